Source: an optimization exercise on an open RTL-to-GDS flow (aim: small area, a short achievable clock period and few clock cycles). Production flows keep margins and buffers that such runs may drop. RTL that was checked went through simulation tests only; none was proved equivalent to the original. The runs stand in the order in which they began. Some may have run side by side, so a run need not build on the results above it, and the first need not be the original design. The series may have gaps, and a smaller design here may also do less where the tests do not look. For runs 10, 12, 14, 16, 20, 21 and 23 to 25, only the layout was checked, not whether the RTL still works. Power is estimated from default activity; no workload was simulated.

## flow/run.sh

```bash
#!/bin/bash
# synth_recipe.tcl (not shown) runs the flow's synth.tcl, then flattens the netlist and writes it again
# the make line also repeats each setting of config.mk as NAME=value (left out here)
make -C /OpenROAD-flow-scripts/flow DESIGN_CONFIG=/design/flow/config.mk WORK_HOME=/design/flow/orfs CLKGATE_MAP_FILE= SYNTH_SCRIPT=/design/flow/synth_recipe.tcl finish
```

## flow/config.mk

```make
export PLATFORM = sky130hd
export DESIGN_NAME = CPU_6507
export DESIGN_NICKNAME = CPU_6507
export VERILOG_FILES = /design/flow/design.v
export SDC_FILE = /design/flow/constraint.sdc
export NUM_CORES = 4
export LEC_CHECK = 0
export CAP_MARGIN = 20
export CORE_MARGIN = 2
export CORE_UTILIZATION = 40
export SLEW_MARGIN = 20
```

## flow/constraint.sdc

```tcl
create_clock -name core_clock -period 9.0 [get_ports {clk}]
set_input_delay 1.8000 -clock core_clock [delete_from_list [all_inputs] [get_ports {clk}]]
set_output_delay 1.8000 -clock core_clock [all_outputs]
set_load 0.01 [all_outputs]
```

## flow/design.v

```verilog
module CPU_6507(
	output [12:0] addr_bus,
	output reg [7:0] d_out,
	input [7:0] d_in,
	output reg wenb,
	input clk,
	input rstb,
	input rdy
);
reg [7:0] A;
reg [7:0] X;
reg [7:0] Y;
reg carry;
reg intr_disable;
reg overflow;
reg decimal;
reg [7:0] stack_ptr;
reg negative;
reg zero;
reg [15:0] PC;
reg [15:0] full_addr;
assign addr_bus = full_addr[12:0];
reg [7:0] addr_in_buff;
reg [7:0] I;
reg is_reset;
reg [3:0] phase;
wire [7:0] instr = phase == 1 ? d_in : I;
wire isNOP = instr == 8'hEA;
wire isLoadOrStore = instr[7:6] == 2'b10 && !isNOP && !(
		instr == 8'h90 ||
		instr == 8'hB0 ||
		instr[3:0] == 4'h8 ||
		instr[3:0] == 4'hA
	);
wire isLoad = isLoadOrStore && instr[5];
wire isStore = isLoadOrStore && !instr[5];
wire isJSR = instr == 8'h20;
wire isRTS = instr == 8'h60;
wire isRTI = instr == 8'h40;
wire isTransfer = instr == 8'h98 || instr == 8'hA8 || (instr[3:0] == 4'hA && instr[7:6] == 2'b10);
wire isBranch = instr[4:0] == 5'h10;
wire isJump = instr == 8'h4C || instr == 8'h6C;
wire isStack = ~instr[7] && instr[4:0] == 5'h08;
wire pull = instr[5];
wire isSpecial = (~instr[7] && instr[4:0] == 5'h18) || instr == 8'hB8 || instr == 8'hD8 || instr == 8'hF8;
wire isArith = !isLoadOrStore && !isNOP && !isTransfer && !isBranch && !isJump && !isTransfer && !isStack && !isSpecial;
wire isBreak = instr == 8'h00;
wire isImplied = instr[3:0] == 4'hA || instr[3:0] == 4'h8;
wire isImmediate = instr[4:0] == 5'h09 || instr[3:0] == 4'h02 || (instr[7] && ~instr[4] && instr[3:0] == 0); 
wire isIndexed = instr[4];
wire indexedByY = instr[3:0] == 4'h1 || instr[3:0] == 4'h9 || instr == 8'h96 || instr == 8'hB6 || instr == 8'hBE;
wire indexedIndirect = instr[4:0] == 5'h01;
wire indirectIndexed = instr[4:0] == 5'h11;
wire zeropage = (indexedIndirect || indirectIndexed || instr[3:2] == 2'b01) && !isImplied;
wire addr16 = !isImmediate && (instr[3:0] == 4'h9 || instr[3:2] == 2'b11 || instr == 8'h20) && !isImplied;
wire isCompare = (instr[7:5] == 3'b110 && instr[1:0] == 2'b01) || instr[3:0] == 4'h4 || instr[3:0] == 4'h0 || instr[3:0] == 4'hC;
wire isBit = instr == 8'h2C || instr == 8'h24;
wire [7:0] ALU_in1 = ~instr[0] && instr[3:0] != 4'hA && ~instr[7] ? d_in : (  
		instr[7] && instr[1:0] == 2'b00 ? (instr[5] ? X : Y) : (
		instr[7] && instr[1:0] == 2'b01 ? A : (
		(instr[7] && instr[1:0] == 2'b10 && instr != 8'hCA) || isBit ? d_in : (
		instr == 8'hCA ? X : (instr == 8'h88 ? Y : A)
	))));
wire [7:0] ALU_in2 = d_in;
wire [7:0] ALU_nin2 = ~d_in;
reg [8:0] ALU_res;
wire [7:0] ALU_sub = ALU_in1 - ALU_in2;
wire [7:0] ALU_sbc = ALU_sub - !carry;
wire [3:0] ALU_opsel = {instr[0], instr[7:5]};
wire [8:0] CMP_res = {1'b0, ALU_in1} + {1'b0, ALU_nin2} + 9'd1;
always @(*) begin
	case(ALU_opsel)
		0: ALU_res <= {ALU_in1, 1'b0};
		1: ALU_res <= {ALU_in1, carry};
		2: ALU_res <= {ALU_in1[0], 1'b0, ALU_in1[7:1]};
		3: ALU_res <= {ALU_in1[0], carry, ALU_in1[7:1]};
		4: ALU_res <= {carry, ALU_in1 - 1'b1};
		5: ALU_res <= {carry, ALU_in1};
		6: ALU_res <= instr == 8'hC8 ? {carry, ALU_in1 + 1'b1} : {carry, ALU_in1 - 1'b1};
		7: ALU_res <= {carry, ALU_in1 + 1'b1};
		8: ALU_res <= {carry, ALU_in1 | ALU_in2};
		9: ALU_res <= {carry, ALU_in1 & ALU_in2};
		10: ALU_res <= {carry, ALU_in1 ^ ALU_in2};
		11: ALU_res <= ALU_in1 + ALU_in2 + carry;
		12: ALU_res <= {carry, ALU_in1};
		13: ALU_res <= {carry, ALU_in1};
		14: ALU_res <= ALU_in1 + ALU_nin2 + 1'b1;
		15: ALU_res <= ALU_in1 + ALU_nin2 + carry;
	endcase
end
wire toA = !isLoadOrStore && !isCompare && (
		instr[3:0] == 4'h1 ||
		instr[3:0] == 4'h5 ||
		instr[3:0] == 4'h9 ||
		(instr[3:0] == 4'hA && ~instr[7]) ||
		instr[3:0] == 4'hD
	);
wire toY = instr == 8'hC8 || instr == 8'h88;
wire toX = instr == 8'hE8 || instr == 8'hCA;
wire toMem = (instr[3:0] == 4'hE || instr[3:0] == 4'h6) && !isLoadOrStore;
wire loadstoreTargetA = instr[1:0] == 2'b01;
wire loadstoreTargetX = instr[1:0] == 2'b10;
wire loadstoreTargetY = instr[1:0] == 2'b00;
wire [7:0] status_word = {negative, overflow, 1'b0, 1'b0, decimal, intr_disable, zero, carry};
reg should_branch;
always @(*) begin
	case(instr[7:5])
		0: should_branch <= negative == 1'b0;
		1: should_branch <= negative == 1'b1;
		2: should_branch <= overflow == 1'b0;
		3: should_branch <= overflow == 1'b1;
		4: should_branch <= carry == 1'b0;
		5: should_branch <= carry == 1'b1;
		6: should_branch <= zero == 1'b0;
		7: should_branch <= zero == 1'b1;
	endcase
end
wire [2:0] transfer_idx = {instr[1], instr[5:4]};
reg [7:0] transfer_source;
always @(*) begin
	case(transfer_idx)
		1: transfer_source <= Y;
		2: transfer_source <= A;
		4: transfer_source <= X;
		5: transfer_source <= X;
		6: transfer_source <= A;
		7: transfer_source <= stack_ptr;
		default: transfer_source <= A;
	endcase
end
always @(posedge clk) begin
	if(!rstb) begin
		d_out <= 8'h00;
		full_addr <= 16'h0000;
		phase <= 2;
		is_reset <= 1'b1;
		I <= 8'h00;  
		wenb <= 1'b1;
		carry <= 1'b0;
		addr_in_buff <= 8'h00;
		intr_disable <= 1'b1;
		overflow <= 1'b0;
		decimal <= 1'b0;
		stack_ptr <= 8'h00;
		negative <= 1'b0;
		A <= 8'h00;
		X <= 8'h00;
		Y <= 8'h00;
		zero <= 1'b1;
	end else if(rdy) begin
		phase <= phase + 1;
		if(phase == 0) begin
			wenb <= 1'b1;
			full_addr <= PC;
			PC <= PC + 1;
		end else if(phase == 1) begin
			I <= d_in;
			if(isNOP) begin
				phase <= 0;
			end else if(isStack) begin
				if(pull) begin
					full_addr <= {8'h01, stack_ptr + 1'b1};
					stack_ptr <= stack_ptr + 1'b1;
					wenb <= 1'b1;
					phase <= 4;
				end else begin
					full_addr <= {8'h01, stack_ptr};
					stack_ptr <= stack_ptr - 1'b1;
					wenb <= 1'b0;
					d_out <= instr[6] ? A : status_word;
					phase <= 0;
				end
			end else if(isSpecial) begin
				case(instr[7:5])
					0: carry <= 1'b0;
					1: carry <= 1'b1;
					2: intr_disable <= 1'b0;
					3: intr_disable <= 1'b1;
					5: overflow <= 1'b0;
					6: decimal <= 1'b0;
					7: decimal <= 1'b1;
				endcase
				phase <= 0;
			end else if(isRTS || isRTI) begin
				phase <= isRTS ? 14 : 13;
				full_addr <= {8'h01, stack_ptr + 1'b1};
				stack_ptr <= stack_ptr + 1;
				wenb <= 1'b1;
			end else if(isTransfer) begin
				case(transfer_idx)
					1: A <= transfer_source;
					2: Y <= transfer_source;
					4: A <= transfer_source;
					5: stack_ptr <= transfer_source;
					6: X <= transfer_source;
					7: X <= transfer_source;
				endcase
				if(transfer_idx != 5) begin
					negative <= transfer_source[7];
					zero <= transfer_source == 8'h00;
				end
				phase <= 0;
			end else begin
				if(isImmediate || isBranch) begin
					full_addr <= PC;
					PC <= PC + 1;
					phase <= 4;
				end
				if(zeropage || addr16 || isJump || isJSR) begin
					full_addr <= PC;
					PC <= PC + 1;
				end
			end
		end else if(phase == 2) begin
			if(isBreak) begin
				full_addr <= 16'hFFFC | (~is_reset << 1);
			end else begin
				if(zeropage) begin
					if(indexedIndirect) begin
						full_addr <= {8'h00, d_in + X};
						phase <= 8;
					end else if(indirectIndexed) begin
						full_addr <= {8'h00, d_in};
						phase <= 8;
					end else if(isIndexed) begin
						full_addr <= {8'h00, d_in + (indexedByY ? Y : X)};
						phase <= 4;
					end else begin
						full_addr <= {8'h00, d_in};
						phase <= 4;
					end
				end
				if(addr16 || isJump || isJSR) begin
					addr_in_buff <= d_in;
					full_addr <= PC;
					PC <= PC + 1;
					if(isJSR) begin
						phase <= 10;
					end
				end
			end
		end else if(phase == 3) begin
			if(isBreak) begin
				addr_in_buff <= d_in;
				full_addr <= full_addr | 1;
			end else if(addr16 || isJump) begin
				if(instr == 8'h6C) begin
					full_addr <= {d_in, addr_in_buff};
					phase <= 8;
				end else if(isIndexed) begin
					full_addr <= {d_in, addr_in_buff} + (indexedByY ? Y : X);
				end else begin
					full_addr <= {d_in, addr_in_buff};
				end
			end
		end else if(phase == 4) begin
			phase <= 0;
			if(isBreak) begin
				if(is_reset) begin
					PC <= {d_in, addr_in_buff};
				end else begin
					phase <= 10;
				end
				is_reset <= 1'b0;
			end else if(isStack) begin
				if(instr[6]) begin
					A <= d_in;
					negative <= d_in[7];
					zero <= d_in == 8'h00;
				end else begin
					negative <= d_in[7];
					overflow <= d_in[6];
					decimal <= d_in[3];
					intr_disable <= d_in[2];
					zero <= d_in[1];
					carry <= d_in[0];
				end
			end else if(isJump) begin
				PC <= full_addr;
			end else if(isBranch) begin
				if(should_branch) begin
					PC <= PC + {d_in[7], d_in[7], d_in[7], d_in[7], d_in[7], d_in[7], d_in[7], d_in[7], d_in};
				end
			end else if(isBit) begin
				negative <= ALU_in1[7];
				overflow <= ALU_in1[6];
				zero <= (A & d_in) == 8'h00;
			end else if(isLoadOrStore) begin
				if(isLoad) begin
					if(loadstoreTargetA) begin
						A <= d_in;
					end else if(loadstoreTargetX) begin
						X <= d_in;
					end else if(loadstoreTargetY) begin
						Y <= d_in;
					end
					negative <= d_in[7];
					zero <= d_in == 8'h00;
				end else if(isStore) begin
					if(loadstoreTargetA) begin
						d_out <= A;
					end else if(loadstoreTargetX) begin
						d_out <= X;
					end else if(loadstoreTargetY) begin
						d_out <= Y;
					end
					wenb <= 1'b0;
				end
			end else if(toMem) begin
				d_out <= ALU_res[7:0];
				wenb <= 1'b0;
				negative <= ALU_res[7];
				zero <= ALU_res[7:0] == 0;
				if(~instr[7]) begin
					carry <= ALU_res[8];
				end
			end else if(toA) begin
				A <= ALU_res[7:0];
				carry <= ALU_res[8];
				zero <= ALU_res[7:0] == 0;
				negative <= ALU_res[7];
				if(ALU_opsel == 4'd11 || ALU_opsel == 4'd15) begin
					overflow <= (ALU_in1[7] == (ALU_opsel == 4'd11 ? ALU_in2[7] : ALU_nin2[7])) && (ALU_res[7] != ALU_in1[7]);
				end
			end else if(toX) begin
				X <= ALU_res[7:0];
				zero <= ALU_res[7:0] == 0;
				negative <= ALU_res[7];
			end else if(toY) begin
				Y <= ALU_res[7:0];
				zero <= ALU_res[7:0] == 0;
				negative <= ALU_res[7];
			end else if(isCompare) begin
				carry <= CMP_res[8];
				zero <= CMP_res[7:0] == 0;
				negative <= CMP_res[7];
			end
		end else if(phase == 8) begin
			addr_in_buff <= d_in;
			full_addr <= {full_addr[15:8], full_addr[7:0] + 1'b1};
			wenb <= 1'b1;
		end else if(phase == 9) begin
			if(indirectIndexed) begin
				full_addr <= {d_in, addr_in_buff} + Y;
			end else begin
				full_addr <= {d_in, addr_in_buff};
			end
			phase <= 4;
		end else if(phase == 10) begin
			full_addr <= {8'h01, stack_ptr};
			d_out <= PC[15:8];
			PC[15:8] <= d_in;
			wenb <= 1'b0;
			stack_ptr <= stack_ptr - 1;
		end else if(phase == 11) begin
			full_addr <= {8'h01, stack_ptr};
			d_out <= PC[7:0];
			PC[7:0] <= addr_in_buff;
			wenb <= 1'b0;
			stack_ptr <= stack_ptr - 1;
			if(!isBreak) begin
				phase <= 0;
			end
		end else if(phase == 12) begin
			full_addr <= {8'h01, stack_ptr};
			d_out <= status_word;
			wenb <= 1'b0;
			stack_ptr <= stack_ptr - 1;
			phase <= 0;
			intr_disable <= 1'b1;
		end else if(phase == 13) begin
			negative <= d_in[7];
			overflow <= d_in[6];
			decimal <= d_in[3];
			intr_disable <= d_in[2];
			zero <= d_in[1];
			carry <= d_in[0];
			full_addr <= {8'h01, stack_ptr + 1'b1};
			stack_ptr <= stack_ptr + 1;
			wenb <= 1'b1;
		end else if(phase == 14) begin
			PC[7:0] <= d_in;
			full_addr <= {8'h01, stack_ptr + 1'b1};
			stack_ptr <= stack_ptr + 1;
			wenb <= 1'b1;
		end else if(phase == 15) begin
			PC[15:8] <= d_in;
			full_addr <= {8'h01, stack_ptr + 1'b1};
			wenb <= 1'b1;
			phase <= 0;
		end else begin
			phase <= 0;
		end
	end
end
endmodule
```

==> impl_metrics.ini, run 1 <==
[floorplanning]
ios = 33
initial_core_util = 0.404
core_sq_um = 36300
dieWidth_um = 196
die_h_um = 196
rows = 70
die_area_sq_um = 38300

[grt]
grt.busiest_layer = met2
antenna_found_initial = 2
grtUsageTotal = 0.379
grt_use_met3 = 0.0902
use_met1 = 0.508
use_met2 = 0.562
grt_max_degree = 57
grt_pass1_vias = 16400
overflow = 0
grt_pass1_wl_um = 109000

[timing]
tightest_slew_ns = 1.15
rsz0062_at_grt = false
hold_viol = 0
period_share = 0.889
hold_slack_ns = 0.477
min_period_ns = 8.00
fin_tns_setup_ns = 0
fmax_mhz = 125
skew_ns = 0.0144
slew_headroom = 0.236
setup_viol = 0
drv_slew = 0

[power]
power.total_mw = 2.87
p_leak_nw = 5.72
power_frac_seq = 0.218
netSwitchingFraction = 0.540
pwr-share-clk = 0.146
powerDensity_nw_per_um2 = 184
p_comb_frac = 0.636
ir_worst_vdd_mv = 0.120
netSwitchingPower_mw = 1.55
p_int_mw = 1.32

[route]
wl_um = 74000
ant_nets = 0
vias = 17800
drtIter0Drc = 2784
post_drt_wl_per_cell_um = 29.6
dr.pass1.iters = 8
drc = 0
vias_per_cell = 7.14

[synthesis]
synth-edff-count = 16
synth-compound-area-share = 0.359
synthDominantCellAreaShare = 0.115
yosys.area_share.adder = 0.0830
yosysMostFrequentCell = nand2_1
synthMuxAreaShare = 0.0461
synthArstFlopShare = 0
synthFlopType = dfxtp_1
synth_cells = 2084
ys_seq_elements = 100
yosysTopAreaCell = dfxtp_1
ys_types = 109
synth_xor_area_frac = 0.0608
synth_top_family_by_area = compound AO/OA/AOI/OAI gates
syn_area_per_cell_sq_um = 7.05
synth_common_cells = nand2_1 (217), nor2_1 (202), a21oi_1 (172)
ys_top_cells_by_area = dfxtp_1 (11%), ha_1 (7.1%), a21oi_1 (5.9%), nand2_1 (5.5%), nor2_1 (5.2%)
syn_area_sq_um = 14700
synth-warning-count = 1
seq_area_frac_synth = 0.147
synth-simple-area-share = 0.236
syn_nets = 2187

[cts]
cts_tree = done
holdBufCountCts = 0
cts_buffer_depth = 2
post_cts_resized = 0
h-tree-depth = 3
cts_root_buf = clkbuf_16
cts_buffers = 9
path_clk_slew_ns = 0.08
post-cts-setup-buffer-count = 0
clkSinkCount = 100
clock_latency_ns = 0.40

[critical_path]
ff2ff_setup_slack_ns = 1.80
critPathLaunchType = input pin
crit_fanout = 22
crit-reg2reg-launch = phase[0]$_SDFFE_PN0P_
crit_required_ns = 9.29
path_class = in -> reg
critPathLaunch = d_in[2]
cp.arrival_ns = 8.29
r2r_cells = 21
cp-end-kind = register
rr_endpoint = Y[7]$_SDFFE_PN0P_

[layout]
fillers = 3795
multi_input_area_sq_um = 11500
layout-drive-gt1-share = 0.0819
seq_area_sq_um = 2160
syn_to_final_growth_pct = 6.47
final_net_count = 2126

[place]
gp_congestion = 1.05
io_buffer_count = 32
place_hpwl_um = 55300

[min_path]
min_to = d_out[0]$_SDFFE_PN0P_
hold_depth = 2
hold_class = reg -> reg
min_from = d_out[0]$_SDFFE_PN0P_

[run_status]
outcome = no timing/DRC/antenna violations

[job]
max_cap_viol_count = 0
[kinds of logic after synthesis]
group / after synthesis
simple gates: 726
fa+ha+maj: 92
mux: 65
compound gates: 760
buf+inv: 239
flops: 100
xor+xnor: 102
[worst max-delay path, cell delays in order]
cell and delay, ns:
clkdlybuf4s50_1 0.53, buf_4 0.34, nor2b_1 0.51, nand4_1 0.20, a32oi_1 0.65, a21oi_1 0.19, o31ai_2 0.84, ha_1 0.44
o21bai_1 0.22, a21oi_1 0.14, o31ai_1 0.33, a221o_1 0.22, xor2_1 0.14, nor2_1 0.06, o32a_1 0.35, a211oi_1 0.33
and2_1 0.43, a211oi_1 0.17, o311a_1 0.37
[area by class of cell]
| class | count | area share |
|---|---|---|
| clock buffer | 11 | 0.0155 |
| sequential | 100 | 0.138 |
| clock inverter | 5 | 0.00272 |
| tap | 468 | 0.0375 |
| antenna | 3 | 0.000480 |
| inverter | 72 | 0.0174 |
| multi-input combinational | 1745 | 0.739 |
| timing repair buffer | 95 | 0.0495 |
[per-layer routing]
layer	vias to the layer above	part of all wire
met4	0	0.063
li1	7747	-
met2	1380	0.41
met3	309	0.13
met5	-	0
met1	8404	0.40
[registers in the layout (all words and copies together), names as in the netlist, 4 cells and up]
register      flops
PC               16
full_addr        16
A                 8
I                 8
X                 8
Y                 8
addr_in_buff      8
d_out             8
stack_ptr         8
phase             4
[through the flow]
step                setup WS [ns]  cell area (sq um)  instances   util
global placement            0.980              15300       2480  0.422
finish                       1.00              15600       2499  0.430
floorplan                    2.24              14700       2084      -
global route                0.797              15600       2496  0.430
CTS                          1.25              15600       2496  0.430
detailed placement          0.844              15300       2480  0.422
[layout by cell type (no fill, tap or decap), drive strengths merged, types with 10 or more instances in the layout]
| master | Yosys | layout |
|---|---|---|
| nand2 | 219 | 219 |
| nor2 | 203 | 203 |
| a21oi | 175 | 175 |
| o21ai | 138 | 138 |
| dfxtp | 84 | 84 |
| ha | 83 | 83 |
| nand3 | 73 | 73 |
| inv | 69 | 73 |
| nor3 | 67 | 67 |
| buf | 46 | 67 |
| xnor2 | 65 | 65 |
| a211oi | 52 | 52 |
| mux2i | 44 | 44 |
| o22ai | 38 | 38 |
| xor2 | 37 | 37 |
| o211ai | 37 | 37 |
| a31oi | 37 | 37 |
| o221ai | 33 | 33 |
| o31ai | 32 | 32 |
| a221oi | 30 | 30 |
| clkdlybuf4s50 | 0 | 28 |
| and3 | 25 | 25 |
| mux2 | 21 | 21 |
| a21o | 21 | 21 |
| and2 | 19 | 19 |
| nand2b | 18 | 18 |
| nand4 | 17 | 17 |
| edfxtp | 16 | 16 |
| a22oi | 16 | 16 |
| nor4 | 15 | 15 |
| o21bai | 14 | 14 |
| or3 | 13 | 13 |
| o21a | 12 | 12 |
| nor2b | 11 | 11 |
| clkbuf | 121 | 11 |
| a311oi | 10 | 10 |
| o311a | 10 | 10 |
[worst max path at each step]
| stage | endpoint | slack (ns) | depth (start not counted) |
|---|---|---|---|
| 5_1_grt | Y[7]$_SDFFE_PN0P_ | 0.80 | 19 |
| 4_1_cts | Y[7]$_SDFFE_PN0P_ | 1.25 | 19 |
| 3_5_place_dp | Y[7]$_SDFFE_PN0P_ | 0.84 | 19 |
| 3_3_place_gp | Y[7]$_SDFFE_PN0P_ | 0.98 | 19 |
| 2_1_floorplan | Y[7]$_SDFFE_PN0P_ | 2.24 | 23 |
| 6_report | Y[7]$_SDFFE_PN0P_ | 1.00 | 19 |
[power by group through the flow]
stage	Combinational (mW)	Sequential (mW)	Clock [mW]
floorplan	1.22	0.567	0
global placement	1.74	0.632	0
detailed placement	1.74	0.631	0
CTS	1.75	0.621	0.419
global route	1.93	0.629	0.433
finish	1.82	0.626	0.420
Testbench counts, summed over its fixed seeds: cycles 295,555.
==> inputs of run 2 (changes only) <==
==> flow/design.v (replaced) <==
module CPU_6507(
	output [12:0] addr_bus,
	output reg [7:0] d_out,
	input [7:0] d_in,
	output reg wenb,
	input clk,
	input rstb,
	input rdy
);
localparam T0 = 5'd0, T1 = 5'd1, ABS2 = 5'd2, IDX = 5'd3, BR = 5'd4, BRFIX = 5'd5;
localparam DATA = 5'd8, MOD = 5'd9, WR = 5'd10, PLO = 5'd11, PHI = 5'd12, PHIJ = 5'd13;
localparam PUSHH = 5'd16, PUSHL = 5'd17, PUSHR = 5'd18, SINC = 5'd19, PULLP = 5'd20, PULLL = 5'd21, PULLH = 5'd22, PULLA = 5'd23;
reg [7:0] A, X, Y, S;
reg N, V, D, I, Z, C;
reg [15:0] PC;
reg [7:0] IR, DL, ABL;
reg [4:0] ABH;
reg [4:0] st;
wire [7:0] P = {N, V, 2'b00, D, I, Z, C};
assign addr_bus = st[4] ? {5'b00001, S} : st[3] ? {ABH, ABL} : PC[12:0];
wire [2:0] aaa = IR[7:5];
wire [2:0] bbb = IR[4:2];
wire [1:0] cc = IR[1:0];
wire g1 = cc == 2'b01;
wire g2 = cc == 2'b10;
wire g0 = cc == 2'b00;
wire m_imm = (g1 & bbb == 3'b010) | (~g1 & bbb == 3'b000 & aaa[2]);
wire m_zp = bbb == 3'b001;
wire m_zpi = bbb == 3'b101;
wire m_izx = g1 & bbb == 3'b000;
wire m_izy = g1 & bbb == 3'b100;
wire m_absi = bbb == 3'b111 | (g1 & bbb == 3'b110);
wire use_y = (g1 & (bbb == 3'b110 | bbb == 3'b100)) | (g2 & aaa[2:1] == 2'b10);
wire is_store = aaa == 3'b100 & ~(g0 & ~bbb[0]) & ~(g2 & bbb[1:0] == 2'b10);
wire is_rmw = g2 & ~(aaa[2:1] == 2'b10) & bbb[0];
wire is_branch = g0 & bbb == 3'b100;
wire is_jmp = IR == 8'h4C;
wire is_jmpi = IR == 8'h6C;
wire is_jsr = IR == 8'h20;
wire is_brk = IR == 8'h00;
reg take;
always @(*) begin
	case (aaa[2:1])
		2'b00: take = N;
		2'b01: take = V;
		2'b10: take = C;
		default: take = Z;
	endcase
	take = take == aaa[0];
end
localparam R0 = 4'd0, RA = 4'd1, RX = 4'd2, RY = 4'd3, RS = 4'd4, RPL = 4'd5, RPH = 4'd6, RAL = 4'd7, RDL = 4'd8;
localparam OP_ADD = 3'd0, OP_AND = 3'd1, OP_OR = 3'd2, OP_EOR = 3'd3, OP_SHL = 3'd4, OP_SHR = 3'd5;
reg [3:0] rsel;
reg [1:0] msel;  
reg [2:0] op;
reg cin;
reg wA, wX, wY, wS, wNZ, wC, wV, bitop;
always @(*) begin
	rsel = R0; msel = 2'd2; op = OP_OR; cin = 1'b0;
	wA = 0; wX = 0; wY = 0; wS = 0; wNZ = 0; wC = 0; wV = 0; bitop = 0;
	case (st)
		T0: begin
			casez (IR)
				8'b000???01: begin rsel = RA; msel = 0; op = OP_OR; wA = 1; wNZ = 1; end
				8'b001???01: begin rsel = RA; msel = 0; op = OP_AND; wA = 1; wNZ = 1; end
				8'b010???01: begin rsel = RA; msel = 0; op = OP_EOR; wA = 1; wNZ = 1; end
				8'b011???01: begin rsel = RA; msel = 0; op = OP_ADD; cin = C; wA = 1; wNZ = 1; wC = 1; wV = 1; end
				8'b111???01: begin rsel = RA; msel = 1; op = OP_ADD; cin = C; wA = 1; wNZ = 1; wC = 1; wV = 1; end
				8'b101???01, 8'h68: begin msel = 0; wA = 1; wNZ = 1; end
				8'b110???01: begin rsel = RA; msel = 1; op = OP_ADD; cin = 1; wNZ = 1; wC = 1; end
				8'hA2, 8'hA6, 8'hAE, 8'hB6, 8'hBE: begin msel = 0; wX = 1; wNZ = 1; end
				8'hA0, 8'hA4, 8'hAC, 8'hB4, 8'hBC: begin msel = 0; wY = 1; wNZ = 1; end
				8'hE0, 8'hE4, 8'hEC: begin rsel = RX; msel = 1; op = OP_ADD; cin = 1; wNZ = 1; wC = 1; end
				8'hC0, 8'hC4, 8'hCC: begin rsel = RY; msel = 1; op = OP_ADD; cin = 1; wNZ = 1; wC = 1; end
				8'h24, 8'h2C: begin rsel = RA; msel = 0; op = OP_AND; wNZ = 1; bitop = 1; wV = 1; end
				8'hAA: begin rsel = RA; wX = 1; wNZ = 1; end
				8'hA8: begin rsel = RA; wY = 1; wNZ = 1; end
				8'h8A: begin rsel = RX; wA = 1; wNZ = 1; end
				8'h98: begin rsel = RY; wA = 1; wNZ = 1; end
				8'hBA: begin rsel = RS; wX = 1; wNZ = 1; end
				8'h9A: begin rsel = RX; wS = 1; end
				8'hE8: begin rsel = RX; op = OP_ADD; cin = 1; wX = 1; wNZ = 1; end
				8'hCA: begin rsel = RX; msel = 3; op = OP_ADD; wX = 1; wNZ = 1; end
				8'hC8: begin rsel = RY; op = OP_ADD; cin = 1; wY = 1; wNZ = 1; end
				8'h88: begin rsel = RY; msel = 3; op = OP_ADD; wY = 1; wNZ = 1; end
				8'h0A: begin rsel = RA; op = OP_SHL; cin = 0; wA = 1; wNZ = 1; wC = 1; end
				8'h2A: begin rsel = RA; op = OP_SHL; cin = C; wA = 1; wNZ = 1; wC = 1; end
				8'h4A: begin rsel = RA; op = OP_SHR; cin = 0; wA = 1; wNZ = 1; wC = 1; end
				8'h6A: begin rsel = RA; op = OP_SHR; cin = C; wA = 1; wNZ = 1; wC = 1; end
				default: ;
			endcase
		end
		MOD: begin
			rsel = RDL; wNZ = 1;
			case (aaa)
				3'b000: begin op = OP_SHL; cin = 0; wC = 1; end
				3'b001: begin op = OP_SHL; cin = C; wC = 1; end
				3'b010: begin op = OP_SHR; cin = 0; wC = 1; end
				3'b011: begin op = OP_SHR; cin = C; wC = 1; end
				3'b110: begin op = OP_ADD; msel = 3; end
				default: begin op = OP_ADD; cin = 1; end
			endcase
		end
		IDX: begin rsel = use_y ? RY : RX; msel = 0; op = OP_ADD; end
		ABS2: begin rsel = m_absi ? (use_y ? RY : RX) : R0; msel = 0; op = OP_ADD; end
		PHI: begin rsel = m_izy ? RY : R0; msel = 0; op = OP_ADD; end
		PLO: begin rsel = RAL; op = OP_ADD; cin = 1; end
		BR: begin rsel = RPL; msel = 0; op = OP_ADD; end
		BRFIX: begin rsel = RPH; msel = DL[7] ? 2'd3 : 2'd2; op = OP_ADD; cin = ~DL[7]; end
		PUSHH, PUSHL, PUSHR: begin rsel = RS; msel = 3; op = OP_ADD; wS = 1; end
		SINC, PULLL: begin rsel = RS; op = OP_ADD; cin = 1; wS = 1; end
		PULLP: begin rsel = RS; op = OP_ADD; cin = 1; wS = ~IR[3]; end
		default: ;
	endcase
end
reg [7:0] R;
always @(*) begin
	case (rsel)
		RA: R = A;
		RX: R = X;
		RY: R = Y;
		RS: R = S;
		RPL: R = PC[7:0];
		RPH: R = PC[15:8];
		RAL: R = ABL;
		RDL: R = DL;
		default: R = 8'h00;
	endcase
end
wire [7:0] M = msel == 2'd0 ? DL : msel == 2'd1 ? ~DL : msel == 2'd2 ? 8'h00 : 8'hFF;
wire [8:0] sum = {1'b0, R} + {1'b0, M} + {8'b0, cin};
reg [7:0] res;
reg cout;
always @(*) begin
	cout = sum[8];
	case (op)
		OP_ADD: res = sum[7:0];
		OP_AND: res = R & M;
		OP_OR: res = R | M;
		OP_EOR: res = R ^ M;
		OP_SHL: begin res = {R[6:0], cin}; cout = R[7]; end
		default: begin res = {cin, R[7:1]}; cout = R[0]; end
	endcase
end
wire ovf = (R[7] == M[7]) & (res[7] != R[7]);
reg [4:0] ns;
always @(*) begin
	ns = T0;
	case (st)
		T0: begin
			if ((d_in[3:0] == 4'h8 & (d_in[7] | d_in[4])) | (d_in[3:0] == 4'hA & (d_in[7] | ~d_in[4])))
				ns = T0;
			else if (d_in == 8'h08 || d_in == 8'h48) ns = PUSHR;
			else if (d_in == 8'h00) ns = PUSHH;
			else if (d_in == 8'h28 || d_in == 8'h68 || d_in == 8'h40 || d_in == 8'h60) ns = SINC;
			else ns = T1;
		end
		T1: begin
			if (m_imm) ns = T0;
			else if (is_branch) ns = take ? BR : T0;
			else if (m_zp) ns = DATA;
			else if (m_zpi | m_izx) ns = IDX;
			else if (m_izy) ns = PLO;
			else ns = ABS2;
		end
		IDX: ns = m_izx ? PLO : DATA;
		ABS2: ns = is_jmp ? T0 : is_jsr ? PUSHH : is_jmpi ? PLO : DATA;
		PLO: ns = (is_jmpi | is_brk) ? PHIJ : PHI;
		PHI: ns = DATA;
		PHIJ: ns = T0;
		DATA: ns = is_rmw ? MOD : T0;
		MOD: ns = WR;
		WR: ns = T0;
		BR: ns = (cout != DL[7]) ? BRFIX : T0;
		BRFIX: ns = T0;
		PUSHH: ns = PUSHL;
		PUSHL: ns = is_brk ? PUSHR : T0;
		PUSHR: ns = is_brk ? PLO : T0;
		SINC: ns = IR[3] ? (IR[6] ? PULLA : PULLP) : (IR[5] ? PULLL : PULLP);
		PULLP: ns = IR[3] ? T0 : PULLL;
		PULLL: ns = PULLH;
		PULLH: ns = T0;
		PULLA: ns = T0;
		default: ns = T0;
	endcase
end
always @(*) begin
	if (st[4]) begin
		case (st[1:0])
			2'b00: d_out = PC[15:8];
			2'b01: d_out = PC[7:0];
			default: d_out = IR[6] ? A : P;
		endcase
	end else if (st[1]) d_out = DL;
	else d_out = cc[0] ? A : cc[1] ? X : Y;
end
wire [15:0] PCinc = PC + 16'd1;
wire [4:0] ABHc = d_in[4:0] + {4'b0, cout};
always @(posedge clk) begin
	if (!rstb) begin
		st <= PLO;
		IR <= 8'h00;
		ABL <= 8'hFC;
		ABH <= 5'h1F;
		wenb <= 1'b1;
		A <= 0; X <= 0; Y <= 0; S <= 0;
		N <= 0; V <= 0; D <= 0; I <= 1; Z <= 1; C <= 0;
	end else if (rdy) begin
		st <= ns;
		wenb <= ~(ns == WR || ns == PUSHH || ns == PUSHL || ns == PUSHR || (ns == DATA && is_store));
		if (wA) A <= res;
		if (wX) X <= res;
		if (wY) Y <= res;
		if (wS) S <= res;
		if (wNZ) begin N <= bitop ? M[7] : res[7]; Z <= res == 8'h00; end
		if (wC) C <= cout;
		if (wV) V <= bitop ? M[6] : ovf;
		case (st)
			T0: begin
				IR <= d_in;
				PC <= PCinc;
				casez (IR)
					8'b00?11000: C <= IR[5];
					8'b01?11000: I <= IR[5];
					8'hB8: V <= 1'b0;
					8'b11?11000: D <= IR[5];
					default: ;
				endcase
			end
			T1: begin
				DL <= d_in;
				PC <= PCinc;
				ABL <= d_in;
				ABH <= 5'd0;
			end
			IDX: begin ABL <= res; ABH <= 5'd0; end
			ABS2: begin
				if (is_jmp) PC <= {d_in, DL};
				else PC <= PCinc;
				if (is_jsr) ABL <= d_in;
				else begin ABL <= res; ABH <= ABHc; end
			end
			PLO: begin DL <= d_in; ABL <= res; end
			PHI: begin ABL <= res; ABH <= ABHc; end
			PHIJ: PC <= {d_in, DL};
			DATA: DL <= d_in;
			MOD: DL <= res;
			BR: PC[7:0] <= res;
			BRFIX: PC[15:8] <= res;
			PUSHH: if (is_jsr) PC[15:8] <= ABL;
			PUSHL: if (is_jsr) PC[7:0] <= DL;
			PUSHR: if (is_brk) begin I <= 1'b1; ABL <= 8'hFE; ABH <= 5'h1F; end
			PULLP: begin N <= d_in[7]; V <= d_in[6]; D <= d_in[3]; I <= d_in[2]; Z <= d_in[1]; C <= d_in[0]; end
			PULLL: PC[7:0] <= d_in;
			PULLH: PC[15:8] <= d_in;
			PULLA: DL <= d_in;
			default: ;
		endcase
	end
end
endmodule
==> run 2 against run 1 <==
Compared with the run above: core utilization rose by 1.5 points; critical path type is now reg -> reg; wire length fell by 52%; synthesized cell count fell by 46%; first-iteration DRC count fell by 52%; still clean.
==> impl_metrics.ini, run 2 <==
[critical_path]
r2r_cells = 24
worstSetupPathDepth = 24
cp-end-kind = register
critPathSlowestCell = dfxtp_1
crit-reg2reg-launch = IR[0]$_SDFFE_PN0P_
path_class = reg -> reg
crit_fanout = 34
path_delay_family = compound AO/OA/AOI/OAI gates
path_cells = nand4bb_1 > nor3_1 > o31ai_1 > a21oi_1 > a22o_1 > a221o_1 > fa_1 > inv_1 > fa_1 > nor2b_1 > o31a_1 > o21a_1 > o21a_1 > o21ai_0 > nand2_1 > o221ai_2 > inv_1 > ha_1 > ha_1 > nand3_1 > xnor2_1 > o211ai_1 > o21ai_0 > nand2_1
crit_required_ns = 9.25
rr_endpoint = ABH[4]$_SDFFE_PN1P_
cp.arrival_ns = 6.76
max_stage_delay_ns = 1.09
critPathLaunchType = register
crit_buf_inv = 2
ff2ff_setup_slack_ns = 2.49

[run_status]
outcome = no timing/DRC/antenna violations

[synthesis]
synth-simple-area-share = 0.226
syn_area_per_cell_sq_um = 7.72
synth-compound-area-share = 0.299
synthFlopType = dfxtp_1
yosysMostFrequentCell = nand2_1
seq_area_frac_synth = 0.235
synthArstFlopShare = 0
synth-warning-count = 1
syn_nets = 1149
synth_top_family_by_area = compound AO/OA/AOI/OAI gates
synth-edff-count = 24
synth_xor_area_frac = 0.0335
yosys.area_share.adder = 0.0334
synthMuxAreaShare = 0.110
ys_types = 102
synthDominantCellAreaShare = 0.151
syn_area_sq_um = 8620
synth_cells = 1117
ys_top_cells_by_area = dfxtp_1 (15%), edfxtp_1 (8.4%), mux2i_1 (6.5%), nand2_1 (5.4%), nor2_1 (5.0%)
ys_seq_elements = 89
synth_common_cells = nand2_1 (123), nor2_1 (115), o21ai_0 (85)
yosysTopAreaCell = dfxtp_1

[layout]
layout-drive-gt1-share = 0.0933
largest_register = PC
syn_to_final_growth_pct = 8.91
most-common-layout-cells = nand2_1 (123), nor2_1 (115), o21ai_0 (85), a21oi_1 (70), dfxtp_1 (64)
final_net_count = 1131
largest_register_ffs = 16
final_common_cell = nand2_1
diodes = 0

[cts]
cts_buffer_depth = 2
post-cts-setup-buffer-count = 0
holdBufCountCts = 0
h-tree-depth = 3
cts_root_buf = clkbuf_16
cts_buffers = 9
clock_latency_ns = 0.38
cts_tree = done
post_cts_resized = 0
clkSinkCount = 89
path_clk_slew_ns = 0.08

[grt]
antenna_found_initial = 0
grt_pass1_wl_um = 53100
grtUsageTotal = 0.312
overflow = 0
grt_max_degree = 46
grt_pass1_vias = 8562

[floorplanning]
die_area_sq_um = 22700
rows = 53
core_sq_um = 21100
initial_core_util = 0.409
dieWidth_um = 151
die_h_um = 151
ios = 33

[route]
vias_per_cell = 6.68
dr.pass1.iters = 5
vias = 9208
drtIter0Drc = 1341
ant_nets = 0
wl_um = 35400
post_drt_wl_per_cell_um = 25.7
drc = 0

[power]
pwr-share-clk = 0.308
netSwitchingFraction = 0.411
p_comb_frac = 0.376
power_frac_seq = 0.316
ir_worst_vdd_mv = 0.0977
p_int_mw = 0.843
powerDensity_nw_per_um2 = 153
p_leak_nw = 3.14
netSwitchingPower_mw = 0.589

[place]
gp_congestion = 1.00
place_hpwl_um = 25700
place_ws_ns = 2.76
io_buffer_count = 32

[timing]
fmax_mhz = 154
rsz0062_at_grt = false
final.setup.worst_slack_ns = 2.49
setup_viol = 0
period_share = 0.723
skew_ns = 0.0154
slew_headroom = 0.230
tightest_slew_ns = 1.15
min_period_ns = 6.51
drv_slew = 0
fin_tns_setup_ns = 0
hold_viol = 0

[min_path]
hold_class = reg -> reg
min_from = I$_SDFFE_PN1P_
hold_depth = 1
min_to = I$_SDFFE_PN1P_

[job]
max_cap_viol_count = 0
## run 2: changes by cell type in the layout (fill, tap and decap cells not counted), sizes merged, moves of 46 or more
cell   previous run  this run
ha               83        19
a21oi           175        72
nand2           219       123
xnor2            65        13
nor2            203       120
buf              67        21
## run 2: worst register-to-register path, delay by kind of cell (launching register included)
| kind | cells | cell delay, ns |
|---|---|---|
| and+or+nand+nor | 6 | 0.94 |
| xor gates and xnor gates | 1 | 0.13 |
| buffers and inverters | 2 | 0.18 |
| DFF | 1 | 1.09 |
| AOI/OAI and AO/OA | 11 | 3.00 |
| adders and majority gates | 4 | 1.05 |
## run 2: final cells by class
class,instances,area [sq um]
Clock inverter,7,90.1
Multi-Input combinational cell,905,6070
Inverter,41,154
Sequential cell,89,2020
Tap cell,275,344
Fill cell,2188,11700
Clock buffer,9,225
Timing Repair Buffer,53,478
## run 2: cell families after synthesis
| group | after synthesis |
|---|---|
| and+or+nand+nor | 406 |
| AOI/OAI and AO/OA | 361 |
| buffers and inverters | 123 |
| DFF | 89 |
| muxes | 83 |
| xor gates and xnor gates | 33 |
| adders and majority gates | 22 |
## run 2: metrics by stage
step / power (mW) / cell area [sq um] / hold WS (ns) / std cells / utilization
finish: 1.43 / 9390 / 0.510 / 1379 / 0.445
floorplan: 0.801 / 8620 / 0.431 / 1117 / -
global route: 1.48 / 9390 / 0.531 / 1379 / 0.445
global placement: 0.981 / 9070 / 0.477 / 1363 / 0.430
detailed placement: 0.979 / 9070 / 0.480 / 1363 / 0.430
CTS: 1.41 / 9380 / 0.505 / 1379 / 0.445
## run 2: worst max path at each step
stage / start / end
2_1_floorplan: st[2]$_SDFFE_PN0P_ / ABH[4]$_SDFFE_PN1P_
4_1_cts: IR[0]$_SDFFE_PN0P_ / ABH[4]$_SDFFE_PN1P_
6_report: IR[0]$_SDFFE_PN0P_ / ABH[4]$_SDFFE_PN1P_
3_3_place_gp: IR[0]$_SDFFE_PN0P_ / ABH[4]$_SDFFE_PN1P_
3_5_place_dp: IR[0]$_SDFFE_PN0P_ / ABH[4]$_SDFFE_PN1P_
5_1_grt: IR[0]$_SDFFE_PN0P_ / ABH[4]$_SDFFE_PN1P_
## run 2: power groups by stage
stage          Combinational [mW]  Clock (mW)  Sequential (mW)
6_report                    0.538       0.442            0.452
5_1_grt                     0.570       0.453            0.453
4_1_cts                     0.522       0.439            0.451
3_5_place_dp                0.519           0            0.460
3_3_place_gp                0.520           0            0.461
2_1_floorplan               0.353           0            0.448
## run 2: per-layer routing
metal  GRT usage  part of all wire  wire [um]
met3      0.0584              0.10       3670
met4       0.132             0.040       1430
met5           0                 0          0
met2       0.478              0.44      15500
met1       0.429              0.42      14800
Testbench counts for the RTL of run 2, summed over its fixed seeds: cycles 244,174.
==> inputs of run 3 (changes only) <==
--- a/flow/design.v
+++ b/flow/design.v
@@ -50,82 +50,89 @@
 end
-localparam R0 = 4'd0, RA = 4'd1, RX = 4'd2, RY = 4'd3, RS = 4'd4, RPL = 4'd5, RPH = 4'd6, RAL = 4'd7, RDL = 4'd8;
 localparam OP_ADD = 3'd0, OP_AND = 3'd1, OP_OR = 3'd2, OP_EOR = 3'd3, OP_SHL = 3'd4, OP_SHR = 3'd5;
-reg [3:0] rsel;
-reg [1:0] msel;  
-reg [2:0] op;
-reg cin;
-reg wA, wX, wY, wS, wNZ, wC, wV, bitop;
-always @(*) begin
-	rsel = R0; msel = 2'd2; op = OP_OR; cin = 1'b0;
-	wA = 0; wX = 0; wY = 0; wS = 0; wNZ = 0; wC = 0; wV = 0; bitop = 0;
+localparam [7:0] SA = 8'h80, SX = 8'h40, SY = 8'h20, SS = 8'h10, SPL = 8'h08, SPH = 8'h04, SAL = 8'h02, SDL = 8'h01, S0 = 8'h00;
+localparam [1:0] MDL = 2'b10, MNDL = 2'b11, M00 = 2'b00, MFF = 2'b01;
+localparam [1:0] C0 = 2'b00, C1 = 2'b10, CC = 2'b01;
+function [14:0] cw;
+	input [7:0] r; input [1:0] m; input [1:0] c; input [2:0] o;
+	cw = {r, m, c, o};
+endfunction
+localparam [14:0] CW_NONE = 15'd0;
+localparam [14:0] CW_SDEC = {SS, MFF, C0, OP_ADD};
+localparam [14:0] CW_SINC = {SS, M00, C1, OP_ADD};
+localparam [14:0] CW_ALINC = {SAL, M00, C1, OP_ADD};
+reg [14:0] cw_exec;
+always @(*) begin
+	casez (IR)
+		8'b000???01: cw_exec = {SA, MDL, C0, OP_OR};
+		8'b001???01: cw_exec = {SA, MDL, C0, OP_AND};
+		8'b010???01: cw_exec = {SA, MDL, C0, OP_EOR};
+		8'b011???01: cw_exec = {SA, MDL, CC, OP_ADD};
+		8'b111???01: cw_exec = {SA, MNDL, CC, OP_ADD};
+		8'b110???01: cw_exec = {SA, MNDL, C1, OP_ADD};
+		8'b111???00: cw_exec = {SX, MNDL, C1, OP_ADD};
+		8'b110???00: cw_exec = {SY, MNDL, C1, OP_ADD};
+		8'b001???00: cw_exec = {SA, MDL, C0, OP_AND};
+		default: cw_exec = {S0, MDL, C0, OP_OR};    
+	endcase
+end
+reg [14:0] cw_mod;
+always @(*) begin
+	case (aaa)
+		3'b000: cw_mod = {SDL, M00, C0, OP_SHL};
+		3'b001: cw_mod = {SDL, M00, CC, OP_SHL};
+		3'b010: cw_mod = {SDL, M00, C0, OP_SHR};
+		3'b011: cw_mod = {SDL, M00, CC, OP_SHR};
+		3'b110: cw_mod = {SDL, MFF, C0, OP_ADD};
+		default: cw_mod = {SDL, M00, C1, OP_ADD};
+	endcase
+end
+wire [7:0] idxsel = use_y ? SY : SX;
+reg [14:0] cw_op;
+always @(*) begin
+	casez (d_in)
+		8'b00?0_1010: cw_op = {SA, M00, C0, OP_SHL} | {8'h0, 2'b0, 1'b0, d_in[5], 3'b0};
+		8'b01?0_1010: cw_op = {SA, M00, C0, OP_SHR} | {8'h0, 2'b0, 1'b0, d_in[5], 3'b0};
+		8'h8A, 8'h9A: cw_op = {SX, M00, C0, OP_OR};
+		8'hAA, 8'hA8: cw_op = {SA, M00, C0, OP_OR};
+		8'hBA: cw_op = {SS, M00, C0, OP_OR};
+		8'h98: cw_op = {SY, M00, C0, OP_OR};
+		8'hE8: cw_op = {SX, M00, C1, OP_ADD};
+		8'hCA: cw_op = {SX, MFF, C0, OP_ADD};
+		8'hC8: cw_op = {SY, M00, C1, OP_ADD};
+		8'h88: cw_op = {SY, MFF, C0, OP_ADD};
+		8'h08, 8'h48, 8'h00: cw_op = CW_SDEC;
+		default: cw_op = CW_SINC;
+	endcase
+end
+reg [14:0] cw_nx;
+always @(*) begin
 	case (st)
-		T0: begin
-			casez (IR)
-				8'b000???01: begin rsel = RA; msel = 0; op = OP_OR; wA = 1; wNZ = 1; end
-				8'b001???01: begin rsel = RA; msel = 0; op = OP_AND; wA = 1; wNZ = 1; end
-				8'b010???01: begin rsel = RA; msel = 0; op = OP_EOR; wA = 1; wNZ = 1; end
-				8'b011???01: begin rsel = RA; msel = 0; op = OP_ADD; cin = C; wA = 1; wNZ = 1; wC = 1; wV = 1; end
-				8'b111???01: begin rsel = RA; msel = 1; op = OP_ADD; cin = C; wA = 1; wNZ = 1; wC = 1; wV = 1; end
-				8'b101???01, 8'h68: begin msel = 0; wA = 1; wNZ = 1; end
-				8'b110???01: begin rsel = RA; msel = 1; op = OP_ADD; cin = 1; wNZ = 1; wC = 1; end
-				8'hA2, 8'hA6, 8'hAE, 8'hB6, 8'hBE: begin msel = 0; wX = 1; wNZ = 1; end
-				8'hA0, 8'hA4, 8'hAC, 8'hB4, 8'hBC: begin msel = 0; wY = 1; wNZ = 1; end
-				8'hE0, 8'hE4, 8'hEC: begin rsel = RX; msel = 1; op = OP_ADD; cin = 1; wNZ = 1; wC = 1; end
-				8'hC0, 8'hC4, 8'hCC: begin rsel = RY; msel = 1; op = OP_ADD; cin = 1; wNZ = 1; wC = 1; end
-				8'h24, 8'h2C: begin rsel = RA; msel = 0; op = OP_AND; wNZ = 1; bitop = 1; wV = 1; end
-				8'hAA: begin rsel = RA; wX = 1; wNZ = 1; end
-				8'hA8: begin rsel = RA; wY = 1; wNZ = 1; end
-				8'h8A: begin rsel = RX; wA = 1; wNZ = 1; end
-				8'h98: begin rsel = RY; wA = 1; wNZ = 1; end
-				8'hBA: begin rsel = RS; wX = 1; wNZ = 1; end
-				8'h9A: begin rsel = RX; wS = 1; end
-				8'hE8: begin rsel = RX; op = OP_ADD; cin = 1; wX = 1; wNZ = 1; end
-				8'hCA: begin rsel = RX; msel = 3; op = OP_ADD; wX = 1; wNZ = 1; end
-				8'hC8: begin rsel = RY; op = OP_ADD; cin = 1; wY = 1; wNZ = 1; end
-				8'h88: begin rsel = RY; msel = 3; op = OP_ADD; wY = 1; wNZ = 1; end
-				8'h0A: begin rsel = RA; op = OP_SHL; cin = 0; wA = 1; wNZ = 1; wC = 1; end
-				8'h2A: begin rsel = RA; op = OP_SHL; cin = C; wA = 1; wNZ = 1; wC = 1; end
-				8'h4A: begin rsel = RA; op = OP_SHR; cin = 0; wA = 1; wNZ = 1; wC = 1; end
-				8'h6A: begin rsel = RA; op = OP_SHR; cin = C; wA = 1; wNZ = 1; wC = 1; end
-				default: ;
-			endcase
-		end
-		MOD: begin
-			rsel = RDL; wNZ = 1;
-			case (aaa)
-				3'b000: begin op = OP_SHL; cin = 0; wC = 1; end
-				3'b001: begin op = OP_SHL; cin = C; wC = 1; end
-				3'b010: begin op = OP_SHR; cin = 0; wC = 1; end
-				3'b011: begin op = OP_SHR; cin = C; wC = 1; end
-				3'b110: begin op = OP_ADD; msel = 3; end
-				default: begin op = OP_ADD; cin = 1; end
-			endcase
-		end
-		IDX: begin rsel = use_y ? RY : RX; msel = 0; op = OP_ADD; end
-		ABS2: begin rsel = m_absi ? (use_y ? RY : RX) : R0; msel = 0; op = OP_ADD; end
-		PHI: begin rsel = m_izy ? RY : R0; msel = 0; op = OP_ADD; end
-		PLO: begin rsel = RAL; op = OP_ADD; cin = 1; end
-		BR: begin rsel = RPL; msel = 0; op = OP_ADD; end
-		BRFIX: begin rsel = RPH; msel = DL[7] ? 2'd3 : 2'd2; op = OP_ADD; cin = ~DL[7]; end
-		PUSHH, PUSHL, PUSHR: begin rsel = RS; msel = 3; op = OP_ADD; wS = 1; end
-		SINC, PULLL: begin rsel = RS; op = OP_ADD; cin = 1; wS = 1; end
-		PULLP: begin rsel = RS; op = OP_ADD; cin = 1; wS = ~IR[3]; end
-		default: ;
-	endcase
-end
-reg [7:0] R;
-always @(*) begin
-	case (rsel)
-		RA: R = A;
-		RX: R = X;
-		RY: R = Y;
-		RS: R = S;
-		RPL: R = PC[7:0];
-		RPH: R = PC[15:8];
-		RAL: R = ABL;
-		RDL: R = DL;
-		default: R = 8'h00;
-	endcase
-end
-wire [7:0] M = msel == 2'd0 ? DL : msel == 2'd1 ? ~DL : msel == 2'd2 ? 8'h00 : 8'hFF;
+		T0: cw_nx = cw_op;
+		T1: begin
+			if (m_imm) cw_nx = cw_exec;
+			else if (is_branch) cw_nx = {SPL, MDL, C0, OP_ADD};
+			else if (m_izy) cw_nx = CW_ALINC;
+			else if (m_zpi | m_izx) cw_nx = {idxsel, MDL, C0, OP_ADD};
+			else cw_nx = {m_absi ? idxsel : S0, MDL, C0, OP_ADD};
+		end
+		IDX: cw_nx = CW_ALINC;
+		ABS2: cw_nx = is_jsr ? CW_SDEC : CW_ALINC;
+		PLO: cw_nx = {m_izy ? SY : S0, MDL, C0, OP_ADD};
+		DATA: cw_nx = is_rmw ? cw_mod : cw_exec;
+		BR: cw_nx = {SPH, 1'b0, DL[7], ~DL[7], 1'b0, OP_ADD};
+		PUSHH, PUSHL: cw_nx = CW_SDEC;
+		PUSHR: cw_nx = CW_ALINC;
+		SINC, PULLP: cw_nx = CW_SINC;
+		PULLA: cw_nx = cw_exec;
+		default: cw_nx = CW_NONE;
+	endcase
+end
+reg [14:0] cwr;
+wire rA = cwr[14], rX = cwr[13], rY = cwr[12], rS = cwr[11], rPL = cwr[10], rPH = cwr[9], rAL = cwr[8], rDL = cwr[7];
+wire mEn = cwr[6], mInv = cwr[5], cOne = cwr[4], cC = cwr[3];
+wire [2:0] op = cwr[2:0];
+wire [7:0] R = ({8{rA}} & A) | ({8{rX}} & X) | ({8{rY}} & Y) | ({8{rS}} & S) |
+	({8{rPL}} & PC[7:0]) | ({8{rPH}} & PC[15:8]) | ({8{rAL}} & ABL) | ({8{rDL}} & DL);
+wire [7:0] M = ({8{mEn}} & DL) ^ {8{mInv}};
+wire cin = cOne | (cC & C);
 wire [8:0] sum = {1'b0, R} + {1'b0, M} + {8'b0, cin};
@@ -145,2 +152,29 @@
 wire ovf = (R[7] == M[7]) & (res[7] != R[7]);
+reg wA, wX, wY, wS, wNZ, wC, wV, bitop;
+always @(*) begin
+	wA = 0; wX = 0; wY = 0; wS = 0; wNZ = 0; wC = 0; wV = 0; bitop = 0;
+	case (st)
+		T0: begin
+			casez (IR)
+				8'b0?0???01, 8'b001???01: begin wA = 1; wNZ = 1; end
+				8'b101???01, 8'h68: begin wA = 1; wNZ = 1; end
+				8'b011???01, 8'b111???01: begin wA = 1; wNZ = 1; wC = 1; wV = 1; end
+				8'b110???01, 8'hE0, 8'hE4, 8'hEC, 8'hC0, 8'hC4, 8'hCC: begin wNZ = 1; wC = 1; end
+				8'hA2, 8'hA6, 8'hAE, 8'hB6, 8'hBE: begin wX = 1; wNZ = 1; end
+				8'hA0, 8'hA4, 8'hAC, 8'hB4, 8'hBC: begin wY = 1; wNZ = 1; end
+				8'h24, 8'h2C: begin wNZ = 1; bitop = 1; wV = 1; end
+				8'hAA, 8'hBA, 8'hE8, 8'hCA: begin wX = 1; wNZ = 1; end
+				8'hA8, 8'hC8, 8'h88: begin wY = 1; wNZ = 1; end
+				8'h8A, 8'h98: begin wA = 1; wNZ = 1; end
+				8'h9A: wS = 1;
+				8'h0A, 8'h2A, 8'h4A, 8'h6A: begin wA = 1; wNZ = 1; wC = 1; end
+				default: ;
+			endcase
+		end
+		MOD: begin wNZ = 1; wC = ~aaa[2]; end
+		PUSHH, PUSHL, PUSHR, SINC, PULLL: wS = 1;
+		PULLP: wS = ~IR[3];
+		default: ;
+	endcase
+end
 reg [4:0] ns;
@@ -197,3 +231,4 @@
 wire [15:0] PCinc = PC + 16'd1;
-wire [4:0] ABHc = d_in[4:0] + {4'b0, cout};
+wire [4:0] dinc = d_in[4:0] + 5'd1;
+wire [4:0] ABHc = cout ? dinc : d_in[4:0];
 always @(posedge clk) begin
@@ -205,2 +240,3 @@
 		wenb <= 1'b1;
+		cwr <= CW_ALINC;
 		A <= 0; X <= 0; Y <= 0; S <= 0;
@@ -209,2 +245,3 @@
 		st <= ns;
+		cwr <= cw_nx;
 		wenb <= ~(ns == WR || ns == PUSHH || ns == PUSHL || ns == PUSHR || (ns == DATA && is_store));
==> run 3 against run 2 <==
Compared with the run above: via count up 0.71%; fmax up 38%; non-clock buffer count up 6; sequential cell count up 15; clock power down 7.5%; synthesized cell count up 3.2%; hold slack about the same; critical path type is now in -> reg.
==> impl_metrics.ini, run 3 <==
[cts]
clock_latency_ns = 0.38
clkSinkCount = 104
holdBufCountCts = 0
post-cts-setup-buffer-count = 0
post_cts_resized = 0
h-tree-depth = 3
path_clk_slew_ns = 0.08
cts_buffer_depth = 2
cts_buffers = 9
cts_tree = done
cts_root_buf = clkbuf_16

[layout]
largest_register_ffs = 16
diodes = 0
biggestRegsByFlops = PC (16), cwr (15)
layout-drive-gt1-share = 0.0805
most-common-layout-cells = nand2_1 (130), nor2_1 (80), dfxtp_1 (78), o21ai_0 (67), a21oi_1 (61)
final_net_count = 1159
syn_to_final_growth_pct = 8.66
design_area_sq_um = 9720
final_common_cell = nand2_1
largest_register = PC
fillers = 2242

[synthesis]
synthFlopType = dfxtp_1
ys_types = 86
ys_seq_elements = 104
synth-edff-count = 24
synthDominantCellAreaShare = 0.179
synth_common_cells = nand2_1 (130), dfxtp_1 (80), nor2_1 (80)
synth-warning-count = 1
ys_top_cells_by_area = dfxtp_1 (18%), edfxtp_1 (8.1%), mux2i_1 (6.4%), nand2_1 (5.5%), o21ai_0 (3.7%)
synth_cells = 1153
yosysTopAreaCell = dfxtp_1
yosysMostFrequentCell = nand2_1
syn_area_per_cell_sq_um = 7.76
seq_area_frac_synth = 0.260
synthArstFlopShare = 0
syn_nets = 1186
syn_area_sq_um = 8940

[floorplanning]
die_h_um = 154
rows = 54
core_sq_um = 21900
die_area_sq_um = 23600
dieWidth_um = 154
initial_core_util = 0.409
ios = 33

[min_path]
min_from = ABH[0]$_SDFFE_PN1P_
hold_class = reg -> reg

[place]
place_area_sq_um = 9430
gp_congestion = 0.939
io_buffer_count = 32
place_hpwl_um = 24100

[grt]
grtUsageTotal = 0.280
grt_pass1_wl_um = 52100
antenna_found_initial = 0
overflow = 0
grt_pass1_vias = 8379
grt_max_degree = 83

[timing]
hold_slack_ns = 0.510
slew_headroom = 0.236
rsz0062_at_grt = false
period_share = 0.524
hold_viol = 0
min_period_ns = 4.71
skew_ns = 0.0139
fmax_mhz = 212
setup_viol = 0
tightest_slew_ns = 1.14
drv_slew = 0
fin_tns_setup_ns = 0

[critical_path]
crit_fanout = 9
crit-reg2reg-launch = cwr[11]$_SDFFE_PN0P_
critPathLaunchType = input pin
path_class = in -> reg
crit_required_ns = 9.23
cp.arrival_ns = 4.95
critPathLaunch = d_in[0]
cp-end-kind = register

[power]
powerDensity_nw_per_um2 = 133
ir_worst_vdd_mv = 0.0834
p_leak_nw = 3.35
power.total_mw = 1.30

[route]
ant_nets = 0
post_drt_wl_per_cell_um = 24.1
vias_per_cell = 6.57
drtIter0Drc = 1319
drc = 0
wl_um = 33900
vias = 9273
dr.pass1.iters = 6

[job]
max_cap_viol_count = 0

[run_status]
outcome = no timing/DRC/antenna violations
## run 3: cell count changes after synthesis, sizes merged, moves of 15 or more
| cell | before | now |
|---|---|---|
| clkbuf | 48 | 71 |
| dfxtp | 65 | 80 |
| nor2 | 120 | 80 |
| nor2b | 13 | 48 |
| o21ai | 94 | 74 |
## run 3: layer usage
layer  up-vias  global-route usage  share of wire
met5         -                   0              0
met4         0              0.0760          0.023
met3        69              0.0431          0.097
met2       532               0.424           0.43
met1      4442               0.415           0.45
li1       4230                   -              -
## run 3: path summary, 6_finish.rpt
check,cells after the start,endpoint,slack (ns)
worst min-delay path,2,ABH[0]$_SDFFE_PN1P_,0.51
worst max-delay path,10,st[0]$_SDFFE_PN1P_,4.29
worst min register to register,2,ABH[0]$_SDFFE_PN1P_,0.51
worst max register to register,12,C$_SDFFE_PN0P_,4.75
## run 3: metrics by stage
stage / instances / setup WS, ns / utilization
finish: 1411 / 4.29 / 0.444
global placement: 1395 / 4.02 / 0.431
floorplan: 1153 / 4.82 / -
detailed placement: 1395 / 3.97 / 0.431
global route: 1411 / 4.17 / 0.444
CTS: 1411 / 4.34 / 0.444
## run 3: area by class of cell
| class | count | area (sq um) | share of cell area |
|---|---|---|---|
| clock buffers | 9 | 225 | 0.0232 |
| clock inverters | 7 | 65.1 | 0.00669 |
| inverters | 38 | 143 | 0.0147 |
| multi-input cells | 914 | 6090 | 0.627 |
| flip-flops and latches | 104 | 2320 | 0.239 |
| well taps | 280 | 350 | 0.0360 |
| repair buffers | 59 | 518 | 0.0533 |
## run 3: cells by family (layout without fill, tap and decap cells)
logic type / count (synthesis) / after routing / share of synthesized area
XOR/XNOR: 34 / 34 / 0.0333
flip-flops: 104 / 104 / 0.260
buffers and inverters: 135 / 113 / 0.0592
AO/OA/AOI/OAI: 340 / 340 / 0.261
multiplexers: 83 / 83 / 0.108
AND/OR/NAND/NOR: 435 / 435 / 0.246
adder cells (fa/ha/maj): 22 / 22 / 0.0325
## run 3: worst max-delay path, cell delays in order
cell	delay [ns]
clkdlybuf4s50_1	0.62
inv_1	0.26
ha_1	0.35
or4b_4	0.53
or3_1	0.33
a21oi_2	0.15
o21ai_1	0.09
or4_1	0.49
a211oi_2	0.20
a22oi_1	0.12
## run 3: power by group
part | switching, mW | total (mW) | leakage (nW) | internal [mW]
combinational | 0.233 | 0.370 | 2.35 | 0.137
clock | 0.215 | 0.409 | 0.139 | 0.194
sequential | 0.0221 | 0.517 | 0.866 | 0.495
Testbench counts for the RTL of run 3, summed over its fixed seeds: cycles 244,174.
==> inputs of run 4 (changes only) <==
--- a/flow/config.mk
+++ b/flow/config.mk
@@ -7,5 +7,7 @@
 export LEC_CHECK = 0
+export ABC_AREA = 1
 export CAP_MARGIN = 20
 export CORE_MARGIN = 2
-export CORE_UTILIZATION = 40
+export CORE_UTILIZATION = 60
+export SETUP_SLACK_MARGIN = 5
 export SLEW_MARGIN = 20
==> run 4 against run 3 <==
Compared with the run above: wire length grew 5.1%; synthesized cell count grew 25%; combinational power grew 22%; core utilization grew 22 points; still clean on timing, DRC and antenna; largest cell class unchanged; clock skew shrank 0.0010 ns; via count grew 15%; cell count grew 16%; die area shrank 33%; highest routed layer unchanged; critical path type unchanged; critical path depth grew 2; register-to-register slack gained 0.35 ns; design area shrank 0.80%.
==> impl_metrics.ini, run 4 <==
[run_status]
outcome = no timing/DRC/antenna violations

[synthesis]
synth_cells = 1442
synthArstFlopShare = 0
syn_nets = 1475
yosysMostFrequentCell = nand2_1
ys_top_cells_by_area = dfxtp_1 (18%), nand2_1 (16%), edfxtp_1 (8.1%), o21ai_0 (7.2%), a21oi_1 (7.1%)
syn_area_per_cell_sq_um = 6.14
ys_seq_elements = 104
yosysTopAreaCell = dfxtp_1
ys_types = 54
synthDominantCellAreaShare = 0.181
synth_common_cells = nand2_1 (386), nor2_1 (144), inv_1 (135)
synthFlopType = dfxtp_1
syn_area_sq_um = 8860
synth-edff-count = 24
seq_area_frac_synth = 0.262
synth-warning-count = 1

[critical_path]
critPathSlowestCell = clkdlybuf4s50_1
crit_fanout = 7
critPathMostFrequentCell = nand2_1
ff2ff_setup_slack_ns = 5.10
crit-reg2reg-launch = cwr[11]$_SDFFE_PN0P_
rr_endpoint = PC[10]$_DFFE_PP_
cp-end-kind = register
max_stage_delay_ns = 0.77
cp-endpoint = cwr[1]$_SDFFE_PN0P_
path_class = in -> reg
path_cells = clkdlybuf4s50_1 > inv_2 > nand2_1 > nor2_1 > nand3_1 > nand3_1 > nor2_1 > nand2_1 > nand2_1 > o22ai_1 > nand2_1 > o21ai_0
critPathLaunch = d_in[6]
r2r_cells = 14
crit_required_ns = 9.29
critPathLaunchType = input pin
cp.arrival_ns = 4.27

[place]
place_hpwl_um = 26600
io_buffer_count = 32
gp_congestion = 1.07
dp.cells = 1615
place_area_sq_um = 9190

[route]
vias = 10700
drc = 0
ant_nets = 0
wl_um = 35700
wl_met1_um = 13000
top_layer_used = met4
dr.pass1.iters = 9
drtIter0Drc = 1654
vias_per_cell = 6.53
met2WireLength_um = 15100
post_drt_wl_per_cell_um = 21.7
met3WireLength_um = 4990

[layout]
final_common_cell = nand2_1
layout-drive-gt1-share = 0.0940
diodes = 0
multi_input_area_sq_um = 5630
biggestRegsByFlops = PC (16), cwr (15)
design_area_sq_um = 9640
most-common-layout-cells = nand2_1 (385), nor2_1 (143), inv_1 (132), a21oi_1 (126), o21ai_0 (124)
largest_register = PC
final_net_count = 1485
seq_area_sq_um = 2330
fillers = 1346
largest_register_ffs = 16
stdcell_count = 1641
syn_to_final_growth_pct = 8.83

[cts]
holdBufCountCts = 0
path_clk_slew_ns = 0.08
cts_buffers = 9
h-tree-depth = 3
cts_buffer_depth = 2
cts_root_buf = clkbuf_16
clkSinkCount = 104
cts_tree = done
clock_latency_ns = 0.36

[min_path]
hold_class = reg -> reg

[floorplanning]
die_area_sq_um = 15800
core_sq_um = 14500
initial_core_util = 0.612
dieWidth_um = 126
rows = 44
ios = 33
die_h_um = 126

[timing]
min_period_ns = 3.98
tightest_slew_ns = 0.852
hold_viol = 0
drv_slew = 0
fin_tns_setup_ns = 0
slew_headroom = 0.432
skew_ns = 0.0129
period_share = 0.442
hold_slack_ns = 0.472
setup_viol = 0
fmax_mhz = 251
rsz0062_at_grt = true

[power]
p_leak_nw = 4.43
ir_worst_vdd_mv = 0.0859
powerDensity_nw_per_um2 = 144

[job]
max_cap_viol_count = 0

[grt]
antenna_found_initial = 0
grt_pass1_wl_um = 54500
grt_max_degree = 62
overflow = 0
grtUsageTotal = 0.446
grt_pass1_vias = 9838
[run 4: what timing repair did]
action                                  in CTS  in global routing
endpoints found under the setup margin       8                 41
buffers inserted                             5                  5
resized for setup                           18                 20
pin swaps                                    1                  1
[run 4: logic make-up after synthesis]
group | share of synthesized area
AOI/OAI and AO/OA | 0.231
adders and majority gates | 0.0328
and+or+nand+nor | 0.351
xor gates and xnor gates | 0.0178
buffers and inverters | 0.105
DFF | 0.262
[run 4: stage by stage]
stage	util	power [mW]	setup slack, ns
2_1_floorplan	-	0.803	5.52
6_report	0.666	1.39	5.02
5_1_grt	0.666	1.42	4.96
3_3_place_gp	0.634	0.961	4.52
4_1_cts	0.660	1.35	5.00
3_5_place_dp	0.635	0.967	4.44
[run 4: layout make-up]
| class | count | share of cell area |
|---|---|---|
| clock buffers | 12 | 0.0266 |
| clock inverters | 4 | 0.00311 |
| flip-flops and latches | 104 | 0.242 |
| well taps | 184 | 0.0239 |
| multi-input cells | 1113 | 0.584 |
| repair buffers | 49 | 0.0501 |
| inverters | 175 | 0.0709 |
[run 4: layer usage]
metal  vias to the layer above  global-route usage
li1                       4827                   -
met1                      4795               0.578
met2                       878               0.671
met3                       210               0.114
met4                         0               0.263
met5                         -                   0
[run 4: worst min path at each step]
| stage | from | to | cells after the start |
|---|---|---|---|
| 6_report | ABH[1]$_SDFFE_PN1P_ | ABH[1]$_SDFFE_PN1P_ | 2 |
| 5_1_grt | ABH[1]$_SDFFE_PN1P_ | ABH[1]$_SDFFE_PN1P_ | 2 |
| 4_1_cts | ABH[1]$_SDFFE_PN1P_ | ABH[1]$_SDFFE_PN1P_ | 2 |
| 3_5_place_dp | ABH[1]$_SDFFE_PN1P_ | ABH[1]$_SDFFE_PN1P_ | 2 |
| 3_3_place_gp | ABH[1]$_SDFFE_PN1P_ | ABH[1]$_SDFFE_PN1P_ | 2 |
| 2_1_floorplan | ABH[2]$_SDFFE_PN1P_ | ABH[2]$_SDFFE_PN1P_ | 2 |
[run 4: critical path: cells and delay by family]
family / cells / cell delay (ns)
simple gates: 8 / 0.99
buf+inv: 2 / 1.15
compound gates: 2 / 0.31
[run 4: report_power, final]
part	leakage (nW)	internal [mW]	switching (mW)
combinational	3.42	0.137	0.316
clock	0.139	0.204	0.195
sequential	0.869	0.501	0.0329
total	4.43	0.843	0.544
==> inputs of run 5 (changes only) <==
--- a/flow/config.mk
+++ b/flow/config.mk
@@ -11,3 +11,2 @@
 export CORE_UTILIZATION = 60
-export SETUP_SLACK_MARGIN = 5
 export SLEW_MARGIN = 20
==> run 5 against run 4 <==
Compared with the run above: still clean; synthesized cell count did not move; core utilization fell by 1.1 points; combinational power fell by 2%; global-route usage fell by 0.32 points.
==> impl_metrics.ini, run 5 <==
[power]
powerDensity_nw_per_um2 = 145
p_int_mw = 0.841
power.total_mw = 1.38
p_leak_nw = 4.25
netSwitchingPower_mw = 0.538
p_comb_frac = 0.323
power_frac_seq = 0.388
ir_worst_vdd_mv = 0.0869
netSwitchingFraction = 0.390
pwr-share-clk = 0.288

[timing]
fmax_mhz = 194
rsz0062_at_grt = false
hold_viol = 0
final.setup.worst_slack_ns = 3.84
fin_tns_setup_ns = 0
hold_slack_ns = 0.473
setup_viol = 0
tightest_slew_ns = 1.04
min_period_ns = 5.16
drv_slew = 0
skew_ns = 0.00984
slew_headroom = 0.302
period_share = 0.573

[cts]
post_cts_resized = 0
holdBufCountCts = 0
cts_buffer_depth = 2
post-cts-setup-buffer-count = 0
cts_buffers = 9
clock_latency_ns = 0.36
h-tree-depth = 3
cts_tree = done
clkSinkCount = 104
path_clk_slew_ns = 0.08
cts_root_buf = clkbuf_16

[critical_path]
cp-end-kind = output port
path_class = reg -> out
cp.arrival_ns = 3.36
crit_fanout = 17
critPathLaunchType = register
crit_required_ns = 7.20

[place]
gp_congestion = 1.07
place_area_sq_um = 9190
io_buffer_count = 32
place_hpwl_um = 26600
place_ws_ns = 4.44
dp.cells = 1615

[synthesis]
ys_seq_elements = 104
synth_cells = 1442
synth_common_cells = nand2_1 (386), nor2_1 (144), inv_1 (135)
yosysMostFrequentCell = nand2_1
syn_area_sq_um = 8860
syn_nets = 1475
yosysTopAreaCell = dfxtp_1
ys_types = 54
synthDominantCellAreaShare = 0.181
synthFlopType = dfxtp_1
syn_area_per_cell_sq_um = 6.14
ys_top_cells_by_area = dfxtp_1 (18%), nand2_1 (16%), edfxtp_1 (8.1%), o21ai_0 (7.2%), a21oi_1 (7.1%)
synth-warning-count = 1
synthArstFlopShare = 0
synth-edff-count = 24
seq_area_frac_synth = 0.262

[floorplanning]
die_area_sq_um = 15800
initial_core_util = 0.612
rows = 44
die_h_um = 126
dieWidth_um = 126
ios = 33
core_sq_um = 14500

[grt]
overflow = 0
grt_pass1_vias = 9794
grt_max_degree = 62
grtUsageTotal = 0.443
antenna_found_initial = 0
grt_pass1_wl_um = 54200

[layout]
biggestRegsByFlops = PC (16), cwr (15)
largest_register = PC
design_area_sq_um = 9480
stdcell_count = 1632
layout-drive-gt1-share = 0.0802
final_util = 0.655
final_common_cell = nand2_1
final_net_count = 1475
fillers = 1366
syn_to_final_growth_pct = 6.96
most-common-layout-cells = nand2_1 (386), nor2_1 (144), inv_1 (135), o21ai_0 (127), a21oi_1 (126)
largest_register_ffs = 16

[route]
post_drt_wl_per_cell_um = 21.7
wl_um = 35400
vias_per_cell = 6.49
drtIter0Drc = 1622
vias = 10600
drc = 0
dr.pass1.iters = 6
ant_nets = 0

[job]
max_cap_viol_count = 0

[run_status]
outcome = no timing/DRC/antenna violations

[min_path]
hold_class = reg -> reg
[run 5: path summary, 6_finish.rpt]
path	start	endpoint	slack, ns	cells past startpoint
setup reg to reg	cwr[11]$_SDFFE_PN0P_	Z$_SDFFE_PN1P_	5.09	20
hold / removal	ABH[1]$_SDFFE_PN1P_	ABH[1]$_SDFFE_PN1P_	0.47	2
setup / recovery	st[1]$_SDFFE_PN1P_	d_out[0]	3.84	7
hold reg to reg	ABH[1]$_SDFFE_PN1P_	ABH[1]$_SDFFE_PN1P_	0.47	2
[run 5: logic make-up after synthesis]
family,count (synthesis),synth area share
DFF,104,0.262
and+or+nand+nor,711,0.351
AOI/OAI and AO/OA,362,0.231
adders and majority gates,22,0.0328
xor gates and xnor gates,18,0.0178
buffers and inverters,225,0.105
[run 5: cell type report]
class / instances / area, sq um / area share
Inverter: 175 / 664 / 0.0701
Timing Repair Buffer: 39 / 363 / 0.0383
Sequential cell: 104 / 2320 / 0.245
Antenna cell: 1 / 2.50 / 0.000264
Multi-Input combinational cell: 1113 / 5610 / 0.592
Tap cell: 184 / 230 / 0.0243
Clock buffer: 12 / 256 / 0.0271
Clock inverter: 4 / 30.0 / 0.00317
[run 5: power by group through the flow]
| stage | Clock, mW | Combinational, mW | Sequential (mW) |
|---|---|---|---|
| after global placement | 0 | 0.419 | 0.543 |
| after floorplan | 0 | 0.278 | 0.525 |
| after CTS | 0.391 | 0.427 | 0.532 |
| after global routing | 0.408 | 0.476 | 0.535 |
| after detailed placement | 0 | 0.424 | 0.543 |
| final | 0.397 | 0.446 | 0.535 |
[run 5: routing by layer]
layer,vias up,track usage,wire [um]
met5,-,0,0
met4,0,0.263,2290
met3,170,0.116,4820
met2,838,0.667,15200
met1,4763,0.569,13100
li1,4813,-,-
[run 5: critical path, stage by stage, from the launching register on]
cell,delay [ns]
dfxtp_1,0.84
clkinv_1,0.70
a21oi_1,0.30
o21ai_0,0.12
o21ai_0,0.08
a21oi_1,0.05
o21ai_0,0.29
clkdlybuf4s50_1,0.60
==> inputs of run 6 (changes only) <==
--- a/flow/design.v
+++ b/flow/design.v
@@ -2,3 +2,3 @@
 	output [12:0] addr_bus,
-	output reg [7:0] d_out,
+	output [7:0] d_out,
 	input [7:0] d_in,
@@ -11,3 +11,3 @@
 localparam DATA = 5'd8, MOD = 5'd9, WR = 5'd10, PLO = 5'd11, PHI = 5'd12, PHIJ = 5'd13;
-localparam PUSHH = 5'd16, PUSHL = 5'd17, PUSHR = 5'd18, SINC = 5'd19, PULLP = 5'd20, PULLL = 5'd21, PULLH = 5'd22, PULLA = 5'd23;
+localparam PUSH = 5'd16, SINC = 5'd17, PUSHL = 5'd18, PUSHP = 5'd19, PULLP = 5'd20, PULLL = 5'd21, PULLH = 5'd22, PULLA = 5'd23;
 reg [7:0] A, X, Y, S;
@@ -51,14 +51,8 @@
 localparam OP_ADD = 3'd0, OP_AND = 3'd1, OP_OR = 3'd2, OP_EOR = 3'd3, OP_SHL = 3'd4, OP_SHR = 3'd5;
-localparam [7:0] SA = 8'h80, SX = 8'h40, SY = 8'h20, SS = 8'h10, SPL = 8'h08, SPH = 8'h04, SAL = 8'h02, SDL = 8'h01, S0 = 8'h00;
+localparam [8:0] SA = 9'h100, SX = 9'h080, SY = 9'h040, SS = 9'h020, SPL = 9'h010, SPH = 9'h008, SAL = 9'h004, SDL = 9'h002, SP = 9'h001, S0 = 9'h000;
 localparam [1:0] MDL = 2'b10, MNDL = 2'b11, M00 = 2'b00, MFF = 2'b01;
 localparam [1:0] C0 = 2'b00, C1 = 2'b10, CC = 2'b01;
-function [14:0] cw;
-	input [7:0] r; input [1:0] m; input [1:0] c; input [2:0] o;
-	cw = {r, m, c, o};
-endfunction
-localparam [14:0] CW_NONE = 15'd0;
-localparam [14:0] CW_SDEC = {SS, MFF, C0, OP_ADD};
-localparam [14:0] CW_SINC = {SS, M00, C1, OP_ADD};
-localparam [14:0] CW_ALINC = {SAL, M00, C1, OP_ADD};
-reg [14:0] cw_exec;
+localparam [15:0] CW_NONE = 16'd0;
+localparam [15:0] CW_ALINC = {SAL, M00, C1, OP_ADD};
+reg [15:0] cw_exec;
 always @(*) begin
@@ -77,3 +71,3 @@
 end
-reg [14:0] cw_mod;
+reg [15:0] cw_mod;
 always @(*) begin
@@ -88,10 +82,12 @@
 end
-wire [7:0] idxsel = use_y ? SY : SX;
-reg [14:0] cw_op;
+wire [8:0] idxsel = use_y ? SY : SX;
+wire [8:0] stsel = cc[0] ? SA : cc[1] ? SX : SY;
+wire [15:0] CW_STORE = {stsel, M00, C0, OP_OR};
+reg [15:0] cw_op;
 always @(*) begin
 	casez (d_in)
-		8'b00?0_1010: cw_op = {SA, M00, C0, OP_SHL} | {8'h0, 2'b0, 1'b0, d_in[5], 3'b0};
-		8'b01?0_1010: cw_op = {SA, M00, C0, OP_SHR} | {8'h0, 2'b0, 1'b0, d_in[5], 3'b0};
+		8'b00?0_1010: cw_op = {SA, M00, C0, OP_SHL} | {9'h0, 2'b0, 1'b0, d_in[5], 3'b0};
+		8'b01?0_1010: cw_op = {SA, M00, C0, OP_SHR} | {9'h0, 2'b0, 1'b0, d_in[5], 3'b0};
 		8'h8A, 8'h9A: cw_op = {SX, M00, C0, OP_OR};
-		8'hAA, 8'hA8: cw_op = {SA, M00, C0, OP_OR};
+		8'hAA, 8'hA8, 8'h48: cw_op = {SA, M00, C0, OP_OR};
 		8'hBA: cw_op = {SS, M00, C0, OP_OR};
@@ -102,7 +98,7 @@
 		8'h88: cw_op = {SY, MFF, C0, OP_ADD};
-		8'h08, 8'h48, 8'h00: cw_op = CW_SDEC;
-		default: cw_op = CW_SINC;
-	endcase
-end
-reg [14:0] cw_nx;
+		8'h00: cw_op = {SPH, M00, C0, OP_OR};
+		default: cw_op = {SP, M00, C0, OP_OR};
+	endcase
+end
+reg [15:0] cw_nx;
 always @(*) begin
@@ -113,2 +109,3 @@
 			else if (is_branch) cw_nx = {SPL, MDL, C0, OP_ADD};
+			else if (m_zp) cw_nx = CW_STORE;
 			else if (m_izy) cw_nx = CW_ALINC;
@@ -117,10 +114,12 @@
 		end
-		IDX: cw_nx = CW_ALINC;
-		ABS2: cw_nx = is_jsr ? CW_SDEC : CW_ALINC;
+		IDX: cw_nx = m_izx ? CW_ALINC : CW_STORE;
+		ABS2: cw_nx = is_jsr ? {SPH, M00, C0, OP_OR} : is_jmpi ? CW_ALINC : CW_STORE;
 		PLO: cw_nx = {m_izy ? SY : S0, MDL, C0, OP_ADD};
+		PHI: cw_nx = CW_STORE;
 		DATA: cw_nx = is_rmw ? cw_mod : cw_exec;
+		MOD: cw_nx = {SDL, M00, C0, OP_OR};
 		BR: cw_nx = {SPH, 1'b0, DL[7], ~DL[7], 1'b0, OP_ADD};
-		PUSHH, PUSHL: cw_nx = CW_SDEC;
-		PUSHR: cw_nx = CW_ALINC;
-		SINC, PULLP: cw_nx = CW_SINC;
+		PUSH: cw_nx = {SPL, M00, C0, OP_OR};
+		PUSHL: cw_nx = {SP, M00, C0, OP_OR};
+		PUSHP: cw_nx = CW_ALINC;
 		PULLA: cw_nx = cw_exec;
@@ -129,4 +128,4 @@
 end
-reg [14:0] cwr;
-wire rA = cwr[14], rX = cwr[13], rY = cwr[12], rS = cwr[11], rPL = cwr[10], rPH = cwr[9], rAL = cwr[8], rDL = cwr[7];
+reg [15:0] cwr;
+wire rA = cwr[15], rX = cwr[14], rY = cwr[13], rS = cwr[12], rPL = cwr[11], rPH = cwr[10], rAL = cwr[9], rDL = cwr[8], rP = cwr[7];
 wire mEn = cwr[6], mInv = cwr[5], cOne = cwr[4], cC = cwr[3];
@@ -134,3 +133,4 @@
 wire [7:0] R = ({8{rA}} & A) | ({8{rX}} & X) | ({8{rY}} & Y) | ({8{rS}} & S) |
-	({8{rPL}} & PC[7:0]) | ({8{rPH}} & PC[15:8]) | ({8{rAL}} & ABL) | ({8{rDL}} & DL);
+	({8{rPL}} & PC[7:0]) | ({8{rPH}} & PC[15:8]) | ({8{rAL}} & ABL) | ({8{rDL}} & DL) | ({8{rP}} & P);
+assign d_out = R;
 wire [7:0] M = ({8{mEn}} & DL) ^ {8{mInv}};
@@ -174,4 +174,2 @@
 		MOD: begin wNZ = 1; wC = ~aaa[2]; end
-		PUSHH, PUSHL, PUSHR, SINC, PULLL: wS = 1;
-		PULLP: wS = ~IR[3];
 		default: ;
@@ -179,13 +177,16 @@
 end
+wire sdec = st == PUSH || st == PUSHL || st == PUSHP;
+wire sinc = st == SINC || st == PULLL || (st == PULLP && ~IR[3]);
+wire d_stk = ~d_in[7] & ~d_in[4] & ~d_in[2] & ~d_in[1] & ~d_in[0] & (d_in[3] | ~(d_in[5] & ~d_in[6]));
+wire d_push = d_stk & ~d_in[5] & (d_in[3] | ~d_in[6]);
+wire d_impl = (d_in[3:0] == 4'h8 & (d_in[7] | d_in[4])) | (d_in[3:0] == 4'hA & (d_in[7] | ~d_in[4]));
 reg [4:0] ns;
+reg wr_n;
 always @(*) begin
 	ns = T0;
+	wr_n = 1'b0;
 	case (st)
 		T0: begin
-			if ((d_in[3:0] == 4'h8 & (d_in[7] | d_in[4])) | (d_in[3:0] == 4'hA & (d_in[7] | ~d_in[4])))
-				ns = T0;
-			else if (d_in == 8'h08 || d_in == 8'h48) ns = PUSHR;
-			else if (d_in == 8'h00) ns = PUSHH;
-			else if (d_in == 8'h28 || d_in == 8'h68 || d_in == 8'h40 || d_in == 8'h60) ns = SINC;
-			else ns = T1;
+			ns = {d_stk, 3'b000, ~d_impl & ~d_push};
+			wr_n = d_push;
 		end
@@ -198,10 +199,14 @@
 			else ns = ABS2;
-		end
-		IDX: ns = m_izx ? PLO : DATA;
-		ABS2: ns = is_jmp ? T0 : is_jsr ? PUSHH : is_jmpi ? PLO : DATA;
+			wr_n = m_zp & is_store;
+		end
+		IDX: begin ns = m_izx ? PLO : DATA; wr_n = ~m_izx & is_store; end
+		ABS2: begin
+			ns = is_jmp ? T0 : is_jsr ? PUSH : is_jmpi ? PLO : DATA;
+			wr_n = is_jsr | (is_store & ~is_jmp & ~is_jmpi);
+		end
 		PLO: ns = (is_jmpi | is_brk) ? PHIJ : PHI;
-		PHI: ns = DATA;
+		PHI: begin ns = DATA; wr_n = is_store; end
 		PHIJ: ns = T0;
 		DATA: ns = is_rmw ? MOD : T0;
-		MOD: ns = WR;
+		MOD: begin ns = WR; wr_n = 1'b1; end
 		WR: ns = T0;
@@ -209,5 +214,5 @@
 		BRFIX: ns = T0;
-		PUSHH: ns = PUSHL;
-		PUSHL: ns = is_brk ? PUSHR : T0;
-		PUSHR: ns = is_brk ? PLO : T0;
+		PUSH: begin ns = (is_brk | is_jsr) ? PUSHL : T0; wr_n = is_brk | is_jsr; end
+		PUSHL: begin ns = is_brk ? PUSHP : T0; wr_n = is_brk; end
+		PUSHP: ns = PLO;
 		SINC: ns = IR[3] ? (IR[6] ? PULLA : PULLP) : (IR[5] ? PULLL : PULLP);
@@ -220,13 +225,5 @@
 end
-always @(*) begin
-	if (st[4]) begin
-		case (st[1:0])
-			2'b00: d_out = PC[15:8];
-			2'b01: d_out = PC[7:0];
-			default: d_out = IR[6] ? A : P;
-		endcase
-	end else if (st[1]) d_out = DL;
-	else d_out = cc[0] ? A : cc[1] ? X : Y;
-end
 wire [15:0] PCinc = PC + 16'd1;
+wire [7:0] sx = S ^ {8{sdec}};
+wire [6:0] st_t = {&sx[6:0], &sx[5:0], &sx[4:0], &sx[3:0], &sx[2:0], &sx[1:0], sx[0]};
 wire [4:0] dinc = d_in[4:0] + 5'd1;
@@ -246,3 +243,3 @@
 		cwr <= cw_nx;
-		wenb <= ~(ns == WR || ns == PUSHH || ns == PUSHL || ns == PUSHR || (ns == DATA && is_store));
+		wenb <= ~wr_n;
 		if (wA) A <= res;
@@ -251,2 +248,3 @@
 		if (wS) S <= res;
+		else if (sdec | sinc) S <= S ^ {st_t, 1'b1};
 		if (wNZ) begin N <= bitop ? M[7] : res[7]; Z <= res == 8'h00; end
@@ -281,3 +279,3 @@
 			PHI: begin ABL <= res; ABH <= ABHc; end
-			PHIJ: PC <= {d_in, DL};
+			PHIJ, PULLH: PC <= {d_in, DL};
 			DATA: DL <= d_in;
@@ -286,9 +284,7 @@
 			BRFIX: PC[15:8] <= res;
-			PUSHH: if (is_jsr) PC[15:8] <= ABL;
+			PUSH: if (is_jsr) PC[15:8] <= ABL;
 			PUSHL: if (is_jsr) PC[7:0] <= DL;
-			PUSHR: if (is_brk) begin I <= 1'b1; ABL <= 8'hFE; ABH <= 5'h1F; end
+			PUSHP: begin I <= 1'b1; ABL <= 8'hFE; ABH <= 5'h1F; end
 			PULLP: begin N <= d_in[7]; V <= d_in[6]; D <= d_in[3]; I <= d_in[2]; Z <= d_in[1]; C <= d_in[0]; end
-			PULLL: PC[7:0] <= d_in;
-			PULLH: PC[15:8] <= d_in;
-			PULLA: DL <= d_in;
+			PULLL, PULLA: DL <= d_in;
 			default: ;
--- a/flow/config.mk
+++ b/flow/config.mk
@@ -11,2 +11,3 @@
 export CORE_UTILIZATION = 60
+export SETUP_SLACK_MARGIN = 5
 export SLEW_MARGIN = 20
==> run 6 against run 5 <==
Compared with the run above: fmax is 32% higher; sequential cell count rose by 1; critical path depth decreased by 2; wire length decreased by 11%; cell count down 3.1%.
==> impl_metrics.ini, run 6 <==
[power]
powerDensity_nw_per_um2 = 145
p_leak_nw = 4.22
ir_worst_vdd_mv = 0.114

[critical_path]
cp-end-kind = output port
path_class = reg -> out
crit_fanout = 9
ff2ff_setup_slack_ns = 5.30
cp.arrival_ns = 2.12
crit_required_ns = 7.20
critPathLaunchType = register

[grt]
overflow = 0
grt_pass1_vias = 8717
grt_pass1_wl_um = 47500
grtUsageTotal = 0.414
antenna_found_initial = 0
grt_max_degree = 45

[floorplanning]
die_h_um = 123
die_area_sq_um = 15200
ios = 33
initial_core_util = 0.616
rows = 43
core_sq_um = 13900
dieWidth_um = 123

[synthesis]
ys_top_cells_by_area = dfxtp_1 (19%), nand2_1 (18%), edfxtp_1 (8.4%), a21oi_1 (7.0%), o21ai_0 (6.7%)
synth-warning-count = 1
synth-edff-count = 24
yosysMostFrequentCell = nand2_1
syn_area_per_cell_sq_um = 6.11
synthArstFlopShare = 0
seq_area_frac_synth = 0.274
synth_cells = 1399
yosysTopAreaCell = dfxtp_1
syn_nets = 1432
ys_seq_elements = 105
ys_types = 50
syn_area_sq_um = 8550
synthDominantCellAreaShare = 0.190
synth_common_cells = nand2_1 (418), inv_1 (147), nor2_1 (128)
synthFlopType = dfxtp_1

[layout]
biggestRegsByFlops = PC (16), cwr (16)
syn_to_final_growth_pct = 7.89
fillers = 1337
final_net_count = 1430
final_common_cell = nand2_1
most-common-layout-cells = nand2_1 (418), inv_1 (146), nor2_1 (128), a21oi_1 (120), o21ai_0 (115)
diodes = 0
layout-drive-gt1-share = 0.0449

[route]
met3WireLength_um = 3830
ant_nets = 0
wl_um = 31600
wl_met1_um = 12300
dr.pass1.iters = 10
vias = 9986
vias_per_cell = 6.31
top_layer_used = met4
post_drt_wl_per_cell_um = 20.0
met2WireLength_um = 13900
drtIter0Drc = 1664
drc = 0

[timing]
tightest_slew_ns = 0.903
fin_tns_setup_ns = 0
hold_slack_ns = 0.473
hold_viol = 0
setup_viol = 0
period_share = 0.435
final.setup.worst_slack_ns = 5.08
min_period_ns = 3.92
slew_headroom = 0.395
fmax_mhz = 255
rsz0062_at_grt = true
drv_slew = 0
skew_ns = 0.0107

[cts]
cts_buffers = 9
cts_tree = done
path_clk_slew_ns = 0.07
cts_buffer_depth = 2
cts_root_buf = clkbuf_16
clock_latency_ns = 0.37
clkSinkCount = 105
holdBufCountCts = 0
h-tree-depth = 3

[run_status]
outcome = no timing/DRC/antenna violations

[place]
io_buffer_count = 32
place_hpwl_um = 23700
gp_congestion = 1.06
place_ws_ns = 4.64

[min_path]
hold_class = reg -> reg

[job]
max_cap_viol_count = 0
-- run 6: cell types whose count changed after synthesis, sizes merged, moves of 14 or more --
| cell | before | now |
|---|---|---|
| o21ai | 163 | 124 |
| inv | 172 | 157 |
| nor2 | 170 | 137 |
| buf | 34 | 20 |
| clkbuf | 16 | 31 |
| nand2 | 402 | 423 |
-- run 6: logic make-up (layout without fill, tap and decap cells) --
logic type               Yosys count  count (layout)  share of synthesized area
AND/OR/NAND/NOR                  723             723                      0.362
AO/OA/AOI/OAI                    316             316                      0.211
buffers and inverters            211             214                     0.0963
flip-flops                       105             105                      0.274
adder cells (fa/ha/maj)           22              22                     0.0340
XOR/XNOR                          22              22                     0.0225
-- run 6: power breakdown --
part,leakage [nW],total (mW),switching (mW),internal (mW)
clock network,0.141,0.405,0.188,0.217
registers,0.877,0.539,0.0349,0.504
logic,3.20,0.390,0.270,0.119
total,4.22,1.33,0.493,0.841
-- run 6: layout make-up --
cell class / count / area [sq um] / share of cell area
Multi-Input combinational cell: 1083 / 5390 / 0.585
Sequential cell: 105 / 2340 / 0.254
Inverter: 160 / 604 / 0.0655
Timing Repair Buffer: 38 / 365 / 0.0396
Clock buffer: 12 / 236 / 0.0256
Tap cell: 180 / 225 / 0.0244
Clock inverter: 4 / 52.6 / 0.00570
-- run 6: worst paths after layout --
check | start | end | cells past startpoint
worst max-delay path | cwr[12]$_SDFFE_PN0P_ | d_out[7] | 5
worst min-delay path | cwr[3]$_SDFFE_PN0P_ | cwr[3]$_SDFFE_PN0P_ | 2
worst max register to register | PC[8]$_DFFE_PP_ | Z$_SDFFE_PN1P_ | 20
worst min register to register | cwr[3]$_SDFFE_PN0P_ | cwr[3]$_SDFFE_PN0P_ | 2
-- run 6: through the flow --
step / util / area (sq um) / instances / power [mW]
after floorplan: - / 8550 / 1399 / 0.769
after global placement: 0.641 / 8900 / 1564 / 0.916
after detailed placement: 0.641 / 8900 / 1565 / 0.919
after CTS: 0.663 / 9200 / 1581 / 1.31
after global routing: 0.664 / 9220 / 1582 / 1.37
final: 0.664 / 9220 / 1582 / 1.33
-- run 6: per-layer routing --
| layer | vias to the layer above | global-route usage |
|---|---|---|
| met4 | 0 | 0.205 |
| met3 | 133 | 0.0923 |
| li1 | 4658 | - |
| met2 | 676 | 0.644 |
| met1 | 4519 | 0.541 |
| met5 | - | 0 |
-- run 6: what timing repair did --
| item | in CTS | in global routing |
|---|---|---|
| endpoints found under the setup margin | 13 | 25 |
| buffers inserted | 0 | 1 |
| endpoints found under the hold margin | 0 | 0 |
| gates resized for setup | 3 | 2 |
-- run 6: critical path, cell delays in order, from the launching register on --
cell,delay [ns]
dfxtp_1,0.62
nand2_1,0.16
nand2_1,0.12
inv_1,0.05
nand3_1,0.21
clkdlybuf4s50_1,0.59
Testbench counts for the RTL of run 6, summed over its fixed seeds: cycles 244,174.
==> inputs of run 7 (changes only) <==
==> flow/flow/run.sh (new file) <==
#!/bin/bash
set -euo pipefail
bash standard.sh SETUP_SLACK_MARGIN=6.0 finish > flow_make.log 2>&1
==> flow/standard.sh (new file) <==
#!/bin/bash
# synth_recipe.tcl (not shown) runs the flow's synth.tcl, then flattens the netlist and writes it again
# the make line also repeats each setting of config.mk as NAME=value (left out here)
make -C /OpenROAD-flow-scripts/flow DESIGN_CONFIG=/design/flow/config.mk WORK_HOME=/design/flow/orfs CLKGATE_MAP_FILE= SYNTH_SCRIPT=/design/flow/synth_recipe.tcl "${@:-finish}"
--- a/flow/config.mk
+++ b/flow/config.mk
@@ -11,3 +11,2 @@
 export CORE_UTILIZATION = 60
-export SETUP_SLACK_MARGIN = 5
 export SLEW_MARGIN = 20
removed: flow/run.sh
==> run 7 against run 6 <==
Compared with the run above: cell count increased by 5.6%; still clean; global-route usage up 3.3 points; die area did not move; synthesized area is the same; critical path type unchanged.
==> impl_metrics.ini, run 7 <==
[synthesis]
syn_nets = 1432
yosysTopAreaCell = dfxtp_1
synth-edff-count = 24
synthFlopType = dfxtp_1
synthDominantCellAreaShare = 0.190
synth-warning-count = 1
seq_area_frac_synth = 0.274
synthArstFlopShare = 0
yosysMostFrequentCell = nand2_1
ys_top_cells_by_area = dfxtp_1 (19%), nand2_1 (18%), edfxtp_1 (8.4%), a21oi_1 (7.0%), o21ai_0 (6.7%)
synth_common_cells = nand2_1 (418), inv_1 (147), nor2_1 (128)
synth_cells = 1399
syn_area_sq_um = 8550
syn_area_per_cell_sq_um = 6.11
ys_types = 50
ys_seq_elements = 105

[floorplanning]
rows = 43
die_h_um = 123
core_sq_um = 13900
dieWidth_um = 123
die_area_sq_um = 15200
initial_core_util = 0.616
ios = 33

[route]
ant_nets = 0
drtIter0Drc = 1810
vias_per_cell = 6.51
drc = 0
wl_um = 34900
post_drt_wl_per_cell_um = 20.9
vias = 10900
dr.pass1.iters = 8

[grt]
grt_use_met3 = 0.112
use_met1 = 0.578
grt.busiest_layer = met2
grt_max_degree = 40
overflow = 0
grt_pass1_wl_um = 51700
grt_pass1_vias = 9425
use_met2 = 0.688
antenna_found_initial = 0
grtUsageTotal = 0.447

[power]
p_int_mw = 0.885
netSwitchingFraction = 0.387
netSwitchingPower_mw = 0.558
ir_worst_vdd_mv = 0.111
p_comb_frac = 0.338
powerDensity_nw_per_um2 = 137
pwr-share-clk = 0.291
power_frac_seq = 0.371
p_leak_nw = 4.82

[critical_path]
cp-end-kind = output port
critPathSlowestCell = edfxtp_1
max_stage_delay_ns = 0.44
path_class = reg -> out
crit_fanout = 3
path_cells = nand2_1 > nand2_2 > nor2_2 > nand3_2 > buf_6
cp.arrival_ns = 1.47
critPathLaunchType = register
crit_required_ns = 7.20

[layout]
stdcell_count = 1671
layout-drive-gt1-share = 0.197
most-common-layout-cells = nand2_1 (397), inv_1 (131), nor2_1 (117), o21ai_0 (108), a21oi_1 (107)
fillers = 1086
seq_area_sq_um = 2390
final_common_cell = nand2_1
syn_to_final_growth_pct = 23.3
multi_input_area_sq_um = 5810
biggestRegsByFlops = PC (16), cwr (16)
final_net_count = 1518

[timing]
slew_headroom = 0.463
min_period_ns = 3.27
hold_slack_ns = 0.480
drv_slew = 0
hold_viol = 0
setup_viol = 0
rsz0062_at_grt = true
fin_tns_setup_ns = 0
period_share = 0.363
skew_ns = 0.0114
fmax_mhz = 306
tightest_slew_ns = 0.785

[min_path]
hold_class = reg -> reg

[run_status]
outcome = no timing/DRC/antenna violations

[place]
io_buffer_count = 32
place_hpwl_um = 23300
gp_congestion = 0.988
dp.cells = 1565

[cts]
cts_root_buf = clkbuf_16
cts_tree = done
cts_buffer_depth = 2
path_clk_slew_ns = 0.08
h-tree-depth = 3
clkSinkCount = 105
clock_latency_ns = 0.37
cts_buffers = 9

[job]
max_cap_viol_count = 0
==> run 7: cell counts after synthesis <==
Identical to the previous run, type by type.
==> run 7: worst paths after layout <==
path / startpoint / endpoint / slack [ns] / cells after the start
max: PC[8]$_DFFE_PP_ / d_out[0] / 5.73 / 5
min: cwr[3]$_SDFFE_PN0P_ / cwr[3]$_SDFFE_PN0P_ / 0.48 / 2
max reg2reg: PC[8]$_DFFE_PP_ / PC[10]$_DFFE_PP_ / 5.94 / 19
min reg2reg: cwr[3]$_SDFFE_PN0P_ / cwr[3]$_SDFFE_PN0P_ / 0.48 / 2
==> run 7: worst max-delay path: cells and delay by family, from the launching register on <==
family	cells	cell delay (ns)
DFF	1	0.44
and+or+nand+nor	4	0.48
buffers and inverters	1	0.17
==> run 7: timing repair <==
item                       in CTS  in global routing
setup buffers                  65                 21
setup endpoints to repair     140                 73
hold endpoints to repair        0                  0
hold buffers                    0                  0
pin swaps                      34                 41
resized for setup             214                103
gates cloned                    3                  0
==> run 7: cells by family after synthesis <==
group,after synthesis,synth area share
AOI/OAI and AO/OA,316,0.211
buffers and inverters,211,0.0963
and+or+nand+nor,723,0.362
adders and majority gates,22,0.0340
DFF,105,0.274
xor gates and xnor gates,22,0.0225
==> run 7: power by group through the flow <==
stage                     Clock, mW  Combinational, mW  Sequential (mW)
after floorplan                   0              0.242            0.528
after global placement            0              0.368            0.546
after detailed placement          0              0.369            0.547
after CTS                     0.407              0.421            0.531
after global routing          0.428              0.513            0.536
final                         0.419              0.488            0.536
==> run 7: stage by stage <==
stage / area, sq um / total power, mW / setup slack (ns) / utilization
finish: 10500 / 1.44 / 5.73 / 0.759
global route: 10500 / 1.48 / 5.72 / 0.759
CTS: 10100 / 1.36 / 5.79 / 0.726
detailed placement: 8930 / 0.916 / 4.75 / 0.643
global placement: 8930 / 0.914 / 4.87 / 0.643
floorplan: 8570 / 0.769 / 5.76 / -
==> run 7: layer usage <==
metal | share of wire | up-vias
met5 | 0 | -
met3 | 0.14 | 272
met4 | 0.074 | 0
li1 | - | 4839
met2 | 0.43 | 990
met1 | 0.36 | 4782
==> run 7: final cells by class <==
cell class | count | share of cell area
clock inverter | 6 | 0.00487
tap | 180 | 0.0214
inverter | 160 | 0.0611
clock buffer | 10 | 0.0237
multi-input combinational | 1083 | 0.551
timing repair inverter | 1 | 0.00107
sequential | 105 | 0.227
timing repair buffer | 125 | 0.110
antenna | 1 | 0.000237
==> inputs of run 8 (changes only) <==
--- a/flow/design.v
+++ b/flow/design.v
@@ -54,28 +54,28 @@
 localparam [1:0] C0 = 2'b00, C1 = 2'b10, CC = 2'b01;
-localparam [15:0] CW_NONE = 16'd0;
-localparam [15:0] CW_ALINC = {SAL, M00, C1, OP_ADD};
-reg [15:0] cw_exec;
+localparam [16:0] CW_NONE = 17'd0;
+localparam [16:0] CW_ALINC = {1'b0, SAL, M00, C1, OP_ADD};
+reg [16:0] cw_exec;
 always @(*) begin
 	casez (IR)
-		8'b000???01: cw_exec = {SA, MDL, C0, OP_OR};
-		8'b001???01: cw_exec = {SA, MDL, C0, OP_AND};
-		8'b010???01: cw_exec = {SA, MDL, C0, OP_EOR};
-		8'b011???01: cw_exec = {SA, MDL, CC, OP_ADD};
-		8'b111???01: cw_exec = {SA, MNDL, CC, OP_ADD};
-		8'b110???01: cw_exec = {SA, MNDL, C1, OP_ADD};
-		8'b111???00: cw_exec = {SX, MNDL, C1, OP_ADD};
-		8'b110???00: cw_exec = {SY, MNDL, C1, OP_ADD};
-		8'b001???00: cw_exec = {SA, MDL, C0, OP_AND};
-		default: cw_exec = {S0, MDL, C0, OP_OR};    
-	endcase
-end
-reg [15:0] cw_mod;
+		8'b000???01: cw_exec = {1'b0, SA, MDL, C0, OP_OR};
+		8'b001???01: cw_exec = {1'b0, SA, MDL, C0, OP_AND};
+		8'b010???01: cw_exec = {1'b0, SA, MDL, C0, OP_EOR};
+		8'b011???01: cw_exec = {1'b0, SA, MDL, CC, OP_ADD};
+		8'b111???01: cw_exec = {1'b0, SA, MNDL, CC, OP_ADD};
+		8'b110???01: cw_exec = {1'b0, SA, MNDL, C1, OP_ADD};
+		8'b111???00: cw_exec = {1'b0, SX, MNDL, C1, OP_ADD};
+		8'b110???00: cw_exec = {1'b0, SY, MNDL, C1, OP_ADD};
+		8'b001???00: cw_exec = {1'b0, SA, MDL, C0, OP_AND};
+		default: cw_exec = {1'b0, S0, MDL, C0, OP_OR};    
+	endcase
+end
+reg [16:0] cw_mod;
 always @(*) begin
 	case (aaa)
-		3'b000: cw_mod = {SDL, M00, C0, OP_SHL};
-		3'b001: cw_mod = {SDL, M00, CC, OP_SHL};
-		3'b010: cw_mod = {SDL, M00, C0, OP_SHR};
-		3'b011: cw_mod = {SDL, M00, CC, OP_SHR};
-		3'b110: cw_mod = {SDL, MFF, C0, OP_ADD};
-		default: cw_mod = {SDL, M00, C1, OP_ADD};
+		3'b000: cw_mod = {1'b0, SDL, M00, C0, OP_SHL};
+		3'b001: cw_mod = {1'b0, SDL, M00, CC, OP_SHL};
+		3'b010: cw_mod = {1'b0, SDL, M00, C0, OP_SHR};
+		3'b011: cw_mod = {1'b0, SDL, M00, CC, OP_SHR};
+		3'b110: cw_mod = {1'b0, SDL, MFF, C0, OP_ADD};
+		default: cw_mod = {1'b0, SDL, M00, C1, OP_ADD};
 	endcase
@@ -84,21 +84,24 @@
 wire [8:0] stsel = cc[0] ? SA : cc[1] ? SX : SY;
-wire [15:0] CW_STORE = {stsel, M00, C0, OP_OR};
-reg [15:0] cw_op;
+wire [16:0] CW_STORE = {1'b0, stsel, M00, C0, OP_OR};
+reg [16:0] cw_op;
 always @(*) begin
 	casez (d_in)
-		8'b00?0_1010: cw_op = {SA, M00, C0, OP_SHL} | {9'h0, 2'b0, 1'b0, d_in[5], 3'b0};
-		8'b01?0_1010: cw_op = {SA, M00, C0, OP_SHR} | {9'h0, 2'b0, 1'b0, d_in[5], 3'b0};
-		8'h8A, 8'h9A: cw_op = {SX, M00, C0, OP_OR};
-		8'hAA, 8'hA8, 8'h48: cw_op = {SA, M00, C0, OP_OR};
-		8'hBA: cw_op = {SS, M00, C0, OP_OR};
-		8'h98: cw_op = {SY, M00, C0, OP_OR};
-		8'hE8: cw_op = {SX, M00, C1, OP_ADD};
-		8'hCA: cw_op = {SX, MFF, C0, OP_ADD};
-		8'hC8: cw_op = {SY, M00, C1, OP_ADD};
-		8'h88: cw_op = {SY, MFF, C0, OP_ADD};
-		8'h00: cw_op = {SPH, M00, C0, OP_OR};
-		default: cw_op = {SP, M00, C0, OP_OR};
-	endcase
-end
-reg [15:0] cw_nx;
+		8'b00?0_1010: cw_op = {1'b0, SA, M00, C0, OP_SHL} | {10'h0, 2'b0, 1'b0, d_in[5], 3'b0};
+		8'b01?0_1010: cw_op = {1'b0, SA, M00, C0, OP_SHR} | {10'h0, 2'b0, 1'b0, d_in[5], 3'b0};
+		8'h8A, 8'h9A: cw_op = {1'b0, SX, M00, C0, OP_OR};
+		8'hAA, 8'hA8, 8'h48: cw_op = {1'b0, SA, M00, C0, OP_OR};
+		8'hBA: cw_op = {1'b0, SS, M00, C0, OP_OR};
+		8'h98: cw_op = {1'b0, SY, M00, C0, OP_OR};
+		8'hE8: cw_op = {1'b0, SX, M00, C1, OP_ADD};
+		8'hCA: cw_op = {1'b0, SX, MFF, C0, OP_ADD};
+		8'hC8: cw_op = {1'b0, SY, M00, C1, OP_ADD};
+		8'h88: cw_op = {1'b0, SY, MFF, C0, OP_ADD};
+		8'h00: cw_op = {1'b0, SPH, M00, C0, OP_OR};
+		8'b???1_0000: cw_op = {1'b1, SPL, M00, C1, OP_ADD};
+		8'b10?1_0110: cw_op = {1'b1, SY, M00, C0, OP_ADD};
+		8'b???1_01??, 8'b???0_0001: cw_op = {1'b1, SX, M00, C0, OP_ADD};
+		default: cw_op = {1'b0, SP, M00, C0, OP_OR};
+	endcase
+end
+reg [16:0] cw_nx;
 always @(*) begin
@@ -108,17 +111,14 @@
 			if (m_imm) cw_nx = cw_exec;
-			else if (is_branch) cw_nx = {SPL, MDL, C0, OP_ADD};
-			else if (m_zp) cw_nx = CW_STORE;
-			else if (m_izy) cw_nx = CW_ALINC;
-			else if (m_zpi | m_izx) cw_nx = {idxsel, MDL, C0, OP_ADD};
-			else cw_nx = {m_absi ? idxsel : S0, MDL, C0, OP_ADD};
-		end
-		IDX: cw_nx = m_izx ? CW_ALINC : CW_STORE;
-		ABS2: cw_nx = is_jsr ? {SPH, M00, C0, OP_OR} : is_jmpi ? CW_ALINC : CW_STORE;
-		PLO: cw_nx = {m_izy ? SY : S0, MDL, C0, OP_ADD};
+			else if (is_branch) cw_nx = {1'b0, SPH, 1'b0, d_in[7], ~d_in[7], 1'b0, OP_ADD};
+			else if (m_zp | m_zpi) cw_nx = CW_STORE;
+			else if (m_izy | m_izx) cw_nx = CW_ALINC;
+			else cw_nx = {1'b0, m_absi ? idxsel : S0, MDL, C0, OP_ADD};
+		end
+		ABS2: cw_nx = is_jsr ? {1'b0, SPH, M00, C0, OP_OR} : is_jmpi ? CW_ALINC : CW_STORE;
+		PLO: cw_nx = {1'b0, m_izy ? SY : S0, MDL, C0, OP_ADD};
 		PHI: cw_nx = CW_STORE;
 		DATA: cw_nx = is_rmw ? cw_mod : cw_exec;
-		MOD: cw_nx = {SDL, M00, C0, OP_OR};
-		BR: cw_nx = {SPH, 1'b0, DL[7], ~DL[7], 1'b0, OP_ADD};
-		PUSH: cw_nx = {SPL, M00, C0, OP_OR};
-		PUSHL: cw_nx = {SP, M00, C0, OP_OR};
+		MOD: cw_nx = {1'b0, SDL, M00, C0, OP_OR};
+		PUSH: cw_nx = {1'b0, SPL, M00, C0, OP_OR};
+		PUSHL: cw_nx = {1'b0, SP, M00, C0, OP_OR};
 		PUSHP: cw_nx = CW_ALINC;
@@ -128,4 +128,4 @@
 end
-reg [15:0] cwr;
-wire rA = cwr[15], rX = cwr[14], rY = cwr[13], rS = cwr[12], rPL = cwr[11], rPH = cwr[10], rAL = cwr[9], rDL = cwr[8], rP = cwr[7];
+reg [16:0] cwr;
+wire mDin = cwr[16], rA = cwr[15], rX = cwr[14], rY = cwr[13], rS = cwr[12], rPL = cwr[11], rPH = cwr[10], rAL = cwr[9], rDL = cwr[8], rP = cwr[7];
 wire mEn = cwr[6], mInv = cwr[5], cOne = cwr[4], cC = cwr[3];
@@ -135,3 +135,3 @@
 assign d_out = R;
-wire [7:0] M = ({8{mEn}} & DL) ^ {8{mInv}};
+wire [7:0] M = mDin ? d_in : ({8{mEn}} & DL) ^ {8{mInv}};
 wire cin = cOne | (cC & C);
@@ -194,10 +194,8 @@
 			if (m_imm) ns = T0;
-			else if (is_branch) ns = take ? BR : T0;
-			else if (m_zp) ns = DATA;
-			else if (m_zpi | m_izx) ns = IDX;
-			else if (m_izy) ns = PLO;
+			else if (is_branch) ns = (take & (cout != d_in[7])) ? BRFIX : T0;
+			else if (m_zp | m_zpi) ns = DATA;
+			else if (m_izy | m_izx) ns = PLO;
 			else ns = ABS2;
-			wr_n = m_zp & is_store;
-		end
-		IDX: begin ns = m_izx ? PLO : DATA; wr_n = ~m_izx & is_store; end
+			wr_n = (m_zp | m_zpi) & is_store;
+		end
 		ABS2: begin
@@ -212,3 +210,2 @@
 		WR: ns = T0;
-		BR: ns = (cout != DL[7]) ? BRFIX : T0;
 		BRFIX: ns = T0;
@@ -266,7 +263,7 @@
 				DL <= d_in;
-				PC <= PCinc;
-				ABL <= d_in;
+				if (is_branch & take) PC[7:0] <= res;
+				else PC <= PCinc;
+				ABL <= (m_zpi | m_izx) ? res : d_in;
 				ABH <= 5'd0;
 			end
-			IDX: begin ABL <= res; ABH <= 5'd0; end
 			ABS2: begin
@@ -282,3 +279,2 @@
 			MOD: DL <= res;
-			BR: PC[7:0] <= res;
 			BRFIX: PC[15:8] <= res;
==> flow/run.sh (new file) <==
#!/bin/bash
# synth_recipe.tcl (not shown) runs the flow's synth.tcl, then flattens the netlist and writes it again
# the make line also repeats each setting of config.mk as NAME=value (left out here)
make -C /OpenROAD-flow-scripts/flow DESIGN_CONFIG=/design/flow/config.mk WORK_HOME=/design/flow/orfs CLKGATE_MAP_FILE= SYNTH_SCRIPT=/design/flow/synth_recipe.tcl finish
--- a/flow/config.mk
+++ b/flow/config.mk
@@ -11,2 +11,3 @@
 export CORE_UTILIZATION = 60
+export SETUP_SLACK_MARGIN = 5
 export SLEW_MARGIN = 20
removed: flow/flow/run.sh
removed: flow/standard.sh
==> run 8 against run 7 <==
Compared with the run above: still clean; first-iteration DRC count fell by 25%; core utilization fell by 9.9 points; total power fell by 6.9%; largest cell class unchanged; largest power group unchanged; global-route usage fell by 2.1 points; combinational power fell by 15%; clock skew fell by 0.0010 ns; die area rose by 6.9%; non-clock buffer count fell by 76.
==> impl_metrics.ini, run 8 <==
[run_status]
outcome = no timing/DRC/antenna violations

[power]
pwr-share-clk = 0.291
powerDensity_nw_per_um2 = 135
p_comb_frac = 0.310
ir_worst_vdd_mv = 0.123
power.total_mw = 1.34
power_frac_seq = 0.399
netSwitchingPower_mw = 0.507
netSwitchingFraction = 0.378
p_int_mw = 0.836
p_leak_nw = 4.49

[critical_path]
crit_fanout = 9
crit-reg2reg-launch = cwr[10]$_SDFFE_PN0P_
path_cells = nand2_1 > nand2_1 > nor2_1 > nand2_1 > clkdlybuf4s50_1
ff2ff_setup_slack_ns = 5.66
critPathLaunch = cwr[10]$_SDFFE_PN0P_
path_class = reg -> out
r2r_cells = 16
cp-endpoint = d_out[5]
cp.arrival_ns = 2.17
max_stage_delay_ns = 0.61
critPathMostFrequentCell = nand2_1
critPathSlowestCell = dfxtp_1
cp-end-kind = output port
rr_endpoint = PC[2]$_DFFE_PP_
crit_required_ns = 7.20
critPathLaunchType = register

[layout]
diodes = 0
layout-drive-gt1-share = 0.0830
most-common-layout-cells = nand2_1 (453), inv_1 (158), a21oi_1 (131), nor2_1 (124), o21ai_0 (117)
stdcell_count = 1718
final_net_count = 1559
largest_register_ffs = 17
syn_to_final_growth_pct = 8.31
design_area_sq_um = 9920
final_common_cell = nand2_1
final_util = 0.660
largest_register = cwr
fillers = 1446
biggestRegsByFlops = cwr (17), PC (16)

[route]
drtIter0Drc = 1364
vias = 10800
wl_um = 34500
dr.pass1.iters = 6
ant_nets = 0
vias_per_cell = 6.27
post_drt_wl_per_cell_um = 20.1
drc = 0

[place]
place_hpwl_um = 25700
gp_congestion = 1.07
place_area_sq_um = 9510
io_buffer_count = 32
place_ws_ns = 3.63
dp.cells = 1694

[timing]
final.setup.worst_slack_ns = 5.03
hold_viol = 0
min_period_ns = 3.97
fmax_mhz = 252
rsz0062_at_grt = true
period_share = 0.441
skew_ns = 0.0104
tightest_slew_ns = 0.875
slew_headroom = 0.417
hold_slack_ns = 0.468
drv_slew = 0
setup_viol = 0
fin_tns_setup_ns = 0

[floorplanning]
die_area_sq_um = 16300
initial_core_util = 0.609
core_sq_um = 15000
dieWidth_um = 128
ios = 33
rows = 45
die_h_um = 128

[synthesis]
yosysTopAreaCell = nand2_1
synthDominantCellAreaShare = 0.189
synth_common_cells = nand2_1 (462), inv_1 (161), a21oi_1 (132)
syn_area_sq_um = 9160
seq_area_frac_synth = 0.258
syn_area_per_cell_sq_um = 6.02
synth-warning-count = 1
synthArstFlopShare = 0
yosysMostFrequentCell = nand2_1
synth_cells = 1521
synth-edff-count = 24
synthFlopType = dfxtp_1
syn_nets = 1555
ys_top_cells_by_area = nand2_1 (19%), dfxtp_1 (18%), edfxtp_1 (7.9%), a21oi_1 (7.2%), inv_1 (6.6%)
ys_types = 57
ys_seq_elements = 106

[cts]
path_clk_slew_ns = 0.07
cts_buffer_depth = 2
clkSinkCount = 106
h-tree-depth = 3
cts_tree = done
clock_latency_ns = 0.37
cts_buffers = 9
cts_root_buf = clkbuf_16

[grt]
grt_pass1_wl_um = 53700
antenna_found_initial = 0
grt_pass1_vias = 9814
grtUsageTotal = 0.426
overflow = 0
grt_max_degree = 46

[job]
max_cap_viol_count = 0

[min_path]
hold_class = reg -> reg
run 8: cell types whose count changed after synthesis, sizes merged, moves of 8 or more:
cell and change:
inv +24, nand3 +9, o21ai +8, nand2 +52, buf +15, a21oi +15, o21a +9, clkbuf -10
run 8: cell type report:
class / instances / area [sq um] / area share
inverter: 183 / 689 / 0.0695
tap: 188 / 235 / 0.0237
sequential: 106 / 2360 / 0.238
timing repair buffer: 49 / 435 / 0.0439
clock inverter: 6 / 42.5 / 0.00429
multi-input combinational: 1176 / 5920 / 0.597
clock buffer: 10 / 229 / 0.0231
run 8: kinds of logic after synthesis:
logic type	Yosys count	synth area share
compound gates	343	0.214
fa+ha+maj	23	0.0331
xor+xnor	19	0.0182
simple gates	791	0.373
flops	106	0.258
buf+inv	239	0.104
run 8: timing repair:
item / 4_1_cts / 5_1_grt
setup buffers: 2 / 6
gates resized for setup: 29 / 22
endpoints found under the hold margin: 0 / 0
hold buffers: 0 / 0
setup endpoints to repair: 86 / 59
pin swaps: 1 / 4
run 8: how the worst min path moves through the flow:
stage | cells after the start | startpoint | endpoint
global route | 2 | wenb$_SDFFE_PN1P_ | wenb$_SDFFE_PN1P_
floorplan | 2 | ABH[2]$_SDFFE_PN1P_ | ABH[2]$_SDFFE_PN1P_
CTS | 2 | cwr[16]$_SDFFE_PN0P_ | cwr[16]$_SDFFE_PN0P_
detailed placement | 2 | cwr[16]$_SDFFE_PN0P_ | cwr[16]$_SDFFE_PN0P_
finish | 2 | cwr[16]$_SDFFE_PN0P_ | cwr[16]$_SDFFE_PN0P_
global placement | 2 | ABH[3]$_SDFFE_PN1P_ | ABH[3]$_SDFFE_PN1P_
run 8: worst max-delay path: cells and delay by family, from the launching register on:
| kind | cells | cell delay [ns] |
|---|---|---|
| AND/OR/NAND/NOR | 4 | 0.62 |
| buffers and inverters | 1 | 0.58 |
| flip-flops | 1 | 0.61 |
run 8: power groups by stage:
stage / Sequential, mW / Clock [mW] / Combinational (mW)
after global routing: 0.537 / 0.403 / 0.447
after floorplan: 0.530 / 0 / 0.251
after detailed placement: 0.545 / 0 / 0.376
after CTS: 0.534 / 0.388 / 0.389
final: 0.535 / 0.391 / 0.416
after global placement: 0.545 / 0 / 0.370
run 8: routing by layer:
metal | up-vias | GRT usage | share of wire
met5 | - | 0 | 0
met4 | 0 | 0.221 | 0.056
met3 | 166 | 0.0972 | 0.12
met2 | 779 | 0.673 | 0.44
met1 | 4804 | 0.545 | 0.38
li1 | 5018 | - | -
Testbench counts for the RTL of run 8, summed over its fixed seeds: cycles 230,376.
==> inputs of run 9 (changes only) <==
==> flow/flow/run.sh (new file) <==
#!/bin/bash
set -euo pipefail
bash standard.sh SETUP_SLACK_MARGIN=5.5 finish > flow_make.log 2>&1
==> flow/standard.sh (new file) <==
#!/bin/bash
# synth_recipe.tcl (not shown) runs the flow's synth.tcl, then flattens the netlist and writes it again
# the make line also repeats each setting of config.mk as NAME=value (left out here)
make -C /OpenROAD-flow-scripts/flow DESIGN_CONFIG=/design/flow/config.mk WORK_HOME=/design/flow/orfs CLKGATE_MAP_FILE= SYNTH_SCRIPT=/design/flow/synth_recipe.tcl "${@:-finish}"
--- a/flow/config.mk
+++ b/flow/config.mk
@@ -11,3 +11,2 @@
 export CORE_UTILIZATION = 60
-export SETUP_SLACK_MARGIN = 5
 export SLEW_MARGIN = 20
removed: flow/run.sh
==> run 9 against run 8 <==
Compared with the run above: hold slack improved by 0.0048 ns; largest power group is now combinational cells; still clean on timing, DRC and antenna; synthesized cell count unchanged; clock skew rose by 0.0019 ns.
==> impl_metrics.ini, run 9 <==
[floorplanning]
dieWidth_um = 128
die_area_sq_um = 16300
die_h_um = 128
ios = 33
core_sq_um = 15000
initial_core_util = 0.609
rows = 45

[timing]
setup_viol = 0
tightest_slew_ns = 0.978
hold_slack_ns = 0.473
fin_tns_setup_ns = 0
drv_slew = 0
skew_ns = 0.0123
rsz0062_at_grt = true
hold_viol = 0
period_share = 0.415
slew_headroom = 0.345
fmax_mhz = 268
min_period_ns = 3.74

[route]
drtIter0Drc = 1765
vias = 11400
ant_nets = 0
drc = 0
post_drt_wl_per_cell_um = 21.2
dr.pass1.iters = 7
wl_um = 37600
vias_per_cell = 6.43

[cts]
h-tree-depth = 3
clkSinkCount = 106
clock_latency_ns = 0.36
cts_tree = done
holdBufCountCts = 0
cts_buffer_depth = 2
cts_root_buf = clkbuf_16
cts_buffers = 9
path_clk_slew_ns = 0.08

[critical_path]
crit-reg2reg-launch = cwr[6]$_SDFFE_PN0P_
critPathLaunchType = input pin
path_class = in -> reg
rr_endpoint = PC[4]$_DFFE_PP_
ff2ff_setup_slack_ns = 5.97
r2r_cells = 17
critPathSlowestCell = fa_2
crit_fanout = 5
path_cells = buf_12 > o21a_1 > inv_2 > fa_2 > fa_2 > inv_2 > nand2_2 > nand2_2 > nand2_1 > nand3_1 > nand3_2 > nand2_4 > inv_4 > o211ai_1 > o211ai_1
crit_required_ns = 9.10
cp.arrival_ns = 3.84
max_stage_delay_ns = 0.42
cp-end-kind = register

[synthesis]
synthFlopType = dfxtp_1
synthArstFlopShare = 0
syn_area_sq_um = 9160
ys_top_cells_by_area = nand2_1 (19%), dfxtp_1 (18%), edfxtp_1 (7.9%), a21oi_1 (7.2%), inv_1 (6.6%)
synth-edff-count = 24
synth_cells = 1521
synthDominantCellAreaShare = 0.189
ys_seq_elements = 106
synth_common_cells = nand2_1 (462), inv_1 (161), a21oi_1 (132)
ys_types = 57
yosysMostFrequentCell = nand2_1
seq_area_frac_synth = 0.258
syn_area_per_cell_sq_um = 6.02
synth-warning-count = 1
syn_nets = 1555
yosysTopAreaCell = nand2_1

[min_path]
hold_depth = 2
hold_class = reg -> reg
min_to = ABH[3]$_SDFFE_PN1P_
min_from = ABH[3]$_SDFFE_PN1P_

[grt]
grt_pass1_wl_um = 55700
grt.busiest_layer = met2
overflow = 0
grt_use_met3 = 0.104
grt_max_degree = 46
use_met2 = 0.695
grt_pass1_vias = 10000
antenna_found_initial = 0
grtUsageTotal = 0.444
use_met1 = 0.564

[place]
gp_congestion = 1.04
place_area_sq_um = 9550
io_buffer_count = 32
place_hpwl_um = 25600

[layout]
most-common-layout-cells = nand2_1 (433), inv_1 (147), nor2_1 (122), a21oi_1 (122), o21ai_0 (95)
final_net_count = 1615
seq_area_sq_um = 2390
design_area_sq_um = 10900
largest_register = cwr
multi_input_area_sq_um = 6310
final_util = 0.727
final_common_cell = nand2_1
diodes = 0
layout-drive-gt1-share = 0.179
syn_to_final_growth_pct = 19.4
largest_register_ffs = 17
biggestRegsByFlops = cwr (17), PC (16)
fillers = 1280

[power]
p_leak_nw = 4.97
ir_worst_vdd_mv = 0.110
powerDensity_nw_per_um2 = 136

[run_status]
outcome = no timing/DRC/antenna violations

[job]
max_cap_viol_count = 0
-- run 9: cell counts after synthesis --
No cell type changed its count.
-- run 9: worst max-delay path, delay by kind of cell --
kind / cells / cell delay (ns)
adders and majority gates: 2 / 0.81
buffers and inverters: 4 / 0.29
and+or+nand+nor: 6 / 0.50
AOI/OAI and AO/OA: 3 / 0.44
-- run 9: metal layers --
layer | part of all wire | up-vias | routed length [um]
met5 | 0 | - | 0
met4 | 0.070 | 0 | 2640
met3 | 0.13 | 205 | 4900
met2 | 0.44 | 933 | 16400
met1 | 0.36 | 5112 | 13600
li1 | - | 5162 | -
-- run 9: layout make-up --
class	count	share of cell area
Inverter	183	0.0675
Clock buffer	9	0.0206
Timing Repair Buffer	104	0.0889
Sequential cell	106	0.218
Clock inverter	7	0.00618
Multi-Input combinational cell	1177	0.577
Tap cell	188	0.0215
-- run 9: worst max-delay path by stage --
| stage | startpoint | to | slack [ns] | cells after the start |
|---|---|---|---|---|
| 2_1_floorplan | d_in[0] | PC[4]$_DFFE_PP_ | 5.24 | 14 |
| 3_3_place_gp | d_in[0] | ABH[2]$_SDFFE_PN1P_ | 4.06 | 19 |
| 3_5_place_dp | d_in[0] | ABH[2]$_SDFFE_PN1P_ | 4.01 | 19 |
| 4_1_cts | d_in[0] | PC[4]$_DFFE_PP_ | 5.33 | 15 |
| 5_1_grt | d_in[0] | ABH[2]$_SDFFE_PN1P_ | 5.20 | 19 |
| 6_report | d_in[0] | PC[4]$_DFFE_PP_ | 5.26 | 15 |
-- run 9: metrics by stage --
stage | setup slack [ns] | cells | power (mW)
final | 5.26 | 1774 | 1.48
after global routing | 5.20 | 1774 | 1.53
after CTS | 5.33 | 1753 | 1.41
after detailed placement | 4.01 | 1693 | 0.927
after global placement | 4.06 | 1693 | 0.922
after floorplan | 5.24 | 1521 | 0.791
-- run 9: what timing repair did --
item | 4_1_cts | 5_1_grt
gates resized for setup | 156 | 72
gates cloned | 1 | 0
setup buffers | 43 | 21
endpoints found under the setup margin | 120 | 94
pin swaps | 44 | 28
-- run 9: kinds of logic (layout without fill, tap and decap cells) --
group,count (synthesis),count (layout),share of synthesized area
AND/OR/NAND/NOR,791,792,0.373
AO/OA/AOI/OAI,343,343,0.214
buffers and inverters,239,303,0.104
flip-flops,106,106,0.258
adder cells (fa/ha/maj),23,23,0.0331
XOR/XNOR,19,19,0.0182
-- run 9: power breakdown --
group	switching [mW]	internal [mW]	leakage (nW)	total (mW)
Sequential	0.0266	0.507	0.890	0.533
Combinational	0.332	0.201	3.93	0.534
Clock	0.200	0.217	0.152	0.417
Total	0.559	0.925	4.97	1.48
==> inputs of run 10 (changes only) <==
--- a/flow/design.v
+++ b/flow/design.v
@@ -54,54 +54,55 @@
 localparam [1:0] C0 = 2'b00, C1 = 2'b10, CC = 2'b01;
-localparam [16:0] CW_NONE = 17'd0;
-localparam [16:0] CW_ALINC = {1'b0, SAL, M00, C1, OP_ADD};
-reg [16:0] cw_exec;
+localparam [17:0] CW_NONE = 18'd0;
+localparam [17:0] CW_ALINC = {2'b0, SAL, M00, C1, OP_ADD};
+reg [17:0] cw_exec;
 always @(*) begin
 	casez (IR)
-		8'b000???01: cw_exec = {1'b0, SA, MDL, C0, OP_OR};
-		8'b001???01: cw_exec = {1'b0, SA, MDL, C0, OP_AND};
-		8'b010???01: cw_exec = {1'b0, SA, MDL, C0, OP_EOR};
-		8'b011???01: cw_exec = {1'b0, SA, MDL, CC, OP_ADD};
-		8'b111???01: cw_exec = {1'b0, SA, MNDL, CC, OP_ADD};
-		8'b110???01: cw_exec = {1'b0, SA, MNDL, C1, OP_ADD};
-		8'b111???00: cw_exec = {1'b0, SX, MNDL, C1, OP_ADD};
-		8'b110???00: cw_exec = {1'b0, SY, MNDL, C1, OP_ADD};
-		8'b001???00: cw_exec = {1'b0, SA, MDL, C0, OP_AND};
-		default: cw_exec = {1'b0, S0, MDL, C0, OP_OR};    
-	endcase
-end
-reg [16:0] cw_mod;
+		8'b000???01: cw_exec = {2'b0, SA, MDL, C0, OP_OR};
+		8'b001???01: cw_exec = {2'b0, SA, MDL, C0, OP_AND};
+		8'b010???01: cw_exec = {2'b0, SA, MDL, C0, OP_EOR};
+		8'b011???01: cw_exec = {2'b0, SA, MDL, CC, OP_ADD};
+		8'b111???01: cw_exec = {2'b0, SA, MNDL, CC, OP_ADD};
+		8'b110???01: cw_exec = {2'b0, SA, MNDL, C1, OP_ADD};
+		8'b111???00: cw_exec = {2'b0, SX, MNDL, C1, OP_ADD};
+		8'b110???00: cw_exec = {2'b0, SY, MNDL, C1, OP_ADD};
+		8'b001???00: cw_exec = {2'b0, SA, MDL, C0, OP_AND};
+		default: cw_exec = {2'b0, S0, MDL, C0, OP_OR};    
+	endcase
+end
+reg [17:0] cw_mod;
 always @(*) begin
 	case (aaa)
-		3'b000: cw_mod = {1'b0, SDL, M00, C0, OP_SHL};
-		3'b001: cw_mod = {1'b0, SDL, M00, CC, OP_SHL};
-		3'b010: cw_mod = {1'b0, SDL, M00, C0, OP_SHR};
-		3'b011: cw_mod = {1'b0, SDL, M00, CC, OP_SHR};
-		3'b110: cw_mod = {1'b0, SDL, MFF, C0, OP_ADD};
-		default: cw_mod = {1'b0, SDL, M00, C1, OP_ADD};
-	endcase
-end
+		3'b000: cw_mod = {2'b01, S0, M00, C0, OP_SHL};
+		3'b001: cw_mod = {2'b01, S0, M00, CC, OP_SHL};
+		3'b010: cw_mod = {2'b01, S0, M00, C0, OP_SHR};
+		3'b011: cw_mod = {2'b01, S0, M00, CC, OP_SHR};
+		3'b110: cw_mod = {2'b11, S0, M00, C0, OP_ADD};
+		default: cw_mod = {2'b01, S0, M00, C1, OP_ADD};
+	endcase
+end
+wire [17:0] cw_data = is_rmw ? cw_mod : CW_STORE;
 wire [8:0] idxsel = use_y ? SY : SX;
 wire [8:0] stsel = cc[0] ? SA : cc[1] ? SX : SY;
-wire [16:0] CW_STORE = {1'b0, stsel, M00, C0, OP_OR};
-reg [16:0] cw_op;
+wire [17:0] CW_STORE = {2'b0, stsel, M00, C0, OP_OR};
+reg [17:0] cw_op;
 always @(*) begin
 	casez (d_in)
-		8'b00?0_1010: cw_op = {1'b0, SA, M00, C0, OP_SHL} | {10'h0, 2'b0, 1'b0, d_in[5], 3'b0};
-		8'b01?0_1010: cw_op = {1'b0, SA, M00, C0, OP_SHR} | {10'h0, 2'b0, 1'b0, d_in[5], 3'b0};
-		8'h8A, 8'h9A: cw_op = {1'b0, SX, M00, C0, OP_OR};
-		8'hAA, 8'hA8, 8'h48: cw_op = {1'b0, SA, M00, C0, OP_OR};
-		8'hBA: cw_op = {1'b0, SS, M00, C0, OP_OR};
-		8'h98: cw_op = {1'b0, SY, M00, C0, OP_OR};
-		8'hE8: cw_op = {1'b0, SX, M00, C1, OP_ADD};
-		8'hCA: cw_op = {1'b0, SX, MFF, C0, OP_ADD};
-		8'hC8: cw_op = {1'b0, SY, M00, C1, OP_ADD};
-		8'h88: cw_op = {1'b0, SY, MFF, C0, OP_ADD};
-		8'h00: cw_op = {1'b0, SPH, M00, C0, OP_OR};
-		8'b???1_0000: cw_op = {1'b1, SPL, M00, C1, OP_ADD};
-		8'b10?1_0110: cw_op = {1'b1, SY, M00, C0, OP_ADD};
-		8'b???1_01??, 8'b???0_0001: cw_op = {1'b1, SX, M00, C0, OP_ADD};
-		default: cw_op = {1'b0, SP, M00, C0, OP_OR};
-	endcase
-end
-reg [16:0] cw_nx;
+		8'b00?0_1010: cw_op = {2'b0, SA, M00, C0, OP_SHL} | {11'h0, 2'b0, 1'b0, d_in[5], 3'b0};
+		8'b01?0_1010: cw_op = {2'b0, SA, M00, C0, OP_SHR} | {11'h0, 2'b0, 1'b0, d_in[5], 3'b0};
+		8'h8A, 8'h9A: cw_op = {2'b0, SX, M00, C0, OP_OR};
+		8'hAA, 8'hA8, 8'h48: cw_op = {2'b0, SA, M00, C0, OP_OR};
+		8'hBA: cw_op = {2'b0, SS, M00, C0, OP_OR};
+		8'h98: cw_op = {2'b0, SY, M00, C0, OP_OR};
+		8'hE8: cw_op = {2'b0, SX, M00, C1, OP_ADD};
+		8'hCA: cw_op = {2'b0, SX, MFF, C0, OP_ADD};
+		8'hC8: cw_op = {2'b0, SY, M00, C1, OP_ADD};
+		8'h88: cw_op = {2'b0, SY, MFF, C0, OP_ADD};
+		8'h00: cw_op = {2'b0, SPH, M00, C0, OP_OR};
+		8'b???1_0000: cw_op = {2'b01, SPL, M00, C1, OP_ADD};
+		8'b10?1_0110: cw_op = {2'b01, SY, M00, C0, OP_ADD};
+		8'b???1_01??, 8'b???0_0001: cw_op = {2'b01, SX, M00, C0, OP_ADD};
+		default: cw_op = {2'b0, SP, M00, C0, OP_OR};
+	endcase
+end
+reg [17:0] cw_nx;
 always @(*) begin
@@ -111,14 +112,13 @@
 			if (m_imm) cw_nx = cw_exec;
-			else if (is_branch) cw_nx = {1'b0, SPH, 1'b0, d_in[7], ~d_in[7], 1'b0, OP_ADD};
-			else if (m_zp | m_zpi) cw_nx = CW_STORE;
+			else if (is_branch) cw_nx = {2'b0, SPH, 1'b0, d_in[7], ~d_in[7], 1'b0, OP_ADD};
+			else if (m_zp | m_zpi) cw_nx = cw_data;
 			else if (m_izy | m_izx) cw_nx = CW_ALINC;
-			else cw_nx = {1'b0, m_absi ? idxsel : S0, MDL, C0, OP_ADD};
-		end
-		ABS2: cw_nx = is_jsr ? {1'b0, SPH, M00, C0, OP_OR} : is_jmpi ? CW_ALINC : CW_STORE;
-		PLO: cw_nx = {1'b0, m_izy ? SY : S0, MDL, C0, OP_ADD};
-		PHI: cw_nx = CW_STORE;
-		DATA: cw_nx = is_rmw ? cw_mod : cw_exec;
-		MOD: cw_nx = {1'b0, SDL, M00, C0, OP_OR};
-		PUSH: cw_nx = {1'b0, SPL, M00, C0, OP_OR};
-		PUSHL: cw_nx = {1'b0, SP, M00, C0, OP_OR};
+			else cw_nx = {2'b0, m_absi ? idxsel : S0, MDL, C0, OP_ADD};
+		end
+		ABS2: cw_nx = is_jsr ? {2'b0, SPH, M00, C0, OP_OR} : is_jmpi ? CW_ALINC : cw_data;
+		PLO: cw_nx = {2'b0, m_izy ? SY : S0, MDL, C0, OP_ADD};
+		PHI: cw_nx = cw_data;
+		DATA: cw_nx = is_rmw ? {2'b0, SDL, M00, C0, OP_OR} : cw_exec;
+		PUSH: cw_nx = {2'b0, SPL, M00, C0, OP_OR};
+		PUSHL: cw_nx = {2'b0, SP, M00, C0, OP_OR};
 		PUSHP: cw_nx = CW_ALINC;
@@ -128,4 +128,4 @@
 end
-reg [16:0] cwr;
-wire mDin = cwr[16], rA = cwr[15], rX = cwr[14], rY = cwr[13], rS = cwr[12], rPL = cwr[11], rPH = cwr[10], rAL = cwr[9], rDL = cwr[8], rP = cwr[7];
+reg [17:0] cwr;
+wire rOnes = cwr[17], mDin = cwr[16], rA = cwr[15], rX = cwr[14], rY = cwr[13], rS = cwr[12], rPL = cwr[11], rPH = cwr[10], rAL = cwr[9], rDL = cwr[8], rP = cwr[7];
 wire mEn = cwr[6], mInv = cwr[5], cOne = cwr[4], cC = cwr[3];
@@ -133,3 +133,3 @@
 wire [7:0] R = ({8{rA}} & A) | ({8{rX}} & X) | ({8{rY}} & Y) | ({8{rS}} & S) |
-	({8{rPL}} & PC[7:0]) | ({8{rPH}} & PC[15:8]) | ({8{rAL}} & ABL) | ({8{rDL}} & DL) | ({8{rP}} & P);
+	({8{rPL}} & PC[7:0]) | ({8{rPH}} & PC[15:8]) | ({8{rAL}} & ABL) | ({8{rDL}} & DL) | ({8{rP}} & P) | {8{rOnes}};
 assign d_out = R;
@@ -137,2 +137,3 @@
 wire cin = cOne | (cC & C);
+wire [7:0] RM = R | M;
 wire [8:0] sum = {1'b0, R} + {1'b0, M} + {8'b0, cin};
@@ -147,4 +148,4 @@
 		OP_EOR: res = R ^ M;
-		OP_SHL: begin res = {R[6:0], cin}; cout = R[7]; end
-		default: begin res = {cin, R[7:1]}; cout = R[0]; end
+		OP_SHL: begin res = {RM[6:0], cin}; cout = RM[7]; end
+		default: begin res = {cin, RM[7:1]}; cout = RM[0]; end
 	endcase
@@ -173,3 +174,4 @@
 		end
-		MOD: begin wNZ = 1; wC = ~aaa[2]; end
+		DATA: wC = is_rmw & ~aaa[2];
+		WR: wNZ = 1;
 		default: ;
@@ -207,4 +209,3 @@
 		PHIJ: ns = T0;
-		DATA: ns = is_rmw ? MOD : T0;
-		MOD: begin ns = WR; wr_n = 1'b1; end
+		DATA: begin ns = is_rmw ? WR : T0; wr_n = is_rmw; end
 		WR: ns = T0;
@@ -277,4 +278,3 @@
 			PHIJ, PULLH: PC <= {d_in, DL};
-			DATA: DL <= d_in;
-			MOD: DL <= res;
+			DATA: DL <= is_rmw ? res : d_in;
 			BRFIX: PC[15:8] <= res;
==> run 10 against run 9 <==
Compared with the run above: largest power group unchanged; synthesized area up 0.89%; first-iteration DRC count up 40%; sequential power down 2%; count of clock-buffer cells in the layout up 2; design area up 9.3%; still clean on timing, DRC and antenna; fmax down 4.8%; critical path type is now reg -> out; critical path depth down 10; highest routed layer unchanged; cell count up 0.68%.
==> impl_metrics.ini, run 10 <==
[run_status]
outcome = no timing/DRC/antenna violations

[place]
dp.cells = 1657
place_area_sq_um = 9670
place_hpwl_um = 27300
place_ws_ns = 4.01
gp_congestion = 1.06
io_buffer_count = 32

[job]
max_cap_viol_count = 0

[power]
ir_worst_vdd_mv = 0.107
powerDensity_nw_per_um2 = 127
power.total_mw = 1.52
p_leak_nw = 5.23

[cts]
h-tree-depth = 3
cts_root_buf = clkbuf_16
path_clk_slew_ns = 0.08
clkSinkCount = 107
cts_buffers = 9
holdBufCountCts = 0
clock_latency_ns = 0.37
cts_tree = done
cts_buffer_depth = 2

[grt]
grt_pass1_wl_um = 61100
overflow = 0
grt_use_met3 = 0.134
use_met2 = 0.750
grt_max_degree = 47
antenna_found_initial = 1
use_met1 = 0.596
grt_pass1_vias = 10900
grtUsageTotal = 0.487
grt.busiest_layer = met2

[floorplanning]
rows = 45
die_h_um = 128
core_sq_um = 15100
dieWidth_um = 128
ios = 33
initial_core_util = 0.610
die_area_sq_um = 16400

[timing]
hold_viol = 0
period_share = 0.436
final.setup.worst_slack_ns = 5.08
skew_ns = 0.0125
min_period_ns = 3.92
slew_headroom = 0.339
tightest_slew_ns = 0.986
fin_tns_setup_ns = 0
hold_slack_ns = 0.469
rsz0062_at_grt = true
drv_slew = 0
setup_viol = 0
fmax_mhz = 255

[synthesis]
syn_area_per_cell_sq_um = 6.21
yosysTopAreaCell = dfxtp_1
synth_cells = 1488
seq_area_frac_synth = 0.258
synthDominantCellAreaShare = 0.180
ys_types = 58
synth-warning-count = 1
synth-edff-count = 24
yosysMostFrequentCell = nand2_1
synth_common_cells = nand2_1 (397), inv_1 (161), nor2_1 (134)
synthFlopType = dfxtp_1
syn_area_sq_um = 9240
ys_top_cells_by_area = dfxtp_1 (18%), nand2_1 (16%), edfxtp_1 (7.8%), inv_1 (6.5%), nand3_1 (6.2%)
synthArstFlopShare = 0
ys_seq_elements = 107
syn_nets = 1522

[layout]
largest_register = cwr
design_area_sq_um = 12000
multi_input_area_sq_um = 6890
final_common_cell = nand2_1
seq_area_sq_um = 2400
stdcell_count = 1786
final_net_count = 1626
final_util = 0.789
layout-drive-gt1-share = 0.279
largest_register_ffs = 18
fillers = 1080
syn_to_final_growth_pct = 29.4
biggestRegsByFlops = cwr (18), PC (16)
most-common-layout-cells = nand2_1 (340), inv_1 (134), nor2_1 (123), a21oi_1 (93), nand3_1 (87)

[critical_path]
crit_fanout = 2
critPathLaunchType = register
cp-end-kind = output port
crit_required_ns = 7.20
path_class = reg -> out
ff2ff_setup_slack_ns = 5.09
cp.arrival_ns = 2.12

[route]
drtIter0Drc = 2465
vias = 12300
wl_um = 43600
post_drt_wl_per_cell_um = 24.4
vias_per_cell = 6.88
ant_nets = 0
dr.pass1.iters = 22
drc = 0

[min_path]
hold_class = reg -> reg
run 10: final cells by class:
type	instances	area share
timing repair buffer	148	0.112
multi-input combinational	1137	0.576
clock buffer	11	0.0221
sequential	107	0.201
inverter	189	0.0654
tap	188	0.0197
antenna	1	0.000209
clock inverter	5	0.00345
run 10: critical path: stages (launching register included):
cell,delay [ns]
edfxtp_1,0.46
a221oi_2,0.38
nand4_1,0.22
nor3_4,0.44
inv_2,0.11
buf_6,0.14
run 10: cell families after synthesis:
family          after synthesis  synth area share
compound gates              334             0.215
xor+xnor                     22            0.0209
fa+ha+maj                    23            0.0328
buf+inv                     247             0.110
flops                       107             0.258
simple gates                755             0.364
run 10: what timing repair did:
action / CTS / global route
endpoints found under the setup margin: 135 / 107
setup buffers: 77 / 32
cloned: 3 / 0
pin swaps: 65 / 76
endpoints found under the hold margin: 0 / 0
resized for setup: 225 / 154
run 10: worst paths after layout:
kind / to / startpoint / depth (start not counted)
worst max-delay path: d_out[5] / DL[5]$_DFFE_PP_ / 5
worst max register to register: Z$_SDFFE_PN1P_ / DL[5]$_DFFE_PP_ / 24
worst min register to register: ABH[1]$_SDFFE_PN1P_ / ABH[1]$_SDFFE_PN1P_ / 2
worst min-delay path: ABH[1]$_SDFFE_PN1P_ / ABH[1]$_SDFFE_PN1P_ / 2
run 10: power breakdown:
part	leakage, nW	internal [mW]	switching (mW)	total [mW]
combinational	4.18	0.219	0.348	0.567
clock	0.151	0.217	0.210	0.426
sequential	0.897	0.504	0.0196	0.523
run 10: layer usage:
layer	routed length, um	share of wire
met5	0	0
met4	4590	0.11
met3	6270	0.14
met2	18000	0.41
met1	14800	0.34
==> inputs of run 11 (changes only) <==
==> flow/design.v: back to that of run 6 <==
==> run 11 against run 10 <==
Compared with the run above: still clean on timing, DRC and antenna; first-iteration DRC count fell by 26%; total power shrank 12%; register-to-register slack improved by 0.57 ns; setup slack gained 0.43 ns; clock power decreased by 4.7%; global-route usage down 6.7 points; via count down 16%; non-clock buffer count shrank 76; clock skew fell by 0.00099 ns.
==> impl_metrics.ini, run 11 <==
[cts]
cts_root_buf = clkbuf_16
cts_buffers = 9
clock_latency_ns = 0.37
h-tree-depth = 3
cts_tree = done
holdBufCountCts = 0
path_clk_slew_ns = 0.07
cts_buffer_depth = 2
clkSinkCount = 105

[timing]
drv_slew = 0
skew_ns = 0.0115
period_share = 0.388
slew_headroom = 0.420
fmax_mhz = 286
setup_viol = 0
rsz0062_at_grt = false
tightest_slew_ns = 0.849
hold_slack_ns = 0.471
fin_tns_setup_ns = 0
min_period_ns = 3.49
hold_viol = 0
final.setup.worst_slack_ns = 5.51

[synthesis]
seq_area_frac_synth = 0.274
yosysMostFrequentCell = nand2_1
syn_area_per_cell_sq_um = 6.11
synth_cells = 1399
synthArstFlopShare = 0
ys_top_cells_by_area = dfxtp_1 (19%), nand2_1 (18%), edfxtp_1 (8.4%), a21oi_1 (7.0%), o21ai_0 (6.7%)
ys_types = 50
syn_area_sq_um = 8550
synthFlopType = dfxtp_1
synth-edff-count = 24
yosysTopAreaCell = dfxtp_1
synthDominantCellAreaShare = 0.190
synth-warning-count = 1
synth_common_cells = nand2_1 (418), inv_1 (147), nor2_1 (128)
syn_nets = 1432
ys_seq_elements = 105

[route]
drc = 0
vias = 10300
vias_per_cell = 6.36
ant_nets = 0
dr.pass1.iters = 6
wl_um = 32700
drtIter0Drc = 1814
post_drt_wl_per_cell_um = 20.2

[floorplanning]
die_h_um = 123
initial_core_util = 0.616
dieWidth_um = 123
die_area_sq_um = 15200
ios = 33
core_sq_um = 13900
rows = 43

[grt]
grtUsageTotal = 0.420
grt_max_degree = 45
grt_pass1_wl_um = 48300
antenna_found_initial = 0
overflow = 0
grt_pass1_vias = 8928

[layout]
diodes = 0
seq_area_sq_um = 2370
biggestRegsByFlops = PC (16), cwr (16)
syn_to_final_growth_pct = 12.1
multi_input_area_sq_um = 5460
layout-drive-gt1-share = 0.0877
final_util = 0.690
most-common-layout-cells = nand2_1 (413), inv_1 (143), nor2_1 (126), a21oi_1 (119), o21ai_0 (114)
fillers = 1295
stdcell_count = 1616
final_net_count = 1464
final_common_cell = nand2_1

[critical_path]
cp.arrival_ns = 1.69
critPathLaunchType = register
crit_required_ns = 7.20
path_class = reg -> out
cp-end-kind = output port
crit_fanout = 4

[place]
place_hpwl_um = 23700
gp_congestion = 1.06
dp.cells = 1565
io_buffer_count = 32
place_ws_ns = 4.64

[job]
max_cap_viol_count = 0

[min_path]
hold_class = reg -> reg

[power]
p_leak_nw = 4.48
powerDensity_nw_per_um2 = 140
ir_worst_vdd_mv = 0.109

[run_status]
outcome = no timing/DRC/antenna violations
-- run 11: power by group --
group | switching, mW | internal (mW)
Sequential | 0.0325 | 0.504
Clock | 0.189 | 0.218
Combinational | 0.279 | 0.120
Total | 0.500 | 0.841
-- run 11: repair_timing --
action	4_1_cts	5_1_grt
gates resized for setup	47	30
cloned	0	0
pin swaps	1	3
endpoints found under the setup margin	80	56
setup buffers	24	11
-- run 11: worst paths after layout --
kind / start / end / slack [ns] / cells past startpoint
max: PC[12]$_DFFE_PP_ / d_out[4] / 5.51 / 4
min: ABH[0]$_SDFFE_PN1P_ / ABH[0]$_SDFFE_PN1P_ / 0.47 / 2
max reg2reg: PC[0]$_DFFE_PP_ / DL[2]$_DFFE_PP_ / 5.66 / 17
min reg2reg: ABH[0]$_SDFFE_PN1P_ / ABH[0]$_SDFFE_PN1P_ / 0.47 / 2
-- run 11: cell type report --
cell class / instances / share of cell area
Inverter: 160 / 0.0644
Clock buffer: 12 / 0.0247
Sequential cell: 105 / 0.247
Clock inverter: 4 / 0.00549
Timing Repair Buffer: 72 / 0.0651
Tap cell: 180 / 0.0235
Multi-Input combinational cell: 1083 / 0.570
-- run 11: metrics by stage --
stage               area, sq um  power (mW)
CTS                        9420        1.31
detailed placement         8900       0.919
finish                     9580        1.34
global route               9580        1.38
floorplan                  8550       0.769
global placement           8900       0.916
-- run 11: layer usage --
metal	up-vias	share of wire	GRT usage
li1	4726	-	-
met1	4653	0.39	0.551
met2	751	0.43	0.653
met3	151	0.12	0.0950
met4	0	0.053	0.203
met5	-	0	0
-- run 11: cells by family (layout without fill, tap and decap cells) --
| group | Yosys count | after routing | share of synthesized area |
|---|---|---|---|
| simple gates | 723 | 723 | 0.362 |
| compound gates | 316 | 316 | 0.211 |
| buf+inv | 211 | 248 | 0.0963 |
| flops | 105 | 105 | 0.274 |
| fa+ha+maj | 22 | 22 | 0.0340 |
| xor+xnor | 22 | 22 | 0.0225 |
-- run 11: critical path, stage by stage (launching register included) --
cell           delay [ns]
edfxtp_1             0.45
a22o_1               0.24
nor2_1               0.11
nand2_1              0.18
dlygate4sd2_1        0.34
Testbench counts for the RTL of run 11, summed over its fixed seeds: cycles 244,174.
==> inputs of run 12 (changes only) <==
--- a/flow/design.v
+++ b/flow/design.v
@@ -9,4 +9,4 @@
 );
-localparam T0 = 5'd0, T1 = 5'd1, ABS2 = 5'd2, IDX = 5'd3, BR = 5'd4, BRFIX = 5'd5;
-localparam DATA = 5'd8, MOD = 5'd9, WR = 5'd10, PLO = 5'd11, PHI = 5'd12, PHIJ = 5'd13;
+localparam T0 = 5'd0, T1 = 5'd1, ABS2 = 5'd2, BRFIX = 5'd5;
+localparam DATA = 5'd8, WR = 5'd10, PLO = 5'd11, PHI = 5'd12, PHIJ = 5'd13;
 localparam PUSH = 5'd16, SINC = 5'd17, PUSHL = 5'd18, PUSHP = 5'd19, PULLP = 5'd20, PULLL = 5'd21, PULLH = 5'd22, PULLA = 5'd23;
@@ -71,13 +71,2 @@
 end
-reg [15:0] cw_mod;
-always @(*) begin
-	case (aaa)
-		3'b000: cw_mod = {SDL, M00, C0, OP_SHL};
-		3'b001: cw_mod = {SDL, M00, CC, OP_SHL};
-		3'b010: cw_mod = {SDL, M00, C0, OP_SHR};
-		3'b011: cw_mod = {SDL, M00, CC, OP_SHR};
-		3'b110: cw_mod = {SDL, MFF, C0, OP_ADD};
-		default: cw_mod = {SDL, M00, C1, OP_ADD};
-	endcase
-end
 wire [8:0] idxsel = use_y ? SY : SX;
@@ -108,9 +97,7 @@
 			if (m_imm) cw_nx = cw_exec;
-			else if (is_branch) cw_nx = {SPL, MDL, C0, OP_ADD};
-			else if (m_zp) cw_nx = CW_STORE;
-			else if (m_izy) cw_nx = CW_ALINC;
-			else if (m_zpi | m_izx) cw_nx = {idxsel, MDL, C0, OP_ADD};
+			else if (is_branch) cw_nx = {SPH, 1'b0, d_in[7], ~d_in[7], 1'b0, OP_ADD};
+			else if (m_zp | m_zpi) cw_nx = CW_STORE;
+			else if (m_izy | m_izx) cw_nx = CW_ALINC;
 			else cw_nx = {m_absi ? idxsel : S0, MDL, C0, OP_ADD};
 		end
-		IDX: cw_nx = m_izx ? CW_ALINC : CW_STORE;
 		ABS2: cw_nx = is_jsr ? {SPH, M00, C0, OP_OR} : is_jmpi ? CW_ALINC : CW_STORE;
@@ -118,5 +105,3 @@
 		PHI: cw_nx = CW_STORE;
-		DATA: cw_nx = is_rmw ? cw_mod : cw_exec;
-		MOD: cw_nx = {SDL, M00, C0, OP_OR};
-		BR: cw_nx = {SPH, 1'b0, DL[7], ~DL[7], 1'b0, OP_ADD};
+		DATA: cw_nx = is_rmw ? {SDL, M00, C0, OP_OR} : cw_exec;
 		PUSH: cw_nx = {SPL, M00, C0, OP_OR};
@@ -152,2 +137,7 @@
 wire ovf = (R[7] == M[7]) & (res[7] != R[7]);
+wire [7:0] AR = (st == T1) ? (is_branch ? PC[7:0] : (use_y ? Y : X)) : {8{~aaa[0]}};
+wire acin = (st == T1) ? is_branch : aaa[0];
+wire [8:0] aa = {1'b0, AR} + {1'b0, d_in} + {8'b0, acin};
+wire rmw_c = aaa[0] & C;
+wire [7:0] rmw_val = aaa[2] ? aa[7:0] : aaa[1] ? {rmw_c, d_in[7:1]} : {d_in[6:0], rmw_c};
 reg wA, wX, wY, wS, wNZ, wC, wV, bitop;
@@ -173,3 +163,3 @@
 		end
-		MOD: begin wNZ = 1; wC = ~aaa[2]; end
+		WR: wNZ = 1;
 		default: ;
@@ -194,10 +184,8 @@
 			if (m_imm) ns = T0;
-			else if (is_branch) ns = take ? BR : T0;
-			else if (m_zp) ns = DATA;
-			else if (m_zpi | m_izx) ns = IDX;
-			else if (m_izy) ns = PLO;
+			else if (is_branch) ns = (take & (aa[8] != d_in[7])) ? BRFIX : T0;
+			else if (m_zp | m_zpi) ns = DATA;
+			else if (m_izy | m_izx) ns = PLO;
 			else ns = ABS2;
-			wr_n = m_zp & is_store;
-		end
-		IDX: begin ns = m_izx ? PLO : DATA; wr_n = ~m_izx & is_store; end
+			wr_n = (m_zp | m_zpi) & is_store;
+		end
 		ABS2: begin
@@ -209,6 +197,4 @@
 		PHIJ: ns = T0;
-		DATA: ns = is_rmw ? MOD : T0;
-		MOD: begin ns = WR; wr_n = 1'b1; end
+		DATA: begin ns = is_rmw ? WR : T0; wr_n = is_rmw; end
 		WR: ns = T0;
-		BR: ns = (cout != DL[7]) ? BRFIX : T0;
 		BRFIX: ns = T0;
@@ -266,7 +252,7 @@
 				DL <= d_in;
-				PC <= PCinc;
-				ABL <= d_in;
+				if (is_branch & take) PC[7:0] <= aa[7:0];
+				else PC <= PCinc;
+				ABL <= (m_zpi | m_izx) ? aa[7:0] : d_in;
 				ABH <= 5'd0;
 			end
-			IDX: begin ABL <= res; ABH <= 5'd0; end
 			ABS2: begin
@@ -280,5 +266,6 @@
 			PHIJ, PULLH: PC <= {d_in, DL};
-			DATA: DL <= d_in;
-			MOD: DL <= res;
-			BR: PC[7:0] <= res;
+			DATA: begin
+				DL <= is_rmw ? rmw_val : d_in;
+				if (is_rmw & ~aaa[2]) C <= aaa[1] ? d_in[0] : d_in[7];
+			end
 			BRFIX: PC[15:8] <= res;
==> run 12 against run 11 <==
Compared with the run above: still clean; via count grew 15%; clock skew is 0.0044 ns lower; register-to-register slack worse by 0.27 ns; die area is 9.5% higher; clock power is 2% higher; combinational power shrank 5.5%; non-clock buffer count increased by 24; sequential share of layout area fell by 2.6 points; critical path type is now reg -> reg.
==> impl_metrics.ini, run 12 <==
[timing]
tightest_slew_ns = 0.756
hold_viol = 0
min_period_ns = 3.61
fmax_mhz = 277
slew_headroom = 0.492
period_share = 0.401
skew_ns = 0.00715
final.setup.worst_slack_ns = 5.39
setup_viol = 0
rsz0062_at_grt = true
drv_slew = 0
fin_tns_setup_ns = 0

[layout]
final_net_count = 1625
syn_to_final_growth_pct = 14.6
most-common-layout-cells = nand2_1 (440), inv_1 (157), a21oi_1 (134), nor2_1 (114), o21ai_0 (103)
layout-drive-gt1-share = 0.141
final_common_cell = nand2_1
biggestRegsByFlops = PC (16), cwr (16)

[cts]
h-tree-depth = 3
path_clk_slew_ns = 0.08
cts_buffer_depth = 2
holdBufCountCts = 0
cts_tree = done
cts_buffers = 9
cts_root_buf = clkbuf_16
clkSinkCount = 105
clock_latency_ns = 0.37

[place]
io_buffer_count = 32
gp_congestion = 1.13
place_hpwl_um = 29400
place_ws_ns = 4.51

[synthesis]
synthArstFlopShare = 0
yosysMostFrequentCell = nand2_1
ys_top_cells_by_area = nand2_1 (18%), dfxtp_1 (17%), edfxtp_1 (7.7%), a21oi_1 (7.3%), inv_1 (6.7%)
ys_types = 54
synthDominantCellAreaShare = 0.178
yosysTopAreaCell = nand2_1
syn_nets = 1575
synthFlopType = dfxtp_1
synth_cells = 1533
synth-warning-count = 1
ys_seq_elements = 105
syn_area_per_cell_sq_um = 6.12
syn_area_sq_um = 9380
synth-edff-count = 24
seq_area_frac_synth = 0.250
synth_common_cells = nand2_1 (446), inv_1 (167), a21oi_1 (137)

[min_path]
hold_class = reg -> reg

[job]
max_cap_viol_count = 0

[floorplanning]
rows = 45
dieWidth_um = 129
die_area_sq_um = 16700
die_h_um = 129
ios = 33
initial_core_util = 0.615
core_sq_um = 15300

[route]
post_drt_wl_per_cell_um = 22.8
ant_nets = 0
drtIter0Drc = 2309
vias = 11800
drc = 0
vias_per_cell = 6.54
dr.pass1.iters = 8
wl_um = 41000

[critical_path]
max_stage_delay_ns = 0.50
critPathSlowestCell = dfxtp_1
path_class = reg -> reg
crit_fanout = 8
cp.arrival_ns = 3.73
critPathLaunchType = register
crit_required_ns = 9.12
cp-end-kind = register
critPathMostFrequentCell = nand2_1
path_cells = inv_2 > nor2_4 > nand3_4 > clkinvlp_4 > nor2_2 > inv_2 > o21ai_0 > a31oi_1 > ha_1 > nand2_1 > nand2_1 > nand2_1 > nand2_1 > xor2_1 > inv_1 > a22oi_1 > nand2_1

[power]
p_leak_nw = 4.84
power.total_mw = 1.31
ir_worst_vdd_mv = 0.113
powerDensity_nw_per_um2 = 122

[grt]
antenna_found_initial = 3
grt_max_degree = 45
overflow = 0
grt_pass1_wl_um = 61000
grtUsageTotal = 0.487
use_met1 = 0.617
grt.busiest_layer = met2
use_met2 = 0.712
grt_use_met3 = 0.199
grt_pass1_vias = 10600

[run_status]
outcome = no timing/DRC/antenna violations
[run 12: changes by cell type after synthesis, moves of 7 or more]
cell     delta
o21ai_0     -8
a31oi_1     +9
ha_1        +7
a21oi_1    +17
nor2_2     +12
nand2_1    +28
inv_2       +8
a22oi_1    +10
nor2_1      -9
inv_1      +20
[run 12: power by group]
group / total [mW] / internal [mW] / switching, mW
registers: 0.523 / 0.496 / 0.0270
clock network: 0.414 / 0.208 / 0.205
logic: 0.377 / 0.116 / 0.261
[run 12: worst max-delay path: cells and delay by family, from the launching register on]
| family | cells | cell delay (ns) |
|---|---|---|
| AOI/OAI and AO/OA | 3 | 0.87 |
| xor gates and xnor gates | 1 | 0.14 |
| adders and majority gates | 1 | 0.39 |
| buffers and inverters | 4 | 0.55 |
| DFF | 1 | 0.50 |
| and+or+nand+nor | 8 | 0.91 |
[run 12: metal layers]
layer / share of wire / up-vias / wire [um]
li1: - / 5220 / -
met1: 0.35 / 5267 / 14300
met2: 0.41 / 1007 / 16800
met3: 0.17 / 278 / 6910
met4: 0.072 / 2 / 2950
met5: 0.00046 / - / 19
[run 12: final cells by class]
| class | instances | area [sq um] |
|---|---|---|
| Multi-Input combinational cell | 1179 | 6240 |
| Fill cell | 1374 | 4500 |
| Sequential cell | 105 | 2380 |
| Timing Repair Buffer | 96 | 786 |
| Inverter | 192 | 785 |
| Tap cell | 211 | 264 |
| Clock buffer | 11 | 253 |
| Clock inverter | 5 | 43.8 |
| Antenna cell | 2 | 5.00 |
[run 12: final timing paths]
check / startpoint / slack, ns / to / cells after the start
worst max-delay path: st[0]$_SDFFE_PN1P_ / 5.39 / PC[5]$_DFFE_PP_ / 17
worst min-delay path: I$_SDFFE_PN1P_ / 0.49 / I$_SDFFE_PN1P_ / 2
worst max register to register: st[0]$_SDFFE_PN1P_ / 5.39 / PC[5]$_DFFE_PP_ / 17
worst min register to register: I$_SDFFE_PN1P_ / 0.49 / I$_SDFFE_PN1P_ / 2
[run 12: logic make-up (layout without fill, tap and decap cells)]
logic type	after synthesis	count (layout)	share of synthesized area
and+or+nand+nor	764	765	0.355
other	0	2	0
buffers and inverters	250	304	0.108
xor gates and xnor gates	26	26	0.0243
adders and majority gates	31	31	0.0445
AOI/OAI and AO/OA	357	357	0.219
DFF	105	105	0.250
[run 12: repair_timing]
action	in CTS	in global routing
buffers inserted	40	13
resized for setup	91	58
endpoints found under the setup margin	101	69
cloned	0	1
pin swaps	9	8
hold endpoints to repair	0	0
[run 12: per-stage QoR]
stage / cells / instance area (sq um) / utilization / hold WS (ns)
floorplan: 1533 / 9400 / - / 0.434
global placement: 1729 / 9790 / 0.641 / 0.452
detailed placement: 1729 / 9790 / 0.641 / 0.465
CTS: 1785 / 10500 / 0.689 / 0.481
global route: 1799 / 10800 / 0.705 / 0.507
finish: 1801 / 10800 / 0.705 / 0.487
==> inputs of run 13 (changes only) <==
==> flow/design.v: back to that of run 6 <==
==> flow/flow/run.sh (replaced) <==
#!/bin/bash
set -euo pipefail
bash standard.sh "BUFFER_PORTS_ARGS=-buffer_cell sky130_fd_sc_hd__buf_4" SETUP_SLACK_MARGIN=5.5 finish > flow_make.log 2>&1
==> run 13 against run 12 <==
Compared with the run above: critical path depth shrank 12; cell count is 12% lower; core utilization shrank 4.4 points; design area down 15%; clock skew grew 0.0015 ns; non-clock buffer count down 60; fmax grew 4.0%; still clean; die area is 8.7% lower; critical path type is now reg -> out; setup slack improved by 0.14 ns; first-iteration DRC count down 42%; hold slack got worse by 0.018 ns; total power rose by 0.48%.
==> impl_metrics.ini, run 13 <==
[timing]
hold_viol = 0
period_share = 0.386
skew_ns = 0.00864
final.setup.worst_slack_ns = 5.53
min_period_ns = 3.47
fmax_mhz = 288
fin_tns_setup_ns = 0
tightest_slew_ns = 0.967
drv_slew = 0
rsz0062_at_grt = true
slew_headroom = 0.339
setup_viol = 0

[synthesis]
yosysMostFrequentCell = nand2_1
seq_area_frac_synth = 0.274
syn_nets = 1432
syn_area_per_cell_sq_um = 6.11
ys_top_cells_by_area = dfxtp_1 (19%), nand2_1 (18%), edfxtp_1 (8.4%), a21oi_1 (7.0%), o21ai_0 (6.7%)
yosys.area_share.adder = 0.0340
synth-simple-area-share = 0.362
yosysTopAreaCell = dfxtp_1
synth_common_cells = nand2_1 (418), inv_1 (147), nor2_1 (128)
synthFlopType = dfxtp_1
ys_types = 50
ys_seq_elements = 105
syn_area_sq_um = 8550
synth-compound-area-share = 0.211
synthArstFlopShare = 0
synthDominantCellAreaShare = 0.190
synthMuxAreaShare = 0
synth_cells = 1399
synth_top_family_by_area = simple AND/OR/NAND/NOR gates
synth-warning-count = 1
synth-edff-count = 24
synth_xor_area_frac = 0.0225

[layout]
final_net_count = 1428
layout-drive-gt1-share = 0.0779
stdcell_count = 1580
final_common_cell = nand2_1
biggestRegsByFlops = PC (16), cwr (16)
diodes = 0
syn_to_final_growth_pct = 7.32
most-common-layout-cells = nand2_1 (413), inv_1 (145), nor2_1 (128), a21oi_1 (120), o21ai_0 (114)

[power]
powerDensity_nw_per_um2 = 144
p_leak_nw = 4.25
ir_worst_vdd_mv = 0.0986

[grt]
grt_use_met3 = 0.0798
use_met1 = 0.520
use_met2 = 0.648
overflow = 0
grt.busiest_layer = met2
grt_pass1_vias = 8671
grt_max_degree = 45
grt_pass1_wl_um = 46600
antenna_found_initial = 0
grtUsageTotal = 0.403

[route]
ant_nets = 0
post_drt_wl_per_cell_um = 19.5
drtIter0Drc = 1347
wl_um = 30800
vias = 9862
drc = 0
dr.pass1.iters = 5
vias_per_cell = 6.24

[place]
dp.cells = 1562
place_ws_ns = 5.16
io_buffer_count = 32
place_hpwl_um = 22900
gp_congestion = 1.08

[critical_path]
max_stage_delay_ns = 0.49
critPathMostFrequentCell = nand2_1
critPathLaunchType = register
crit_required_ns = 7.20
critPathSlowestCell = edfxtp_1
path_class = reg -> out
path_cells = nand2_1 > nand2_1 > nor2_1 > nand3_1 > buf_4
crit_fanout = 6
cp.arrival_ns = 1.67
cp-end-kind = output port

[cts]
cts_root_buf = clkbuf_16
path_clk_slew_ns = 0.08
cts_buffer_depth = 2
holdBufCountCts = 0
clock_latency_ns = 0.37
cts_buffers = 9
clkSinkCount = 105
cts_tree = done
h-tree-depth = 3

[floorplanning]
core_sq_um = 13900
initial_core_util = 0.616
ios = 33
die_area_sq_um = 15200
rows = 43
die_h_um = 123
dieWidth_um = 123

[run_status]
outcome = no timing/DRC/antenna violations

[job]
max_cap_viol_count = 0

[min_path]
hold_class = reg -> reg
==> run 13: cell types whose count changed in the layout (fill, tap and decap cells not counted), sizes merged, moves of 6 or more <==
cell	delta
nand2	-31
buf	-30
inv	-24
dlygate4sd2	-20
a21oi	-18
a22oi	-10
a31oi	-8
ha	-7
clkbuf	-6
nor2	-6
==> run 13: kinds of logic (layout without fill, tap and decap cells) <==
| kind of cell | count (synthesis) | in the layout |
|---|---|---|
| AOI/OAI and AO/OA | 316 | 316 |
| xor gates and xnor gates | 22 | 22 |
| adders and majority gates | 22 | 22 |
| buffers and inverters | 211 | 212 |
| DFF | 105 | 105 |
| and+or+nand+nor | 723 | 723 |
==> run 13: stage by stage <==
stage / hold WS, ns / instance area, sq um / utilization / total power, mW
2_1_floorplan: 0.435 / 8550 / - / 0.769
3_3_place_gp: 0.452 / 8800 / 0.634 / 0.902
3_5_place_dp: 0.456 / 8800 / 0.634 / 0.905
4_1_cts: 0.470 / 9110 / 0.656 / 1.30
5_1_grt: 0.491 / 9170 / 0.661 / 1.36
6_report: 0.469 / 9170 / 0.661 / 1.32
==> run 13: per-layer routing <==
metal	vias up	wire [um]
li1	4652	-
met1	4456	12200
met2	641	13800
met3	113	3270
met4	0	1450
met5	-	0
==> run 13: what timing repair did <==
item | in CTS | in global routing
gates cloned | 0 | 0
setup buffers | 1 | 1
setup endpoints to repair | 17 | 53
resized for setup | 6 | 14
endpoints found under the hold margin | 0 | 0
==> run 13: layout make-up <==
cell class / count / area, sq um
Timing Repair Buffer: 36 / 270
Fill cell: 1368 / 4710
Tap cell: 180 / 225
Clock inverter: 7 / 62.6
Sequential cell: 105 / 2350
Inverter: 160 / 604
Multi-Input combinational cell: 1083 / 5430
Clock buffer: 9 / 225
==> run 13: final timing paths <==
kind	slack (ns)	to	startpoint	cells past startpoint
hold / removal	0.47	cwr[3]$_SDFFE_PN0P_	cwr[3]$_SDFFE_PN0P_	2
setup / recovery	5.53	d_out[6]	PC[6]$_DFFE_PP_	5
hold reg to reg	0.47	cwr[3]$_SDFFE_PN0P_	cwr[3]$_SDFFE_PN0P_	2
setup reg to reg	5.73	Z$_SDFFE_PN1P_	PC[0]$_DFFE_PP_	20
==> run 13: power breakdown <==
part | switching (mW) | internal, mW
Sequential | 0.0330 | 0.504
Combinational | 0.264 | 0.112
Clock | 0.212 | 0.195
==> run 13: worst max-delay path, delay by kind of cell, from the launching register on <==
| family | cells | cell delay, ns |
|---|---|---|
| buf+inv | 1 | 0.24 |
| flops | 1 | 0.49 |
| simple gates | 4 | 0.57 |
Testbench counts for the RTL of run 13, summed over its fixed seeds: cycles 244,174.
==> inputs of run 14 (changes only) <==
--- a/flow/design.v
+++ b/flow/design.v
@@ -10,3 +10,3 @@
 localparam T0 = 5'd0, T1 = 5'd1, ABS2 = 5'd2, IDX = 5'd3, BR = 5'd4, BRFIX = 5'd5;
-localparam DATA = 5'd8, MOD = 5'd9, WR = 5'd10, PLO = 5'd11, PHI = 5'd12, PHIJ = 5'd13;
+localparam DATA = 5'd8, MOD = 5'd9, WR = 5'd10, PLO = 5'd11, PHI = 5'd12, PHIJ = 5'd13, VEC = 5'd14;
 localparam PUSH = 5'd16, SINC = 5'd17, PUSHL = 5'd18, PUSHP = 5'd19, PULLP = 5'd20, PULLL = 5'd21, PULLH = 5'd22, PULLA = 5'd23;
@@ -123,3 +123,2 @@
 		PUSHL: cw_nx = {SP, M00, C0, OP_OR};
-		PUSHP: cw_nx = CW_ALINC;
 		PULLA: cw_nx = cw_exec;
@@ -206,3 +205,4 @@
 		end
-		PLO: ns = (is_jmpi | is_brk) ? PHIJ : PHI;
+		PLO: ns = is_jmpi ? PHIJ : PHI;
+		VEC: ns = PHIJ;
 		PHI: begin ns = DATA; wr_n = is_store; end
@@ -216,3 +216,3 @@
 		PUSHL: begin ns = is_brk ? PUSHP : T0; wr_n = is_brk; end
-		PUSHP: ns = PLO;
+		PUSHP: ns = VEC;
 		SINC: ns = IR[3] ? (IR[6] ? PULLA : PULLP) : (IR[5] ? PULLL : PULLP);
@@ -230,5 +230,23 @@
 wire [4:0] ABHc = cout ? dinc : d_in[4:0];
+always @(posedge clk) if (rdy) cwr <= cw_nx;
+always @(posedge clk) begin
+	if (rdy) begin
+		case (st)
+			T0: PC <= PCinc;
+			T1: begin DL <= d_in; PC <= PCinc; end
+			ABS2: PC <= is_jmp ? {d_in, DL} : PCinc;
+			PLO, VEC, DATA, PULLL, PULLA: DL <= d_in;
+			PHIJ, PULLH: PC <= {d_in, DL};
+			MOD: DL <= res;
+			BR: PC[7:0] <= res;
+			BRFIX: PC[15:8] <= res;
+			PUSH: if (is_jsr) PC[15:8] <= ABL;
+			PUSHL: if (is_jsr) PC[7:0] <= DL;
+			default: ;
+		endcase
+	end
+end
 always @(posedge clk) begin
 	if (!rstb) begin
-		st <= PLO;
+		st <= VEC;
 		IR <= 8'h00;
@@ -237,3 +255,2 @@
 		wenb <= 1'b1;
-		cwr <= CW_ALINC;
 		A <= 0; X <= 0; Y <= 0; S <= 0;
@@ -242,3 +259,2 @@
 		st <= ns;
-		cwr <= cw_nx;
 		wenb <= ~wr_n;
@@ -255,3 +271,2 @@
 				IR <= d_in;
-				PC <= PCinc;
 				casez (IR)
@@ -265,4 +280,2 @@
 			T1: begin
-				DL <= d_in;
-				PC <= PCinc;
 				ABL <= d_in;
@@ -272,4 +285,2 @@
 			ABS2: begin
-				if (is_jmp) PC <= {d_in, DL};
-				else PC <= PCinc;
 				if (is_jsr) ABL <= d_in;
@@ -277,14 +288,7 @@
 			end
-			PLO: begin DL <= d_in; ABL <= res; end
+			PLO: ABL <= res;
 			PHI: begin ABL <= res; ABH <= ABHc; end
-			PHIJ, PULLH: PC <= {d_in, DL};
-			DATA: DL <= d_in;
-			MOD: DL <= res;
-			BR: PC[7:0] <= res;
-			BRFIX: PC[15:8] <= res;
-			PUSH: if (is_jsr) PC[15:8] <= ABL;
-			PUSHL: if (is_jsr) PC[7:0] <= DL;
+			VEC: ABL[0] <= 1'b1;
 			PUSHP: begin I <= 1'b1; ABL <= 8'hFE; ABH <= 5'h1F; end
 			PULLP: begin N <= d_in[7]; V <= d_in[6]; D <= d_in[3]; I <= d_in[2]; Z <= d_in[1]; C <= d_in[0]; end
-			PULLL, PULLA: DL <= d_in;
 			default: ;
==> flow/flow/run.sh (replaced) <==
#!/bin/bash
set -euo pipefail
bash standard.sh "BUFFER_PORTS_ARGS=-buffer_cell sky130_fd_sc_hd__buf_4" SETUP_SLACK_MARGIN=5.8 finish > flow_make.log 2>&1
==> run 14 against run 13 <==
Compared with the run above: clock skew is 0.0011 ns higher; sequential share of layout area is 0.57 points lower; design area is 9.1% higher; still clean on timing, DRC and antenna; first-iteration DRC count is 0.97% lower; via count is 3.1% higher; combinational power hardly changed; total power is 0.61% higher.
==> impl_metrics.ini, run 14 <==
[layout]
most-common-layout-cells = nand2_1 (353), inv_1 (138), nor2_1 (129), o21ai_0 (104), a21oi_1 (97)
final_util = 0.715
layout-drive-gt1-share = 0.166
final_common_cell = nand2_1
final_net_count = 1449
stdcell_count = 1601
syn_to_final_growth_pct = 15.8
biggestRegsByFlops = PC (16), cwr (16)
diodes = 0

[cts]
h-tree-depth = 3
cts_tree = done
clkSinkCount = 105
cts_root_buf = clkbuf_16
path_clk_slew_ns = 0.07
holdBufCountCts = 0
cts_buffer_depth = 2
clock_latency_ns = 0.37
cts_buffers = 9

[power]
p_comb_frac = 0.281
netSwitchingFraction = 0.356
p_leak_nw = 4.54
p_int_mw = 0.855
power_frac_seq = 0.406
ir_worst_vdd_mv = 0.106
powerDensity_nw_per_um2 = 133
netSwitchingPower_mw = 0.472
pwr-share-clk = 0.313

[synthesis]
synth-warning-count = 1
synth-edff-count = 40
seq_area_frac_synth = 0.290
ys_seq_elements = 105
synth_common_cells = nand2_1 (373), inv_1 (152), nor2_1 (134)
ys_top_cells_by_area = nand2_1 (16%), dfxtp_1 (15%), edfxtp_1 (14%), inv_1 (6.6%), o21ai_0 (6.4%)
synthFlopType = dfxtp_1
ys_types = 50
yosysMostFrequentCell = nand2_1
yosysTopAreaCell = nand2_1
syn_nets = 1401
synthArstFlopShare = 0
synth_cells = 1368
syn_area_per_cell_sq_um = 6.32
synthDominantCellAreaShare = 0.162
syn_area_sq_um = 8640

[critical_path]
crit_required_ns = 7.20
max_stage_delay_ns = 0.52
crit-reg2reg-launch = cwr[8]$_DFFE_PP_
critPathSlowestCell = edfxtp_1
critPathLaunchType = register
crit_fanout = 8
cp.arrival_ns = 1.56
r2r_cells = 16
cp-end-kind = output port
rr_endpoint = PC[2]$_DFFE_PP_
ff2ff_setup_slack_ns = 5.91
crit_buf_inv = 1
path_cells = nand2_1 > nand3_1 > nand3b_1 > buf_4
path_class = reg -> out
path_delay_family = flip-flops

[place]
io_buffer_count = 32
dp.cells = 1532
place_hpwl_um = 24400
gp_congestion = 1.02

[timing]
rsz0062_at_grt = true
slew_headroom = 0.316
skew_ns = 0.00978
period_share = 0.374
min_period_ns = 3.36
tightest_slew_ns = 1.02
fin_tns_setup_ns = 0
hold_viol = 0
drv_slew = 0
setup_viol = 0
fmax_mhz = 297

[min_path]
min_to = D$_SDFFE_PN0P_
hold_class = reg -> reg
hold_depth = 2
min_from = D$_SDFFE_PN0P_

[floorplanning]
die_area_sq_um = 15400
ios = 33
core_sq_um = 14000
initial_core_util = 0.618
dieWidth_um = 124
rows = 43
die_h_um = 124

[grt]
antenna_found_initial = 0
overflow = 0
grt_max_degree = 47
grtUsageTotal = 0.432
grt_pass1_vias = 8987
grt_pass1_wl_um = 49500

[route]
drtIter0Drc = 1334
vias = 10200
vias_per_cell = 6.35
drc = 0
dr.pass1.iters = 6
ant_nets = 0
post_drt_wl_per_cell_um = 20.9
wl_um = 33500

[run_status]
outcome = no timing/DRC/antenna violations

[job]
max_cap_viol_count = 0
[run 14: worst max-delay path by stage]
stage / startpoint / end / depth (start not counted) / slack (ns)
3_3_place_gp: d_in[6] / cwr[13]$_DFFE_PP_ / 10 / 5.00
2_1_floorplan: d_in[0] / cwr[14]$_DFFE_PP_ / 12 / 5.81
3_5_place_dp: d_in[0] / cwr[13]$_DFFE_PP_ / 13 / 5.08
6_report: cwr[9]$_DFFE_PP_ / d_out[6] / 4 / 5.64
5_1_grt: cwr[13]$_DFFE_PP_ / d_out[6] / 4 / 5.61
4_1_cts: cwr[9]$_DFFE_PP_ / d_out[6] / 4 / 5.67
[run 14: worst register-to-register path, cell delays in order, from the launching register on]
cell	delay [ns]
edfxtp_1	0.52
nand2_1	0.16
nand3_2	0.09
nor2_2	0.13
nand2_2	0.10
fa_2	0.39
inv_2	0.08
fa_1	0.16
inv_1	0.07
or2_2	0.27
nand3_1	0.08
nand2_1	0.05
nor2_1	0.08
nand2_1	0.10
nor2_4	0.25
buf_4	0.21
o221ai_1	0.12
[run 14: per-stage QoR]
stage / power (mW) / hold WS [ns] / instance area, sq um / worst slack (ns)
after floorplan: 0.746 / 0.435 / 8680 / 5.81
after global placement: 0.856 / 0.449 / 8910 / 5.00
after detailed placement: 0.859 / 0.456 / 8910 / 5.08
after CTS: 1.28 / 0.469 / 9680 / 5.67
after global routing: 1.37 / 0.507 / 10000 / 5.61
final: 1.33 / 0.469 / 10000 / 5.64
[run 14: final cells by class]
| cell class | instances | area [sq um] |
|---|---|---|
| sequential | 105 | 2510 |
| fill | 1248 | 3980 |
| multi-input combinational | 1045 | 5580 |
| inverter | 169 | 678 |
| clock buffer | 9 | 225 |
| timing repair buffer | 86 | 713 |
| clock inverter | 7 | 75.1 |
| tap | 180 | 225 |
[run 14: layer usage]
metal / GRT usage / share of wire / wire [um] / vias up
met2: 0.682 / 0.44 / 14800 / 724
met5: 0 / 0 / 0 / -
met4: 0.218 / 0.055 / 1840 / 0
met1: 0.551 / 0.38 / 12800 / 4629
li1: - / - / - / 4662
met3: 0.104 / 0.12 / 3990 / 148
[run 14: timing repair]
action / CTS / global route
pin swaps: 37 / 32
setup endpoints to repair: 84 / 73
cloned: 0 / 0
buffers inserted: 32 / 21
gates resized for setup: 64 / 46
[run 14: power groups by stage]
stage	clock network [mW]	registers, mW	logic (mW)
after detailed placement	0	0.553	0.307
after global routing	0.428	0.539	0.399
final	0.416	0.538	0.373
after global placement	0	0.553	0.304
after CTS	0.410	0.537	0.337
after floorplan	0	0.534	0.212
[run 14: cells by family (layout without fill, tap and decap cells)]
group           Yosys count  in the layout  synth area share
fa+ha+maj                22             22            0.0336
flops                   105            105             0.290
simple gates            696            696             0.350
xor+xnor                 22             22            0.0223
compound gates          305            305             0.203
buf+inv                 218            271             0.101
==> inputs of run 15 (changes only) <==
==> flow/design.v: back to that of run 6 <==
==> run 15 against run 14 <==
Compared with the run above: wire length down 3.3%; critical endpoint is now d_out[4]; largest cell class unchanged; clock power down 2%; design area down 2.8%; synthesized cell count up 2.3%; clock skew down 0.00088 ns; critical path depth unchanged; critical path type unchanged; global-route usage down 1.5 points.
==> impl_metrics.ini, run 15 <==
[run_status]
outcome = no timing/DRC/antenna violations

[grt]
grt_pass1_wl_um = 48200
grt_pass1_vias = 9004
overflow = 0
grt_max_degree = 45
grtUsageTotal = 0.417
antenna_found_initial = 1

[synthesis]
synth_common_cells = nand2_1 (418), inv_1 (147), nor2_1 (128)
syn_area_sq_um = 8550
synthFlopType = dfxtp_1
yosysMostFrequentCell = nand2_1
syn_area_per_cell_sq_um = 6.11
seq_area_frac_synth = 0.274
synth_cells = 1399
yosysTopAreaCell = dfxtp_1
synth-edff-count = 24
synth-warning-count = 1
ys_types = 50
ys_seq_elements = 105
ys_top_cells_by_area = dfxtp_1 (19%), nand2_1 (18%), edfxtp_1 (8.4%), a21oi_1 (7.0%), o21ai_0 (6.7%)
synthArstFlopShare = 0
synthDominantCellAreaShare = 0.190
syn_nets = 1432

[cts]
holdBufCountCts = 0
path_clk_slew_ns = 0.08
clkSinkCount = 105
cts_tree = done
cts_root_buf = clkbuf_16
clock_latency_ns = 0.37
cts_buffers = 9
h-tree-depth = 3
cts_buffer_depth = 2

[critical_path]
crit_fanout = 2
cp.arrival_ns = 1.46
crit-reg2reg-launch = PC[8]$_DFFE_PP_
ff2ff_setup_slack_ns = 5.90
rr_endpoint = Z$_SDFFE_PN1P_
path_class = reg -> out
cp-end-kind = output port
critPathLaunchType = register
r2r_cells = 19
crit_required_ns = 7.20

[timing]
period_share = 0.362
fmax_mhz = 307
fin_tns_setup_ns = 0
rsz0062_at_grt = true
hold_slack_ns = 0.467
slew_headroom = 0.356
min_period_ns = 3.26
skew_ns = 0.00890
hold_viol = 0
setup_viol = 0
drv_slew = 0
tightest_slew_ns = 0.942

[route]
drc = 0
drtIter0Drc = 1637
dr.pass1.iters = 12
vias_per_cell = 6.29
ant_nets = 0
post_drt_wl_per_cell_um = 19.9
vias = 10300
wl_um = 32300

[min_path]
min_to = cwr[3]$_SDFFE_PN0P_
hold_depth = 2
hold_class = reg -> reg
min_from = cwr[3]$_SDFFE_PN0P_

[place]
dp.cells = 1562
gp_congestion = 1.08
io_buffer_count = 32
place_hpwl_um = 22900

[floorplanning]
dieWidth_um = 123
rows = 43
core_sq_um = 13900
initial_core_util = 0.616
die_h_um = 123
ios = 33
die_area_sq_um = 15200

[layout]
final_common_cell = nand2_1
syn_to_final_growth_pct = 13.8
diodes = 0
final_net_count = 1477
most-common-layout-cells = nand2_1 (406), inv_1 (142), nor2_1 (119), a21oi_1 (117), o21ai_0 (113)
fillers = 1275
biggestRegsByFlops = PC (16), cwr (16)
layout-drive-gt1-share = 0.136
stdcell_count = 1629

[power]
powerDensity_nw_per_um2 = 140
p_leak_nw = 4.51
ir_worst_vdd_mv = 0.0988
power.total_mw = 1.36

[job]
max_cap_viol_count = 0
## run 15: per-stage QoR
step / worst slack (ns) / area (sq um) / util
2_1_floorplan: 5.76 / 8550 / -
3_3_place_gp: 5.25 / 8800 / 0.634
3_5_place_dp: 5.16 / 8800 / 0.634
4_1_cts: 5.78 / 9450 / 0.681
5_1_grt: 5.74 / 9720 / 0.701
6_report: 5.74 / 9720 / 0.701
## run 15: routing by layer
| metal | global-route usage | up-vias | wire length [um] |
|---|---|---|---|
| met1 | 0.529 | 4605 | 12200 |
| met4 | 0.203 | 0 | 1590 |
| met3 | 0.0913 | 153 | 3950 |
| li1 | - | 4753 | - |
| met5 | 0 | - | 0 |
| met2 | 0.670 | 742 | 14600 |
## run 15: timing repair
| action | in CTS | in global routing |
|---|---|---|
| buffers inserted | 31 | 19 |
| gates resized for setup | 43 | 34 |
| gates cloned | 0 | 1 |
| setup endpoints to repair | 100 | 49 |
| pin swaps | 12 | 12 |
## run 15: where the power goes
| part | leakage (nW) | switching (mW) | internal (mW) |
|---|---|---|---|
| registers | 0.883 | 0.0303 | 0.503 |
| logic | 3.48 | 0.286 | 0.136 |
| clock network | 0.146 | 0.212 | 0.195 |
| total | 4.51 | 0.528 | 0.834 |
## run 15: worst max-delay path: stages, from the launching register on
cell      delay, ns
edfxtp_1       0.45
a22o_1         0.24
nor2_2         0.13
nand2_2        0.10
buf_4          0.16
## run 15: worst max-delay path by stage
stage / startpoint / end / depth (start not counted)
after floorplan: rdy / PC[10]$_DFFE_PP_ / 3
after global placement: rdy / X[4]$_SDFFE_PN0P_ / 7
after detailed placement: rdy / A[0]$_SDFFE_PN0P_ / 7
after CTS: PC[12]$_DFFE_PP_ / d_out[4] / 4
after global routing: PC[8]$_DFFE_PP_ / d_out[0] / 5
final: PC[12]$_DFFE_PP_ / d_out[4] / 4
## run 15: cell families (layout without fill, tap and decap cells)
| group | count (synthesis) | count (layout) | share of synthesized area |
|---|---|---|---|
| xor+xnor | 22 | 22 | 0.0225 |
| flops | 105 | 105 | 0.274 |
| simple gates | 723 | 724 | 0.362 |
| buf+inv | 211 | 260 | 0.0963 |
| fa+ha+maj | 22 | 22 | 0.0340 |
| compound gates | 316 | 316 | 0.211 |
## run 15: final cells by class
cell class	instances	area (sq um)	area share
flip-flops and latches	105	2370	0.244
well taps	180	225	0.0232
clock buffers	9	225	0.0232
inverters	160	623	0.0641
multi-input cells	1084	5560	0.571
repair buffers	84	658	0.0677
clock inverters	7	62.6	0.00643
Testbench counts for the RTL of run 15, summed over its fixed seeds: cycles 244,174.
==> inputs of run 16 (changes only) <==
==> flow/design.v: back to that of run 12 <==
==> flow/flow/run.sh (replaced) <==
#!/bin/bash
set -euo pipefail
bash standard.sh "BUFFER_PORTS_ARGS=-buffer_cell sky130_fd_sc_hd__buf_4" SETUP_SLACK_MARGIN=5.5 finish > flow_make.log 2>&1
==> run 16 against run 15 <==
Compared with the run above: clock skew increased by 0.0075 ns; synthesized area increased by 9.8%; sequential cell count unchanged; largest power group unchanged; critical path depth increased by 11; wire length increased by 26%; hold slack improved by 0.0072 ns; clock power increased by 2%; sequential share of layout area decreased by 1.5 points; synthesized cell count increased by 9.6%.
==> impl_metrics.ini, run 16 <==
[layout]
design_area_sq_um = 10400
syn_to_final_growth_pct = 10.3
biggestRegsByFlops = PC (16), cwr (16)
stdcell_count = 1767
layout-drive-gt1-share = 0.121
most-common-layout-cells = nand2_1 (441), inv_1 (161), a21oi_1 (134), nor2_1 (119), o21ai_0 (105)
final_net_count = 1592
final_util = 0.678
final_common_cell = nand2_1

[cts]
holdBufCountCts = 0
path_clk_slew_ns = 0.08
cts_buffer_depth = 2
cts_tree = done
h-tree-depth = 3
cts_root_buf = clkbuf_16
clkSinkCount = 105
cts_buffers = 9
clock_latency_ns = 0.38

[floorplanning]
initial_core_util = 0.615
die_h_um = 129
dieWidth_um = 129
rows = 45
ios = 33
core_sq_um = 15300
die_area_sq_um = 16700

[power]
ir_worst_vdd_mv = 0.111
pwr-share-clk = 0.318
p_leak_nw = 4.66
netSwitchingFraction = 0.384
p_comb_frac = 0.281
powerDensity_nw_per_um2 = 126
p_int_mw = 0.803
power_frac_seq = 0.401
netSwitchingPower_mw = 0.501
power.total_mw = 1.30

[critical_path]
rr_endpoint = PC[6]$_DFFE_PP_
cp-end-kind = register
critPathLaunchType = input pin
crit_required_ns = 9.13
r2r_cells = 22
cp.arrival_ns = 3.75
crit-reg2reg-launch = IR[2]$_SDFFE_PN0P_
crit_fanout = 4
ff2ff_setup_slack_ns = 5.45
path_class = in -> reg

[run_status]
outcome = no timing/DRC/antenna violations

[place]
place_hpwl_um = 30400
gp_congestion = 1.10
place_area_sq_um = 9680
io_buffer_count = 32
dp.cells = 1724
place_ws_ns = 4.78

[synthesis]
syn_nets = 1575
ys_types = 54
ys_seq_elements = 105
synthFlopType = dfxtp_1
synth-edff-count = 24
yosysTopAreaCell = nand2_1
synthDominantCellAreaShare = 0.178
syn_area_per_cell_sq_um = 6.12
seq_area_frac_synth = 0.250
yosysMostFrequentCell = nand2_1
syn_area_sq_um = 9380
ys_top_cells_by_area = nand2_1 (18%), dfxtp_1 (17%), edfxtp_1 (7.7%), a21oi_1 (7.3%), inv_1 (6.7%)
synth-warning-count = 1
synthArstFlopShare = 0
synth_common_cells = nand2_1 (446), inv_1 (167), a21oi_1 (137)
synth_cells = 1533

[route]
drtIter0Drc = 2222
vias_per_cell = 6.57
post_drt_wl_per_cell_um = 23.1
wl_um = 40900
ant_nets = 0
drc = 0
dr.pass1.iters = 8
vias = 11600

[min_path]
min_from = cwr[4]$_SDFFE_PN1P_
hold_class = reg -> reg
min_to = cwr[4]$_SDFFE_PN1P_
hold_depth = 2

[grt]
grt_pass1_wl_um = 60200
overflow = 0
grt_pass1_vias = 10400
grtUsageTotal = 0.483
grt_max_degree = 45
antenna_found_initial = 0

[timing]
min_period_ns = 3.62
skew_ns = 0.0164
hold_viol = 0
drv_slew = 0
fmax_mhz = 276
slew_headroom = 0.444
fin_tns_setup_ns = 0
tightest_slew_ns = 0.834
setup_viol = 0
period_share = 0.402
final.setup.worst_slack_ns = 5.38
rsz0062_at_grt = true
hold_slack_ns = 0.474

[job]
max_cap_viol_count = 0
==> run 16: repair_timing <==
| action | in CTS | in global routing |
|---|---|---|
| resized for setup | 16 | 42 |
| setup buffers | 3 | 23 |
| pin swaps | 3 | 11 |
| setup endpoints to repair | 49 | 45 |
| cloned | 0 | 0 |
| endpoints found under the hold margin | 0 | 0 |
==> run 16: worst max-delay path by stage <==
stage	cells after the start	to	slack, ns	startpoint
final	15	PC[6]$_DFFE_PP_	5.38	d_in[0]
after global routing	21	PC[6]$_DFFE_PP_	5.26	st[2]$_SDFFE_PN0P_
after floorplan	14	PC[6]$_DFFE_PP_	5.38	d_in[0]
after CTS	15	PC[6]$_DFFE_PP_	5.43	d_in[0]
after global placement	21	PC[6]$_DFFE_PP_	4.96	st[4]$_SDFFE_PN0P_
after detailed placement	21	PC[6]$_DFFE_PP_	4.78	st[4]$_SDFFE_PN0P_
==> run 16: power groups by stage <==
stage / clock, mW / combinational [mW] / sequential [mW]
6_report: 0.415 / 0.366 / 0.523
5_1_grt: 0.423 / 0.386 / 0.523
4_1_cts: 0.408 / 0.333 / 0.520
3_5_place_dp: 0 / 0.329 / 0.532
3_3_place_gp: 0 / 0.323 / 0.532
2_1_floorplan: 0 / 0.219 / 0.516
==> run 16: metal layers <==
layer / vias to the layer above / global-route usage / routed length [um] / share of wire
li1: 5162 / - / - / -
met3: 228 / 0.173 / 6390 / 0.16
met5: - / 0 / 0 / 0
met4: 0 / 0.245 / 2510 / 0.061
met1: 5212 / 0.621 / 15000 / 0.37
met2: 1013 / 0.718 / 17000 / 0.42
==> run 16: logic make-up after synthesis <==
| group | share of synthesized area |
|---|---|
| XOR/XNOR | 0.0243 |
| buffers and inverters | 0.108 |
| adder cells (fa/ha/maj) | 0.0445 |
| flip-flops | 0.250 |
| AND/OR/NAND/NOR | 0.355 |
| AO/OA/AOI/OAI | 0.219 |
==> run 16: worst max-delay path, cell delays in order <==
cell	delay [ns]
buf_12	0.11
fa_2	0.41
fa_2	0.41
nand2_1	0.07
nand2_1	0.06
nand2_2	0.07
nand2_2	0.07
nand2_2	0.08
nand2_1	0.05
nand2_1	0.06
nand2_1	0.07
xor2_1	0.15
inv_1	0.10
a22oi_1	0.17
nand2_1	0.07
==> run 16: cell type report <==
type	count	area [sq um]
Multi-Input combinational cell	1178	6150
Clock buffer	9	225
Sequential cell	105	2370
Fill cell	1424	4910
Tap cell	211	264
Timing Repair Buffer	64	503
Clock inverter	7	72.6
Inverter	192	761
Antenna cell	1	2.50
==> inputs of run 17 (changes only) <==
==> flow/design.v: back to that of run 6 <==
==> flow/flow/run.sh (replaced) <==
#!/bin/bash
set -euo pipefail
bash standard.sh "BUFFER_PORTS_ARGS=-buffer_cell sky130_fd_sc_hd__buf_4" SETUP_SLACK_MARGIN=5.8 finish > flow_make.log 2>&1
--- a/flow/config.mk
+++ b/flow/config.mk
@@ -7,3 +7,2 @@
 export LEC_CHECK = 0
-export ABC_AREA = 1
 export CAP_MARGIN = 20
==> run 17 against run 16 <==
Compared with the run above: design area increased by 5.7%; first-iteration DRC count decreased by 14%; core utilization rose by 8.0 points; still clean on timing, DRC and antenna; sequential share of layout area decreased by 1.1 points; synthesized area down 6.1%; sequential cell count is the same; cell count shrank 20%; wire length is 9.4% lower; combinational power rose by 89%; clock power about the same; largest cell class unchanged; sequential power up 7.5%; fmax is 1.7% higher; largest power group is now combinational cells.
==> impl_metrics.ini, run 17 <==
[critical_path]
path_class = reg -> reg
critPathSlowestCell = or4b_1
max_stage_delay_ns = 0.56
cp-end-kind = register
r2r_cells = 12
path_cells = buf_4 > nand2_1 > xnor2_1 > inv_1 > fa_2 > nand2b_1 > a21oi_1 > xor2_1 > a211oi_1 > nor2_2 > or4b_1 > o31ai_2
critPathLaunchType = register
crit_buf_inv = 2
crit_fanout = 8
cp.arrival_ns = 3.84
ff2ff_setup_slack_ns = 5.44
worstSetupPathDepth = 12
crit_required_ns = 9.29
path_delay_family = simple AND/OR/NAND/NOR gates

[floorplanning]
ios = 33
rows = 44
die_area_sq_um = 15700
die_h_um = 125
core_sq_um = 14400
initial_core_util = 0.611
dieWidth_um = 125

[cts]
cts_buffer_depth = 2
cts_buffers = 9
cts_root_buf = clkbuf_16
h-tree-depth = 3
path_clk_slew_ns = 0.09
clkSinkCount = 105
holdBufCountCts = 0
clock_latency_ns = 0.38
cts_tree = done

[power]
p_leak_nw = 4.03
ir_worst_vdd_mv = 0.0987
powerDensity_nw_per_um2 = 153

[job]
max_cap_viol_count = 0

[synthesis]
synthDominantCellAreaShare = 0.184
synthArstFlopShare = 0
synth-edff-count = 24
synth_common_cells = nand2_1 (127), nor2_1 (120), dfxtp_1 (81)
synthFlopType = dfxtp_1
synth-warning-count = 1
syn_area_per_cell_sq_um = 7.50
yosysTopAreaCell = dfxtp_1
ys_seq_elements = 105
synth_cells = 1176
syn_area_sq_um = 8810
syn_nets = 1209
yosysMostFrequentCell = nand2_1
ys_types = 96
ys_top_cells_by_area = dfxtp_1 (18%), edfxtp_1 (8.2%), nand2_1 (5.4%), nor2_1 (5.1%), a21oi_1 (4.2%)
seq_area_frac_synth = 0.266

[timing]
fin_tns_setup_ns = 0
slew_headroom = 0.356
final.setup.worst_slack_ns = 5.44
rsz0062_at_grt = true
tightest_slew_ns = 0.958
drv_slew = 0
period_share = 0.395
hold_slack_ns = 0.508
setup_viol = 0
fmax_mhz = 281
hold_viol = 0
min_period_ns = 3.56
skew_ns = 0.0146

[layout]
final_net_count = 1256
fillers = 1053
layout-drive-gt1-share = 0.258
final_common_cell = nand2_1
diodes = 0
biggestRegsByFlops = PC (16), cwr (16)
stdcell_count = 1412
syn_to_final_growth_pct = 24.1
most-common-layout-cells = nand2_1 (117), nor2_1 (114), buf_4 (91), a21oi_1 (64), dfxtp_1 (56)
design_area_sq_um = 10900

[route]
dr.pass1.iters = 7
vias_per_cell = 7.35
post_drt_wl_per_cell_um = 26.3
drc = 0
vias = 10400
ant_nets = 0
drtIter0Drc = 1921
wl_um = 37100

[grt]
grt_max_degree = 56
overflow = 0
grt_pass1_wl_um = 54200
grtUsageTotal = 0.445
grt_pass1_vias = 8965
antenna_found_initial = 1

[place]
place_hpwl_um = 24200
io_buffer_count = 32
dp.cells = 1309
gp_congestion = 1.04
place_area_sq_um = 9090
place_ws_ns = 5.05

[run_status]
outcome = no timing/DRC/antenna violations

[min_path]
hold_depth = 2
hold_class = reg -> reg
[run 17: layout make-up]
type | instances | area, sq um | area share
timing repair buffer | 130 | 1260 | 0.115
inverter | 45 | 198 | 0.0181
clock buffer | 9 | 225 | 0.0206
clock inverter | 7 | 66.3 | 0.00606
multi-input combinational | 932 | 6580 | 0.601
sequential | 105 | 2390 | 0.218
tap | 184 | 230 | 0.0210
[run 17: logic make-up (layout without fill, tap and decap cells)]
family                   after synthesis  in the layout  synth area share
flip-flops                           105            105             0.266
adder cells (fa/ha/maj)               22             22            0.0329
buffers and inverters                139            191            0.0643
multiplexers                          45             45            0.0548
AND/OR/NAND/NOR                      472            472             0.267
AO/OA/AOI/OAI                        360            360             0.282
XOR/XNOR                              33             33            0.0328
[run 17: per-layer routing]
layer  up-vias  track usage  part of all wire
met5         -            0                 0
met4         0        0.156             0.049
met3       171        0.136              0.15
met2       937        0.645              0.42
met1      4831        0.631              0.38
li1       4439            -                 -
[run 17: through the flow]
step           total power [mW]  utilization
4_1_cts                    1.54        0.709
6_report                   1.67        0.759
3_5_place_dp               1.05        0.631
2_1_floorplan             0.881            -
5_1_grt                    1.70        0.759
3_3_place_gp               1.04        0.631
[run 17: where the power goes]
| group | internal [mW] | switching [mW] | total, mW | leakage, nW |
|---|---|---|---|---|
| Clock | 0.197 | 0.220 | 0.417 | 0.145 |
| Combinational | 0.291 | 0.400 | 0.690 | 3.00 |
| Sequential | 0.512 | 0.0506 | 0.562 | 0.886 |
| Total | 0.999 | 0.670 | 1.67 | 4.03 |
[run 17: final timing paths]
| check | startpoint | to |
|---|---|---|
| worst max register to register | DL[0]$_DFFE_PP_ | Z$_SDFFE_PN1P_ |
| worst max-delay path | DL[0]$_DFFE_PP_ | Z$_SDFFE_PN1P_ |
| worst min register to register | X[2]$_SDFFE_PN0P_ | X[2]$_SDFFE_PN0P_ |
| worst min-delay path | X[2]$_SDFFE_PN0P_ | X[2]$_SDFFE_PN0P_ |
[run 17: what timing repair did]
| action | CTS | global route |
|---|---|---|
| gates cloned | 3 | 0 |
| pin swaps | 21 | 39 |
| endpoints found under the setup margin | 104 | 104 |
| resized for setup | 101 | 102 |
| buffers inserted | 48 | 35 |
[run 17: worst reg2reg max path: stages (launching register included)]
cell      delay, ns
edfxtp_1       0.46
buf_4          0.18
nand2_1        0.07
xnor2_1        0.21
inv_1          0.12
fa_2           0.39
nand2b_1       0.20
a21oi_1        0.18
xor2_1         0.11
a211oi_1       0.50
nor2_2         0.24
or4b_1         0.57
o31ai_2        0.24
Testbench counts for the RTL of run 17, summed over its fixed seeds: cycles 244,174.
==> inputs of run 18 (changes only) <==
--- a/flow/config.mk
+++ b/flow/config.mk
@@ -7,2 +7,3 @@
 export LEC_CHECK = 0
+export ABC_AREA = 1
 export CAP_MARGIN = 20
@@ -11 +12,2 @@
 export SLEW_MARGIN = 20
+export TNS_END_PERCENT = 30
==> run 18 against run 17 <==
Compared with the run above: die area down 2.9%; design area down 12%; critical path depth down 7; cell count up 15%; sequential cell count unchanged; fmax up 5.1%; non-clock buffer count down 57; via count down 2.9%; core utilization down 6.6 points; first-iteration DRC count down 27%; combinational power down 41%; critical path type is now reg -> out; largest cell class unchanged; largest power group is now sequential cells.
==> impl_metrics.ini, run 18 <==
[floorplanning]
die_area_sq_um = 15200
ios = 33
dieWidth_um = 123
initial_core_util = 0.616
rows = 43
die_h_um = 123
core_sq_um = 13900

[cts]
clock_latency_ns = 0.37
cts_tree = done
cts_buffers = 9
h-tree-depth = 3
clkSinkCount = 105
cts_buffer_depth = 2
cts_root_buf = clkbuf_16
path_clk_slew_ns = 0.08

[synthesis]
syn_nets = 1432
synth-edff-count = 24
synth_cells = 1399
ys_types = 50
synthFlopType = dfxtp_1
yosysTopAreaCell = dfxtp_1
synthDominantCellAreaShare = 0.190
synth-warning-count = 1
syn_area_per_cell_sq_um = 6.11
seq_area_frac_synth = 0.274
yosysMostFrequentCell = nand2_1
syn_area_sq_um = 8550
synth_common_cells = nand2_1 (418), inv_1 (147), nor2_1 (128)
ys_top_cells_by_area = dfxtp_1 (19%), nand2_1 (18%), edfxtp_1 (8.4%), a21oi_1 (7.0%), o21ai_0 (6.7%)
ys_seq_elements = 105
synthArstFlopShare = 0

[timing]
fin_tns_setup_ns = 0
drv_slew = 0
fmax_mhz = 295
skew_ns = 0.00860
tightest_slew_ns = 0.962
period_share = 0.376
rsz0062_at_grt = true
slew_headroom = 0.342
min_period_ns = 3.39
hold_viol = 0
final.setup.worst_slack_ns = 5.61
setup_viol = 0

[route]
drtIter0Drc = 1410
drc = 0
vias_per_cell = 6.23
vias = 10100
post_drt_wl_per_cell_um = 19.9
wl_um = 32100
ant_nets = 0
dr.pass1.iters = 5

[critical_path]
crit_fanout = 7
path_cells = nand2_1 > nand2_1 > nor2_1 > nand2_1 > buf_4
path_delay_family = flip-flops
critPathLaunchType = register
cp-end-kind = output port
max_stage_delay_ns = 0.51
crit_required_ns = 7.20
crit_buf_inv = 1
path_class = reg -> out
cp.arrival_ns = 1.59
critPathMostFrequentCell = nand2_1
critPathSlowestCell = edfxtp_1

[layout]
multi_input_area_sq_um = 5550
diodes = 0
final_net_count = 1466
most-common-layout-cells = nand2_1 (409), inv_1 (142), nor2_1 (122), a21oi_1 (118), o21ai_0 (113)
syn_to_final_growth_pct = 12.4
fillers = 1297
seq_area_sq_um = 2360
final_common_cell = nand2_1
biggestRegsByFlops = PC (16), cwr (16)
layout-drive-gt1-share = 0.125

[grt]
grtUsageTotal = 0.411
antenna_found_initial = 0
grt_pass1_wl_um = 47300
overflow = 0
grt_pass1_vias = 8765
grt_max_degree = 45

[place]
place_ws_ns = 5.16
place_hpwl_um = 22900
io_buffer_count = 32
gp_congestion = 1.08

[power]
powerDensity_nw_per_um2 = 141
p_leak_nw = 4.46
ir_worst_vdd_mv = 0.0972
power.total_mw = 1.35

[min_path]
hold_class = reg -> reg

[run_status]
outcome = no timing/DRC/antenna violations

[job]
max_cap_viol_count = 0
## run 18: repair_timing
item | CTS | global route
resized for setup | 28 | 36
endpoints found under the hold margin | 0 | 0
setup endpoints to repair | 100 | 58
buffers inserted | 10 | 29
gates cloned | 0 | 1
pin swaps | 2 | 13
hold buffers | 0 | 0
## run 18: where the power goes
| part | switching (mW) | internal (mW) | total, mW |
|---|---|---|---|
| logic | 0.278 | 0.130 | 0.408 |
| clock network | 0.212 | 0.195 | 0.407 |
| registers | 0.0318 | 0.504 | 0.536 |
## run 18: final timing paths
kind,startpoint,end,slack (ns),cells after the start
setup / recovery,PC[5]$_DFFE_PP_,d_out[5],5.61,5
hold / removal,cwr[3]$_SDFFE_PN0P_,cwr[3]$_SDFFE_PN0P_,0.47,2
setup reg to reg,PC[0]$_DFFE_PP_,Z$_SDFFE_PN1P_,5.91,19
hold reg to reg,cwr[3]$_SDFFE_PN0P_,cwr[3]$_SDFFE_PN0P_,0.47,2
## run 18: layout make-up
class / instances / area share
multi-input combinational: 1084 / 0.577
sequential: 105 / 0.246
inverter: 160 / 0.0639
timing repair buffer: 73 / 0.0595
clock buffer: 9 / 0.0234
tap: 180 / 0.0234
clock inverter: 7 / 0.00651
## run 18: per-stage QoR
stage | hold WS [ns] | util | instance area [sq um] | instances
6_report | 0.470 | 0.692 | 9610 | 1618
5_1_grt | 0.492 | 0.692 | 9610 | 1618
4_1_cts | 0.470 | 0.666 | 9250 | 1588
3_5_place_dp | 0.456 | 0.634 | 8800 | 1562
3_3_place_gp | 0.452 | 0.634 | 8800 | 1562
2_1_floorplan | 0.435 | - | 8550 | 1399
## run 18: cells by family after synthesis
group / count (synthesis) / synth area share
buffers and inverters: 211 / 0.0963
flip-flops: 105 / 0.274
AND/OR/NAND/NOR: 723 / 0.362
AO/OA/AOI/OAI: 316 / 0.211
XOR/XNOR: 22 / 0.0225
adder cells (fa/ha/maj): 22 / 0.0340
## run 18: layer usage
metal  vias to the layer above  GRT usage  part of all wire
met5                         -          0                 0
met4                         0      0.182             0.049
met3                       143     0.0858              0.11
met2                       663      0.663              0.45
met1                      4545      0.530              0.39
li1                       4722          -                 -
## run 18: worst register-to-register path: stages, from the launching register on
cell      delay (ns)
edfxtp_1        0.44
nand2_1         0.09
nand2_1         0.07
nor2_1          0.13
nand3_2         0.16
inv_2           0.14
fa_2            0.22
inv_1           0.08
fa_2            0.40
buf_4           0.15
nand4_1         0.11
nand3_1         0.09
nand2_1         0.06
nand3_1         0.06
nand3_1         0.16
nand2_2         0.24
nand4_1         0.19
nand2_1         0.07
nand2_1         0.06
nand2_1         0.05
==> inputs of run 19 (changes only) <==
--- a/flow/config.mk
+++ b/flow/config.mk
@@ -11,3 +11,3 @@
 export CORE_UTILIZATION = 60
+export CTS_BUF_LIST = sky130_fd_sc_hd__clkbuf_4 sky130_fd_sc_hd__clkbuf_8
 export SLEW_MARGIN = 20
-export TNS_END_PERCENT = 30
==> run 19 against run 18 <==
Compared with the run above: die area stayed put; synthesized cell count stayed put; sequential share of layout area is 0.27 points lower; design area is 1.6% higher; largest power group unchanged; highest routed layer unchanged.
==> impl_metrics.ini, run 19 <==
[layout]
syn_to_final_growth_pct = 14.3
final_common_cell = nand2_1
final_net_count = 1480
diodes = 0
biggestRegsByFlops = PC (16), cwr (16)
layout-drive-gt1-share = 0.149
most-common-layout-cells = nand2_1 (404), inv_1 (140), nor2_1 (120), a21oi_1 (112), o21ai_0 (109)

[synthesis]
synthMuxAreaShare = 0
synthFlopType = dfxtp_1
synth-compound-area-share = 0.211
seq_area_frac_synth = 0.274
synth_common_cells = nand2_1 (418), inv_1 (147), nor2_1 (128)
synthArstFlopShare = 0
syn_area_per_cell_sq_um = 6.11
ys_top_cells_by_area = dfxtp_1 (19%), nand2_1 (18%), edfxtp_1 (8.4%), a21oi_1 (7.0%), o21ai_0 (6.7%)
synth_top_family_by_area = simple AND/OR/NAND/NOR gates
yosys.area_share.adder = 0.0340
synth_xor_area_frac = 0.0225
syn_nets = 1432
synth_cells = 1399
synth-simple-area-share = 0.362
ys_seq_elements = 105
ys_types = 50
yosysTopAreaCell = dfxtp_1
syn_area_sq_um = 8550
synthDominantCellAreaShare = 0.190
synth-warning-count = 1
synth-edff-count = 24
yosysMostFrequentCell = nand2_1

[timing]
drv_slew = 0
setup_viol = 0
min_period_ns = 3.33
tightest_slew_ns = 0.933
fin_tns_setup_ns = 0
skew_ns = 0.0160
fmax_mhz = 301
slew_headroom = 0.362
hold_viol = 0
rsz0062_at_grt = true
period_share = 0.370

[grt]
grt_pass1_vias = 8879
grtUsageTotal = 0.412
grt_max_degree = 45
grt.busiest_layer = met2
grt_use_met3 = 0.0830
overflow = 0
grt_pass1_wl_um = 47800
antenna_found_initial = 0
use_met1 = 0.536
use_met2 = 0.660

[critical_path]
crit_buf_inv = 1
cp-end-kind = output port
critPathSlowestCell = edfxtp_1
path_delay_family = flip-flops
crit_required_ns = 7.20
cp.arrival_ns = 1.53
crit_fanout = 5
path_class = reg -> out
max_stage_delay_ns = 0.52
critPathLaunchType = register
path_cells = a21oi_2 > nand2_2 > buf_4

[cts]
clkSinkCount = 105
cts_buffers = 9
h-tree-depth = 3
clock_latency_ns = 0.42
cts_root_buf = clkbuf_8
path_clk_slew_ns = 0.11
cts_tree = done
cts_buffer_depth = 2
holdBufCountCts = 0

[place]
io_buffer_count = 32
place_hpwl_um = 22900
gp_congestion = 1.08

[floorplanning]
core_sq_um = 13900
initial_core_util = 0.616
dieWidth_um = 123
die_area_sq_um = 15200
die_h_um = 123
rows = 43
ios = 33

[route]
dr.pass1.iters = 6
drc = 0
ant_nets = 0
vias_per_cell = 6.32
drtIter0Drc = 1737
post_drt_wl_per_cell_um = 19.9
vias = 10300
wl_um = 32500

[job]
max_cap_viol_count = 0

[power]
ir_worst_vdd_mv = 0.0787
powerDensity_nw_per_um2 = 130
power.total_mw = 1.27
p_leak_nw = 4.53

[min_path]
hold_class = reg -> reg

[run_status]
outcome = no timing/DRC/antenna violations
## run 19: logic make-up after synthesis
logic type / after synthesis
buf+inv: 211
compound gates: 316
fa+ha+maj: 22
flops: 105
xor+xnor: 22
simple gates: 723
## run 19: worst register-to-register path, stage by stage, from the launching register on
cell      delay (ns)
edfxtp_1        0.45
nand2_1         0.10
nand2_1         0.07
nor2_1          0.12
nand3_2         0.17
buf_4           0.19
inv_2           0.07
fa_2            0.21
inv_1           0.08
fa_2            0.43
nand3_2         0.11
nand3_2         0.09
nand4_1         0.08
nand2_1         0.06
nand2_1         0.10
nand3_4         0.16
nand2_8         0.16
buf_4           0.12
nand2_1         0.04
nand3_1         0.08
nand2_1         0.05
nand2_1         0.07
nand2_1         0.05
## run 19: stage by stage
stage          utilization  setup WS, ns  area, sq um  hold WS [ns]  cells
6_report             0.704          5.67         9770         0.474   1632
5_1_grt              0.704          5.66         9770         0.501   1632
4_1_cts              0.673          5.65         9340         0.475   1607
3_5_place_dp         0.634          5.16         8800         0.456   1562
3_3_place_gp         0.634          5.25         8800         0.452   1562
2_1_floorplan            -          5.76         8550         0.435   1399
## run 19: repair_timing
action / 4_1_cts / 5_1_grt
resized for setup: 42 / 67
pin swaps: 9 / 20
gates cloned: 0 / 2
endpoints found under the setup margin: 93 / 62
setup buffers: 29 / 23
## run 19: final timing paths
path,start,to,slack [ns],depth (start not counted)
setup reg to reg,PC[8]$_DFFE_PP_,ABH[3]$_SDFFE_PN1P_,5.83,22
hold / removal,cwr[3]$_SDFFE_PN0P_,cwr[3]$_SDFFE_PN0P_,0.47,2
setup / recovery,PC[9]$_DFFE_PP_,d_out[1],5.67,3
hold reg to reg,cwr[3]$_SDFFE_PN0P_,cwr[3]$_SDFFE_PN0P_,0.47,2
## run 19: cell type report
class                           count  area (sq um)
Fill cell                        1255          4120
Timing Repair Buffer               87           724
Clock buffer                        9           124
Tap cell                          180           225
Inverter                          160           624
Sequential cell                   105          2380
Clock inverter                      7          62.6
Multi-Input combinational cell   1084          5630
## run 19: layer usage
layer | share of wire | up-vias | routed length, um
li1 | - | 4761 | -
met1 | 0.38 | 4640 | 12300
met2 | 0.45 | 736 | 14600
met3 | 0.12 | 170 | 3950
met4 | 0.052 | 0 | 1680
met5 | 0 | - | 0
## run 19: power breakdown
part	switching (mW)	internal, mW
logic	0.288	0.144
registers	0.0313	0.504
clock network	0.201	0.107
==> inputs of run 20 (changes only) <==
--- a/flow/design.v
+++ b/flow/design.v
@@ -10,3 +10,3 @@
 localparam T0 = 5'd0, T1 = 5'd1, ABS2 = 5'd2, IDX = 5'd3, BR = 5'd4, BRFIX = 5'd5;
-localparam DATA = 5'd8, MOD = 5'd9, WR = 5'd10, PLO = 5'd11, PHI = 5'd12, PHIJ = 5'd13;
+localparam DATA = 5'd8, MOD = 5'd9, WR = 5'd10, PLO = 5'd11, PHI = 5'd12, PHIJ = 5'd13, VEC = 5'd14;
 localparam PUSH = 5'd16, SINC = 5'd17, PUSHL = 5'd18, PUSHP = 5'd19, PULLP = 5'd20, PULLL = 5'd21, PULLH = 5'd22, PULLA = 5'd23;
@@ -123,3 +123,2 @@
 		PUSHL: cw_nx = {SP, M00, C0, OP_OR};
-		PUSHP: cw_nx = CW_ALINC;
 		PULLA: cw_nx = cw_exec;
@@ -206,3 +205,4 @@
 		end
-		PLO: ns = (is_jmpi | is_brk) ? PHIJ : PHI;
+		PLO: ns = is_jmpi ? PHIJ : PHI;
+		VEC: ns = PHIJ;
 		PHI: begin ns = DATA; wr_n = is_store; end
@@ -216,3 +216,3 @@
 		PUSHL: begin ns = is_brk ? PUSHP : T0; wr_n = is_brk; end
-		PUSHP: ns = PLO;
+		PUSHP: ns = VEC;
 		SINC: ns = IR[3] ? (IR[6] ? PULLA : PULLP) : (IR[5] ? PULLL : PULLP);
@@ -230,5 +230,6 @@
 wire [4:0] ABHc = cout ? dinc : d_in[4:0];
+always @(posedge clk) if (rdy) cwr <= cw_nx;
 always @(posedge clk) begin
 	if (!rstb) begin
-		st <= PLO;
+		st <= VEC;
 		IR <= 8'h00;
@@ -237,3 +238,2 @@
 		wenb <= 1'b1;
-		cwr <= CW_ALINC;
 		A <= 0; X <= 0; Y <= 0; S <= 0;
@@ -242,3 +242,2 @@
 		st <= ns;
-		cwr <= cw_nx;
 		wenb <= ~wr_n;
@@ -279,2 +278,3 @@
 			PHI: begin ABL <= res; ABH <= ABHc; end
+			VEC: begin DL <= d_in; ABL[0] <= 1'b1; end
 			PHIJ, PULLH: PC <= {d_in, DL};
--- a/flow/config.mk
+++ b/flow/config.mk
@@ -11,3 +11,2 @@
 export CORE_UTILIZATION = 60
-export CTS_BUF_LIST = sky130_fd_sc_hd__clkbuf_4 sky130_fd_sc_hd__clkbuf_8
 export SLEW_MARGIN = 20
==> run 20 against run 19 <==
Compared with the run above: critical path depth is 1 higher; clock power is 39% higher; setup slack worse by 0.038 ns; sequential power hardly changed; combinational power is 19% lower; fmax is 1.1% lower; via count is 0.16% lower; register-to-register slack hardly changed; synthesized cell count is 0.14% higher; critical path type unchanged; critical endpoint is now d_out[0]; largest cell class unchanged.
==> impl_metrics.ini, run 20 <==
[critical_path]
crit_fanout = 7
worstSetupPathDepth = 4
path_delay_family = flip-flops
path_cells = buf_4 > a21oi_2 > nand3_4 > buf_6
ff2ff_setup_slack_ns = 5.82
critPathSlowestCell = edfxtp_1
path_class = reg -> out
critPathLaunchType = register
rr_endpoint = PC[5]$_DFFE_PP_
crit-reg2reg-launch = cwr[8]$_DFFE_PP_
r2r_cells = 19
crit_buf_inv = 2
cp-end-kind = output port
max_stage_delay_ns = 0.53
cp.arrival_ns = 1.57
crit_required_ns = 7.20

[floorplanning]
die_area_sq_um = 15500
die_h_um = 125
dieWidth_um = 125
initial_core_util = 0.608
core_sq_um = 14400
ios = 33
rows = 44

[synthesis]
yosysMostFrequentCell = nand2_1
synth_common_cells = nand2_1 (412), inv_1 (162), nor2_1 (137)
syn_area_per_cell_sq_um = 6.23
synth-warning-count = 1
syn_area_sq_um = 8730
synth_cells = 1401
ys_seq_elements = 105
synthArstFlopShare = 0
seq_area_frac_synth = 0.287
synthDominantCellAreaShare = 0.177
yosysTopAreaCell = nand2_1
ys_types = 52
ys_top_cells_by_area = nand2_1 (18%), dfxtp_1 (15%), edfxtp_1 (14%), inv_1 (7.0%), a21oi_1 (6.5%)
synth-edff-count = 40
syn_nets = 1434
synthFlopType = dfxtp_1

[route]
drc = 0
ant_nets = 0
wl_um = 32800
dr.pass1.iters = 6
post_drt_wl_per_cell_um = 20.0
drtIter0Drc = 1540
vias_per_cell = 6.29
vias = 10300

[timing]
slew_headroom = 0.338
fmax_mhz = 297
drv_slew = 0
min_period_ns = 3.37
setup_viol = 0
period_share = 0.374
fin_tns_setup_ns = 0
skew_ns = 0.0111
hold_viol = 0
final.setup.worst_slack_ns = 5.63
tightest_slew_ns = 0.992
rsz0062_at_grt = true

[min_path]
min_to = ABH[4]$_SDFFE_PN1P_
hold_class = reg -> reg
min_from = ABH[4]$_SDFFE_PN1P_
hold_depth = 2

[layout]
biggestRegsByFlops = PC (16), cwr (16)
diodes = 0
final_common_cell = nand2_1
multi_input_area_sq_um = 5570
syn_to_final_growth_pct = 15.1
layout-drive-gt1-share = 0.146
most-common-layout-cells = nand2_1 (391), inv_1 (153), nor2_1 (130), a21oi_1 (104), o21ai_0 (97)
seq_area_sq_um = 2510
fillers = 1291
final_net_count = 1479

[cts]
clock_latency_ns = 0.37
holdBufCountCts = 0
path_clk_slew_ns = 0.07
cts_root_buf = clkbuf_16
cts_tree = done
cts_buffer_depth = 2
clkSinkCount = 105
cts_buffers = 9
h-tree-depth = 3

[grt]
grt_pass1_vias = 9099
antenna_found_initial = 1
grtUsageTotal = 0.407
grt_max_degree = 45
overflow = 0
grt_pass1_wl_um = 49600

[run_status]
outcome = no timing/DRC/antenna violations

[place]
place_hpwl_um = 24300
place_ws_ns = 5.37
gp_congestion = 1.05
io_buffer_count = 32

[job]
max_cap_viol_count = 0

[power]
ir_worst_vdd_mv = 0.0975
p_leak_nw = 4.53
powerDensity_nw_per_um2 = 131
run 20: cells by family (layout without fill, tap and decap cells):
kind of cell	count (synthesis)	after routing	synth area share
simple gates	727	727	0.357
compound gates	298	298	0.196
flops	105	105	0.287
fa+ha+maj	22	22	0.0332
buf+inv	228	278	0.106
xor+xnor	21	21	0.0211
run 20: what timing repair did:
item,4_1_cts,5_1_grt
pin swaps,19,25
setup endpoints to repair,77,76
buffers inserted,22,26
gates resized for setup,46,61
run 20: how the worst max path moves through the flow:
stage	from	endpoint
after detailed placement	rdy	Y[1]$_SDFFE_PN0P_
after CTS	cwr[10]$_DFFE_PP_	d_out[3]
final	cwr[10]$_DFFE_PP_	d_out[0]
after floorplan	d_in[0]	cwr[13]$_DFFE_PP_
after global routing	cwr[8]$_DFFE_PP_	d_out[3]
after global placement	d_in[1]	cwr[14]$_DFFE_PP_
run 20: power breakdown:
group | switching [mW] | internal (mW)
combinational | 0.233 | 0.117
sequential | 0.0257 | 0.513
clock | 0.187 | 0.243
run 20: worst reg2reg max path: stages (launching register included):
cell	delay (ns)
edfxtp_1	0.51
buf_6	0.19
nand2_4	0.05
nand2_2	0.06
nor2_2	0.14
nand2_2	0.11
buf_4	0.17
ha_1	0.40
nand2_1	0.13
nor2_1	0.11
nand2_1	0.08
nand3_1	0.07
nand2_1	0.05
nand3_1	0.09
nand2_1	0.08
nand2_2	0.22
inv_1	0.20
nand2_1	0.10
a22o_1	0.12
o21ai_0	0.06
run 20: final cells by class:
class	instances	share of cell area
repair buffers	80	0.0711
inverters	182	0.0712
well taps	184	0.0229
multi-input cells	1068	0.554
flip-flops and latches	105	0.250
clock buffers	10	0.0228
clock inverters	6	0.00834
run 20: metal layers:
metal / vias up / global-route usage / wire length (um)
li1: 4733 / - / -
met1: 4592 / 0.540 / 12500
met2: 769 / 0.639 / 14200
met3: 195 / 0.0902 / 4110
met4: 2 / 0.174 / 1960
met5: - / 0 / 11
run 20: per-stage QoR:
step / hold WS [ns] / area [sq um] / std cells / power [mW] / utilization
after detailed placement: 0.455 / 8960 / 1571 / 0.845 / 0.624
after global routing: 0.494 / 10100 / 1635 / 1.36 / 0.700
final: 0.466 / 10100 / 1635 / 1.32 / 0.700
after floorplan: 0.435 / 8730 / 1401 / 0.740 / -
after global placement: 0.454 / 8960 / 1571 / 0.843 / 0.624
after CTS: 0.473 / 9590 / 1609 / 1.28 / 0.668
==> inputs of run 21 (changes only) <==
--- a/flow/design.v
+++ b/flow/design.v
@@ -10,3 +10,3 @@
 localparam T0 = 5'd0, T1 = 5'd1, ABS2 = 5'd2, IDX = 5'd3, BR = 5'd4, BRFIX = 5'd5;
-localparam DATA = 5'd8, MOD = 5'd9, WR = 5'd10, PLO = 5'd11, PHI = 5'd12, PHIJ = 5'd13, VEC = 5'd14;
+localparam DATA = 5'd8, MOD = 5'd9, WR = 5'd10, PLO = 5'd11, PHI = 5'd12, PHIJ = 5'd13;
 localparam PUSH = 5'd16, SINC = 5'd17, PUSHL = 5'd18, PUSHP = 5'd19, PULLP = 5'd20, PULLL = 5'd21, PULLH = 5'd22, PULLA = 5'd23;
@@ -19,3 +19,4 @@
 wire [7:0] P = {N, V, 2'b00, D, I, Z, C};
-assign addr_bus = st[4] ? {5'b00001, S} : st[3] ? {ABH, ABL} : PC[12:0];
+reg a_pc, a_ab, a_sk;
+assign addr_bus = ({13{a_pc}} & PC[12:0]) | ({13{a_ab}} & {ABH, ABL}) | ({13{a_sk}} & {5'b00001, S});
 wire [2:0] aaa = IR[7:5];
@@ -123,2 +124,3 @@
 		PUSHL: cw_nx = {SP, M00, C0, OP_OR};
+		PUSHP: cw_nx = CW_ALINC;
 		PULLA: cw_nx = cw_exec;
@@ -205,4 +207,3 @@
 		end
-		PLO: ns = is_jmpi ? PHIJ : PHI;
-		VEC: ns = PHIJ;
+		PLO: ns = (is_jmpi | is_brk) ? PHIJ : PHI;
 		PHI: begin ns = DATA; wr_n = is_store; end
@@ -216,3 +217,3 @@
 		PUSHL: begin ns = is_brk ? PUSHP : T0; wr_n = is_brk; end
-		PUSHP: ns = VEC;
+		PUSHP: ns = PLO;
 		SINC: ns = IR[3] ? (IR[6] ? PULLA : PULLP) : (IR[5] ? PULLL : PULLP);
@@ -230,6 +231,6 @@
 wire [4:0] ABHc = cout ? dinc : d_in[4:0];
-always @(posedge clk) if (rdy) cwr <= cw_nx;
 always @(posedge clk) begin
 	if (!rstb) begin
-		st <= VEC;
+		st <= PLO;
+		a_pc <= 1'b0; a_ab <= 1'b1; a_sk <= 1'b0;
 		IR <= 8'h00;
@@ -238,2 +239,3 @@
 		wenb <= 1'b1;
+		cwr <= CW_ALINC;
 		A <= 0; X <= 0; Y <= 0; S <= 0;
@@ -242,2 +244,6 @@
 		st <= ns;
+		a_pc <= ns[4:3] == 2'b00;
+		a_ab <= ns[4:3] == 2'b01;
+		a_sk <= ns[4:3] == 2'b10;
+		cwr <= cw_nx;
 		wenb <= ~wr_n;
@@ -278,3 +284,2 @@
 			PHI: begin ABL <= res; ABH <= ABHc; end
-			VEC: begin DL <= d_in; ABL[0] <= 1'b1; end
 			PHIJ, PULLH: PC <= {d_in, DL};
==> run 21 against run 20 <==
Compared with the run above: sequential cell count grew 3; fmax grew 4.1%; count of clock-buffer cells in the layout grew 4; non-clock buffer count grew 2; largest power group unchanged; highest routed layer is now met4; synthesized area shrank 0.29%; critical path type unchanged; via count grew 2.1%.
==> impl_metrics.ini, run 21 <==
[timing]
fmax_mhz = 309
rsz0062_at_grt = true
period_share = 0.359
fin_tns_setup_ns = 0
tightest_slew_ns = 0.753
min_period_ns = 3.23
skew_ns = 0.0115
setup_viol = 0
hold_viol = 0
slew_headroom = 0.495
drv_slew = 0

[critical_path]
path_class = reg -> out
r2r_cells = 9
critPathSlowestCell = dfxtp_4
critPathLaunchType = register
max_stage_delay_ns = 0.38
path_cells = nand2_2 > nand2_1 > a21oi_2 > nand3b_1 > buf_4
cp-end-kind = output port
crit_required_ns = 7.20
cp.arrival_ns = 1.43
crit_fanout = 9

[layout]
final_common_cell = nand2_1
layout-drive-gt1-share = 0.131
syn_to_final_growth_pct = 13.7
most-common-layout-cells = nand2_1 (382), inv_1 (169), o21ai_0 (143), nor2_1 (115), nand3_1 (91)
design_area_sq_um = 9890
biggestRegsByFlops = PC (16), cwr (16)
final_net_count = 1496
diodes = 0

[power]
power_frac_seq = 0.396
netSwitchingFraction = 0.364
powerDensity_nw_per_um2 = 140
p_comb_frac = 0.309
pwr-share-clk = 0.295
p_leak_nw = 4.65
ir_worst_vdd_mv = 0.105
p_int_mw = 0.883
netSwitchingPower_mw = 0.506

[route]
drc = 0
wl_um = 33700
dr.pass1.iters = 9
vias_per_cell = 6.36
vias = 10500
drtIter0Drc = 1558
ant_nets = 0
post_drt_wl_per_cell_um = 20.4

[cts]
cts_buffer_depth = 2
clock_latency_ns = 0.37
clkSinkCount = 108
cts_root_buf = clkbuf_16
cts_buffers = 9
path_clk_slew_ns = 0.07
cts_tree = done
h-tree-depth = 3

[min_path]
hold_depth = 2
hold_class = reg -> reg

[floorplanning]
dieWidth_um = 124
die_h_um = 124
die_area_sq_um = 15500
initial_core_util = 0.606
ios = 33
core_sq_um = 14400
rows = 44

[synthesis]
synth-compound-area-share = 0.216
ys_types = 52
synth-simple-area-share = 0.340
syn_nets = 1449
synth_top_family_by_area = simple AND/OR/NAND/NOR gates
synthFlopType = dfxtp_1
ys_top_cells_by_area = dfxtp_1 (19%), nand2_1 (17%), o21ai_0 (8.3%), edfxtp_1 (8.3%), inv_1 (7.5%)
synth_common_cells = nand2_1 (397), inv_1 (174), o21ai_0 (144)
synth-edff-count = 24
seq_area_frac_synth = 0.276
synthArstFlopShare = 0
synthDominantCellAreaShare = 0.193
synthMuxAreaShare = 0
syn_area_sq_um = 8710
synth_cells = 1416
syn_area_per_cell_sq_um = 6.15
synth-warning-count = 1
ys_seq_elements = 108
yosysMostFrequentCell = nand2_1
yosysTopAreaCell = dfxtp_1
yosys.area_share.adder = 0.0333
synth_xor_area_frac = 0.0262

[grt]
overflow = 0
grt_max_degree = 57
grtUsageTotal = 0.414
grt_pass1_vias = 9217
antenna_found_initial = 0
grt_pass1_wl_um = 50400

[place]
gp_congestion = 0.977
place_area_sq_um = 8980
place_hpwl_um = 25000
io_buffer_count = 32

[run_status]
outcome = no timing/DRC/antenna violations

[job]
max_cap_viol_count = 0
-- run 21: repair_timing --
action,in CTS,in global routing
setup buffers,22,25
setup endpoints to repair,79,59
hold buffers,0,0
resized for setup,38,39
pin swaps,6,14
-- run 21: cells by family (layout without fill, tap and decap cells) --
group,Yosys count,in the layout
compound gates,326,326
flops,108,108
fa+ha+maj,22,22
buf+inv,239,291
simple gates,695,695
xor+xnor,26,26
-- run 21: area by class of cell --
class / count / area, sq um
Sequential cell: 108 / 2430
Inverter: 193 / 749
Fill cell: 1352 / 4470
Tap cell: 184 / 230
Clock buffer: 14 / 254
Clock inverter: 2 / 36.3
Timing Repair Buffer: 82 / 647
Multi-Input combinational cell: 1069 / 5550
-- run 21: power groups by stage --
stage | Combinational (mW) | Sequential [mW] | Clock (mW)
final | 0.430 | 0.549 | 0.409
after global routing | 0.454 | 0.550 | 0.421
after CTS | 0.390 | 0.547 | 0.405
after detailed placement | 0.374 | 0.560 | 0
after global placement | 0.372 | 0.560 | 0
after floorplan | 0.241 | 0.542 | 0
-- run 21: path summary, 6_finish.rpt --
| kind | startpoint | end | slack [ns] |
|---|---|---|---|
| hold / removal | cwr[3]$_SDFFE_PN0P_ | cwr[3]$_SDFFE_PN0P_ | 0.47 |
| setup reg to reg | st[4]$_SDFFE_PN0P_ | ABL[1]$_SDFFE_PN0P_ | 6.02 |
| hold reg to reg | cwr[3]$_SDFFE_PN0P_ | cwr[3]$_SDFFE_PN0P_ | 0.47 |
| setup / recovery | cwr[13]$_SDFFE_PN0P_ | d_out[3] | 5.77 |
-- run 21: per-layer routing --
metal  part of all wire  track usage
met3               0.12       0.0842
met4              0.059        0.213
met1               0.38        0.553
met5                  0            0
met2               0.43        0.636
-- run 21: metrics by stage --
stage               power, mW  cells  utilization  setup WS, ns  hold slack [ns]
floorplan               0.783   1416            -          5.88            0.424
global placement        0.932   1589        0.625          5.20            0.438
detailed placement      0.934   1589        0.625          5.10            0.444
CTS                      1.34   1627        0.664          5.79            0.457
global route             1.43   1652        0.689          5.76            0.497
finish                   1.39   1652        0.689          5.77            0.474
-- run 21: critical path, delay by kind of cell, from the launching register on --
family,cells,cell delay (ns)
buf+inv,1,0.20
simple gates,3,0.36
flops,1,0.38
compound gates,1,0.12
==> inputs of run 22 (changes only) <==
--- a/flow/design.v
+++ b/flow/design.v
@@ -19,4 +19,3 @@
 wire [7:0] P = {N, V, 2'b00, D, I, Z, C};
-reg a_pc, a_ab, a_sk;
-assign addr_bus = ({13{a_pc}} & PC[12:0]) | ({13{a_ab}} & {ABH, ABL}) | ({13{a_sk}} & {5'b00001, S});
+assign addr_bus = st[4] ? {5'b00001, S} : st[3] ? {ABH, ABL} : PC[12:0];
 wire [2:0] aaa = IR[7:5];
@@ -234,3 +233,2 @@
 		st <= PLO;
-		a_pc <= 1'b0; a_ab <= 1'b1; a_sk <= 1'b0;
 		IR <= 8'h00;
@@ -244,5 +242,2 @@
 		st <= ns;
-		a_pc <= ns[4:3] == 2'b00;
-		a_ab <= ns[4:3] == 2'b01;
-		a_sk <= ns[4:3] == 2'b10;
 		cwr <= cw_nx;
==> flow/flow/run.sh (replaced) <==
#!/bin/bash
set -euo pipefail
W=$PWD
sed -e "s#^\(\s*\)log_cmd abc {\*}\$abc_args#\1log_cmd abc {*}[lreplace \$abc_args 1 1 $W/flow/abc_nf.script]#" \
    "$FLOW_HOME/scripts/synth.tcl" > "$W/flow_synth_core.tcl"
grep -q 'abc_nf.script' "$W/flow_synth_core.tcl"
sed -e "s#source \$::env(SCRIPTS_DIR)/synth.tcl#source $W/flow_synth_core.tcl#" \
    "$W/synth_recipe.tcl" > "$W/flow_synth.tcl"
grep -q "flow_synth_core.tcl" "$W/flow_synth.tcl"
bash standard.sh SYNTH_SCRIPT="$W/flow_synth.tcl" "BUFFER_PORTS_ARGS=-buffer_cell sky130_fd_sc_hd__buf_4" SETUP_SLACK_MARGIN=5.8 finish > "$W/flow_make.log" 2>&1
==> flow/flow/abc_nf.script (new file) <==
strash
&get -n
&dch -f
&nf
&put
topo
stime -c
buffer -c
upsize -c
dnsize -c
--- a/flow/config.mk
+++ b/flow/config.mk
@@ -7,3 +7,2 @@
 export LEC_CHECK = 0
-export ABC_AREA = 1
 export CAP_MARGIN = 20
==> run 22 against run 21 <==
Compared with the run above: die area decreased by 4.0%; still clean on timing, DRC and antenna; synthesized area shrank 4.1%; sequential cell count is 3 lower; cell count fell by 20%; core utilization up 2.8 points; clock power decreased by 1%; sequential share of layout area is 0.51 points lower; design area is 0.68% lower; largest cell class unchanged; highest routed layer unchanged; setup slack got worse by 0.34 ns.
==> impl_metrics.ini, run 22 <==
[run_status]
outcome = no timing/DRC/antenna violations

[timing]
final.setup.worst_slack_ns = 5.43
rsz0062_at_grt = true
min_period_ns = 3.57
setup_viol = 0
tightest_slew_ns = 1.02
drv_slew = 0
slew_headroom = 0.316
period_share = 0.397
fmax_mhz = 280
hold_viol = 0
fin_tns_setup_ns = 0
skew_ns = 0.0113

[synthesis]
synth-compound-area-share = 0.304
synth_xor_area_frac = 0.0439
synth-edff-count = 24
synth_common_cells = nand2_1 (126), a21oi_1 (114), o21ai_0 (103)
seq_area_frac_synth = 0.281
synthMuxAreaShare = 0.0349
ys_top_cells_by_area = dfxtp_1 (19%), edfxtp_1 (8.6%), a21oi_1 (6.8%), o21ai_0 (6.2%), nand2_1 (5.7%)
synth-warning-count = 1
synthFlopType = dfxtp_1
yosys.area_share.adder = 0.0348
syn_area_per_cell_sq_um = 7.54
yosysTopAreaCell = dfxtp_1
yosysMostFrequentCell = nand2_1
synth-simple-area-share = 0.242
ys_seq_elements = 105
synth_top_family_by_area = compound AO/OA/AOI/OAI gates
synth_cells = 1107
synthDominantCellAreaShare = 0.194
synthArstFlopShare = 0
syn_nets = 1140
ys_types = 91
syn_area_sq_um = 8350

[power]
p_leak_nw = 3.67
powerDensity_nw_per_um2 = 146
ir_worst_vdd_mv = 0.113

[critical_path]
cp-end-kind = output port
crit_required_ns = 7.20
critPathLaunchType = register
cp.arrival_ns = 1.77
ff2ff_setup_slack_ns = 5.54
path_class = reg -> out
path_delay_family = flip-flops
critPathSlowestCell = edfxtp_1
crit-reg2reg-launch = cwr[12]$_SDFFE_PN0P_
max_stage_delay_ns = 0.52
r2r_cells = 14
crit_buf_inv = 2
crit_fanout = 2
path_cells = a222oi_1 > and3_4 > inv_4 > buf_6
rr_endpoint = Z$_SDFFE_PN1P_

[grt]
grt_max_degree = 48
grtUsageTotal = 0.443
grt_pass1_vias = 8585
overflow = 0
grt_pass1_wl_um = 49900
antenna_found_initial = 0

[layout]
most-common-layout-cells = nand2_1 (125), a21oi_1 (106), nor2_1 (100), o21ai_0 (90), buf_4 (79)
layout-drive-gt1-share = 0.202
diodes = 0
biggestRegsByFlops = PC (16), cwr (16)
final_net_count = 1172
final_common_cell = nand2_1
design_area_sq_um = 9830
fillers = 1113
syn_to_final_growth_pct = 17.7

[route]
vias = 9607
post_drt_wl_per_cell_um = 25.6
ant_nets = 0
drtIter0Drc = 1598
wl_um = 33900
vias_per_cell = 7.26
dr.pass1.iters = 7
drc = 0

[place]
place_ws_ns = 4.85
io_buffer_count = 32
place_hpwl_um = 22700
place_area_sq_um = 8580
gp_congestion = 1.01

[floorplanning]
ios = 33
core_sq_um = 13700
rows = 43
initial_core_util = 0.608
die_area_sq_um = 14900
dieWidth_um = 122
die_h_um = 122

[job]
max_cap_viol_count = 0

[cts]
h-tree-depth = 3
cts_tree = done
path_clk_slew_ns = 0.08
clkSinkCount = 105
cts_buffers = 9
cts_buffer_depth = 2
clock_latency_ns = 0.37
cts_root_buf = clkbuf_16

[min_path]
min_from = ABH[0]$_SDFFE_PN1P_
hold_class = reg -> reg
hold_depth = 2
min_to = ABH[0]$_SDFFE_PN1P_
[run 22: cell types whose count changed in the layout (fill, tap and decap cells not counted), sizes merged, moves of 17 or more]
cell	delta
o21ai	-34
nand3	-64
nor2	-26
a222oi	+20
buf	+24
nand2	-276
xnor2	+19
inv	-151
mux2i	+28
a21oi	+17
[run 22: power breakdown]
| part | total, mW | switching, mW | internal (mW) |
|---|---|---|---|
| registers | 0.540 | 0.0356 | 0.504 |
| logic | 0.492 | 0.294 | 0.198 |
| clock network | 0.405 | 0.211 | 0.194 |
[run 22: cells by family after synthesis]
logic type,after synthesis
buf+inv,118
xor+xnor,41
simple gates,407
mux,29
compound gates,385
fa+ha+maj,22
flops,105
[run 22: worst min-delay path, cell delays in order (launching register included)]
cell and delay, ns:
dfxtp_1 0.33, mux2i_1 0.07, nand2_1 0.06
[run 22: repair_timing]
item	CTS	global route
setup buffers	37	29
pin swaps	22	26
endpoints found under the setup margin	101	88
hold buffers	0	0
gates resized for setup	61	65
[run 22: worst max-delay path by stage]
stage | startpoint | endpoint | slack [ns] | cells past startpoint
after CTS | PC[11]$_DFFE_PP_ | d_out[3] | 5.49 | 3
after global placement | rdy | A[0]$_SDFFE_PN0P_ | 4.97 | 6
after detailed placement | rdy | A[5]$_SDFFE_PN0P_ | 4.85 | 6
after global routing | PC[8]$_DFFE_PP_ | Z$_SDFFE_PN1P_ | 5.35 | 14
final | PC[14]$_DFFE_PP_ | d_out[6] | 5.43 | 4
after floorplan | d_in[0] | st[0]$_SDFFE_PN1P_ | 5.68 | 10
[run 22: layer usage]
| layer | vias up | part of all wire | global-route usage |
|---|---|---|---|
| met5 | - | 0 | 0 |
| met4 | 0 | 0.053 | 0.202 |
| met3 | 164 | 0.13 | 0.0964 |
| met2 | 821 | 0.44 | 0.681 |
| met1 | 4434 | 0.38 | 0.594 |
| li1 | 4188 | - | - |
[run 22: final cells by class]
class	count	area, sq um	area share
clock buffers	9	225	0.0229
clock inverters	7	62.6	0.00637
inverters	33	146	0.0149
multi-input cells	884	5870	0.597
flip-flops and latches	105	2360	0.240
well taps	180	225	0.0229
repair buffers	106	940	0.0956
[run 22: per-stage QoR]
stage	utilization	hold slack [ns]	instances	power, mW
2_1_floorplan	-	0.435	1107	0.776
3_3_place_gp	0.625	0.462	1242	0.901
3_5_place_dp	0.625	0.470	1242	0.902
4_1_cts	0.685	0.491	1295	1.35
5_1_grt	0.716	0.517	1324	1.47
6_report	0.716	0.486	1324	1.44
Testbench counts for the RTL of run 22, summed over its fixed seeds: cycles 244,174.
==> inputs of run 23 (changes only) <==
==> flow/design.v: back to that of run 12 <==
==> flow/flow/run.sh (replaced) <==
#!/bin/bash
set -euo pipefail
bash standard.sh ADDER_MAP_FILE= "BUFFER_PORTS_ARGS=-buffer_cell sky130_fd_sc_hd__buf_4" SETUP_SLACK_MARGIN=5.8 finish > flow_make.log 2>&1
--- a/flow/config.mk
+++ b/flow/config.mk
@@ -7,2 +7,3 @@
 export LEC_CHECK = 0
+export ABC_AREA = 1
 export CAP_MARGIN = 20
removed: flow/flow/abc_nf.script
==> run 23 against run 22 <==
Compared with the run above: largest cell class unchanged; via count rose by 31%; count of clock-buffer cells in the layout did not move; fmax rose by 6.2%; still clean on timing, DRC and antenna; synthesized area rose by 13%; first-iteration DRC count rose by 42%; setup slack improved by 0.21 ns; register-to-register slack improved by 0.15 ns; highest routed layer unchanged.
==> impl_metrics.ini, run 23 <==
[timing]
slew_headroom = 0.377
fin_tns_setup_ns = 0
hold_viol = 0
period_share = 0.374
min_period_ns = 3.37
fmax_mhz = 297
rsz0062_at_grt = true
drv_slew = 0
setup_viol = 0
skew_ns = 0.0173
final.setup.worst_slack_ns = 5.63
tightest_slew_ns = 0.911

[cts]
clkSinkCount = 105
path_clk_slew_ns = 0.09
h-tree-depth = 3
cts_buffer_depth = 2
cts_tree = done
holdBufCountCts = 0
cts_root_buf = clkbuf_16
clock_latency_ns = 0.38
cts_buffers = 9

[layout]
syn_to_final_growth_pct = 21.0
most-common-layout-cells = nand2_1 (409), inv_1 (167), nor2_1 (152), a21oi_1 (126), o21ai_0 (118)
final_net_count = 1678
layout-drive-gt1-share = 0.201
biggestRegsByFlops = PC (16), cwr (16)
final_common_cell = nand2_1

[synthesis]
yosysMostFrequentCell = nand2_1
ys_types = 63
yosysTopAreaCell = nand2_1
synthFlopType = dfxtp_1
seq_area_frac_synth = 0.249
synthDominantCellAreaShare = 0.174
ys_seq_elements = 105
synth_common_cells = nand2_1 (436), inv_1 (178), nor2_1 (169)
synth-warning-count = 1
syn_area_sq_um = 9410
synth-edff-count = 24
ys_top_cells_by_area = nand2_1 (17%), dfxtp_1 (17%), edfxtp_1 (7.7%), a21oi_1 (7.2%), inv_1 (7.1%)
synthArstFlopShare = 0
synth_cells = 1584
syn_area_per_cell_sq_um = 5.94
syn_nets = 1595

[floorplanning]
die_h_um = 129
ios = 33
core_sq_um = 15300
dieWidth_um = 129
rows = 45
die_area_sq_um = 16700
initial_core_util = 0.617

[critical_path]
cp-end-kind = output port
critPathSlowestCell = edfxtp_1
max_stage_delay_ns = 0.57
crit_required_ns = 7.20
critPathLaunch = DL[4]$_DFFE_PP_
path_class = reg -> out
critPathMostFrequentCell = nand2_2
path_cells = nand2_1 > nand2_2 > nor2_4 > nand2_2 > buf_6
critPathLaunchType = register
cp.arrival_ns = 1.57
crit-reg2reg-launch = cwr[15]$_SDFFE_PN0P_
crit_fanout = 4

[route]
drc = 0
post_drt_wl_per_cell_um = 23.3
vias_per_cell = 6.65
vias = 12500
drtIter0Drc = 2267
ant_nets = 0
wl_um = 43900
dr.pass1.iters = 8

[grt]
grt_pass1_vias = 10900
antenna_found_initial = 0
grt_pass1_wl_um = 62900
grtUsageTotal = 0.503
overflow = 0
grt_max_degree = 46

[power]
powerDensity_nw_per_um2 = 120
p_leak_nw = 5.14
ir_worst_vdd_mv = 0.104
netSwitchingPower_mw = 0.526
pwr-share-clk = 0.317
power_frac_seq = 0.378
p_comb_frac = 0.305
netSwitchingFraction = 0.384
p_int_mw = 0.843

[min_path]
hold_class = reg -> reg
min_from = cwr[3]$_SDFFE_PN0P_

[run_status]
outcome = no timing/DRC/antenna violations

[place]
place_ws_ns = 4.82
place_hpwl_um = 29900
gp_congestion = 1.09
io_buffer_count = 32

[job]
max_cap_viol_count = 0
## run 23: cells by family after synthesis
family | share of synthesized area
xor+xnor | 0.0242
compound gates | 0.244
buf+inv | 0.114
simple gates | 0.370
flops | 0.249
## run 23: final timing paths
kind | slack (ns) | cells past startpoint | endpoint
setup / recovery | 5.63 | 5 | d_out[4]
hold / removal | 0.48 | 2 | cwr[3]$_SDFFE_PN0P_
setup reg to reg | 5.69 | 26 | Z$_SDFFE_PN1P_
hold reg to reg | 0.48 | 2 | cwr[3]$_SDFFE_PN0P_
## run 23: metal layers
metal	routed length, um	global-route usage	vias to the layer above	share of wire
li1	-	-	5459	-
met1	14900	0.618	5549	0.34
met2	17200	0.726	1180	0.39
met3	7340	0.169	351	0.17
met4	4520	0.380	0	0.10
met5	0	0.00588	-	0
## run 23: power groups by stage
| stage | combinational [mW] | clock (mW) | sequential (mW) |
|---|---|---|---|
| 2_1_floorplan | 0.212 | 0 | 0.517 |
| 3_3_place_gp | 0.307 | 0 | 0.530 |
| 3_5_place_dp | 0.311 | 0 | 0.530 |
| 4_1_cts | 0.349 | 0.423 | 0.516 |
| 5_1_grt | 0.437 | 0.447 | 0.518 |
| 6_report | 0.418 | 0.434 | 0.517 |
## run 23: layout make-up
cell class / count / area [sq um]
Inverter: 200 / 816
Clock buffer: 9 / 225
Timing Repair Buffer: 134 / 1120
Multi-Input combinational cell: 1217 / 6480
Clock inverter: 7 / 93.8
Fill cell: 1239 / 3870
Sequential cell: 105 / 2380
Antenna cell: 2 / 5.00
Tap cell: 211 / 264
## run 23: critical path: cells and delay by family, from the launching register on
kind / cells / cell delay, ns
AND/OR/NAND/NOR: 4 / 0.50
flip-flops: 1 / 0.57
buffers and inverters: 1 / 0.13
## run 23: per-stage QoR
| stage | area (sq um) | cells | total power, mW | hold WS (ns) | util |
|---|---|---|---|---|---|
| 5_1_grt | 11400 | 1883 | 1.40 | 0.526 | 0.746 |
| 2_1_floorplan | 9520 | 1584 | 0.729 | 0.432 | - |
| 6_report | 11400 | 1885 | 1.37 | 0.483 | 0.746 |
| 4_1_cts | 10800 | 1845 | 1.29 | 0.481 | 0.707 |
| 3_3_place_gp | 9710 | 1769 | 0.837 | 0.456 | 0.636 |
| 3_5_place_dp | 9710 | 1769 | 0.842 | 0.468 | 0.636 |
## run 23: repair_timing
item,CTS,global route
endpoints found under the setup margin,98,89
pin swaps,28,32
gates cloned,0,1
setup buffers,60,36
resized for setup,85,86
==> inputs of run 24 (changes only) <==
--- a/flow/design.v
+++ b/flow/design.v
@@ -9,4 +9,4 @@
 );
-localparam T0 = 5'd0, T1 = 5'd1, ABS2 = 5'd2, BRFIX = 5'd5;
-localparam DATA = 5'd8, WR = 5'd10, PLO = 5'd11, PHI = 5'd12, PHIJ = 5'd13;
+localparam T0 = 5'd0, T1 = 5'd1, ABS2 = 5'd2, IDX = 5'd3, BR = 5'd4, BRFIX = 5'd5;
+localparam DATA = 5'd8, MOD = 5'd9, WR = 5'd10, PLO = 5'd11, PHI = 5'd12, PHIJ = 5'd13;
 localparam PUSH = 5'd16, SINC = 5'd17, PUSHL = 5'd18, PUSHP = 5'd19, PULLP = 5'd20, PULLL = 5'd21, PULLH = 5'd22, PULLA = 5'd23;
@@ -71,2 +71,13 @@
 end
+reg [15:0] cw_mod;
+always @(*) begin
+	case (aaa)
+		3'b000: cw_mod = {SDL, M00, C0, OP_SHL};
+		3'b001: cw_mod = {SDL, M00, CC, OP_SHL};
+		3'b010: cw_mod = {SDL, M00, C0, OP_SHR};
+		3'b011: cw_mod = {SDL, M00, CC, OP_SHR};
+		3'b110: cw_mod = {SDL, MFF, C0, OP_ADD};
+		default: cw_mod = {SDL, M00, C1, OP_ADD};
+	endcase
+end
 wire [8:0] idxsel = use_y ? SY : SX;
@@ -74,19 +85,15 @@
 wire [15:0] CW_STORE = {stsel, M00, C0, OP_OR};
-reg [15:0] cw_op;
-always @(*) begin
-	casez (d_in)
-		8'b00?0_1010: cw_op = {SA, M00, C0, OP_SHL} | {9'h0, 2'b0, 1'b0, d_in[5], 3'b0};
-		8'b01?0_1010: cw_op = {SA, M00, C0, OP_SHR} | {9'h0, 2'b0, 1'b0, d_in[5], 3'b0};
-		8'h8A, 8'h9A: cw_op = {SX, M00, C0, OP_OR};
-		8'hAA, 8'hA8, 8'h48: cw_op = {SA, M00, C0, OP_OR};
-		8'hBA: cw_op = {SS, M00, C0, OP_OR};
-		8'h98: cw_op = {SY, M00, C0, OP_OR};
-		8'hE8: cw_op = {SX, M00, C1, OP_ADD};
-		8'hCA: cw_op = {SX, MFF, C0, OP_ADD};
-		8'hC8: cw_op = {SY, M00, C1, OP_ADD};
-		8'h88: cw_op = {SY, MFF, C0, OP_ADD};
-		8'h00: cw_op = {SPH, M00, C0, OP_OR};
-		default: cw_op = {SP, M00, C0, OP_OR};
-	endcase
-end
+wire [7:0] d = d_in;
+wire co_rA = d[7] ? (~d[6] & d[5] & ~d[4]) : (d[6] | d[1]);    
+wire co_rX = d[7] & (d[1] ? (d[6] | ~d[5]) : (d[6] & d[5]));    
+wire co_rY = d[7] & ~d[1] & ~d[5];                              
+wire co_rS = d[7] & d[1] & ~d[6] & d[5] & d[4];                 
+wire co_rPH = ~d[7] & ~d[3];                                    
+wire co_rP = ~d[7] & d[3] & ~d[6] & ~d[1];                      
+wire co_mInv = d[7] & ~d[5] & ~d[4] & ~(d[6] ^ d[1]);           
+wire co_cOne = d[7] & d[6] & ~d[1];                             
+wire co_cC = ~d[7] & d[5] & d[1];                               
+wire [2:0] co_op = {~d[7] & d[1], d[7] & ~d[6] & (d[5] | d[4] | d[1]), ~d[7] & d[6] & d[1]};
+wire [15:0] cw_op = {co_rA, co_rX, co_rY, co_rS, 1'b0, co_rPH, 1'b0, 1'b0, co_rP,
+	1'b0, co_mInv, co_cOne, co_cC, co_op};
 reg [15:0] cw_nx;
@@ -97,7 +104,9 @@
 			if (m_imm) cw_nx = cw_exec;
-			else if (is_branch) cw_nx = {SPH, 1'b0, d_in[7], ~d_in[7], 1'b0, OP_ADD};
-			else if (m_zp | m_zpi) cw_nx = CW_STORE;
-			else if (m_izy | m_izx) cw_nx = CW_ALINC;
+			else if (is_branch) cw_nx = {SPL, MDL, C0, OP_ADD};
+			else if (m_zp) cw_nx = CW_STORE;
+			else if (m_izy) cw_nx = CW_ALINC;
+			else if (m_zpi | m_izx) cw_nx = {idxsel, MDL, C0, OP_ADD};
 			else cw_nx = {m_absi ? idxsel : S0, MDL, C0, OP_ADD};
 		end
+		IDX: cw_nx = m_izx ? CW_ALINC : CW_STORE;
 		ABS2: cw_nx = is_jsr ? {SPH, M00, C0, OP_OR} : is_jmpi ? CW_ALINC : CW_STORE;
@@ -105,3 +114,5 @@
 		PHI: cw_nx = CW_STORE;
-		DATA: cw_nx = is_rmw ? {SDL, M00, C0, OP_OR} : cw_exec;
+		DATA: cw_nx = is_rmw ? cw_mod : cw_exec;
+		MOD: cw_nx = {SDL, M00, C0, OP_OR};
+		BR: cw_nx = {SPH, 1'b0, DL[7], ~DL[7], 1'b0, OP_ADD};
 		PUSH: cw_nx = {SPL, M00, C0, OP_OR};
@@ -137,7 +148,2 @@
 wire ovf = (R[7] == M[7]) & (res[7] != R[7]);
-wire [7:0] AR = (st == T1) ? (is_branch ? PC[7:0] : (use_y ? Y : X)) : {8{~aaa[0]}};
-wire acin = (st == T1) ? is_branch : aaa[0];
-wire [8:0] aa = {1'b0, AR} + {1'b0, d_in} + {8'b0, acin};
-wire rmw_c = aaa[0] & C;
-wire [7:0] rmw_val = aaa[2] ? aa[7:0] : aaa[1] ? {rmw_c, d_in[7:1]} : {d_in[6:0], rmw_c};
 reg wA, wX, wY, wS, wNZ, wC, wV, bitop;
@@ -163,3 +169,3 @@
 		end
-		WR: wNZ = 1;
+		MOD: begin wNZ = 1; wC = ~aaa[2]; end
 		default: ;
@@ -184,8 +190,10 @@
 			if (m_imm) ns = T0;
-			else if (is_branch) ns = (take & (aa[8] != d_in[7])) ? BRFIX : T0;
-			else if (m_zp | m_zpi) ns = DATA;
-			else if (m_izy | m_izx) ns = PLO;
+			else if (is_branch) ns = take ? BR : T0;
+			else if (m_zp) ns = DATA;
+			else if (m_zpi | m_izx) ns = IDX;
+			else if (m_izy) ns = PLO;
 			else ns = ABS2;
-			wr_n = (m_zp | m_zpi) & is_store;
-		end
+			wr_n = m_zp & is_store;
+		end
+		IDX: begin ns = m_izx ? PLO : DATA; wr_n = ~m_izx & is_store; end
 		ABS2: begin
@@ -197,4 +205,6 @@
 		PHIJ: ns = T0;
-		DATA: begin ns = is_rmw ? WR : T0; wr_n = is_rmw; end
+		DATA: ns = is_rmw ? MOD : T0;
+		MOD: begin ns = WR; wr_n = 1'b1; end
 		WR: ns = T0;
+		BR: ns = (cout != DL[7]) ? BRFIX : T0;
 		BRFIX: ns = T0;
@@ -252,7 +262,7 @@
 				DL <= d_in;
-				if (is_branch & take) PC[7:0] <= aa[7:0];
-				else PC <= PCinc;
-				ABL <= (m_zpi | m_izx) ? aa[7:0] : d_in;
+				PC <= PCinc;
+				ABL <= d_in;
 				ABH <= 5'd0;
 			end
+			IDX: begin ABL <= res; ABH <= 5'd0; end
 			ABS2: begin
@@ -266,6 +276,5 @@
 			PHIJ, PULLH: PC <= {d_in, DL};
-			DATA: begin
-				DL <= is_rmw ? rmw_val : d_in;
-				if (is_rmw & ~aaa[2]) C <= aaa[1] ? d_in[0] : d_in[7];
-			end
+			DATA: DL <= d_in;
+			MOD: DL <= res;
+			BR: PC[7:0] <= res;
 			BRFIX: PC[15:8] <= res;
==> flow/flow/run.sh (replaced) <==
#!/bin/bash
set -euo pipefail
bash standard.sh "BUFFER_PORTS_ARGS=-buffer_cell sky130_fd_sc_hd__buf_4" SETUP_SLACK_MARGIN=5.8 finish > flow_make.log 2>&1
==> run 24 against run 23 <==
Compared with the run above: total power rose by 1.7%; global-route usage is 7.3 points lower; sequential share of layout area rose by 3.6 points; clock skew is 0.0093 ns lower; sequential power increased by 2%; non-clock buffer count down 40; setup slack better by 0.051 ns; cell count is 16% lower; critical path depth stayed put; die area is 11% lower; critical path type unchanged; highest routed layer unchanged.
==> impl_metrics.ini, run 24 <==
[route]
post_drt_wl_per_cell_um = 20.8
drtIter0Drc = 1786
dr.pass1.iters = 7
drc = 0
wl_um = 32800
vias = 9944
vias_per_cell = 6.31
ant_nets = 0

[layout]
layout-drive-gt1-share = 0.149
final_common_cell = nand2_1
final_util = 0.705
syn_to_final_growth_pct = 16.0
diodes = 0
most-common-layout-cells = nand2_1 (316), inv_1 (192), a21oi_1 (115), o21ai_0 (111), nor2_1 (99)
biggestRegsByFlops = PC (16), cwr (16)
final_net_count = 1424
seq_area_sq_um = 2380
fillers = 1193
multi_input_area_sq_um = 5210
design_area_sq_um = 9700

[floorplanning]
rows = 43
die_area_sq_um = 14900
core_sq_um = 13800
dieWidth_um = 122
initial_core_util = 0.607
die_h_um = 122
ios = 33

[cts]
holdBufCountCts = 0
cts_buffers = 9
path_clk_slew_ns = 0.08
h-tree-depth = 3
cts_tree = done
cts_root_buf = clkbuf_16
clkSinkCount = 105
cts_buffer_depth = 2
clock_latency_ns = 0.37

[critical_path]
cp.arrival_ns = 1.52
crit_required_ns = 7.20
critPathLaunchType = register
crit_fanout = 9
path_class = reg -> out
cp-end-kind = output port

[place]
gp_congestion = 1.07
place_ws_ns = 5.05
place_hpwl_um = 23300
place_area_sq_um = 8650
io_buffer_count = 32

[timing]
drv_slew = 0
hold_viol = 0
final.setup.worst_slack_ns = 5.68
fin_tns_setup_ns = 0
hold_slack_ns = 0.471
skew_ns = 0.00795
setup_viol = 0
fmax_mhz = 302
slew_headroom = 0.263
period_share = 0.368
rsz0062_at_grt = true
min_period_ns = 3.32
tightest_slew_ns = 1.10

[synthesis]
ys_types = 55
synth_cells = 1336
synth_common_cells = nand2_1 (328), inv_1 (197), a21oi_1 (122)
yosysMostFrequentCell = nand2_1
synthDominantCellAreaShare = 0.194
synthArstFlopShare = 0
ys_top_cells_by_area = dfxtp_1 (19%), nand2_1 (15%), inv_1 (8.8%), edfxtp_1 (8.6%), a21oi_1 (7.3%)
seq_area_frac_synth = 0.280
syn_nets = 1369
yosysTopAreaCell = dfxtp_1
syn_area_sq_um = 8370
synthFlopType = dfxtp_1
synth-warning-count = 1
syn_area_per_cell_sq_um = 6.26
synth-edff-count = 24
ys_seq_elements = 105

[run_status]
outcome = no timing/DRC/antenna violations

[grt]
grt_pass1_wl_um = 48600
antenna_found_initial = 0
overflow = 0
grtUsageTotal = 0.430
grt_max_degree = 45
grt_pass1_vias = 8768

[min_path]
hold_class = reg -> reg

[power]
powerDensity_nw_per_um2 = 143
p_leak_nw = 4.43
ir_worst_vdd_mv = 0.107

[job]
max_cap_viol_count = 0
run 24: cell count changes in the layout (fill, tap and decap cells not counted), sizes merged, moves of 19 or more:
cell	change
nand2	-120
buf	-40
nor3	+19
o21ai	-22
nand3	-43
nor2	-77
ha	+21
run 24: kinds of logic (layout without fill, tap and decap cells):
group                    after synthesis  count (layout)  synth area share
AND/OR/NAND/NOR                      577             577             0.294
AO/OA/AOI/OAI                        349             349             0.243
flip-flops                           105             105             0.280
buffers and inverters                257             317             0.122
XOR/XNOR                              26              26            0.0272
adder cells (fa/ha/maj)               22              22            0.0338
run 24: per-layer routing:
metal,GRT usage,routed length (um),up-vias
met5,0,0,-
met4,0.226,2220,0
met3,0.0960,4150,194
met2,0.666,14100,722
met1,0.560,12400,4464
li1,-,-,4564
run 24: critical path: stages (launching register included):
cell	delay (ns)
dfxtp_2	0.39
nand2_1	0.12
nand3_4	0.09
nor4_4	0.33
inv_2	0.08
buf_6	0.13
run 24: cell type report:
class / instances / area share
multi-input cells: 974 / 0.537
flip-flops and latches: 105 / 0.245
inverters: 207 / 0.0833
repair buffers: 94 / 0.0788
clock buffers: 11 / 0.0284
well taps: 180 / 0.0232
clock inverters: 5 / 0.00425
run 24: timing repair:
action / CTS / global route
endpoints found under the setup margin: 62 / 61
gates resized for setup: 53 / 43
buffers inserted: 32 / 25
endpoints found under the hold margin: 0 / 0
pin swaps: 14 / 17
run 24: through the flow:
step / instances / total power [mW]
4_1_cts: 1551 / 1.33
5_1_grt: 1576 / 1.42
3_3_place_gp: 1503 / 0.887
6_report: 1576 / 1.39
2_1_floorplan: 1336 / 0.751
3_5_place_dp: 1503 / 0.888
run 24: worst paths after layout:
| path | startpoint | end | slack [ns] | cells after the start |
|---|---|---|---|---|
| setup / recovery | cwr[12]$_SDFFE_PN0P_ | d_out[7] | 5.68 | 5 |
| hold / removal | cwr[3]$_SDFFE_PN0P_ | cwr[3]$_SDFFE_PN0P_ | 0.47 | 2 |
| setup reg to reg | cwr[13]$_SDFFE_PN0P_ | PC[4]$_DFFE_PP_ | 5.83 | 16 |
| hold reg to reg | cwr[3]$_SDFFE_PN0P_ | cwr[3]$_SDFFE_PN0P_ | 0.47 | 2 |
run 24: where the power goes:
group	internal (mW)	total [mW]	switching, mW
registers	0.503	0.528	0.0246
clock network	0.225	0.430	0.205
logic	0.148	0.435	0.287
total	0.876	1.39	0.516
==> inputs of run 25 (changes only) <==
==> flow/flow/run.sh (replaced) <==
#!/bin/bash
set -euo pipefail
bash standard.sh ADDER_MAP_FILE= "BUFFER_PORTS_ARGS=-buffer_cell sky130_fd_sc_hd__buf_4" SETUP_SLACK_MARGIN=5.8 finish > flow_make.log 2>&1
==> run 25 against run 24 <==
Compared with the run above: sequential cell count unchanged; synthesized cell count up 4.0%; sequential share of layout area down 0.56 points; total power down 0.83%; core utilization down 1.8 points; first-iteration DRC count down 19%; via count up 3.3%; global-route usage down 0.60 points; combinational power down 3%; clock power about the same; clock skew up 0.0051 ns; largest cell class unchanged.
==> impl_metrics.ini, run 25 <==
[timing]
min_period_ns = 3.28
period_share = 0.364
fin_tns_setup_ns = 0
slew_headroom = 0.356
rsz0062_at_grt = true
final.setup.worst_slack_ns = 5.72
setup_viol = 0
fmax_mhz = 305
skew_ns = 0.0130
drv_slew = 0
hold_viol = 0
tightest_slew_ns = 0.959

[floorplanning]
die_area_sq_um = 15500
initial_core_util = 0.607
dieWidth_um = 125
ios = 33
core_sq_um = 14400
die_h_um = 125
rows = 44

[power]
power.total_mw = 1.38
pwr-share-clk = 0.311
netSwitchingFraction = 0.367
p_leak_nw = 4.46
netSwitchingPower_mw = 0.506
p_int_mw = 0.874
power_frac_seq = 0.384
p_comb_frac = 0.306
ir_worst_vdd_mv = 0.117
powerDensity_nw_per_um2 = 140

[synthesis]
syn_nets = 1401
yosysMostFrequentCell = nand2_1
syn_area_per_cell_sq_um = 6.27
ys_seq_elements = 105
synth-edff-count = 24
seq_area_frac_synth = 0.269
ys_types = 62
synth_common_cells = nand2_1 (353), inv_1 (154), a21oi_1 (134)
yosysTopAreaCell = dfxtp_1
syn_area_sq_um = 8720
synthFlopType = dfxtp_1
synth-warning-count = 1
synthDominantCellAreaShare = 0.186
ys_top_cells_by_area = dfxtp_1 (19%), nand2_1 (15%), edfxtp_1 (8.3%), a21oi_1 (7.7%), inv_1 (6.6%)
synth_cells = 1390
synthArstFlopShare = 0

[job]
max_cap_viol_count = 0

[grt]
grt_pass1_vias = 9310
overflow = 0
grt_pass1_wl_um = 51800
antenna_found_initial = 0
grtUsageTotal = 0.424
grt_max_degree = 43

[critical_path]
crit_buf_inv = 1
cp.arrival_ns = 1.48
critPathSlowestCell = dfxtp_4
path_class = reg -> out
path_delay_family = flip-flops
critPathLaunchType = register
path_cells = a22o_4 > nor3_4 > nand2_2 > buf_6
max_stage_delay_ns = 0.38
crit_required_ns = 7.20
crit_fanout = 8
cp-end-kind = output port

[place]
place_hpwl_um = 25300
gp_congestion = 1.04
place_area_sq_um = 8940
place_ws_ns = 4.98
io_buffer_count = 32

[layout]
design_area_sq_um = 9870
final_net_count = 1444
final_common_cell = nand2_1
biggestRegsByFlops = PC (16), cwr (16)
layout-drive-gt1-share = 0.185
fillers = 1331
most-common-layout-cells = nand2_1 (339), inv_1 (150), a21oi_1 (129), nor2_1 (111), o21ai_0 (101)
syn_to_final_growth_pct = 13.1
diodes = 0
final_util = 0.687

[cts]
h-tree-depth = 3
path_clk_slew_ns = 0.07
cts_buffer_depth = 2
clkSinkCount = 105
holdBufCountCts = 0
clock_latency_ns = 0.36
cts_tree = done
cts_root_buf = clkbuf_16
cts_buffers = 9

[route]
post_drt_wl_per_cell_um = 20.8
vias_per_cell = 6.33
vias = 10300
ant_nets = 0
dr.pass1.iters = 9
drtIter0Drc = 1443
drc = 0
wl_um = 33700

[min_path]
hold_class = reg -> reg

[run_status]
outcome = no timing/DRC/antenna violations
run 25: cell types whose count changed in the layout (fill, tap and decap cells not counted), moves of 9 or more:
| cell | before | now |
|---|---|---|
| a21oi_1 | 115 | 129 |
| ha_1 | 20 | 0 |
| nand2_4 | 3 | 15 |
| inv_2 | 8 | 31 |
| inv_1 | 192 | 150 |
| xor2_1 | 23 | 14 |
| nor2_1 | 99 | 111 |
| nor2_4 | 5 | 15 |
| nor2_2 | 8 | 17 |
| nor3_1 | 35 | 22 |
| o21ai_1 | 4 | 29 |
| nand2_1 | 316 | 339 |
| nand2_2 | 14 | 33 |
| o21ai_0 | 111 | 101 |
run 25: final cells by class:
cell class,instances,area [sq um],area share
sequential,105,2360,0.239
tap,184,230,0.0233
inverter,191,743,0.0753
clock buffer,10,250,0.0254
multi-input combinational,1045,5560,0.563
timing repair buffer,81,652,0.0661
clock inverter,6,72.6,0.00735
run 25: logic make-up after synthesis:
group                  Yosys count  synth area share
XOR/XNOR                        19            0.0225
buffers and inverters          240             0.115
AO/OA/AOI/OAI                  369             0.246
flip-flops                     105             0.269
AND/OR/NAND/NOR                657             0.348
run 25: repair_timing:
action | in CTS | in global routing
pin swaps | 18 | 15
endpoints found under the hold margin | 0 | 0
gates cloned | 0 | 0
setup endpoints to repair | 42 | 47
setup buffers | 29 | 16
resized for setup | 38 | 35
run 25: per-stage QoR:
stage | cells | hold slack (ns)
after floorplan | 1390 | 0.435
after global placement | 1561 | 0.446
after detailed placement | 1561 | 0.455
after CTS | 1606 | 0.466
after global routing | 1622 | 0.498
final | 1622 | 0.468
run 25: power groups by stage:
stage / Combinational [mW] / Clock [mW] / Sequential (mW)
CTS: 0.388 / 0.427 / 0.528
global placement: 0.364 / 0 / 0.544
global route: 0.449 / 0.444 / 0.531
detailed placement: 0.366 / 0 / 0.544
floorplan: 0.252 / 0 / 0.527
finish: 0.422 / 0.429 / 0.530
run 25: final timing paths:
kind,end,from,cells after the start,slack (ns)
hold / removal,cwr[3]$_SDFFE_PN0P_,cwr[3]$_SDFFE_PN0P_,2,0.47
setup / recovery,d_out[7],cwr[15]$_SDFFE_PN0P_,4,5.72
hold reg to reg,cwr[3]$_SDFFE_PN0P_,cwr[3]$_SDFFE_PN0P_,2,0.47
setup reg to reg,PC[3]$_DFFE_PP_,st[3]$_SDFFE_PN1P_,8,5.85
run 25: worst min-delay path, delay by kind of cell (launching register included):
| family | cells | cell delay, ns |
|---|---|---|
| DFF | 1 | 0.31 |
| and+or+nand+nor | 1 | 0.06 |
| AOI/OAI and AO/OA | 1 | 0.05 |
run 25: metal layers:
layer	GRT usage	up-vias	share of wire
met3	0.0924	187	0.12
met1	0.541	4592	0.38
met5	0	-	0
met4	0.256	0	0.071
met2	0.658	771	0.43
li1	-	4719	-
==> inputs of run 26 (changes only) <==
--- a/flow/design.v
+++ b/flow/design.v
@@ -85,15 +85,19 @@
 wire [15:0] CW_STORE = {stsel, M00, C0, OP_OR};
-wire [7:0] d = d_in;
-wire co_rA = d[7] ? (~d[6] & d[5] & ~d[4]) : (d[6] | d[1]);    
-wire co_rX = d[7] & (d[1] ? (d[6] | ~d[5]) : (d[6] & d[5]));    
-wire co_rY = d[7] & ~d[1] & ~d[5];                              
-wire co_rS = d[7] & d[1] & ~d[6] & d[5] & d[4];                 
-wire co_rPH = ~d[7] & ~d[3];                                    
-wire co_rP = ~d[7] & d[3] & ~d[6] & ~d[1];                      
-wire co_mInv = d[7] & ~d[5] & ~d[4] & ~(d[6] ^ d[1]);           
-wire co_cOne = d[7] & d[6] & ~d[1];                             
-wire co_cC = ~d[7] & d[5] & d[1];                               
-wire [2:0] co_op = {~d[7] & d[1], d[7] & ~d[6] & (d[5] | d[4] | d[1]), ~d[7] & d[6] & d[1]};
-wire [15:0] cw_op = {co_rA, co_rX, co_rY, co_rS, 1'b0, co_rPH, 1'b0, 1'b0, co_rP,
-	1'b0, co_mInv, co_cOne, co_cC, co_op};
+reg [15:0] cw_op;
+always @(*) begin
+	casez (d_in)
+		8'b00?0_1010: cw_op = {SA, M00, C0, OP_SHL} | {9'h0, 2'b0, 1'b0, d_in[5], 3'b0};
+		8'b01?0_1010: cw_op = {SA, M00, C0, OP_SHR} | {9'h0, 2'b0, 1'b0, d_in[5], 3'b0};
+		8'h8A, 8'h9A: cw_op = {SX, M00, C0, OP_OR};
+		8'hAA, 8'hA8, 8'h48: cw_op = {SA, M00, C0, OP_OR};
+		8'hBA: cw_op = {SS, M00, C0, OP_OR};
+		8'h98: cw_op = {SY, M00, C0, OP_OR};
+		8'hE8: cw_op = {SX, M00, C1, OP_ADD};
+		8'hCA: cw_op = {SX, MFF, C0, OP_ADD};
+		8'hC8: cw_op = {SY, M00, C1, OP_ADD};
+		8'h88: cw_op = {SY, MFF, C0, OP_ADD};
+		8'h00: cw_op = {SPH, M00, C0, OP_OR};
+		default: cw_op = {SP, M00, C0, OP_OR};
+	endcase
+end
 reg [15:0] cw_nx;
==> run 26 against run 25 <==
Compared with the run above: hold slack improved by 0.0049 ns; sequential power rose by 0.9%; wire length rose by 1.3%; design area fell by 1.2%; count of clock-buffer cells in the layout rose by 3; via count rose by 3.6%; synthesized area fell by 2.9%; global-route usage rose by 2.3 points; total power fell by 1.5%; register-to-register slack improved by 0.04 ns; synthesized cell count rose by 0.29%; critical endpoint unchanged; highest routed layer unchanged.
==> impl_metrics.ini, run 26 <==
[timing]
drv_slew = 0
setup_viol = 0
slew_headroom = 0.218
period_share = 0.360
tightest_slew_ns = 1.16
hold_viol = 0
rsz0062_at_grt = true
fmax_mhz = 308
skew_ns = 0.0134
min_period_ns = 3.24
fin_tns_setup_ns = 0

[place]
gp_congestion = 1.08
place_hpwl_um = 24500
dp.cells = 1563
io_buffer_count = 32

[synthesis]
synth_common_cells = nand2_1 (379), inv_1 (161), nor2_1 (145)
synth_cells = 1394
syn_area_sq_um = 8470
synthFlopType = dfxtp_1
synth-simple-area-share = 0.352
synth_xor_area_frac = 0.0216
synthMuxAreaShare = 0
synth-warning-count = 1
ys_top_cells_by_area = dfxtp_1 (19%), nand2_1 (17%), edfxtp_1 (8.5%), a21oi_1 (7.4%), inv_1 (7.1%)
synth-compound-area-share = 0.241
yosysMostFrequentCell = nand2_1
ys_types = 58
yosysTopAreaCell = dfxtp_1
yosys.area_share.adder = 0
syn_area_per_cell_sq_um = 6.08
synthDominantCellAreaShare = 0.191
syn_nets = 1405
ys_seq_elements = 105
synthArstFlopShare = 0
seq_area_frac_synth = 0.277
synth_top_family_by_area = simple AND/OR/NAND/NOR gates
synth-edff-count = 24

[cts]
path_clk_slew_ns = 0.07
cts_root_buf = clkbuf_16
cts_tree = done
cts_buffer_depth = 2
clkSinkCount = 105
h-tree-depth = 3
clock_latency_ns = 0.37
cts_buffers = 9

[floorplanning]
dieWidth_um = 123
initial_core_util = 0.613
core_sq_um = 13800
ios = 33
die_h_um = 123
rows = 43
die_area_sq_um = 15100

[grt]
grt_max_degree = 46
grtUsageTotal = 0.448
grt_pass1_wl_um = 51000
grt_pass1_vias = 9370
overflow = 0
antenna_found_initial = 0

[run_status]
outcome = no timing/DRC/antenna violations

[power]
ir_worst_vdd_mv = 0.105
powerDensity_nw_per_um2 = 139
p_leak_nw = 4.36

[route]
vias = 10600
post_drt_wl_per_cell_um = 20.9
dr.pass1.iters = 14
ant_nets = 0
vias_per_cell = 6.50
drtIter0Drc = 1965
wl_um = 34200
drc = 0

[critical_path]
critPathSlowestCell = edfxtp_1
crit_required_ns = 7.20
cp.arrival_ns = 1.44
critPathMostFrequentCell = nand2_2
path_cells = nand2_2 > nand3_2 > a211oi_4 > nand2_2 > buf_6
max_stage_delay_ns = 0.43
path_delay_family = flip-flops
crit-reg2reg-launch = st[3]$_SDFFE_PN1P_
cp-end-kind = output port
crit_fanout = 2
path_class = reg -> out
ff2ff_setup_slack_ns = 5.89
critPathLaunchType = register
crit_buf_inv = 1
rr_endpoint = S[5]$_SDFFE_PN0P_
r2r_cells = 10

[min_path]
min_to = cwr[3]$_SDFFE_PN0P_
hold_class = reg -> reg
min_from = cwr[3]$_SDFFE_PN0P_
hold_depth = 2

[layout]
syn_to_final_growth_pct = 15.1
final_common_cell = nand2_1
layout-drive-gt1-share = 0.175
fillers = 1235
biggestRegsByFlops = PC (16), cwr (16)
final_util = 0.705
diodes = 0
most-common-layout-cells = nand2_1 (365), inv_1 (156), nor2_1 (135), a21oi_1 (124), buf_4 (88)
stdcell_count = 1635
final_net_count = 1461

[job]
max_cap_viol_count = 0
-- run 26: stage by stage --
stage | hold WS [ns] | area (sq um) | setup slack (ns) | power, mW
2_1_floorplan | 0.435 | 8480 | 5.75 | 0.765
3_3_place_gp | 0.455 | 8770 | 5.45 | 0.899
3_5_place_dp | 0.460 | 8770 | 5.38 | 0.900
4_1_cts | 0.472 | 9450 | 5.73 | 1.31
5_1_grt | 0.513 | 9750 | 5.70 | 1.40
6_report | 0.473 | 9750 | 5.76 | 1.36
-- run 26: timing repair --
item,in CTS,in global routing
pin swaps,10,23
buffers inserted,35,21
hold buffers,0,0
resized for setup,43,43
endpoints found under the setup margin,41,41
-- run 26: logic make-up (layout without fill, tap and decap cells) --
group | Yosys count | in the layout
AND/OR/NAND/NOR | 691 | 691
AO/OA/AOI/OAI | 342 | 342
buffers and inverters | 236 | 297
flip-flops | 105 | 105
XOR/XNOR | 20 | 20
-- run 26: layer usage --
layer  part of all wire  global-route usage
met1               0.37               0.573
met3               0.13               0.108
met5                  0                   0
met4              0.074               0.262
met2               0.43               0.684
-- run 26: area by class of cell --
class	count	area (sq um)	area share
Multi-Input combinational cell	1053	5410	0.555
Sequential cell	105	2380	0.244
Timing Repair Buffer	94	728	0.0747
Inverter	187	716	0.0734
Clock buffer	13	272	0.0278
Tap cell	180	225	0.0231
Clock inverter	3	21.3	0.00218
-- run 26: worst max-delay path by stage --
| stage | from | endpoint | slack (ns) | cells past startpoint |
|---|---|---|---|---|
| 3_5_place_dp | d_in[3] | cwr[14]$_SDFFE_PN0P_ | 5.38 | 13 |
| 3_3_place_gp | d_in[0] | cwr[14]$_SDFFE_PN0P_ | 5.45 | 12 |
| 6_report | PC[7]$_DFFE_PP_ | d_out[7] | 5.76 | 5 |
| 4_1_cts | PC[7]$_DFFE_PP_ | d_out[7] | 5.73 | 5 |
| 2_1_floorplan | rdy | PC[0]$_DFFE_PP_ | 5.75 | 3 |
| 5_1_grt | d_in[3] | cwr[14]$_SDFFE_PN0P_ | 5.70 | 13 |
-- run 26: power breakdown --
part	switching [mW]	internal, mW	leakage, nW
Combinational	0.284	0.138	3.34
Clock	0.191	0.213	0.141
Sequential	0.0311	0.504	0.882
Total	0.505	0.855	4.36
-- run 26: worst min-delay path: stages (launching register included) --
cell and delay [ns]:
dfxtp_1 0.31, nand2_1 0.06, a21oi_1 0.06
Testbench counts for the RTL of run 26, summed over its fixed seeds: cycles 244,174.
==> inputs of run 27 (changes only) <==
==> flow/flow/run.sh (replaced) <==
#!/bin/bash
set -euo pipefail
bash standard.sh "BUFFER_PORTS_ARGS=-buffer_cell sky130_fd_sc_hd__buf_4" SETUP_SLACK_MARGIN=5.8 finish > flow_make.log 2>&1
--- a/flow/config.mk
+++ b/flow/config.mk
@@ -10,3 +10,3 @@
 export CORE_MARGIN = 2
-export CORE_UTILIZATION = 60
+export CORE_UTILIZATION = 55
 export SLEW_MARGIN = 20
==> run 27 against run 26 <==
Compared with the run above: still clean; sequential share of layout area fell by 0.18 points; register-to-register slack better by 0.13 ns; global-route usage is 6.0 points lower; cell count increased by 0.37%; sequential power about the same; clock skew about the same; wire length is 4.7% lower; synthesized cell count rose by 0.36%; critical endpoint is now d_out[4]; largest cell class unchanged; highest routed layer unchanged.
==> impl_metrics.ini, run 27 <==
[run_status]
outcome = no timing/DRC/antenna violations

[timing]
fin_tns_setup_ns = 0
hold_viol = 0
fmax_mhz = 310
slew_headroom = 0.446
skew_ns = 0.0130
min_period_ns = 3.23
final.setup.worst_slack_ns = 5.77
period_share = 0.359
tightest_slew_ns = 0.828
rsz0062_at_grt = true
setup_viol = 0
drv_slew = 0

[grt]
grt_pass1_vias = 8970
overflow = 0
grt_max_degree = 45
antenna_found_initial = 0
grt_pass1_wl_um = 49200
grtUsageTotal = 0.387

[synthesis]
ys_types = 50
synth-simple-area-share = 0.362
synthArstFlopShare = 0
yosysTopAreaCell = dfxtp_1
synth_common_cells = nand2_1 (418), inv_1 (147), nor2_1 (128)
yosysMostFrequentCell = nand2_1
synthMuxAreaShare = 0
yosys.area_share.adder = 0.0340
synth-edff-count = 24
syn_area_per_cell_sq_um = 6.11
syn_nets = 1432
synth_top_family_by_area = simple AND/OR/NAND/NOR gates
synth_xor_area_frac = 0.0225
synth-compound-area-share = 0.211
synth_cells = 1399
synth-warning-count = 1
synthFlopType = dfxtp_1
synthDominantCellAreaShare = 0.190
ys_top_cells_by_area = dfxtp_1 (19%), nand2_1 (18%), edfxtp_1 (8.4%), a21oi_1 (7.0%), o21ai_0 (6.7%)
ys_seq_elements = 105
syn_area_sq_um = 8550
seq_area_frac_synth = 0.274

[route]
dr.pass1.iters = 6
drtIter0Drc = 1240
drc = 0
vias_per_cell = 6.15
vias = 10100
ant_nets = 0
wl_um = 32500
post_drt_wl_per_cell_um = 19.8

[floorplanning]
rows = 45
ios = 33
dieWidth_um = 129
core_sq_um = 15200
die_area_sq_um = 16600
initial_core_util = 0.562
die_h_um = 129

[layout]
biggestRegsByFlops = PC (16), cwr (16)
layout-drive-gt1-share = 0.144
final_common_cell = nand2_1
syn_to_final_growth_pct = 14.7
most-common-layout-cells = nand2_1 (403), inv_1 (140), nor2_1 (117), a21oi_1 (117), o21ai_0 (112)
fillers = 1541
final_net_count = 1481
diodes = 0

[critical_path]
cp-end-kind = output port
cp.arrival_ns = 1.43
path_class = reg -> out
cp-endpoint = d_out[4]
r2r_cells = 19
crit_fanout = 4
crit_required_ns = 7.20
rr_endpoint = ABH[4]$_SDFFE_PN1P_
critPathLaunch = ABL[4]$_SDFFE_PN1P_
ff2ff_setup_slack_ns = 6.02
critPathLaunchType = register
crit-reg2reg-launch = DL[0]$_DFFE_PP_

[cts]
h-tree-depth = 3
holdBufCountCts = 0
cts_tree = done
cts_buffers = 9
cts_buffer_depth = 2
cts_root_buf = clkbuf_16
clock_latency_ns = 0.37
path_clk_slew_ns = 0.07
clkSinkCount = 105

[place]
place_ws_ns = 5.14
io_buffer_count = 32
gp_congestion = 0.996
place_hpwl_um = 23700

[power]
p_leak_nw = 4.54
power.total_mw = 1.36
ir_worst_vdd_mv = 0.104
powerDensity_nw_per_um2 = 138

[min_path]
hold_class = reg -> reg

[job]
max_cap_viol_count = 0
run 27: worst min-delay path by stage:
stage                              startpoint                   to  slack (ns)  cells after the start
after floorplan           ABH[3]$_SDFFE_PN1P_  ABH[3]$_SDFFE_PN1P_        0.43                      2
after global placement    ABH[2]$_SDFFE_PN1P_  ABH[2]$_SDFFE_PN1P_        0.45                      2
after detailed placement  cwr[4]$_SDFFE_PN1P_  cwr[4]$_SDFFE_PN1P_        0.46                      2
after CTS                 cwr[4]$_SDFFE_PN1P_  cwr[4]$_SDFFE_PN1P_        0.47                      2
after global routing      cwr[4]$_SDFFE_PN1P_  cwr[4]$_SDFFE_PN1P_        0.50                      2
final                     cwr[4]$_SDFFE_PN1P_  cwr[4]$_SDFFE_PN1P_        0.48                      2
run 27: per-layer routing:
metal  vias up  share of wire  track usage
li1       4767              -            -
met1      4674           0.40        0.509
met2       556           0.46        0.633
met3        96          0.099       0.0690
met4         0          0.043        0.157
met5         -              0            0
run 27: layout make-up:
type / instances / area (sq um) / share of cell area
Clock buffer: 9 / 225 / 0.0230
Multi-Input combinational cell: 1083 / 5580 / 0.570
Inverter: 160 / 628 / 0.0641
Clock inverter: 7 / 58.8 / 0.00600
Timing Repair Buffer: 89 / 693 / 0.0707
Tap cell: 188 / 235 / 0.0240
Sequential cell: 105 / 2370 / 0.242
run 27: kinds of logic (layout without fill, tap and decap cells):
family	Yosys count	in the layout
AND/OR/NAND/NOR	723	723
XOR/XNOR	22	22
AO/OA/AOI/OAI	316	316
flip-flops	105	105
adder cells (fa/ha/maj)	22	22
buffers and inverters	211	265
run 27: repair_timing:
item / in CTS / in global routing
setup endpoints to repair: 93 / 65
resized for setup: 39 / 55
setup buffers: 34 / 19
pin swaps: 9 / 11
run 27: stage by stage:
step,cell area (sq um),hold WS (ns),util,std cells
final,9800,0.475,0.645,1641
after CTS,9470,0.473,0.623,1622
after floorplan,8550,0.435,-,1399
after global placement,8820,0.451,0.580,1571
after detailed placement,8830,0.455,0.581,1572
after global routing,9800,0.498,0.645,1641
run 27: power breakdown:
group / switching [mW] / total (mW) / internal [mW]
clock network: 0.204 / 0.398 / 0.194
registers: 0.0286 / 0.532 / 0.503
logic: 0.288 / 0.427 / 0.139
run 27: worst max-delay path, cell delays in order, from the launching register on:
cell     delay (ns)
dfxtp_1        0.38
a22o_1         0.29
nor2_2         0.13
nand2_2        0.10
buf_4          0.16

-- static timing again, ports no longer ideal --
Ports are ideal in the flow. The routed layouts listed here were re-timed in OpenROAD. Step 1 assumes that a clkbuf_16 drives the clock port and a buf_2 every other input. Step 2 moves the port delays by t, midway between the first and last clock arrival at a register: inputs arrive t later, outputs are due t later. That takes back most of the time a late clock gives input paths. a / b / c = ideal ports / drivers / drivers and shift; a / b = the first two.
run | t, ns | slack for setup (ns) | clock arrival spread, ns
run 1 | 0.449 | 1.002 / 0.928 / 0.480 | 0.015 / 0.015
run 2 | 0.416 | 2.490 / 2.490 / 2.490 | 0.015 / 0.015
run 3 | 0.415 | 4.286 / 4.309 / 3.894 | 0.014 / 0.014
run 4 | 0.403 | 5.019 / 5.007 / 4.642 | 0.012 / 0.013
run 5 | 0.407 | 3.841 / 3.794 / 4.201 | 0.010 / 0.010
run 6 | 0.406 | 5.084 / 5.039 / 4.853 | 0.011 / 0.010
run 7 | 0.411 | 5.733 / 5.689 / 5.626 | 0.012 / 0.011
run 8 | 0.410 | 5.027 / 4.982 / 4.715 | 0.010 / 0.011
run 9 | 0.400 | 5.265 / 5.247 / 4.847 | 0.012 / 0.012
run 10 | 0.406 | 5.076 / 5.031 / 4.725 | 0.012 / 0.012
run 11 | 0.407 | 5.508 / 5.463 / 5.206 | 0.012 / 0.012
run 12 | 0.412 | 5.391 / 5.391 / 5.106 | 0.007 / 0.007
run 13 | 0.414 | 5.530 / 5.485 / 5.285 | 0.009 / 0.008
run 14 | 0.407 | 5.636 / 5.593 / 5.347 | 0.009 / 0.010
run 15 | 0.416 | 5.739 / 5.693 / 5.535 | 0.009 / 0.009
run 16 | 0.418 | 5.379 / 5.381 / 4.963 | 0.017 / 0.016
run 17 | 0.414 | 5.441 / 5.441 / 5.326 | 0.015 / 0.015
run 18 | 0.415 | 5.614 / 5.566 / 5.421 | 0.008 / 0.008
run 19 | 0.452 | 5.673 / 5.633 / 5.471 | 0.016 / 0.016
run 20 | 0.408 | 5.634 / 5.587 / 5.430 | 0.011 / 0.011
run 21 | 0.407 | 5.765 / 5.718 / 5.469 | 0.012 / 0.011
run 22 | 0.411 | 5.426 / 5.380 / 5.239 | 0.011 / 0.012
run 23 | 0.416 | 5.633 / 5.586 / 5.309 | 0.017 / 0.018
run 24 | 0.409 | 5.685 / 5.638 / 5.457 | 0.008 / 0.008
run 25 | 0.400 | 5.721 / 5.677 / 5.473 | 0.013 / 0.013
run 26 | 0.404 | 5.758 / 5.716 / 5.444 | 0.014 / 0.013
run 27 | 0.409 | 5.771 / 5.723 / 5.503 | 0.013 / 0.013
After both steps setup and hold are still met in every run listed. The setup slack of run 1, which loses most, moves by -0.074 ns with the drivers and by -0.522 ns with both steps.
